This is an optimization exercise on Yosys and OpenROAD, whose aim is a short achievable clock period and few clock cycles, not a production implementation.
Where RTL was checked, it was by simulation tests only, not by an equivalence proof against the original.
Runs are listed by start time; runs that overlapped did not see each other's results, and the first one shown may already differ from the original design.
Some runs may be left out. An edit can pass the tests and still lose a function that they never use.
Only the layout flow was run in runs 2, 3, 5, 7 and 12 to 14; the RTL was not checked for function there.
Power is estimated from default activity; no workload was simulated.

===== flow/run.sh =====
#!/bin/bash
# synth_recipe.tcl (not shown) runs the flow's synth.tcl, then flattens the netlist and writes it again
# the make line also repeats each setting of config.mk as NAME=value (left out here)
make -C /OpenROAD-flow-scripts/flow DESIGN_CONFIG=/design/flow/config.mk WORK_HOME=/design/flow/orfs CLKGATE_MAP_FILE= SYNTH_SCRIPT=/design/flow/synth_recipe.tcl finish

===== flow/config.mk =====
export PLATFORM = sky130hd
export DESIGN_NAME = open_risc_v
export DESIGN_NICKNAME = open_risc_v
export VERILOG_FILES = /design/flow/design.v
export SDC_FILE = /design/flow/constraint.sdc
export NUM_CORES = 4
export LEC_CHECK = 0
export CAP_MARGIN = 20
export CORE_MARGIN = 2
export CORE_UTILIZATION = 30
export PLACE_DENSITY = 0.45
export SLEW_MARGIN = 20

===== flow/constraint.sdc =====
create_clock -name core_clock -period 7.2 [get_ports {clk}]
set_input_delay 1.4400 -clock core_clock [delete_from_list [all_inputs] [get_ports {clk}]]
set_output_delay 1.4400 -clock core_clock [all_outputs]
set_load 0.01 [all_outputs]

===== flow/design.v =====
module ctrl(
	input wire [31:0]jump_addr_i,
	input wire    	 jump_en_i,
	input wire   	 hold_flag_ex_i,
	output reg [31:0]jump_addr_o,
	output reg    	 jump_en_o,
	output reg   	 hold_flag_o	
);
	always @(*)begin
		jump_addr_o = jump_addr_i;
		jump_en_o   = jump_en_i; 
		if( jump_en_i || hold_flag_ex_i)begin 
			hold_flag_o = 1'b1;
		end
		else begin
			hold_flag_o = 1'b0;
		end
	end
endmodule
module ifetch(
	input  wire[31:0] pc_addr_i,
	input  wire[31:0] rom_inst_i,
	output wire[31:0] if2rom_addr_o, 
	output wire[31:0] inst_addr_o, 
	output wire[31:0] inst_o
	);
	assign if2rom_addr_o = pc_addr_i;
	assign inst_addr_o  = pc_addr_i;
	assign inst_o = rom_inst_i;
endmodule
module pc_reg(
	input wire 		 clk,
	input wire 		 rst,
	input wire[31:0] jump_addr_i,
	input wire 		 jump_en,
	output reg[31:0] pc_o
);
	always @(posedge clk) begin
		if(rst == 1'b0)
			pc_o <= 32'b0;
		else if(jump_en)
			pc_o <= jump_addr_i;
		else
			pc_o <= pc_o + 3'd4;
	end
endmodule
module if_id(
	input wire clk,
	input wire rst,
	input wire hold_flag_i,
	input wire [31:0]  inst_i, 
	input wire [31:0]  inst_addr_i,
	output wire[31:0]  inst_addr_o, 
	output wire[31:0]  inst_o
);
	if_id_dff_set #(32) dff1(clk,rst,hold_flag_i,32'h00000013,inst_i,inst_o);
	if_id_dff_set #(32) dff2(clk,rst,hold_flag_i,32'b0,inst_addr_i,inst_addr_o);
endmodule
module if_id_dff_set #(
	parameter DW  = 32
)
(
	input wire clk,
	input wire rst,
	input wire hold_flag_i,
	input wire [DW-1:0]  set_data, 
	input wire [DW-1:0]  data_i, 
	output reg [DW-1:0]  data_o	
);
	always @(posedge clk)begin
		if(rst == 1'b0 || hold_flag_i == 1'b1)
			data_o <= set_data;
		else
			data_o <= data_i;
	end	
endmodule
module id(
	input wire[31:0] inst_i			,
	input wire[31:0] inst_addr_i	,
	output reg[4:0] rs1_addr_o		,
	output reg[4:0] rs2_addr_o		,
	input wire[31:0] rs1_data_i		,
	input wire[31:0] rs2_data_i		,
	output reg[31:0] inst_o			,
	output reg[31:0] inst_addr_o	,
	output reg[31:0] op1_o			,	
	output reg[31:0] op2_o			,
	output reg[4:0]  rd_addr_o		,	
	output reg 		 reg_wen		,
	output reg[31:0] base_addr_o	,
	output reg[31:0] addr_offset_o		
);
	wire[6:0] opcode; 
	wire[4:0] rd; 
	wire[2:0] func3; 
	wire[4:0] rs1;
	wire[4:0] rs2;
	wire[6:0] func7;
	wire[11:0]imm;
	wire[4:0] shamt;
	assign opcode = inst_i[6:0];
	assign rd 	  = inst_i[11:7];
	assign func3  = inst_i[14:12];
	assign rs1 	  = inst_i[19:15];
	assign rs2 	  = inst_i[24:20];
	assign func7  = inst_i[31:25];
	assign imm    = inst_i[31:20];
	assign shamt  = inst_i[24:20];
	always @(*)begin
		inst_o  	= inst_i;
		inst_addr_o = inst_addr_i;  
		case(opcode)
			7'b0010011:begin
				base_addr_o		= 32'b0;
				addr_offset_o	= 32'b0;		
				case(func3)
					3'b000,3'b010,3'b011,3'b100,3'b110,3'b111:begin
						rs1_addr_o = rs1;
						rs2_addr_o = 5'b0;
						op1_o 	   = rs1_data_i;
						op2_o      = {{20{imm[11]}},imm};
						rd_addr_o  = rd;
						reg_wen    = 1'b1;
					end
					3'b001,3'b101:begin
						rs1_addr_o = rs1;
						rs2_addr_o = 5'b0;
						op1_o 	   = rs1_data_i;
						op2_o      = {27'b0,shamt};
						rd_addr_o  = rd;
						reg_wen    = 1'b1;					
					end
					default:begin
						rs1_addr_o = 5'b0;
						rs2_addr_o = 5'b0;
						op1_o 	   = 32'b0;
						op2_o      = 32'b0;
						rd_addr_o  = 5'b0;
						reg_wen    = 1'b0;						
					end
				endcase	
			end
			7'b0110011:begin
				base_addr_o		= 32'b0;
				addr_offset_o	= 32'b0;			
				case(func3)
					3'b000,3'b010,3'b011,3'b100,3'b110,3'b111:begin
						rs1_addr_o = rs1;
						rs2_addr_o = rs2;
						op1_o 	   = rs1_data_i;
						op2_o      = rs2_data_i;
						rd_addr_o  = rd;
						reg_wen    = 1'b1;
					end
					3'b001,3'b101:begin
						rs1_addr_o = rs1;
						rs2_addr_o = rs2;
						op1_o 	   = rs1_data_i;
						op2_o      = {27'b0,rs2_data_i[4:0]};
						rd_addr_o  = rd;
						reg_wen    = 1'b1;					
					end
					default:begin
						rs1_addr_o = 5'b0;
						rs2_addr_o = 5'b0;
						op1_o 	   = 32'b0;
						op2_o      = 32'b0;
						rd_addr_o  = 5'b0;
						reg_wen    = 1'b0;						
					end
				endcase				
			end
			7'b1100011:begin
				case(func3)
					3'b001,3'b000,3'b100,3'b101,3'b110,3'b111:begin
						rs1_addr_o = rs1;
						rs2_addr_o = rs2;
						op1_o 	   = rs1_data_i;
						op2_o      = rs2_data_i;
						rd_addr_o  = 5'b0;
						reg_wen    = 1'b0;
						base_addr_o		= inst_addr_i;
						addr_offset_o	= {{19{inst_i[31]}},inst_i[31],inst_i[7],inst_i[30:25],inst_i[11:8],1'b0};						
					end	
					default:begin
						rs1_addr_o = 5'b0;
						rs2_addr_o = 5'b0;
						op1_o 	   = 32'b0;
						op2_o      = 32'b0;
						rd_addr_o  = 5'b0;
						reg_wen    = 1'b0;
						base_addr_o		= 32'b0;
						addr_offset_o	= 32'b0;						
					end
				endcase
			end
			7'b1101111:begin
				rs1_addr_o = 5'b0;
				rs2_addr_o = 5'b0;
				op1_o 	   = inst_addr_i;
				op2_o      = 32'h4;
				rd_addr_o  = rd;
				reg_wen    = 1'b1;
				base_addr_o		= inst_addr_i;
				addr_offset_o	= {{12{inst_i[31]}}, inst_i[19:12], inst_i[20], inst_i[30:21], 1'b0};				
			end
			7'b0110111:begin
				rs1_addr_o = 5'b0;
				rs2_addr_o = 5'b0;
				op1_o 	   = {inst_i[31:12],12'b0};
				op2_o      = 32'b0;
				rd_addr_o  = rd;
				reg_wen    = 1'b1;
				base_addr_o		= 32'b0;
				addr_offset_o	= 32'b0;				
			end	
			7'b1100111:begin
				rs1_addr_o = rs1;
				rs2_addr_o = 5'b0;
				op1_o 	   = inst_addr_i;
				op2_o      = 32'h4;
				rd_addr_o  = rd;
				reg_wen    = 1'b1;	
				base_addr_o		= rs1_data_i;
				addr_offset_o	= {{20{imm[11]}},imm};				
			end
			7'b0010111:begin
				rs1_addr_o = 5'b0;
				rs2_addr_o = 5'b0;
				op1_o 	   = {inst_i[31:12],12'b0};
				op2_o      = inst_addr_i;
				rd_addr_o  = rd;
				reg_wen    = 1'b1;	
				base_addr_o		= 32'b0;
				addr_offset_o	= 32'b0;				
			end
			default:begin
				rs1_addr_o = 5'b0;
				rs2_addr_o = 5'b0;
				op1_o 	   = 32'b0;
				op2_o      = 32'b0;
				rd_addr_o  = 5'b0;
				reg_wen    = 1'b0;	
				base_addr_o		= 32'b0;
				addr_offset_o	= 32'b0;				
			end
		endcase
	end
endmodule
module regs(
	input wire clk,
	input wire rst,
	input wire[4:0] reg1_raddr_i,
	input wire[4:0] reg2_raddr_i,
	output reg[31:0] reg1_rdata_o,
	output reg[31:0] reg2_rdata_o,
	input wire[4:0] reg_waddr_i,
	input wire[31:0]reg_wdata_i,
	input 			reg_wen
);
	reg[31:0] rf_mem[0:31];
	integer i;
	always @(*)begin
		if(rst == 1'b0)
			reg1_rdata_o = 32'b0;
		else if(reg1_raddr_i == 5'b0)
			reg1_rdata_o = 32'b0;
		else if(reg_wen && reg1_raddr_i == reg_waddr_i)
			reg1_rdata_o = reg_wdata_i;
		else
			reg1_rdata_o = rf_mem[reg1_raddr_i];
	end
	always @(*)begin
		if(rst == 1'b0)
			reg2_rdata_o = 32'b0;
		else if(reg2_raddr_i == 5'b0)
			reg2_rdata_o = 32'b0;
		else if(reg_wen && reg2_raddr_i == reg_waddr_i)
			reg2_rdata_o = reg_wdata_i;
		else
			reg2_rdata_o = rf_mem[reg2_raddr_i];
	end
	always @(posedge clk)begin
		if(rst == 1'b0) begin
			for(i=0;i<32;i=i+1)begin
				rf_mem[i] <= 32'b0;
			end
		end	
		else if(reg_wen && reg_waddr_i != 5'b0)begin
			rf_mem[reg_waddr_i] <= reg_wdata_i;
		end	
	end
endmodule
module id_ex(
	input wire clk					,
	input wire rst					,
	input wire hold_flag_i			,
	input wire[31:0] inst_i			,
	input wire[31:0] inst_addr_i	,
	input wire[31:0] op1_i			,	
	input wire[31:0] op2_i			,
	input wire[4:0]  rd_addr_i		,	
	input wire 		 reg_wen_i		,
	input wire[31:0] base_addr_i	,
	input wire[31:0] addr_offset_i	,	
	output wire[31:0] inst_o		,
	output wire[31:0] inst_addr_o	,
	output wire[31:0] op1_o			,	
	output wire[31:0] op2_o			,
	output wire[4:0]  rd_addr_o		,	
	output wire 	  reg_wen_o		,	
	output wire[31:0] base_addr_o	,
	output wire[31:0] addr_offset_o		
);
	id_ex_dff_set #(32) dff1(clk,rst,hold_flag_i,32'h00000013,inst_i,inst_o);
	id_ex_dff_set #(32) dff2(clk,rst,hold_flag_i,32'b0,inst_addr_i,inst_addr_o);
	id_ex_dff_set #(32) dff3(clk,rst,hold_flag_i,32'b0,op1_i,op1_o);
	id_ex_dff_set #(32) dff4(clk,rst,hold_flag_i,32'b0,op2_i,op2_o);
	id_ex_dff_set #(5) dff5(clk,rst,hold_flag_i,5'b0,rd_addr_i,rd_addr_o);
	id_ex_dff_set #(1) dff6(clk,rst,hold_flag_i,1'b0,reg_wen_i,reg_wen_o);
	id_ex_dff_set #(32) dff7(clk,rst,hold_flag_i,32'b0,base_addr_i,base_addr_o);
	id_ex_dff_set #(32) dff8(clk,rst,hold_flag_i,32'b0,addr_offset_i,addr_offset_o);
endmodule
module id_ex_dff_set #(
	parameter DW  = 32
)
(
	input wire clk,
	input wire rst,
	input wire hold_flag_i,
	input wire [DW-1:0]  set_data, 
	input wire [DW-1:0]  data_i, 
	output reg [DW-1:0]  data_o	
);
	always @(posedge clk)begin
		if(rst == 1'b0 || hold_flag_i == 1'b1)
			data_o <= set_data;
		else
			data_o <= data_i;
	end	
endmodule
module ex(
	input wire[31:0] inst_i,	
	input wire[31:0] inst_addr_i,
	input wire[31:0] op1_i,
	input wire[31:0] op2_i,
	input wire[4:0]  rd_addr_i,
	input wire 		 rd_wen_i,
	input wire[31:0] base_addr_i,
	input wire[31:0] addr_offset_i,	
	output reg[4:0] rd_addr_o,
	output reg[31:0]rd_data_o,
	output reg 	    rd_wen_o,
	output reg[31:0]jump_addr_o,
	output reg   	jump_en_o,
	output reg  	hold_flag_o
);
	wire[6:0] opcode; 
	wire[4:0] rd; 
	wire[2:0] func3; 
	wire[4:0] rs1;
	wire[4:0] rs2;
	wire[6:0] func7;
	wire[11:0]imm;
	wire[4:0] shamt;
	assign opcode = inst_i[6:0];
	assign rd 	  = inst_i[11:7];
	assign func3  = inst_i[14:12];
	assign rs1 	  = inst_i[19:15];
	assign rs2 	  = inst_i[24:20];
	assign func7  = inst_i[31:25];
	assign imm    = inst_i[31:20];
	assign shamt  = inst_i[24:20];
	wire  	   op1_i_equal_op2_i;
	wire       op1_i_less_op2_i_signed;
	wire       op1_i_less_op2_i_unsigned;
	assign	   op1_i_less_op2_i_signed = ($signed(op1_i) < $signed(op2_i))?1'b1:1'b0;
	assign	   op1_i_less_op2_i_unsigned = (op1_i < op2_i)?1'b1:1'b0;
	assign	   op1_i_equal_op2_i = (op1_i == op2_i)?1'b1:1'b0;
	wire[31:0] op1_i_add_op2_i;										
	wire[31:0] op1_i_and_op2_i;
	wire[31:0] op1_i_xor_op2_i;
	wire[31:0] op1_i_or_op2_i;
	wire[31:0] op1_i_shift_letf_op2_i;
	wire[31:0] op1_i_shift_right_op2_i;
	wire[31:0] base_addr_add_addr_offset;
	assign op1_i_add_op2_i           = op1_i + op2_i;				 
	assign op1_i_and_op2_i           = op1_i & op2_i;			     
	assign op1_i_xor_op2_i           = op1_i ^ op2_i;			     
	assign op1_i_or_op2_i 			 = op1_i | op2_i;			     
	assign op1_i_shift_letf_op2_i 	 = op1_i << op2_i;			     
	assign op1_i_shift_right_op2_i 	 = op1_i >> op2_i;			     
	assign base_addr_add_addr_offset = base_addr_i + addr_offset_i;  
	wire[31:0] SRA_mask;
	assign 	   SRA_mask = (32'hffff_ffff) >> op2_i[4:0];
	always @(*)begin
		case(opcode)		
			7'b0010011:begin
				jump_addr_o = 32'b0;
				jump_en_o	= 1'b0;
				hold_flag_o = 1'b0;			
				case(func3)				
					3'b000:begin
						rd_data_o = op1_i_add_op2_i;
						rd_addr_o = rd_addr_i;
						rd_wen_o  = 1'b1;
					end
					3'b010:begin
						rd_data_o = {31'b0,op1_i_less_op2_i_signed};
						rd_addr_o = rd_addr_i;
						rd_wen_o  = 1'b1;
					end					
					3'b011:begin
						rd_data_o = {31'b0,op1_i_less_op2_i_unsigned};
						rd_addr_o = rd_addr_i;
						rd_wen_o  = 1'b1;
					end					
					3'b100:begin
						rd_data_o = op1_i_xor_op2_i;
						rd_addr_o = rd_addr_i;
						rd_wen_o  = 1'b1;
					end					
					3'b110:begin
						rd_data_o = op1_i_or_op2_i;
						rd_addr_o = rd_addr_i;
						rd_wen_o  = 1'b1;
					end					
					3'b111:begin
						rd_data_o = op1_i_and_op2_i;
						rd_addr_o = rd_addr_i;
						rd_wen_o  = 1'b1;
					end	
					3'b001:begin
						rd_data_o = op1_i_shift_letf_op2_i;
						rd_addr_o = rd_addr_i;
						rd_wen_o  = 1'b1;					
					end
					3'b101:begin
						if(func7[5] == 1'b1) begin  
							rd_data_o = ((op1_i_shift_right_op2_i) & SRA_mask) | ({32{op1_i[31]}} & (~SRA_mask));
							rd_addr_o = rd_addr_i;
							rd_wen_o  = 1'b1;							
						end
						else begin  
							rd_data_o = op1_i_shift_right_op2_i;
							rd_addr_o = rd_addr_i;
							rd_wen_o  = 1'b1;							
						end
					end					
					default:begin
						rd_data_o = 32'b0;
						rd_addr_o = 5'b0;
						rd_wen_o  = 1'b0;
					end						
				endcase
			end	
			7'b0110011:begin
				jump_addr_o = 32'b0;
				jump_en_o	= 1'b0;
				hold_flag_o = 1'b0;			
				case(func3)				
					3'b000:begin
						if(func7[5] == 1'b0)begin 
							rd_data_o = op1_i_add_op2_i;
							rd_addr_o = rd_addr_i;
							rd_wen_o  = 1'b1;
						end
						else begin
							rd_data_o = op1_i - op2_i;
							rd_addr_o = rd_addr_i;
							rd_wen_o  = 1'b1; 								
						end
					end
					3'b001:begin
						rd_data_o = op1_i_shift_letf_op2_i;
						rd_addr_o = rd_addr_i;
						rd_wen_o  = 1'b1;	
					end
					3'b010:begin
						rd_data_o = {31'b0,op1_i_less_op2_i_signed};
						rd_addr_o = rd_addr_i;
						rd_wen_o  = 1'b1;	
					end
					3'b011:begin
						rd_data_o = {31'b0,op1_i_less_op2_i_unsigned};
						rd_addr_o = rd_addr_i;
						rd_wen_o  = 1'b1;	
					end
					3'b100:begin
						rd_data_o = op1_i_xor_op2_i;
						rd_addr_o = rd_addr_i;
						rd_wen_o  = 1'b1;	
					end	
					3'b110:begin
						rd_data_o = op1_i_or_op2_i;
						rd_addr_o = rd_addr_i;
						rd_wen_o  = 1'b1;	
					end
					3'b111:begin
						rd_data_o = op1_i_and_op2_i;
						rd_addr_o = rd_addr_i;
						rd_wen_o  = 1'b1;	
					end	
					3'b101:begin
						if(func7[5] == 1'b1) begin  
							rd_data_o = ((op1_i_shift_right_op2_i) & SRA_mask) | ({32{op1_i[31]}} & (~SRA_mask));
							rd_addr_o = rd_addr_i;
							rd_wen_o  = 1'b1;							
						end
						else begin  
							rd_data_o = op1_i_shift_right_op2_i;
							rd_addr_o = rd_addr_i;
							rd_wen_o  = 1'b1;							
						end	
					end						
					default:begin
						rd_data_o = 32'b0;
						rd_addr_o = 5'b0;
						rd_wen_o  = 1'b0;					
					end
				endcase
			end	
			7'b1100011:begin
				rd_data_o = 32'b0; 
				rd_addr_o = 5'b0;
				rd_wen_o  = 1'b0;			
				case(func3)
					3'b000:begin
						jump_addr_o = base_addr_add_addr_offset ; 
						jump_en_o	= op1_i_equal_op2_i;
						hold_flag_o = 1'b0;					
					end					
					3'b001:begin
						jump_addr_o = base_addr_add_addr_offset;
						jump_en_o	= ~op1_i_equal_op2_i;
						hold_flag_o = 1'b0;					
					end	
					3'b100:begin
						jump_addr_o = base_addr_add_addr_offset;
						jump_en_o	= op1_i_less_op2_i_signed;
						hold_flag_o = 1'b0;					
					end	
					3'b101:begin
						jump_addr_o = base_addr_add_addr_offset;
						jump_en_o	= ~op1_i_less_op2_i_signed;
						hold_flag_o = 1'b0;					
					end
					3'b110:begin
						jump_addr_o = base_addr_add_addr_offset;
						jump_en_o	= op1_i_less_op2_i_unsigned;
						hold_flag_o = 1'b0;					
					end
					3'b111:begin
						jump_addr_o = base_addr_add_addr_offset;
						jump_en_o	= ~op1_i_less_op2_i_unsigned;
						hold_flag_o = 1'b0;					
					end					
					default:begin
						jump_addr_o = 32'b0;
						jump_en_o	= 1'b0;
						hold_flag_o = 1'b0;					
					end
				endcase
			end
			7'b1101111:begin
				rd_data_o = op1_i_add_op2_i;
				rd_addr_o = rd_addr_i;
				rd_wen_o  = 1'b1;
				jump_addr_o = base_addr_add_addr_offset;
				jump_en_o	= 1'b1;
				hold_flag_o = 1'b0;				
			end
			7'b1100111:begin
				rd_data_o = op1_i_add_op2_i;
				rd_addr_o = rd_addr_i;
				rd_wen_o  = 1'b1;
				jump_addr_o = base_addr_add_addr_offset;
				jump_en_o	= 1'b1;
				hold_flag_o = 1'b0;				
			end				
			7'b0110111:begin
				rd_data_o = op1_i;
				rd_addr_o = rd_addr_i;
				rd_wen_o  = 1'b1;
				jump_addr_o = 32'b0;
				jump_en_o	= 1'b0;
				hold_flag_o = 1'b0;			
			end	
			7'b0010111:begin
				rd_data_o = op1_i_add_op2_i;
				rd_addr_o = rd_addr_i;
				rd_wen_o  = 1'b1;
				jump_addr_o = 32'b0;
				jump_en_o	= 1'b0;
				hold_flag_o = 1'b0;				
			end
			default:begin
				rd_data_o = 32'b0;
				rd_addr_o = 5'b0;
				rd_wen_o  = 1'b0;
				jump_addr_o = 32'b0;
				jump_en_o	= 1'b0;
				hold_flag_o = 1'b0;				
			end
		endcase
	end
endmodule
module open_risc_v(
	input  wire 		  clk   		,
	input  wire 		  rst		    , 
	input  wire [31:0]    inst_i		,
	output wire [31:0]    inst_addr_o	,
	output wire 		  rd_wen_o		,
	output wire [4:0]     rd_addr_o		,
	output wire [31:0]    rd_data_o
);
	wire[31:0] pc_reg_pc_o;
	wire[31:0] if_inst_addr_o;
	wire[31:0] if_inst_o;	
	wire[31:0] if_id_inst_addr_o;
	wire[31:0] if_id_inst_o;	
	wire[4:0]  ex_rd_addr_o;
	wire[31:0] ex_rd_data_o;
	wire       ex_reg_wen_o;
	wire[4:0] id_rs1_addr_o;
	wire[4:0] id_rs2_addr_o;
	wire[31:0] id_inst_o;
	wire[31:0] id_inst_addr_o;
	wire[31:0] id_op1_o;
	wire[31:0] id_op2_o;
	wire[4:0]  id_rd_addr_o;
	wire       id_reg_wen;
	wire[31:0] id_base_addr_o;	
	wire[31:0] id_addr_offset_o;	
	wire[31:0] regs_reg1_rdata_o;
	wire[31:0] regs_reg2_rdata_o;
	wire[31:0] id_ex_inst_o;
	wire[31:0] id_ex_inst_addr_o;
	wire[31:0] id_ex_op1_o;
	wire[31:0] id_ex_op2_o;
	wire[4:0]  id_ex_rd_addr_o;
	wire       id_ex_reg_wen;
	wire[31:0] id_ex_base_addr_o;	
	wire[31:0] id_ex_addr_offset_o;
	wire[31:0] ex_jump_addr_o;
	wire  	   ex_jump_en_o;
	wire 	   ex_hold_flag_o;
	wire[31:0] ctrl_jump_addr_o;
	wire  	   ctrl_jump_en_o;
	wire 	   ctrl_hold_flag_o;		
	pc_reg pc_reg_inst(
		.clk			(clk),
		.rst			(rst),
		.jump_addr_i	(ctrl_jump_addr_o),  
		.jump_en		(ctrl_jump_en_o),		
		.pc_o   		(pc_reg_pc_o)
	);
	ifetch ifetch_inst(
		.pc_addr_i		(pc_reg_pc_o),
		.rom_inst_i		(inst_i),
		.if2rom_addr_o	(inst_addr_o), 
		.inst_addr_o	(if_inst_addr_o), 
		.inst_o         (if_inst_o)
	);
	if_id if_id_inst(
		.clk			(clk		      ),
		.rst			(rst		      ),
		.hold_flag_i	(ctrl_hold_flag_o ),
		.inst_i			(if_inst_o        ),  
		.inst_addr_i	(if_inst_addr_o   ),  
		.inst_addr_o	(if_id_inst_addr_o), 
		.inst_o         (if_id_inst_o	  )
	);
	id id_inst(
		.inst_i			(if_id_inst_o		),
		.inst_addr_i	(if_id_inst_addr_o	),
		.rs1_addr_o		(id_rs1_addr_o		),
		.rs2_addr_o		(id_rs2_addr_o		),
		.rs1_data_i		(regs_reg1_rdata_o	),
		.rs2_data_i		(regs_reg2_rdata_o	),
		.inst_o			(id_inst_o			),
		.inst_addr_o	(id_inst_addr_o		),	
		.op1_o			(id_op1_o			),	
		.op2_o			(id_op2_o			),
		.rd_addr_o		(id_rd_addr_o		),	
		.reg_wen        (id_reg_wen			),
		.base_addr_o	(id_base_addr_o		),
		.addr_offset_o	(id_addr_offset_o	)	
		);
	regs regs_inst(
		.clk			(clk					),
		.rst			(rst					),
		.reg1_raddr_i	(id_rs1_addr_o			),
		.reg2_raddr_i	(id_rs2_addr_o			), 
		.reg1_rdata_o	(regs_reg1_rdata_o		),
		.reg2_rdata_o	(regs_reg2_rdata_o		),
		.reg_waddr_i	(ex_rd_addr_o			),
		.reg_wdata_i	(ex_rd_data_o			),
		.reg_wen        (ex_reg_wen_o			)
	);
	id_ex id_ex_inst(
		.clk			(clk					),
		.rst			(rst					),
		.hold_flag_i	(ctrl_hold_flag_o 		),
		.inst_i			(id_inst_o				),
		.inst_addr_i	(id_inst_addr_o			),
		.op1_i			(id_op1_o				),
		.op2_i			(id_op2_o				),
		.rd_addr_i		(id_rd_addr_o			),
		.reg_wen_i		(id_reg_wen				),
		.base_addr_i	(id_base_addr_o			),
		.addr_offset_i	(id_addr_offset_o		),		
		.inst_o			(id_ex_inst_o			),
		.inst_addr_o    (id_ex_inst_addr_o		),
		.op1_o			(id_ex_op1_o			),
		.op2_o			(id_ex_op2_o			),
		.rd_addr_o		(id_ex_rd_addr_o		),
		.reg_wen_o		(id_ex_reg_wen			),
		.base_addr_o	(id_ex_base_addr_o		),
		.addr_offset_o	(id_ex_addr_offset_o	)		
		);
	ex ex_inst(
		.inst_i			(id_ex_inst_o			),	
		.inst_addr_i	(id_ex_inst_addr_o		),
		.op1_i			(id_ex_op1_o			),
		.op2_i			(id_ex_op2_o			),
		.rd_addr_i		(id_ex_rd_addr_o		),
		.rd_wen_i		(id_ex_reg_wen			),
		.base_addr_i	(id_ex_base_addr_o		),
		.addr_offset_i	(id_ex_addr_offset_o	),		
		.rd_addr_o		(ex_rd_addr_o			),
		.rd_data_o		(ex_rd_data_o			),	
		.rd_wen_o       (ex_reg_wen_o			),
		.jump_addr_o	(ex_jump_addr_o			),		
		.jump_en_o		(ex_jump_en_o			),		
		.hold_flag_o	(ex_hold_flag_o			)		
	);
	assign rd_wen_o  = ex_reg_wen_o && (ex_rd_addr_o != 5'b0) && rst;
	assign rd_addr_o = ex_rd_addr_o;
	assign rd_data_o = ex_rd_data_o;
	ctrl ctrl_inst(
		.jump_addr_i	(ex_jump_addr_o),
		.jump_en_i		(ex_jump_en_o),
		.hold_flag_ex_i	(ex_hold_flag_o),
		.jump_addr_o	(ctrl_jump_addr_o),
		.jump_en_o		(ctrl_jump_en_o),
		.hold_flag_o	(ctrl_hold_flag_o)	
	);
endmodule

==> results of run 1 <==
## stage by stage
stage                     cell area (µm²)  worst slack, ns
after floorplan                     75100             1.67
after CTS                           86400           0.0635
after detailed placement            81200            0.620
after global placement              81200            0.381
final                               86500            0.226
after global routing                86400          0.00287
## sequential cells by signal, summed over array words and instances (netlist names)
register,flops
id_ex_inst.dff8.data_o,21
id_ex_inst.dff7.data_o,32
id_ex_inst.dff5.data_o,5
id_ex_inst.dff1.data_o,11
pc_reg_inst.pc_o,32
regs_inst.rf_mem,1024
if_id_inst.dff1.data_o,32
id_ex_inst.dff4.data_o,32
if_id_inst.dff2.data_o,32
id_ex_inst.dff3.data_o,32
## power groups by stage
| stage | registers [µW] | clock network, µW | logic (µW) |
|---|---|---|---|
| after global placement | 8340 | 0 | 2070 |
| after global routing | 8220 | 8440 | 2190 |
| final | 8200 | 8110 | 2190 |
| after CTS | 8190 | 8180 | 2070 |
| after detailed placement | 8340 | 0 | 2060 |
| after floorplan | 8260 | 0 | 978 |
## cells by family (layout without fill, tap and decap cells)
kind of cell	Yosys count	in the layout	share of synthesized area, %
AND/OR/NAND/NOR	3035	3035	17.5
adder cells (fa/ha/maj)	131	131	2.22
flip-flops	1253	1253	47.1
AO/OA/AOI/OAI	1905	1905	17.3
multiplexers	545	545	9.75
XOR/XNOR	86	86	1.00
other	1	44	0.00500
buffers and inverters	931	941	5.07
## layout by cell type (no fill, tap or decap), drive strengths merged, types with 33 or more instances in the layout
cell | synthesis | final
nor3 | 102 | 102
edfxtp | 1024 | 1024
o221ai | 41 | 41
o21ai | 291 | 291
nand3 | 278 | 278
a21oi | 506 | 506
mux4 | 138 | 138
a221o | 39 | 39
a221oi | 120 | 120
clkinv | 2 | 65
and2 | 114 | 114
mux2i | 304 | 304
o211ai | 56 | 56
o22ai | 57 | 57
a311oi | 73 | 73
nand2 | 810 | 810
a21o | 33 | 33
ha | 128 | 128
a211oi | 173 | 173
clkdlybuf4s50 | 0 | 102
a31oi | 114 | 114
and3 | 109 | 109
clkbuf | 532 | 200
nor2 | 1409 | 1409
mux2 | 103 | 103
dfxtp | 229 | 229
xnor2 | 56 | 56
a22oi | 80 | 80
inv | 152 | 158
buf | 245 | 402
## layout make-up
class | instances | area [µm²] | area share (%)
multi-input cells | 5734 | 36700 | 42.4
flip-flops and latches | 1253 | 35400 | 40.9
repair buffers | 504 | 4490 | 5.20
clock buffers | 200 | 4280 | 4.95
well taps | 3330 | 4170 | 4.82
clock inverters | 83 | 863 | 0.999
inverters | 154 | 584 | 0.676
diodes | 12 | 30.0 | 0.0347
## critical path, stage by stage, from the launching register on
cell and delay (ns):
dfxtp_1 0.49, inv_1 0.21, ha_1 0.59, o211ai_1 0.16, o21ai_1 0.30, o31a_1 0.25, a21o_1 0.36, a22oi_2 0.19
a31oi_1 0.43, mux2_2 0.39, a211o_1 0.28, a22oi_2 0.26, inv_1 0.12, clkdlybuf4s50_1 0.66
## timing repair
item | in CTS | in global routing
pin swaps | 1 | 2
setup endpoints to repair | 1 | 7
gates resized for setup | 0 | 4
buffers inserted | 1 | 1
hold endpoints to repair | 0 | 0
## worst max path at each step
| stage | to | start | depth (start not counted) |
|---|---|---|---|
| 2_1_floorplan | rd_data_o[29] | id_ex_inst.dff4.data_o[1] | 17 |
| 3_3_place_gp | rd_data_o[21] | id_ex_inst.dff3.data_o[1] | 14 |
| 3_5_place_dp | rd_data_o[24] | id_ex_inst.dff3.data_o[0] | 16 |
| 4_1_cts | rd_data_o[31] | id_ex_inst.dff3.data_o[1] | 14 |
| 5_1_grt | rd_data_o[29] | id_ex_inst.dff3.data_o[8] | 13 |
| 6_report | rd_data_o[30] | id_ex_inst.dff4.data_o[5] | 13 |
## layer usage
layer	up-vias	track usage, %	share of wire [%]
li1	28900	-	-
met4	18	18.7	6.8
met1	36100	44.3	40
met3	1219	10.1	13
met2	5625	46.6	41
met5	-	0	0.033
==> impl_metrics.csv, run 1 <==
group,metric,value,unit
logic_synthesis,ys.flop_type,"edfxtp_1",
clocking,clkSlewWorstSetupHoldPaths,0.06,ns
pwr,power_leakage,0.0294,µW
finish,nets,7969,
floorplanning,initial_core_util,30.2,%
floorplanning,ios,104,
logic_synthesis,synth_top_cell_area_share,41.0,%
finish,instances_no_fill,11300,
drt,first_iter_violations,12100,
sta,skew,0.0423,ns
pwr,power.share.sequential,44.3,%
pwr,pwr-share-clk,43.8,%
pwr,irDropWorstVdd,259,µV
placement,gp_congestion,0.983,
sta,tns,0,ns
setup_path,reg2reg_to,"id_ex_inst.dff3.data_o[5]",
logic_synthesis,ys_seq_area_share,47.1,%
pwr,p_sw_share,28.6,%
clocking,clk_latency,0.85,ns
setup_path,crit_required,5.76,ns
clocking,htreeDepth,4,
global_routing,grt_pass1_vias,66800,
logic_synthesis,post-synth-top-count-cell,"nor2_1",
placement,dpl.hpwl,285000,µm
job,cap_violations,0,
setup_path,crit_type,"reg2out",
logic_synthesis,syn_area,0.0750,mm²
clocking,cts_buffers,157,
pwr,p_per_area,214,mW/mm²
pwr,total_power,18500,µW
placement,place_inst,11000,
logic_synthesis,syn_inst,7887,
global_routing,grt_usage,33.0,%
drt,drt_first_pass_iters,10,
setup_path,r2r_slack,1.18,ns
clocking,cts_tree,"yes",
floorplanning,num_rows,183,
global_routing,grt_pass1_wl,585000,µm
sta,finalSetupViolCount,0,
sta,finalMaxSlewViolations,0,
setup_path,worstRegToRegCells,13,
logic_synthesis,netlist-cell-type-count,101,
finish,drive_above_1_share,13.4,%
sta,rsz0062_at_grt,"no",
sta,worst_pin_slew,1.24,ns
sta,finalCriticalPeriod,6.97,ns
worst_hold_path,min_from,"pc_reg_inst.pc_o[3]",
floorplanning,coreArea,0.249,mm²
global_routing,antenna_found_initial,31,
setup_path,arrival,5.53,ns
setup_path,r2r-start,"if_id_inst.dff1.data_o[5]",
global_routing,grt_max_degree,85,
sta,hold_viol_final,0,
drt,vias,71900,
drt,ant_nets,0,
worst_hold_path,min_to,"if_id_inst.dff2.data_o[3]",
clocking,cts-hold-fix-buffers,0,
pwr,internal-power,13200,µW
drt,viasPerCell,6.38,
finish,area_delta_synth_final,15.3,%
sta,hold_ws,0.524,ns
logic_synthesis,ys_warn_count,9,
floorplanning,dieArea,0.254,mm²
global_routing,overflow,0,
worst_hold_path,hold-path-cell-count,1,
logic_synthesis,synth_edf_count,1024,
drt,routed_wl,436000,µm
setup_path,critPathLaunchType,"flip-flop",
sta,finalCritPeriodShare,96.9,%
placement,port_buffers,103,
clocking,clockRootBuffer,"clkbuf_16",
finish,postLayoutCoreUtil,34.8,%
drt,wl_per_cell,38.7,µm
logic_synthesis,synth.area.top_cells,"edfxtp_1 (41%), nor2_1 (7.0%), dfxtp_1 (6.1%), mux4_2 (4.1%), mux2i_1 (4.1%)",
setup_path,cp_max_fo,11,
clocking,clock_path_buffers,3,
logic_synthesis,synth_top_area_cell,"edfxtp_1",
sta,maxSlewHeadroom,17.1,%
logic_synthesis,ys_async_sr_fraction,0,%
run_status,outcome,"no timing/DRC/antenna violations",
setup_path,endpoint_kind,"primary output",
pwr,power_frac_comb,11.8,%
drt,drc,0,
pwr,switchingPower,5290,µW
sta,max_freq,0.143,GHz
logic_synthesis,synth.avg_cell_area,9.51,µm²
floorplanning,die_h,504,µm
finish,fillCellCount,25200,
clocking,cts_sinks,1253,
worst_hold_path,hp-class,"reg2reg",
logic_synthesis,synth_seq_cells,1253,
floorplanning,fp.dieW,504,µm
logic_synthesis,synth_common_cells,"nor2_1 (1407), edfxtp_1 (1024), nand2_1 (810)",
Testbench counts, summed over its fixed seeds: cycles 83,077.
==> run 2, diff against run 1 <==
==> flow/design.v (replaced) <==
module open_risc_v(
	input  wire 		  clk   		,
	input  wire 		  rst		    ,
	input  wire [31:0]    inst_i		,
	output wire [31:0]    inst_addr_o	,
	output wire 		  rd_wen_o		,
	output wire [4:0]     rd_addr_o		,
	output wire [31:0]    rd_data_o
);
	reg [31:0] pc_q;
	reg [31:0] ras_q;
	reg        e_valid;
	reg [31:0] e_op1, e_op2;
	reg        e_fwd1, e_fwd2;
	reg [4:0]  e_rd;
	reg        e_wen;
	reg        e_add, e_sub, e_slt, e_sltu, e_xor, e_or, e_and;
	reg        e_sll, e_srl, e_sra, e_link;
	reg [31:0] e_linkv;
	reg        e_br;
	reg [2:0]  e_f3;
	reg        e_pred;
	reg [31:0] e_alt;
	reg        e_jalr;
	reg        e_jpred;
	reg [31:0] e_ptgt;
	reg        w_wen;
	reg [4:0]  w_rd;
	reg [31:0] w_data;
	reg [31:0] rf [1:31];
	wire [31:0] ins = inst_i;
	wire [4:0]  opc = ins[6:2];
	wire [2:0]  f3  = ins[14:12];
	wire [4:0]  rd  = ins[11:7];
	wire [4:0]  rs1 = ins[19:15];
	wire [4:0]  rs2 = ins[24:20];
	wire is_op    = (opc == 5'b01100);
	wire is_opimm = (opc == 5'b00100);
	wire is_lui   = (opc == 5'b01101);
	wire is_auipc = (opc == 5'b00101);
	wire is_jal   = (opc == 5'b11011);
	wire is_jalr  = (opc == 5'b11001);
	wire is_br    = (opc == 5'b11000);
	wire [31:0] imm_i = {{20{ins[31]}}, ins[31:20]};
	wire [31:0] imm_u = {ins[31:12], 12'b0};
	wire [31:0] imm_b = {{19{ins[31]}}, ins[31], ins[7], ins[30:25], ins[11:8], 1'b0};
	wire [31:0] imm_j = {{11{ins[31]}}, ins[31], ins[19:12], ins[20], ins[30:21], 1'b0};
	wire [31:0] rf1 = (rs1 == 5'd0) ? 32'b0 : rf[rs1];
	wire [31:0] rf2 = (rs2 == 5'd0) ? 32'b0 : rf[rs2];
	wire [31:0] pc4   = pc_q + 32'd4;
	wire [31:0] f_tgt = pc_q + (ins[3] ? imm_j : imm_b);
	wire f_bpred = is_br & (ins[31] | ins[12]);
	wire f_take  = is_jal | f_bpred;
	wire f_jpred = is_jalr & (ins[31:20] == 12'b0);
	wire uses1 = is_op | is_opimm | is_br | is_jalr;
	wire uses2 = is_op | is_br;
	wire e_wr  = e_valid & e_wen;
	wire [31:0] op1_d = is_auipc ? pc_q : (is_lui ? 32'b0 : rf1);
	wire [31:0] op2_d = uses2 ? rf2 : ((is_lui | is_auipc) ? imm_u : imm_i);
	wire alu_rr = is_op;
	wire alu_ri = is_opimm;
	wire alu_any = alu_rr | alu_ri;
	wire [31:0] a = e_fwd1 ? w_data : e_op1;
	wire [31:0] b = e_fwd2 ? w_data : e_op2;
	wire [31:0] sum  = a + b;
	wire [31:0] diff = a - b;
	wire        eq   = (a == b);
	wire        lt   = ($signed(a) < $signed(b));
	wire        ltu  = (a < b);
	wire [31:0] sll  = a << b[4:0];
	wire [31:0] srl  = a >> b[4:0];
	wire [31:0] sra  = $signed(a) >>> b[4:0];
	wire [31:0] result =
		({32{e_add }} & sum ) |
		({32{e_sub }} & diff) |
		({32{e_slt }} & {31'b0, lt }) |
		({32{e_sltu}} & {31'b0, ltu}) |
		({32{e_xor }} & (a ^ b)) |
		({32{e_or  }} & (a | b)) |
		({32{e_and }} & (a & b)) |
		({32{e_sll }} & sll) |
		({32{e_srl }} & srl) |
		({32{e_sra }} & sra) |
		({32{e_link}} & e_linkv);
	reg cond;
	always @(*) begin
		case (e_f3)
			3'b000:  cond = eq;
			3'b001:  cond = ~eq;
			3'b100:  cond = lt;
			3'b101:  cond = ~lt;
			3'b110: cond = ltu;
			3'b111: cond = ~ltu;
			default:    cond = 1'b0;
		endcase
	end
	wire br_mis   = e_valid & e_br & (cond != e_pred);
	wire jalr_mis = e_valid & e_jalr & ~(e_jpred & (a == e_ptgt));
	wire redirect = br_mis | jalr_mis;
	wire [31:0] redirect_tgt = e_jalr ? {sum[31:1], 1'b0} : e_alt;
	integer i;
	always @(posedge clk) begin
		if (rst == 1'b0) begin
			pc_q    <= 32'b0;
			ras_q   <= 32'b0;
			e_valid <= 1'b0;
			w_wen   <= 1'b0;
			for (i = 1; i < 32; i = i + 1)
				rf[i] <= 32'b0;
		end else begin
			if (redirect)
				pc_q <= redirect_tgt;
			else if (f_take)
				pc_q <= f_tgt;
			else if (f_jpred)
				pc_q <= ras_q;
			else
				pc_q <= pc4;
			if (~redirect & (is_jal | is_jalr) & (rd == 5'd1))
				ras_q <= pc4;
			e_valid <= ~redirect;
			w_wen <= e_wr;
			if (e_wr)
				rf[e_rd] <= result;
		end
	end
	always @(posedge clk) begin
		e_op1   <= op1_d;
		e_op2   <= op2_d;
		e_fwd1  <= uses1 & e_wr & (rs1 == e_rd);
		e_fwd2  <= uses2 & e_wr & (rs2 == e_rd);
		e_rd    <= rd;
		e_wen   <= (alu_any | is_lui | is_auipc | is_jal | is_jalr) & (rd != 5'd0);
		e_add   <= (alu_ri & f3 == 3'b000) | (alu_rr & f3 == 3'b000 & ~ins[30]) |
		           is_lui | is_auipc;
		e_sub   <= alu_rr & f3 == 3'b000 & ins[30];
		e_slt   <= alu_any & f3 == 3'b010;
		e_sltu  <= alu_any & f3 == 3'b011;
		e_xor   <= alu_any & f3 == 3'b100;
		e_or    <= alu_any & f3 == 3'b110;
		e_and   <= alu_any & f3 == 3'b111;
		e_sll   <= alu_any & f3 == 3'b001;
		e_srl   <= alu_any & f3 == 3'b101 & ~ins[30];
		e_sra   <= alu_any & f3 == 3'b101 & ins[30];
		e_link  <= is_jal | is_jalr;
		e_linkv <= pc4;
		e_br    <= is_br;
		e_f3    <= f3;
		e_pred  <= f_bpred;
		e_alt   <= f_bpred ? pc4 : f_tgt;
		e_jalr  <= is_jalr;
		e_jpred <= f_jpred;
		e_ptgt  <= ras_q;
		w_rd    <= e_rd;
		w_data  <= result;
	end
	assign inst_addr_o = pc_q;
	assign rd_wen_o    = w_wen & rst;
	assign rd_addr_o   = w_rd;
	assign rd_data_o   = w_data;
endmodule
==> impl_metrics.csv, run 2 <==
group,metric,value,unit
floorplanning,initial_core_util,30.2,%
setup_path,crit_type,"reg2reg",
finish,final_cell_mix,"nor2_1 (1178), edfxtp_1 (1024), mux4_2 (608)",
logic_synthesis,synth_common_cells,"nor2_1 (1181), edfxtp_1 (1024), mux4_2 (608)",
placement,dpl.hpwl,207000,µm
global_routing,grt_pass1_vias,52900,
setup_path,cpMostUsedCell,"mux2i_1",
sta,tns,0,ns
finish,largest_reg_flops,1024,
sta,finalSetupViolCount,0,
drt,drt_first_pass_iters,6,
pwr,irDropWorstVdd,149,µV
logic_synthesis,syn_area,0.0729,mm²
sta,skew,0.0709,ns
floorplanning,dieArea,0.247,mm²
clocking,post_cts_resized,0,
clocking,htreeDepth,4,
logic_synthesis,synth.area.top_cells,"edfxtp_1 (42%), mux4_2 (19%), dfxtp_1 (7.9%), nor2_1 (6.1%), mux2i_1 (3.2%)",
global_routing,grt_max_degree,100,
pwr,power_leakage,0.0286,µW
finish,top_register,"rf",
sta,worst_slack,0.970,ns
run_status,outcome,"no timing/DRC/antenna violations",
global_routing,grt_usage,25.3,%
placement,preCtsSetupSlack,1.14,ns
setup_path,path_cells,"buf_4 -> mux2i_1 -> ha_1 -> nor4_1 -> nand2_1 -> o21ai_0 -> o41a_1 -> a211o_1 -> o221a_2 -> and4_2 -> buf_12 -> mux2i_1",
sta,worst_pin_slew,1.16,ns
pwr,total_power,20900,µW
job,cap_violations,0,
sta,finalMaxSlewViolations,0,
sta,max_freq,0.161,GHz
setup_path,arrival,6.96,ns
pwr,internal-power,14400,µW
clocking,clock_path_buffers,3,
drt,routed_wl,320000,µm
sta,hold_viol_final,0,
logic_synthesis,ys_warn_count,1,
placement,gp_congestion,0.960,
drt,viasPerCell,5.80,
drt,first_iter_violations,6393,
global_routing,use_met1,33.6,%
setup_path,cp_max_fo,23,
logic_synthesis,synth_top_cell_area_share,42.2,%
clocking,cts_setup_buffers,0,
finish,area_delta_synth_final,13.8,%
setup_path,crit_required,7.93,ns
pwr,switchingPower,6450,µW
logic_synthesis,post-synth-top-count-cell,"nor2_1",
clocking,cts_buffers,155,
placement,port_buffers,101,
logic_synthesis,ys_seq_area_share,50.1,%
clocking,clkSlewWorstSetupHoldPaths,0.06,ns
logic_synthesis,synth_edf_count,1024,
logic_synthesis,netlist-cell-type-count,98,
global_routing,overflow,0,
global_routing,grt-busiest-layer,"met2",
setup_path,endpoint_kind,"flip-flop",
sta,finalCritPeriodShare,86.5,%
sta,finalCriticalPeriod,6.23,ns
clocking,cts-hold-fix-buffers,0,
clocking,cts_tree,"yes",
logic_synthesis,ys_async_sr_fraction,0,%
sta,hold_ws,0.365,ns
setup_path,critPathLaunchType,"flip-flop",
clocking,clk_latency,0.82,ns
floorplanning,die_h,497,µm
floorplanning,fp.dieW,497,µm
finish,nets,6039,
pwr,power.share.sequential,41.9,%
drt,drc,0,
setup_path,max_stage_delay,0.92,ns
logic_synthesis,synth_seq_cells,1312,
setup_path,crit_slowest_cell,"mux2i_1",
global_routing,grt_pass1_wl,439000,µm
clocking,cts_sinks,1312,
pwr,pwr-share-clk,38.5,%
drt,ant_nets,0,
floorplanning,ios,104,
logic_synthesis,ys.flop_type,"edfxtp_1",
drt,vias,53400,
worst_hold_path,hp-class,"reg2reg",
sta,maxSlewHeadroom,20.4,%
pwr,p_per_area,251,mW/mm²
finish,layout_commonest_cell,"nor2_1",
drt,wl_per_cell,34.8,µm
logic_synthesis,synth.avg_cell_area,12.3,µm²
sta,rsz0062_at_grt,"no",
logic_synthesis,synth_top_area_cell,"edfxtp_1",
finish,drive_above_1_share,22.0,%
pwr,p_sw_share,30.9,%
floorplanning,coreArea,0.241,mm²
setup_path,r2r_slack,0.97,ns
global_routing,grtUsageMet3,3.97,%
logic_synthesis,syn_inst,5949,
global_routing,antenna_found_initial,22,
floorplanning,num_rows,180,
clocking,clockRootBuffer,"clkbuf_16",
global_routing,use_met2,41.5,%
pwr,power_frac_comb,19.6,%
[run 2: cell types whose count changed after synthesis, moves of 72 or more]
cell,delta
mux4_2,+470
nand2_1,-397
a21oi_1,-315
nand3_1,-236
nor2_1,-226
clkbuf_1,-175
a211oi_1,-101
o21ai_0,-99
a31oi_1,-97
and2_1,-95
and3_1,-93
a221oi_1,-72
[run 2: area by class of cell]
type	instances	area, µm²
Clock inverter	76	791
Tap cell	3185	3990
Sequential cell	1312	36500
Timing Repair Buffer	303	2660
Clock buffer	212	4370
Multi-Input combinational cell	3951	34100
Antenna cell	7	17.5
Inverter	148	556
Fill cell	23800	158000
[run 2: logic make-up after synthesis]
group                      count (synthesis)  share of synthesized area [%]
and+or+nand+nor                         1895                           10.7
xor gates and xnor gates                 137                           1.65
adders and majority gates                134                           2.33
AOI/OAI and AO/OA                        864                           8.06
muxes                                    921                           23.3
DFF                                     1312                           50.1
buffers and inverters                    686                           3.87
[run 2: metrics by stage]
stage | util (%) | instances | instance area (µm²)
2_1_floorplan | - | 5949 | 72900
3_3_place_gp | 32.3 | 8898 | 77800
3_5_place_dp | 32.3 | 8899 | 77800
4_1_cts | 34.4 | 9187 | 83000
5_1_grt | 34.4 | 9188 | 83000
6_report | 34.4 | 9194 | 83000
[run 2: power by group through the flow]
stage               clock network (µW)  logic [µW]  registers (µW)
floorplan                            0        2370            8760
global placement                     0        4020            8880
detailed placement                   0        4020            8900
CTS                               8150        4030            8740
global route                      8450        4260            8760
finish                            8040        4090            8740
[run 2: worst paths after layout]
path / startpoint / end / cells past startpoint
max: e_fwd1 / ras_q[25] / 12
min reg2reg: ras_q[12] / e_ptgt[12] / 0
min: ras_q[12] / e_ptgt[12] / 0
max reg2reg: e_fwd1 / ras_q[25] / 12
[run 2: worst max-delay path, delay by kind of cell (launching register included)]
kind                     cells  cell delay (ns)
buffers and inverters        2             0.68
AO/OA/AOI/OAI                4             1.58
adder cells (fa/ha/maj)      1             0.54
flip-flops                   1             0.77
multiplexers                 2             1.15
AND/OR/NAND/NOR              3             1.36
[run 2: per-layer routing]
layer  routed length, µm  vias up
met5                 100        -
met4               13600       16
met3               22700      498
met2              152000     2439
met1              132000    28200
li1                    -    22200
==> run 3, diff against run 2 <==
==> flow/design.v (replaced) <==
module open_risc_v(
	input  wire 		  clk   		,
	input  wire 		  rst		    ,
	input  wire [31:0]    inst_i		,
	output wire [31:0]    inst_addr_o	,
	output wire 		  rd_wen_o		,
	output wire [4:0]     rd_addr_o		,
	output wire [31:0]    rd_data_o
);
	function [32:0] ks_add;
		input [31:0] x;
		input [31:0] y;
		input        cin;
		reg   [31:0] g, p, gg, pp;
		integer      i, d;
		begin
			g  = x & y;
			p  = x ^ y;
			gg = g;
			gg[0] = g[0] | (p[0] & cin);
			pp = p;
			for (d = 1; d < 32; d = d * 2)
				for (i = 31; i >= d; i = i - 1) begin
					gg[i] = gg[i] | (pp[i] & gg[i-d]);
					pp[i] = pp[i] & pp[i-d];
				end
			ks_add[0] = p[0] ^ cin;
			for (i = 1; i < 32; i = i + 1)
				ks_add[i] = p[i] ^ gg[i-1];
			ks_add[32] = gg[31];
		end
	endfunction
	localparam BB = 7;               
	reg [31:0] pc_q;                 
	reg        redir_q;              
	reg [31:0] rtgt_q;               
	reg [31:0] ras_q;                
	reg [31:0] jt_q;                 
	reg [2:0]  bt [0:(1<<BB)-1];     
	reg        e_valid;
	reg [31:0] e_op1, e_op2;
	reg [31:0] e_sha;                
	reg [4:0]  e_shb;
	reg [4:0]  e_rd;
	reg        e_wen;
	reg        e_add, e_sub, e_slt, e_sltu, e_xor, e_or, e_and;
	reg        e_sll, e_srl, e_sra, e_link;
	reg [31:0] e_pc4;
	reg [31:0] e_tgt;
	reg        e_br;
	reg        e_ceq, e_clt, e_cltu;
	reg        e_x;                  
	reg        e_pred;
	reg        e_jalr;
	reg        e_jpred;
	reg [31:0] e_ptgt;
	reg [BB-1:0] e_bidx;
	reg [2:0]  e_bctr;
	reg        u_bvalid;
	reg        u_taken;
	reg [BB-1:0] u_bidx;
	reg [2:0]  u_bctr;
	reg        u_jvalid;
	reg [31:0] u_jtgt;
	reg        w_wen;
	reg [4:0]  w_rd;
	reg [31:0] w_data;
	reg [31:0] rf [1:31];
	wire [31:0] pc  = redir_q ? rtgt_q : pc_q;
	wire [31:0] ins = inst_i;
	wire [4:0]  opc = ins[6:2];
	wire [2:0]  f3  = ins[14:12];
	wire [4:0]  rd  = ins[11:7];
	wire [4:0]  rs1 = ins[19:15];
	wire [4:0]  rs2 = ins[24:20];
	wire is_op    = (opc == 5'b01100);
	wire is_opimm = (opc == 5'b00100);
	wire is_lui   = (opc == 5'b01101);
	wire is_auipc = (opc == 5'b00101);
	wire is_jal   = (opc == 5'b11011);
	wire is_jalr  = (opc == 5'b11001);
	wire is_br    = (opc == 5'b11000);
	wire [31:0] imm_i = {{20{ins[31]}}, ins[31:20]};
	wire [31:0] imm_u = {ins[31:12], 12'b0};
	wire [31:0] imm_b = {{19{ins[31]}}, ins[31], ins[7], ins[30:25], ins[11:8], 1'b0};
	wire [31:0] imm_j = {{11{ins[31]}}, ins[31], ins[19:12], ins[20], ins[30:21], 1'b0};
	wire [31:0] rf1 = (rs1 == 5'd0) ? 32'b0 : ((w_wen & (rs1 == w_rd)) ? w_data : rf[rs1]);
	wire [31:0] rf2 = (rs2 == 5'd0) ? 32'b0 : ((w_wen & (rs2 == w_rd)) ? w_data : rf[rs2]);
	wire [32:0] pc4_c = ks_add(pc, 32'd4, 1'b0);
	wire [31:0] pc4   = pc4_c[31:0];
	wire [32:0] tgtj_c = ks_add(pc, imm_j, 1'b0);
	wire [32:0] tgtb_c = ks_add(pc, imm_b, 1'b0);
	wire [31:0] f_tgt  = ins[3] ? tgtj_c[31:0] : tgtb_c[31:0];
	wire [BB-1:0] f_bidx = pc[BB+1:2];
	wire [2:0]    f_bctr = bt[f_bidx];
	wire f_bdir  = f_bctr[2] ? f_bctr[1] : (ins[31] | ins[12]);
	wire f_bpred = is_br & f_bdir;
	wire f_take  = is_jal | f_bpred;
	wire f_jpred = is_jalr & (ins[31:20] == 12'b0);
	wire [31:0] f_jtgt = (rd == 5'd0) ? ras_q : jt_q;
	wire uses1 = is_op | is_opimm | is_br | is_jalr;
	wire uses2 = is_op | is_br;
	wire e_wr  = e_valid & e_wen;
	wire [31:0] op1_d = is_auipc ? pc : (is_lui ? 32'b0 : rf1);
	wire [31:0] op2_d = uses2 ? rf2 : ((is_lui | is_auipc) ? imm_u : imm_i);
	wire alu_rr  = is_op;
	wire alu_ri  = is_opimm;
	wire alu_any = alu_rr | alu_ri;
	wire is_shift = alu_any & ((f3 == 3'b001) | (f3 == 3'b101));
	wire fwd1    = uses1 & e_wr & (rs1 == e_rd);
	wire fwd2    = uses2 & e_wr & (rs2 == e_rd);
	wire [31:0] a = e_op1;
	wire [31:0] b = e_op2;
	wire [32:0] sum_c  = ks_add(a, b, 1'b0);
	wire [32:0] diff_c = ks_add(a, ~b, 1'b1);
	wire [31:0] sum  = sum_c[31:0];
	wire [31:0] diff = diff_c[31:0];
	wire        eq   = (a == b);
	wire        ltu  = (a < b);
	wire        lt   = ($signed(a) < $signed(b));
	wire [31:0] sll  = e_sha << e_shb;
	wire [31:0] srl  = e_sha >> e_shb;
	wire [31:0] sra  = $signed(e_sha) >>> e_shb;
	wire [31:0] result =
		({32{e_add }} & sum ) |
		({32{e_sub }} & diff) |
		({32{e_slt }} & {31'b0, lt }) |
		({32{e_sltu}} & {31'b0, ltu}) |
		({32{e_xor }} & (a ^ b)) |
		({32{e_or  }} & (a | b)) |
		({32{e_and }} & (a & b)) |
		({32{e_sll }} & sll) |
		({32{e_srl }} & srl) |
		({32{e_sra }} & sra) |
		({32{e_link}} & e_pc4);
	wire cmp      = (e_ceq & eq) | (e_clt & lt) | (e_cltu & ltu);
	wire br_mis   = e_valid & e_br & (cmp ^ e_x);
	wire jalr_mis = e_valid & e_jalr & ~(e_jpred & (a == e_ptgt));
	wire redirect = br_mis | jalr_mis;
	wire [31:0] redirect_tgt = e_jalr ? {sum[31:1], 1'b0} : (e_pred ? e_pc4 : e_tgt);
	wire taken    = cmp ^ e_x ^ e_pred;
	integer i;
	always @(posedge clk) begin
		if (rst == 1'b0) begin
			pc_q     <= 32'b0;
			redir_q  <= 1'b0;
			ras_q    <= 32'b0;
			jt_q     <= 32'b0;
			e_valid  <= 1'b0;
			u_bvalid <= 1'b0;
			u_jvalid <= 1'b0;
			w_wen    <= 1'b0;
			for (i = 0; i < (1<<BB); i = i + 1)
				bt[i] <= 3'b0;
			for (i = 1; i < 32; i = i + 1)
				rf[i] <= 32'b0;
		end else begin
			redir_q <= redirect;
			if (f_take)
				pc_q <= f_tgt;
			else if (f_jpred)
				pc_q <= f_jtgt;
			else
				pc_q <= pc4;
			if ((is_jal | is_jalr) & (rd == 5'd1))
				ras_q <= pc4;
			e_valid <= ~redirect;
			u_bvalid <= e_valid & e_br;
			u_jvalid <= e_valid & e_jalr & (e_rd != 5'd0);
			if (u_bvalid)
				bt[u_bidx] <= {1'b1, u_bctr[2] ? (u_taken ? ((u_bctr[1:0] == 2'b11) ? 2'b11 : u_bctr[1:0] + 2'b01)
				                                          : ((u_bctr[1:0] == 2'b00) ? 2'b00 : u_bctr[1:0] - 2'b01))
				                               : (u_taken ? 2'b11 : 2'b00)};
			if (u_jvalid)
				jt_q <= u_jtgt;
			w_wen <= e_wr;
			if (w_wen)
				rf[w_rd] <= w_data;
		end
	end
	always @(posedge clk) begin
		e_op1   <= fwd1 ? result : op1_d;
		e_op2   <= fwd2 ? result : op2_d;
		if (is_shift) begin
			e_sha <= fwd1 ? result : op1_d;
			e_shb <= fwd2 ? result[4:0] : op2_d[4:0];
		end
		rtgt_q  <= redirect_tgt;
		e_rd    <= rd;
		e_wen   <= (alu_any | is_lui | is_auipc | is_jal | is_jalr) & (rd != 5'd0);
		e_add   <= (alu_ri & f3 == 3'b000) | (alu_rr & f3 == 3'b000 & ~ins[30]) |
		           is_lui | is_auipc;
		e_sub   <= alu_rr & f3 == 3'b000 & ins[30];
		e_slt   <= alu_any & f3 == 3'b010;
		e_sltu  <= alu_any & f3 == 3'b011;
		e_xor   <= alu_any & f3 == 3'b100;
		e_or    <= alu_any & f3 == 3'b110;
		e_and   <= alu_any & f3 == 3'b111;
		e_sll   <= alu_any & f3 == 3'b001;
		e_srl   <= alu_any & f3 == 3'b101 & ~ins[30];
		e_sra   <= alu_any & f3 == 3'b101 & ins[30];
		e_link  <= is_jal | is_jalr;
		e_pc4   <= pc4;
		e_tgt   <= f_tgt;
		e_br    <= is_br;
		e_ceq   <= (f3[2:1] == 2'b00);
		e_clt   <= (f3[2:1] == 2'b10);
		e_cltu  <= (f3[2:1] == 2'b11);
		e_x     <= f3[0] ^ f_bpred;
		e_pred  <= f_bpred;
		e_jalr  <= is_jalr;
		e_jpred <= f_jpred;
		e_ptgt  <= f_jtgt;
		e_bidx  <= f_bidx;
		e_bctr  <= f_bctr;
		u_taken <= taken;
		u_bidx  <= e_bidx;
		u_bctr  <= e_bctr;
		u_jtgt  <= {sum[31:1], 1'b0};
		w_rd    <= e_rd;
		w_data  <= result;
	end
	assign inst_addr_o = pc;
	assign rd_wen_o    = w_wen & rst;
	assign rd_addr_o   = w_rd;
	assign rd_data_o   = w_data;
endmodule
--- a/flow/config.mk
+++ b/flow/config.mk
@@ -7,6 +7,9 @@
 export LEC_CHECK = 0
+export ABC_CLOCK_PERIOD_IN_PS = 2500
 export CAP_MARGIN = 20
 export CORE_MARGIN = 2
-export CORE_UTILIZATION = 30
-export PLACE_DENSITY = 0.45
+export CORE_UTILIZATION = 40
+export PLACE_DENSITY = 0.6
+export SETUP_SLACK_MARGIN = 4.0
 export SLEW_MARGIN = 20
+export TNS_END_PERCENT = 100
==> impl_metrics.csv, run 3 <==
group,metric,value,unit
global_routing,overflow,0,
clocking,clkSlewWorstSetupHoldPaths,0.06,ns
setup_path,cp_top_family,"buffers and inverters",
job,cap_violations,0,
finish,design_area,0.128,mm²
clocking,cts_sinks,1850,
logic_synthesis,post-synth-top-count-cell,"edfxtp_1",
sta,rsz0062_at_grt,"yes",
finish,layout_commonest_cell,"edfxtp_1",
sta,max_freq,0.252,GHz
logic_synthesis,synth_top_area_cell,"edfxtp_1",
drt,route.met2.wl,195000,µm
global_routing,antenna_found_initial,44,
placement,dpl_cell_area,0.106,mm²
sta,worst_slack,3.23,ns
setup_path,crit_slowest_cell,"dlygate4sd2_1",
sta,finalCriticalPeriod,3.97,ns
drt,wl_per_cell,33.7,µm
finish,top_regs,"rf (1024), bt (384)",
setup_path,max_stage_delay,0.79,ns
setup_path,critPathBufInv,2,
sta,skew,0.121,ns
sta,hold_viol_final,0,
drt,dr_wl_met3,52000,µm
setup_path,crit_type,"in2reg",
logic_synthesis,syn_area,0.100,mm²
setup_path,r2r_slack,3.25,ns
floorplanning,die_h,504,µm
sta,hold_ws,0.317,ns
clocking,cts_tree,"yes",
drt,drt_first_pass_iters,6,
setup_path,critPathLaunchType,"primary input",
floorplanning,fp.dieW,504,µm
placement,preCtsSetupSlack,1.63,ns
global_routing,grt_pass1_vias,79000,
logic_synthesis,synth_edf_count,1317,
pwr,p_per_area,233,mW/mm²
logic_synthesis,synth_top_cell_area_share,39.5,%
clocking,clk_latency,0.93,ns
logic_synthesis,synth_common_cells,"edfxtp_1 (1317), and2_1 (1005), nand2_1 (992)",
sta,finalMaxSlewViolations,0,
clocking,htreeDepth,4,
drt,dr.max_layer_used,"met5",
logic_synthesis,syn_inst,8984,
floorplanning,coreArea,0.249,mm²
finish,area_delta_synth_final,27.3,%
finish,largest_reg_flops,1024,
finish,top_register,"rf",
setup_path,endpoint_kind,"flip-flop",
clocking,clockRootBuffer,"clkbuf_16",
drt,ant_nets,0,
logic_synthesis,synth.area.top_cells,"edfxtp_1 (39%), dfxtp_1 (11%), mux4_2 (10%), and2_1 (6.3%), mux2i_1 (4.9%)",
finish,drive_above_1_share,29.5,%
floorplanning,ios,104,
logic_synthesis,synth_seq_cells,1850,
floorplanning,initial_core_util,40.2,%
placement,gp_congestion,0.987,
logic_synthesis,synth.avg_cell_area,11.1,µm²
logic_synthesis,ys_seq_area_share,50.1,%
setup_path,path_cells,"dlygate4sd2_1 -> ha_4 -> nor2_2 -> nor2_4 -> a21oi_2 -> o211ai_1 -> buf_4 -> a211oi_4 -> nor4b_4 -> or2_4 -> or3_4 -> a31oi_4 -> mux2_4",
clocking,cts_buffers,200,
clocking,clock_path_buffers,3,
floorplanning,num_rows,183,
global_routing,grt_usage,33.1,%
finish,nets,9661,
drt,viasPerCell,6.33,
drt,met1_length,158000,µm
floorplanning,dieArea,0.254,mm²
pwr,irDropWorstVdd,268,µV
clocking,cts-hold-fix-buffers,0,
worst_hold_path,hp-class,"reg2reg",
setup_path,cp_max_fo,4,
global_routing,grt_max_degree,91,
logic_synthesis,ys_warn_count,1,
setup_path,crit_required,7.99,ns
drt,drc,0,
drt,routed_wl,439000,µm
drt,first_iter_violations,12200,
sta,finalSetupViolCount,0,
global_routing,grt_pass1_wl,603000,µm
run_status,outcome,"no timing/DRC/antenna violations",
sta,tns,0,ns
setup_path,arrival,4.76,ns
logic_synthesis,ys_async_sr_fraction,0,%
pwr,power_leakage,0.0483,µW
logic_synthesis,netlist-cell-type-count,102,
logic_synthesis,ys.flop_type,"edfxtp_1",
drt,vias,82300,
placement,port_buffers,101,
sta,finalCritPeriodShare,55.1,%
finish,final_cell_mix,"edfxtp_1 (1317), and2_1 (1004), nand2_1 (975)",
sta,maxSlewHeadroom,17.2,%
sta,worst_pin_slew,1.24,ns
placement,dpl.hpwl,254000,µm
-- run 3: cell types whose count changed in the layout (fill, tap and decap cells not counted), moves of 214 or more --
cell / delta
and2_1: +989
buf_4: +365
edfxtp_1: +293
mux2i_1: +214
nand2_1: +624
nor2_1: -619
-- run 3: repair_timing --
item,in CTS,in global routing
pin swaps,161,182
setup buffers,440,178
cloned,85,13
resized for setup,1324,462
setup endpoints to repair,760,296
-- run 3: kinds of logic after synthesis --
kind of cell,Yosys count,share of synthesized area [%]
AOI/OAI and AO/OA,1702,11.1
xor gates and xnor gates,156,1.36
adders and majority gates,144,1.83
buffers and inverters,974,3.86
DFF,1850,50.1
muxes,1090,16.7
and+or+nand+nor,3068,15.0
-- run 3: area by class of cell --
class / count / area, µm²
Timing Repair inverter: 3 / 26.3
Timing Repair Buffer: 1053 / 12900
Tap cell: 3330 / 4170
Inverter: 206 / 940
Clock buffer: 262 / 5520
Sequential cell: 1850 / 50400
Antenna cell: 24 / 60.1
Fill cell: 21300 / 121000
Clock inverter: 110 / 1520
Multi-Input combinational cell: 6169 / 52000
-- run 3: worst paths after layout --
kind / startpoint / depth (start not counted) / end
min: e_bidx[3] / 0 / u_bidx[3]
min reg2reg: e_bidx[3] / 0 / u_bidx[3]
max: inst_i[25] / 13 / pc_q[24]
max reg2reg: redir_q / 14 / pc_q[24]
-- run 3: worst reg2reg max path: stages (launching register included) --
cell and delay, ns:
dfxtp_4 0.48, buf_6 0.16, mux2_4 0.40, buf_6 0.16
buf_12 0.14, mux4_2 0.44, a21oi_1 0.30, o21ai_0 0.17
a41oi_2 0.35, a211o_1 0.23, nor4_4 0.05, buf_6 0.15
or2_4 0.31, buf_12 0.15, mux2_4 0.29
-- run 3: layer usage --
layer / vias to the layer above / GRT usage (%)
li1: 34100 / -
met1: 41200 / 41.2
met2: 5566 / 50.9
met3: 1404 / 9.65
met4: 22 / 20.1
met5: - / 0
-- run 3: power breakdown --
part | switching, µW | leakage, µW | internal (µW)
registers | 403 | 0.0179 | 11900
clock network | 4700 | 0.00337 | 6320
logic | 3920 | 0.0270 | 2460
-- run 3: per-stage QoR --
stage | power (µW) | utilization, % | std cells
global route | 30300 | 51.2 | 13000
finish | 29700 | 51.2 | 13000
CTS | 29100 | 49.7 | 12800
global placement | 16900 | 42.5 | 11900
detailed placement | 16900 | 42.5 | 11900
floorplan | 15100 | - | 8984
==> run 4, diff against run 3 <==
--- a/flow/design.v
+++ b/flow/design.v
@@ -33,5 +33,3 @@
 	localparam BB = 7;               
-	reg [31:0] pc_q;                 
-	reg        redir_q;              
-	reg [31:0] rtgt_q;               
+	reg [31:0] pc_q;
 	reg [31:0] ras_q;                
@@ -41,4 +39,2 @@
 	reg [31:0] e_op1, e_op2;
-	reg [31:0] e_sha;                
-	reg [4:0]  e_shb;
 	reg [4:0]  e_rd;
@@ -68,3 +64,2 @@
 	reg [31:0] rf [1:31];
-	wire [31:0] pc  = redir_q ? rtgt_q : pc_q;
 	wire [31:0] ins = inst_i;
@@ -88,8 +83,7 @@
 	wire [31:0] rf2 = (rs2 == 5'd0) ? 32'b0 : ((w_wen & (rs2 == w_rd)) ? w_data : rf[rs2]);
-	wire [32:0] pc4_c = ks_add(pc, 32'd4, 1'b0);
+	wire [32:0] pc4_c = ks_add(pc_q, 32'd4, 1'b0);
 	wire [31:0] pc4   = pc4_c[31:0];
-	wire [32:0] tgtj_c = ks_add(pc, imm_j, 1'b0);
-	wire [32:0] tgtb_c = ks_add(pc, imm_b, 1'b0);
-	wire [31:0] f_tgt  = ins[3] ? tgtj_c[31:0] : tgtb_c[31:0];
-	wire [BB-1:0] f_bidx = pc[BB+1:2];
+	wire [32:0] tgt_c = ks_add(pc_q, ins[3] ? imm_j : imm_b, 1'b0);
+	wire [31:0] f_tgt = tgt_c[31:0];
+	wire [BB-1:0] f_bidx = pc_q[BB+1:2];
 	wire [2:0]    f_bctr = bt[f_bidx];
@@ -103,3 +97,3 @@
 	wire e_wr  = e_valid & e_wen;
-	wire [31:0] op1_d = is_auipc ? pc : (is_lui ? 32'b0 : rf1);
+	wire [31:0] op1_d = is_auipc ? pc_q : (is_lui ? 32'b0 : rf1);
 	wire [31:0] op2_d = uses2 ? rf2 : ((is_lui | is_auipc) ? imm_u : imm_i);
@@ -108,5 +102,2 @@
 	wire alu_any = alu_rr | alu_ri;
-	wire is_shift = alu_any & ((f3 == 3'b001) | (f3 == 3'b101));
-	wire fwd1    = uses1 & e_wr & (rs1 == e_rd);
-	wire fwd2    = uses2 & e_wr & (rs2 == e_rd);
 	wire [31:0] a = e_op1;
@@ -120,5 +111,5 @@
 	wire        lt   = ($signed(a) < $signed(b));
-	wire [31:0] sll  = e_sha << e_shb;
-	wire [31:0] srl  = e_sha >> e_shb;
-	wire [31:0] sra  = $signed(e_sha) >>> e_shb;
+	wire [31:0] sll  = a << b[4:0];
+	wire [31:0] srl  = a >> b[4:0];
+	wire [31:0] sra  = $signed(a) >>> b[4:0];
 	wire [31:0] result =
@@ -145,3 +136,2 @@
 			pc_q     <= 32'b0;
-			redir_q  <= 1'b0;
 			ras_q    <= 32'b0;
@@ -157,4 +147,5 @@
 		end else begin
-			redir_q <= redirect;
-			if (f_take)
+			if (redirect)
+				pc_q <= redirect_tgt;
+			else if (f_take)
 				pc_q <= f_tgt;
@@ -164,3 +155,3 @@
 				pc_q <= pc4;
-			if ((is_jal | is_jalr) & (rd == 5'd1))
+			if (~redirect & (is_jal | is_jalr) & (rd == 5'd1))
 				ras_q <= pc4;
@@ -181,9 +172,4 @@
 	always @(posedge clk) begin
-		e_op1   <= fwd1 ? result : op1_d;
-		e_op2   <= fwd2 ? result : op2_d;
-		if (is_shift) begin
-			e_sha <= fwd1 ? result : op1_d;
-			e_shb <= fwd2 ? result[4:0] : op2_d[4:0];
-		end
-		rtgt_q  <= redirect_tgt;
+		e_op1   <= (uses1 & e_wr & (rs1 == e_rd)) ? result : op1_d;
+		e_op2   <= (uses2 & e_wr & (rs2 == e_rd)) ? result : op2_d;
 		e_rd    <= rd;
@@ -222,3 +208,3 @@
 	end
-	assign inst_addr_o = pc;
+	assign inst_addr_o = pc_q;
 	assign rd_wen_o    = w_wen & rst;
==> impl_metrics.csv, run 4 <==
group,metric,value,unit
logic_synthesis,synth_fa_ha_area_share,1.80,%
placement,place_inst,10500,
logic_synthesis,syn_area,0.0952,mm²
global_routing,antenna_found_initial,33,
logic_synthesis,synth_edf_count,1280,
finish,largest_reg_flops,1024,
clocking,cts_tree,"yes",
pwr,p_per_area,235,mW/mm²
global_routing,grt_pass1_wl,504000,µm
global_routing,overflow,0,
finish,final_cell_mix,"edfxtp_1 (1280), and2_1 (1006), mux4_2 (781)",
sta,finalCritPeriodShare,53.0,%
logic_synthesis,ys.flop_type,"edfxtp_1",
drt,ant_nets,0,
logic_synthesis,ys_async_sr_fraction,0,%
clocking,cts_sinks,1780,
placement,dpl.hpwl,213000,µm
finish,instances_no_fill,11300,
logic_synthesis,netlist-cell-type-count,91,
pwr,pwr-share-clk,35.7,%
floorplanning,coreArea,0.237,mm²
drt,first_iter_violations,10400,
logic_synthesis,synth_top_area_cell,"edfxtp_1",
pwr,power_frac_comb,21.3,%
logic_synthesis,ys_warn_count,1,
sta,worst_slack,3.38,ns
finish,top_register,"rf",
logic_synthesis,synth-simple-area-share,14.5,%
placement,gp_congestion,0.970,
global_routing,grt_max_degree,131,
logic_synthesis,post-synth-top-count-cell,"edfxtp_1",
setup_path,critPathLaunchType,"flip-flop",
finish,drive_above_1_share,30.8,%
sta,rsz0062_at_grt,"yes",
logic_synthesis,synth_top_cell_area_share,40.4,%
sta,hold_ws,0.316,ns
sta,max_freq,0.262,GHz
pwr,irDropWorstVdd,216,µV
logic_synthesis,syn_inst,7715,
sta,tns,0,ns
pwr,internal-power,19300,µW
sta,finalMaxSlewViolations,0,
drt,viasPerCell,6.24,
sta,skew,0.0560,ns
clocking,clockRootBuffer,"clkbuf_16",
clocking,clk_latency,0.87,ns
drt,wl_per_cell,32.0,µm
floorplanning,num_rows,179,
logic_synthesis,synth.area.top_cells,"edfxtp_1 (40%), mux4_2 (18%), dfxtp_1 (11%), and2_1 (6.7%), nand2_1 (2.9%)",
logic_synthesis,muxShareOfSynthArea,21.4,%
floorplanning,dieArea,0.242,mm²
setup_path,crit_type,"reg2reg",
pwr,power_leakage,0.0435,µW
drt,drt_first_pass_iters,6,
placement,dpl_cell_area,0.101,mm²
clocking,cts-hold-fix-buffers,0,
global_routing,grt_usage,28.8,%
floorplanning,initial_core_util,40.1,%
setup_path,cp_max_fo,14,
setup_path,crit_required,7.90,ns
pwr,power.share.sequential,43.0,%
clocking,clock_path_buffers,3,
drt,vias,70600,
global_routing,grt_pass1_vias,68800,
floorplanning,fp.dieW,492,µm
job,cap_violations,0,
finish,nets,8149,
finish,fillCellCount,20200,
floorplanning,ios,104,
logic_synthesis,synth_compound_area_share,6.59,%
sta,hold_viol_final,0,
finish,multi_input_area,0.0476,mm²
setup_path,endpoint_kind,"flip-flop",
sta,finalCriticalPeriod,3.82,ns
clocking,cts_buffers,190,
logic_synthesis,synth-xor-area-share,1.33,%
logic_synthesis,synth_common_cells,"edfxtp_1 (1280), and2_1 (1014), mux4_2 (781)",
sta,worst_pin_slew,1.18,ns
setup_path,arrival,4.51,ns
logic_synthesis,synth.avg_cell_area,12.3,µm²
sta,maxSlewHeadroom,21.5,%
logic_synthesis,ys_seq_area_share,50.9,%
pwr,switchingPower,8090,µW
logic_synthesis,synth_seq_cells,1780,
logic_synthesis,synth_top_family_by_area,"multiplexers",
clocking,htreeDepth,4,
finish,seqCellArea,0.0487,mm²
finish,design_area,0.117,mm²
placement,preCtsSetupSlack,1.62,ns
worst_hold_path,hp-class,"reg2reg",
pwr,p_sw_share,29.6,%
finish,layout_commonest_cell,"edfxtp_1",
floorplanning,die_h,492,µm
drt,drc,0,
placement,port_buffers,101,
finish,area_delta_synth_final,22.6,%
drt,routed_wl,363000,µm
finish,top_regs,"rf (1024), bt (384)",
run_status,outcome,"no timing/DRC/antenna violations",
clocking,clkSlewWorstSetupHoldPaths,0.06,ns
sta,finalSetupViolCount,0,
==> run 4: changes by cell type in the layout (fill, tap and decap cells not counted), sizes merged, moves of 63 or more <==
| cell | change |
|---|---|
| nand2 | -255 |
| mux4 | +328 |
| o21ai | -213 |
| mux2 | -95 |
| a21oi | -110 |
| buf | -314 |
| a221oi | -63 |
| mux2i | -268 |
==> run 4: power groups by stage <==
stage                     combinational, µW  clock [µW]  sequential [µW]
final                                  5840        9760            11800
after global routing                   6060       10200            11800
after CTS                              5360        9820            11700
after detailed placement               4280           0            12000
after global placement                 4250           0            12000
after floorplan                        2910           0            11800
==> run 4: cell families after synthesis <==
kind of cell,count (synthesis)
AOI/OAI and AO/OA,969
and+or+nand+nor,2776
adders and majority gates,135
muxes,1056
DFF,1780
xor gates and xnor gates,145
buffers and inverters,854
==> run 4: worst paths after layout <==
check	start	endpoint	slack (ns)	cells past startpoint
max	e_op1[31]	ras_q[19]	3.38	16
min	e_bidx[3]	u_bidx[3]	0.32	0
max reg2reg	e_op1[31]	ras_q[19]	3.38	16
min reg2reg	e_bidx[3]	u_bidx[3]	0.32	0
==> run 4: worst max-delay path: stages (launching register included) <==
cell        delay, ns
dfxtp_1          0.34
buf_8            0.19
clkinvlp_4       0.14
ha_4             0.34
nor4_4           0.25
and3b_2          0.33
nand2_2          0.11
o22ai_2          0.20
nor2_2           0.08
buf_4            0.14
and4_4           0.19
o31a_1           0.41
o31a_4           0.45
buf_6            0.16
buf_16           0.15
a21oi_2          0.12
nor3_1           0.06
==> run 4: layout make-up <==
cell class,instances,share of cell area (%)
tap,3167,3.40
antenna,17,0.0365
timing repair buffer,760,8.19
multi-input combinational,5088,40.8
timing repair inverter,4,0.0268
clock inverter,86,0.717
clock buffer,261,4.49
inverter,156,0.561
sequential,1780,41.8
==> run 4: per-layer routing <==
metal	vias up	global-route usage (%)	part of all wire, %
met2	4351	45.4	46
met5	-	0	0.025
met3	751	6.54	11
li1	29200	-	-
met1	36300	39.0	38
met4	12	10.8	4.1
==> run 4: repair_timing <==
item | 4_1_cts | 5_1_grt
setup endpoints to repair | 1756 | 253
cloned | 69 | 24
resized for setup | 942 | 333
pin swaps | 161 | 148
setup buffers | 216 | 136
endpoints found under the hold margin | 0 | 0
==> run 4: stage by stage <==
step / util [%] / power [µW]
3_5_place_dp: 42.4 / 16300
4_1_cts: 47.9 / 26900
5_1_grt: 49.2 / 28100
6_report: 49.2 / 27400
2_1_floorplan: - / 14800
3_3_place_gp: 42.4 / 16300
Testbench counts for the RTL of run 4, summed over its fixed seeds: cycles 63,656.
==> run 5, diff against run 4 <==
--- a/flow/design.v
+++ b/flow/design.v
@@ -39,2 +39,4 @@
 	reg [31:0] e_op1, e_op2;
+	reg [31:0] e_sha;                
+	reg [4:0]  e_shb;
 	reg [4:0]  e_rd;
@@ -60,2 +62,4 @@
 	reg [31:0] u_jtgt;
+	reg        slow_q;
+	reg [31:0] rtgt_q;
 	reg        w_wen;
@@ -85,4 +89,5 @@
 	wire [31:0] pc4   = pc4_c[31:0];
-	wire [32:0] tgt_c = ks_add(pc_q, ins[3] ? imm_j : imm_b, 1'b0);
-	wire [31:0] f_tgt = tgt_c[31:0];
+	wire [32:0] tgtj_c = ks_add(pc_q, imm_j, 1'b0);
+	wire [32:0] tgtb_c = ks_add(pc_q, imm_b, 1'b0);
+	wire [31:0] f_tgt  = ins[3] ? tgtj_c[31:0] : tgtb_c[31:0];
 	wire [BB-1:0] f_bidx = pc_q[BB+1:2];
@@ -102,2 +107,5 @@
 	wire alu_any = alu_rr | alu_ri;
+	wire is_shift = alu_any & ((f3 == 3'b001) | (f3 == 3'b101));
+	wire fwd1    = uses1 & e_wr & (rs1 == e_rd);
+	wire fwd2    = uses2 & e_wr & (rs2 == e_rd);
 	wire [31:0] a = e_op1;
@@ -111,5 +119,5 @@
 	wire        lt   = ($signed(a) < $signed(b));
-	wire [31:0] sll  = a << b[4:0];
-	wire [31:0] srl  = a >> b[4:0];
-	wire [31:0] sra  = $signed(a) >>> b[4:0];
+	wire [31:0] sll  = e_sha << e_shb;
+	wire [31:0] srl  = e_sha >> e_shb;
+	wire [31:0] sra  = $signed(e_sha) >>> e_shb;
 	wire [31:0] result =
@@ -128,5 +136,6 @@
 	wire br_mis   = e_valid & e_br & (cmp ^ e_x);
-	wire jalr_mis = e_valid & e_jalr & ~(e_jpred & (a == e_ptgt));
+	wire jalr_mis = e_valid & e_jalr & e_jpred & (a != e_ptgt);
+	wire jalr_slow = e_valid & e_jalr & ~e_jpred;
 	wire redirect = br_mis | jalr_mis;
-	wire [31:0] redirect_tgt = e_jalr ? {sum[31:1], 1'b0} : (e_pred ? e_pc4 : e_tgt);
+	wire [31:0] redirect_tgt = e_jalr ? {a[31:1], 1'b0} : (e_pred ? e_pc4 : e_tgt);
 	wire taken    = cmp ^ e_x ^ e_pred;
@@ -136,2 +145,3 @@
 			pc_q     <= 32'b0;
+			slow_q   <= 1'b0;
 			ras_q    <= 32'b0;
@@ -147,3 +157,6 @@
 		end else begin
-			if (redirect)
+			slow_q <= jalr_slow;
+			if (slow_q)
+				pc_q <= rtgt_q;
+			else if (redirect)
 				pc_q <= redirect_tgt;
@@ -155,5 +168,5 @@
 				pc_q <= pc4;
-			if (~redirect & (is_jal | is_jalr) & (rd == 5'd1))
+			if ((is_jal | is_jalr) & (rd == 5'd1))
 				ras_q <= pc4;
-			e_valid <= ~redirect;
+			e_valid <= ~(redirect | jalr_slow | slow_q);
 			u_bvalid <= e_valid & e_br;
@@ -172,4 +185,8 @@
 	always @(posedge clk) begin
-		e_op1   <= (uses1 & e_wr & (rs1 == e_rd)) ? result : op1_d;
-		e_op2   <= (uses2 & e_wr & (rs2 == e_rd)) ? result : op2_d;
+		e_op1   <= fwd1 ? result : op1_d;
+		e_op2   <= fwd2 ? result : op2_d;
+		if (is_shift) begin
+			e_sha <= fwd1 ? result : op1_d;
+			e_shb <= fwd2 ? result[4:0] : op2_d[4:0];
+		end
 		e_rd    <= rd;
@@ -205,2 +222,3 @@
 		u_jtgt  <= {sum[31:1], 1'b0};
+		rtgt_q  <= {sum[31:1], 1'b0};
 		w_rd    <= e_rd;
==> impl_metrics.csv, run 5 <==
group,metric,value,unit
setup_path,max_stage_delay,0.53,ns
logic_synthesis,synth_top_area_cell,"edfxtp_1",
sta,maxSlewHeadroom,18.3,%
pwr,irDropWorstVdd,229,µV
setup_path,crit_slowest_cell,"mux4_2",
setup_path,path_cells,"buf_8 -> buf_12 -> mux4_2 -> mux2i_2 -> mux4_2 -> o211ai_1 -> a221o_1 -> buf_6 -> buf_6 -> a21boi_4 -> a21oi_4 -> buf_12 -> buf_12 -> mux2_4 -> a22oi_2 -> nand2_1",
pwr,pwr-share-clk,37.2,%
logic_synthesis,synth_edf_count,1317,
drt,vias,73200,
logic_synthesis,ys_warn_count,1,
setup_path,arrival,4.62,ns
drt,wl_per_cell,33.5,µm
finish,design_area,0.121,mm²
global_routing,overflow,0,
global_routing,antenna_found_initial,24,
logic_synthesis,post-synth-top-count-cell,"edfxtp_1",
sta,worst_pin_slew,1.22,ns
global_routing,grt_pass1_wl,534000,µm
placement,port_buffers,101,
clocking,cts-hold-fix-buffers,0,
finish,layout_commonest_cell,"edfxtp_1",
clocking,clock_path_buffers,3,
floorplanning,fp.dieW,497,µm
finish,largest_reg_flops,1024,
run_status,outcome,"no timing/DRC/antenna violations",
setup_path,cpMostUsedCell,"buf_12",
pwr,p_sw_share,29.5,%
drt,drt_first_pass_iters,7,
sta,tns,0,ns
job,cap_violations,0,
placement,dpl_cell_area,0.103,mm²
floorplanning,dieArea,0.247,mm²
clocking,cts_buffers,198,
floorplanning,initial_core_util,40.3,%
floorplanning,die_h,497,µm
placement,dpl.hpwl,229000,µm
logic_synthesis,netlist-cell-type-count,86,
sta,finalCritPeriodShare,53.6,%
global_routing,grt_pass1_vias,70900,
setup_path,critPathBufInv,6,
pwr,internal-power,19900,µW
floorplanning,num_rows,180,
finish,final_cell_mix,"edfxtp_1 (1317), and2_1 (1007), nand2_1 (816)",
setup_path,critPathLaunchType,"flip-flop",
pwr,switchingPower,8320,µW
sta,hold_viol_final,0,
finish,top_regs,"rf (1024), bt (384)",
setup_path,crit_required,7.96,ns
floorplanning,coreArea,0.241,mm²
drt,routed_wl,390000,µm
logic_synthesis,ys.flop_type,"edfxtp_1",
setup_path,crit_type,"reg2reg",
clocking,htreeDepth,4,
sta,finalCriticalPeriod,3.86,ns
logic_synthesis,ys_async_sr_fraction,0,%
finish,fillCellCount,20600,
drt,ant_nets,0,
global_routing,grt_usage,30.5,%
finish,drive_above_1_share,30.8,%
clocking,clockRootBuffer,"clkbuf_16",
drt,drc,0,
floorplanning,ios,104,
logic_synthesis,syn_area,0.0971,mm²
pwr,power.share.sequential,42.8,%
logic_synthesis,syn_inst,7930,
drt,first_iter_violations,10000,
logic_synthesis,synth_seq_cells,1818,
sta,skew,0.0811,ns
placement,gp_congestion,0.963,
setup_path,cp_top_family,"multiplexers",
finish,area_delta_synth_final,24.4,%
setup_path,cp_max_fo,6,
sta,rsz0062_at_grt,"yes",
logic_synthesis,synth.area.top_cells,"edfxtp_1 (41%), mux4_2 (17%), dfxtp_1 (10%), and2_1 (6.5%), nand2_1 (3.2%)",
clocking,clkSlewWorstSetupHoldPaths,0.06,ns
sta,finalMaxSlewViolations,0,
global_routing,grt_max_degree,99,
pwr,p_per_area,233,mW/mm²
setup_path,endpoint_kind,"flip-flop",
worst_hold_path,hp-class,"reg2reg",
logic_synthesis,ys_seq_area_share,51.1,%
finish,top_register,"rf",
clocking,cts_sinks,1818,
drt,viasPerCell,6.29,
pwr,power_frac_comb,20.0,%
clocking,cts_tree,"yes",
finish,nets,8456,
logic_synthesis,synth_common_cells,"edfxtp_1 (1317), and2_1 (1008), nand2_1 (832)",
sta,finalSetupViolCount,0,
logic_synthesis,synth_top_cell_area_share,40.7,%
clocking,clk_latency,0.90,ns
sta,hold_ws,0.325,ns
sta,max_freq,0.259,GHz
pwr,power_leakage,0.0452,µW
logic_synthesis,synth.avg_cell_area,12.2,µm²
-- run 5: changes by cell type in the layout (fill, tap and decap cells not counted), moves of 53 or more --
cell	previous run	this run
mux4_2	781	720
nand2_1	727	816
nor2_1	593	519
mux2i_1	171	257
nor3_1	100	47
a21oi_1	235	162
-- run 5: power groups by stage --
stage,Combinational [µW],Clock [µW],Sequential [µW]
6_report,5630,10500,12100
4_1_cts,5060,10500,12000
2_1_floorplan,2560,0,12100
5_1_grt,5790,11000,12100
3_5_place_dp,3970,0,12300
3_3_place_gp,3940,0,12300
-- run 5: logic make-up after synthesis --
family / share of synthesized area, %
and+or+nand+nor: 14.3
AOI/OAI and AO/OA: 7.27
buffers and inverters: 3.40
xor gates and xnor gates: 1.40
muxes: 20.6
DFF: 51.1
adders and majority gates: 1.89
-- run 5: worst paths after layout --
kind	from	end	slack (ns)	cells past startpoint
min	e_bidx[0]	u_bidx[0]	0.33	0
max reg2reg	pc_q[2]	pc_q[22]	3.34	16
max	pc_q[2]	pc_q[22]	3.34	16
min reg2reg	e_bidx[0]	u_bidx[0]	0.33	0
-- run 5: through the flow --
stage / util (%) / power, µW / instances / setup slack, ns
3_3_place_gp: 42.6 / 16200 / 10800 / 1.69
4_1_cts: 48.8 / 27600 / 11500 / 3.36
2_1_floorplan: - / 14700 / 7930 / 3.39
3_5_place_dp: 42.6 / 16300 / 10800 / 1.64
6_report: 50.1 / 28200 / 11600 / 3.34
5_1_grt: 50.1 / 28800 / 11600 / 3.31
-- run 5: what timing repair did --
item,CTS,global route
resized for setup,1205,318
gates cloned,52,21
setup buffers,268,159
endpoints found under the setup margin,952,417
pin swaps,155,158
-- run 5: area by class of cell --
| cell class | instances | area, µm² | area share (%) |
|---|---|---|---|
| flip-flops and latches | 1818 | 49900 | 41.3 |
| multi-input cells | 5272 | 49600 | 41.1 |
| repair buffers | 817 | 9970 | 8.26 |
| clock buffers | 275 | 5460 | 4.52 |
| well taps | 3185 | 3990 | 3.30 |
| clock inverters | 96 | 1130 | 0.934 |
| inverters | 171 | 726 | 0.601 |
| diodes | 4 | 10.0 | 0.00829 |
-- run 5: layer usage --
| metal | vias to the layer above | GRT usage (%) | routed length [µm] |
|---|---|---|---|
| met5 | - | 0 | 142 |
| met4 | 20 | 16.0 | 23400 |
| met3 | 1012 | 7.58 | 43100 |
| met2 | 4544 | 47.6 | 178000 |
| met1 | 37400 | 39.3 | 145000 |
| li1 | 30200 | - | - |
-- run 5: worst reg2reg max path: cells and delay by family (launching register included) --
| kind | cells | cell delay, ns |
|---|---|---|
| AOI/OAI and AO/OA | 5 | 1.08 |
| buffers and inverters | 6 | 0.85 |
| DFF | 1 | 0.42 |
| muxes | 4 | 1.34 |
| and+or+nand+nor | 1 | 0.06 |
==> run 6, diff against run 5 <==
--- a/flow/design.v
+++ b/flow/design.v
@@ -62,4 +62,2 @@
 	reg [31:0] u_jtgt;
-	reg        slow_q;
-	reg [31:0] rtgt_q;
 	reg        w_wen;
@@ -136,6 +134,5 @@
 	wire br_mis   = e_valid & e_br & (cmp ^ e_x);
-	wire jalr_mis = e_valid & e_jalr & e_jpred & (a != e_ptgt);
-	wire jalr_slow = e_valid & e_jalr & ~e_jpred;
+	wire jalr_mis = e_valid & e_jalr & ~(e_jpred & (a == e_ptgt));
 	wire redirect = br_mis | jalr_mis;
-	wire [31:0] redirect_tgt = e_jalr ? {a[31:1], 1'b0} : (e_pred ? e_pc4 : e_tgt);
+	wire [31:0] redirect_tgt = e_jalr ? {sum[31:1], 1'b0} : (e_pred ? e_pc4 : e_tgt);
 	wire taken    = cmp ^ e_x ^ e_pred;
@@ -145,3 +142,2 @@
 			pc_q     <= 32'b0;
-			slow_q   <= 1'b0;
 			ras_q    <= 32'b0;
@@ -157,6 +153,3 @@
 		end else begin
-			slow_q <= jalr_slow;
-			if (slow_q)
-				pc_q <= rtgt_q;
-			else if (redirect)
+			if (redirect)
 				pc_q <= redirect_tgt;
@@ -170,3 +163,3 @@
 				ras_q <= pc4;
-			e_valid <= ~(redirect | jalr_slow | slow_q);
+			e_valid <= ~redirect;
 			u_bvalid <= e_valid & e_br;
@@ -222,3 +215,2 @@
 		u_jtgt  <= {sum[31:1], 1'b0};
-		rtgt_q  <= {sum[31:1], 1'b0};
 		w_rd    <= e_rd;
==> impl_metrics.csv, run 6 <==
group,metric,value,unit
clocking,clkSlewWorstSetupHoldPaths,0.07,ns
setup_path,critPathLaunchType,"flip-flop",
setup_path,worstRegToRegCells,16,
placement,preCtsSetupSlack,1.70,ns
pwr,p_per_area,227,mW/mm²
placement,dpl.hpwl,228000,µm
logic_synthesis,synth_seq_cells,1817,
finish,top_regs,"rf (1024), bt (384)",
drt,wl_per_cell,32.9,µm
clocking,cts_sinks,1817,
logic_synthesis,ys_warn_count,1,
global_routing,grt_pass1_wl,526000,µm
global_routing,grt_pass1_vias,70800,
logic_synthesis,ys_seq_area_share,51.1,%
logic_synthesis,post-synth-top-count-cell,"edfxtp_1",
sta,maxSlewHeadroom,5.19,%
floorplanning,dieArea,0.247,mm²
finish,top_register,"rf",
worst_hold_path,min_from,"e_bidx[0]",
finish,layout_commonest_cell,"edfxtp_1",
job,cap_violations,0,
finish,drive_above_1_share,30.7,%
finish,fillCellCount,20700,
setup_path,crit_required,7.94,ns
setup_path,reg2reg_to,"e_op2[30]",
sta,finalMaxSlewViolations,0,
clocking,cts_buffers,192,
sta,rsz0062_at_grt,"yes",
floorplanning,initial_core_util,40.3,%
sta,finalCriticalPeriod,3.76,ns
logic_synthesis,ys.flop_type,"edfxtp_1",
finish,multi_input_area,0.0489,mm²
floorplanning,ios,104,
logic_synthesis,syn_inst,7964,
clocking,clk_latency,0.89,ns
drt,drc,0,
clocking,cts_tree,"yes",
logic_synthesis,ys_async_sr_fraction,0,%
clocking,cts-hold-fix-buffers,0,
finish,nets,8447,
sta,hold_viol_final,0,
clocking,clockRootBuffer,"clkbuf_16",
setup_path,crit_type,"reg2reg",
sta,finalSetupViolCount,0,
logic_synthesis,netlist-cell-type-count,93,
finish,area_delta_synth_final,23.0,%
finish,seqCellArea,0.0498,mm²
drt,viasPerCell,6.29,
setup_path,r2r-start,"e_op1[0]",
clocking,clock_path_buffers,3,
floorplanning,num_rows,180,
logic_synthesis,syn_area,0.0971,mm²
floorplanning,coreArea,0.241,mm²
floorplanning,fp.dieW,497,µm
setup_path,cp_max_fo,3,
placement,port_buffers,101,
pwr,irDropWorstVdd,202,µV
drt,first_iter_violations,10100,
global_routing,grt_usage,30.0,%
placement,gp_congestion,1.03,
sta,skew,0.0672,ns
logic_synthesis,synth_top_area_cell,"edfxtp_1",
sta,worst_slack,3.44,ns
logic_synthesis,synth_edf_count,1317,
finish,final_cell_mix,"edfxtp_1 (1317), and2_1 (1003), nand2_1 (771)",
sta,worst_pin_slew,1.42,ns
setup_path,arrival,4.49,ns
sta,tns,0,ns
setup_path,setup.worst_path.start,"e_op1[0]",
pwr,power_leakage,0.0447,µW
floorplanning,die_h,497,µm
sta,finalCritPeriodShare,52.2,%
setup_path,r2r_slack,3.44,ns
global_routing,antenna_found_initial,27,
sta,max_freq,0.266,GHz
drt,ant_nets,0,
setup_path,endpoint_kind,"flip-flop",
logic_synthesis,synth_top_cell_area_share,40.7,%
finish,postLayoutCoreUtil,49.5,%
logic_synthesis,synth_common_cells,"edfxtp_1 (1317), and2_1 (1007), nand2_1 (783)",
setup_path,endpoint,"e_op2[30]",
drt,drt_first_pass_iters,10,
clocking,htreeDepth,4,
run_status,outcome,"no timing/DRC/antenna violations",
logic_synthesis,synth.area.top_cells,"edfxtp_1 (41%), mux4_2 (16%), dfxtp_1 (10%), and2_1 (6.5%), nand2_1 (3.0%)",
global_routing,grt_max_degree,94,
worst_hold_path,hp-class,"reg2reg",
logic_synthesis,synth.avg_cell_area,12.2,µm²
drt,vias,73200,
drt,routed_wl,382000,µm
finish,largest_reg_flops,1024,
global_routing,overflow,0,
==> run 6: changes by cell type after synthesis, moves of 27 or more <==
cell      before  now
nand2_1      832  783
nor2_1       579  628
a21oi_1      261  304
nor2b_1       65   30
a211oi_1      31   58
==> run 6: cells by family after synthesis <==
logic type	count (synthesis)	synth area share, %
AND/OR/NAND/NOR	2773	14.1
adder cells (fa/ha/maj)	144	1.89
multiplexers	1087	20.5
buffers and inverters	873	3.58
flip-flops	1817	51.1
AO/OA/AOI/OAI	1112	7.46
XOR/XNOR	158	1.43
==> run 6: metrics by stage <==
| stage | cell area [µm²] | std cells | power, µW | hold WS, ns |
|---|---|---|---|---|
| finish | 119000 | 11600 | 27100 | 0.326 |
| global route | 119000 | 11600 | 27800 | 0.332 |
| CTS | 116000 | 11400 | 26600 | 0.326 |
| detailed placement | 102000 | 10800 | 16000 | 0.312 |
| global placement | 102000 | 10800 | 15900 | 0.312 |
| floorplan | 99000 | 7964 | 14500 | 0.310 |
==> run 6: final cells by class <==
| class | count | share of cell area (%) |
|---|---|---|
| clock inverter | 98 | 0.827 |
| inverter | 190 | 0.634 |
| tap | 3185 | 3.34 |
| clock buffer | 258 | 4.38 |
| sequential | 1817 | 41.8 |
| timing repair buffer | 788 | 8.08 |
| antenna | 16 | 0.0335 |
| multi-input combinational | 5280 | 41.0 |
==> run 6: what timing repair did <==
item	in CTS	in global routing
gates resized for setup	1069	399
cloned	55	20
setup endpoints to repair	1313	289
setup buffers	230	155
pin swaps	139	141
==> run 6: power by group <==
part           switching (µW)  internal (µW)
Combinational            3110           2090
Clock                    4440           5500
Sequential                323          11700
Total                    7880          19200
==> run 6: routing by layer <==
metal,track usage (%),vias up,wire length (µm)
met5,0,-,31
met4,15.6,6,23500
met3,5.98,1017,40500
met2,47.3,4614,176000
met1,39.1,37300,142000
li1,-,30200,-
==> run 6: worst max-delay path: stages (launching register included) <==
cell       delay, ns
dfxtp_4         0.35
inv_4           0.06
ha_4            0.14
inv_2           0.03
fa_2            0.33
nor2b_4         0.14
o311a_4         0.34
buf_4           0.15
o31ai_4         0.28
a31oi_2         0.16
o31a_1          0.35
a211oi_4        0.34
or4b_4          0.20
a31oi_4         0.10
a2111oi_4       0.35
buf_4           0.24
a21oi_2         0.06
==> run 6: how the worst min path moves through the flow <==
stage | end | slack [ns] | depth (start not counted)
2_1_floorplan | u_bctr[0] | 0.31 | 0
3_3_place_gp | u_bctr[1] | 0.31 | 0
3_5_place_dp | u_bidx[4] | 0.31 | 0
4_1_cts | u_bidx[4] | 0.33 | 0
5_1_grt | u_bidx[6] | 0.33 | 0
6_report | u_bidx[0] | 0.33 | 0
Testbench counts for the RTL of run 6, summed over its fixed seeds: cycles 63,656.
==> run 7, diff against run 6 <==
--- a/flow/design.v
+++ b/flow/design.v
@@ -32,3 +32,3 @@
 	endfunction
-	localparam BB = 7;               
+	localparam BB = 6;               
 	reg [31:0] pc_q;
@@ -41,2 +41,3 @@
 	reg [4:0]  e_shb;
+	reg [31:0] e_ca, e_cb;           
 	reg [4:0]  e_rd;
@@ -62,2 +63,4 @@
 	reg [31:0] u_jtgt;
+	reg        slow_q;
+	reg [31:0] rtgt_q;
 	reg        w_wen;
@@ -97,2 +100,5 @@
 	wire [31:0] f_jtgt = (rd == 5'd0) ? ras_q : jt_q;
+	wire [31:0] fpc_nb = f_jpred ? f_jtgt : pc4;
+	wire [31:0] fpc_t  = slow_q ? rtgt_q : ((is_jal | is_br) ? f_tgt : fpc_nb);
+	wire [31:0] fpc_n  = slow_q ? rtgt_q : (is_jal ? f_tgt : fpc_nb);
 	wire uses1 = is_op | is_opimm | is_br | is_jalr;
@@ -106,2 +112,3 @@
 	wire is_shift = alu_any & ((f3 == 3'b001) | (f3 == 3'b101));
+	wire is_cmp   = is_br | is_jalr | (alu_any & ((f3 == 3'b010) | (f3 == 3'b011)));
 	wire fwd1    = uses1 & e_wr & (rs1 == e_rd);
@@ -114,5 +121,5 @@
 	wire [31:0] diff = diff_c[31:0];
-	wire        eq   = (a == b);
-	wire        ltu  = (a < b);
-	wire        lt   = ($signed(a) < $signed(b));
+	wire        eq   = (e_ca == e_cb);
+	wire        ltu  = (e_ca < e_cb);
+	wire        lt   = ($signed(e_ca) < $signed(e_cb));
 	wire [31:0] sll  = e_sha << e_shb;
@@ -120,5 +127,3 @@
 	wire [31:0] sra  = $signed(e_sha) >>> e_shb;
-	wire [31:0] result =
-		({32{e_add }} & sum ) |
-		({32{e_sub }} & diff) |
+	wire [31:0] res_other =
 		({32{e_slt }} & {31'b0, lt }) |
@@ -132,7 +137,9 @@
 		({32{e_link}} & e_pc4);
+	wire [31:0] result = ({32{e_add}} & sum) | ({32{e_sub}} & diff) | res_other;
 	wire cmp      = (e_ceq & eq) | (e_clt & lt) | (e_cltu & ltu);
 	wire br_mis   = e_valid & e_br & (cmp ^ e_x);
-	wire jalr_mis = e_valid & e_jalr & ~(e_jpred & (a == e_ptgt));
+	wire jalr_mis = e_valid & e_jalr & e_jpred & (e_ca != e_ptgt);
+	wire jalr_slow = e_valid & e_jalr & ~e_jpred;
 	wire redirect = br_mis | jalr_mis;
-	wire [31:0] redirect_tgt = e_jalr ? {sum[31:1], 1'b0} : (e_pred ? e_pc4 : e_tgt);
+	wire [31:0] redirect_tgt = e_jalr ? {e_ca[31:1], 1'b0} : (e_pred ? e_pc4 : e_tgt);
 	wire taken    = cmp ^ e_x ^ e_pred;
@@ -142,2 +149,3 @@
 			pc_q     <= 32'b0;
+			slow_q   <= 1'b0;
 			ras_q    <= 32'b0;
@@ -153,13 +161,12 @@
 		end else begin
+			slow_q <= jalr_slow;
 			if (redirect)
 				pc_q <= redirect_tgt;
-			else if (f_take)
-				pc_q <= f_tgt;
-			else if (f_jpred)
-				pc_q <= f_jtgt;
+			else if (f_bdir)
+				pc_q <= fpc_t;
 			else
-				pc_q <= pc4;
+				pc_q <= fpc_n;
 			if ((is_jal | is_jalr) & (rd == 5'd1))
 				ras_q <= pc4;
-			e_valid <= ~redirect;
+			e_valid <= ~(redirect | jalr_slow | slow_q);
 			u_bvalid <= e_valid & e_br;
@@ -178,4 +185,10 @@
 	always @(posedge clk) begin
-		e_op1   <= fwd1 ? result : op1_d;
-		e_op2   <= fwd2 ? result : op2_d;
+		e_op1   <= ({32{fwd1 & e_add}} & sum) | ({32{fwd1 & e_sub}} & diff) |
+		           ({32{fwd1}} & res_other) | ({32{~fwd1}} & op1_d);
+		e_op2   <= ({32{fwd2 & e_add}} & sum) | ({32{fwd2 & e_sub}} & diff) |
+		           ({32{fwd2}} & res_other) | ({32{~fwd2}} & op2_d);
+		if (is_cmp) begin
+			e_ca <= fwd1 ? result : op1_d;
+			e_cb <= fwd2 ? result : op2_d;
+		end
 		if (is_shift) begin
@@ -215,2 +228,3 @@
 		u_jtgt  <= {sum[31:1], 1'b0};
+		rtgt_q  <= {sum[31:1], 1'b0};
 		w_rd    <= e_rd;
==> impl_metrics.csv, run 7 <==
group,metric,value,unit
run_status,outcome,"no timing/DRC/antenna violations",
clocking,clk_latency,0.87,ns
sta,rsz0062_at_grt,"yes",
pwr,p_per_area,221,mW/mm²
logic_synthesis,synth_compound_area_share,7.98,%
drt,vias,69500,
pwr,power.share.sequential,44.0,%
drt,drc,0,
floorplanning,num_rows,175,
sta,hold_viol_final,0,
setup_path,crit_slowest_cell,"a311o_2",
pwr,power_frac_comb,18.7,%
placement,gp_congestion,1.02,
pwr,power_leakage,0.0431,µW
finish,largest_reg_flops,1024,
global_routing,grt_max_degree,89,
logic_synthesis,synth_top_family_by_area,"multiplexers",
sta,finalMaxSlewViolations,0,
setup_path,endpoint,"pc_q[29]",
logic_synthesis,synth_top_area_cell,"edfxtp_1",
job,cap_violations,0,
sta,finalSetupViolCount,0,
finish,drive_above_1_share,33.4,%
sta,finalCriticalPeriod,3.64,ns
setup_path,cp_top_family,"compound AO/OA/AOI/OAI gates",
drt,first_iter_violations,9453,
logic_synthesis,syn_inst,7395,
setup_path,setup.worst_path.start,"inst_i[9]",
setup_path,critPathBufInv,4,
pwr,switchingPower,7160,µW
logic_synthesis,synth_top_cell_area_share,41.0,%
global_routing,antenna_found_initial,27,
setup_path,crit_required,7.94,ns
logic_synthesis,post-synth-top-count-cell,"edfxtp_1",
floorplanning,ios,104,
logic_synthesis,synth_seq_cells,1688,
clocking,clkSlewWorstSetupHoldPaths,0.06,ns
drt,viasPerCell,6.31,
setup_path,crit_type,"in2reg",
logic_synthesis,syn_area,0.0918,mm²
sta,worst_pin_slew,1.17,ns
finish,top_register,"rf",
logic_synthesis,muxShareOfSynthArea,20.7,%
global_routing,overflow,0,
pwr,irDropWorstVdd,311,µV
clocking,clock_path_buffers,3,
drt,routed_wl,367000,µm
setup_path,critPathLaunchType,"primary input",
global_routing,grt_usage,30.7,%
logic_synthesis,synth.area.top_cells,"edfxtp_1 (41%), mux4_2 (17%), dfxtp_1 (9.5%), and2_1 (6.8%), mux2i_1 (3.0%)",
logic_synthesis,synth-simple-area-share,13.4,%
logic_synthesis,synth-xor-area-share,1.55,%
logic_synthesis,ys_warn_count,1,
floorplanning,dieArea,0.233,mm²
drt,ant_nets,0,
sta,skew,0.0393,ns
logic_synthesis,ys.flop_type,"edfxtp_1",
floorplanning,coreArea,0.228,mm²
finish,nets,8063,
sta,tns,0,ns
global_routing,grt_pass1_wl,508000,µm
placement,port_buffers,101,
logic_synthesis,ys_seq_area_share,50.5,%
clocking,cts_tree,"yes",
logic_synthesis,synth_edf_count,1253,
finish,top_regs,"rf (1024), bt (192)",
floorplanning,die_h,483,µm
finish,area_delta_synth_final,25.6,%
logic_synthesis,synth_fa_ha_area_share,2.42,%
drt,wl_per_cell,33.3,µm
sta,maxSlewHeadroom,21.6,%
worst_hold_path,hp-class,"reg2reg",
clocking,htreeDepth,4,
logic_synthesis,ys_async_sr_fraction,0,%
clocking,cts_buffers,185,
pwr,p_sw_share,28.2,%
logic_synthesis,synth.avg_cell_area,12.4,µm²
floorplanning,initial_core_util,40.3,%
setup_path,reg2reg_to,"pc_q[29]",
finish,layout_commonest_cell,"edfxtp_1",
pwr,total_power,25400,µW
setup_path,path_cells,"buf_6 -> buf_8 -> inv_4 -> fa_2 -> nand2b_4 -> a211oi_4 -> buf_6 -> o2111ai_4 -> a21boi_2 -> a31oi_1 -> a311o_2 -> o31ai_4 -> xor2_2 -> a211oi_2 -> o32ai_1",
finish,final_cell_mix,"edfxtp_1 (1253), and2_1 (999), mux4_2 (673)",
sta,max_freq,0.275,GHz
global_routing,grt_pass1_vias,67800,
setup_path,crit_cells,15,
finish,fillCellCount,19200,
logic_synthesis,synth_common_cells,"edfxtp_1 (1253), and2_1 (1001), mux4_2 (673)",
drt,drt_first_pass_iters,6,
logic_synthesis,netlist-cell-type-count,91,
setup_path,cpMostUsedCell,"buf_6",
pwr,pwr-share-clk,37.3,%
setup_path,cp_max_fo,4,
floorplanning,fp.dieW,483,µm
clocking,clockRootBuffer,"clkbuf_16",
clocking,cts_sinks,1688,
setup_path,r2r_slack,3.60,ns
pwr,internal-power,18300,µW
setup_path,worstRegToRegCells,14,
sta,finalCritPeriodShare,50.6,%
placement,dpl.hpwl,218000,µm
setup_path,arrival,4.38,ns
setup_path,max_stage_delay,0.40,ns
setup_path,endpoint_kind,"flip-flop",
setup_path,r2r-start,"pc_q[2]",
## run 7: changes by cell type after synthesis, moves of 27 or more
cell	before	now
o21ai_0	269	240
clkbuf_1	526	477
edfxtp_1	1317	1253
dfxtp_1	500	435
a21boi_0	6	33
nor2b_1	30	58
nor3_1	83	46
nand2_1	783	594
nor2_1	628	476
ha_1	140	171
mux4_2	703	673
## run 7: timing repair
item,in CTS,in global routing
hold buffers,0,0
setup buffers,351,165
endpoints found under the setup margin,1323,385
gates resized for setup,1041,360
gates cloned,61,13
pin swaps,204,203
## run 7: how the worst min path moves through the flow
stage	from	end	cells past startpoint
floorplan	e_bctr[0]	u_bctr[0]	0
global placement	e_bctr[1]	u_bctr[1]	0
detailed placement	e_bctr[2]	u_bctr[2]	0
CTS	e_bidx[0]	u_bidx[0]	0
global route	e_bidx[4]	u_bidx[4]	0
finish	e_bidx[0]	u_bidx[0]	0
## run 7: final cells by class
type / count / area (µm²) / share of cell area (%)
flip-flops and latches: 1688 / 46500 / 40.3
diodes: 8 / 20.0 / 0.0174
well taps: 3009 / 3760 / 3.27
repair buffers: 899 / 11000 / 9.52
inverters: 181 / 704 / 0.611
clock inverters: 99 / 931 / 0.808
clock buffers: 238 / 5000 / 4.34
multi-input cells: 4899 / 47400 / 41.1
## run 7: power groups by stage
stage                     clock (µW)  sequential, µW  combinational (µW)
after global routing            9930           11200                4920
final                           9500           11200                4750
after detailed placement           0           11400                3340
after floorplan                    0           11300                2270
after global placement             0           11400                3310
after CTS                       9560           11200                4290
## run 7: logic make-up (layout without fill, tap and decap cells)
logic type | Yosys count | count (layout)
flip-flops | 1688 | 1688
buffers and inverters | 817 | 1417
XOR/XNOR | 162 | 162
AND/OR/NAND/NOR | 2399 | 2407
adder cells (fa/ha/maj) | 175 | 175
AO/OA/AOI/OAI | 1111 | 1112
multiplexers | 1043 | 1043
other | 0 | 8
## run 7: per-stage QoR
stage / instance area (µm²) / util [%] / std cells / setup slack [ns] / hold slack [ns]
2_1_floorplan: 94000 / - / 7395 / 3.09 / 0.310
6_report: 115000 / 50.6 / 11000 / 3.56 / 0.323
3_5_place_dp: 97400 / 42.8 / 10100 / 1.26 / 0.312
3_3_place_gp: 97300 / 42.7 / 10100 / 1.27 / 0.310
5_1_grt: 115000 / 50.6 / 11000 / 3.49 / 0.328
4_1_cts: 112000 / 49.2 / 10800 / 3.46 / 0.322
## run 7: metal layers
metal  track usage, %  part of all wire [%]
met1             38.8                    36
met2             49.4                    47
met3             7.50                    11
met4             14.7                   5.5
met5                0                 0.025
==> run 8, diff against run 7 <==
--- a/flow/design.v
+++ b/flow/design.v
@@ -32,3 +32,3 @@
 	endfunction
-	localparam BB = 6;               
+	localparam BB = 7;               
 	reg [31:0] pc_q;
@@ -100,5 +100,2 @@
 	wire [31:0] f_jtgt = (rd == 5'd0) ? ras_q : jt_q;
-	wire [31:0] fpc_nb = f_jpred ? f_jtgt : pc4;
-	wire [31:0] fpc_t  = slow_q ? rtgt_q : ((is_jal | is_br) ? f_tgt : fpc_nb);
-	wire [31:0] fpc_n  = slow_q ? rtgt_q : (is_jal ? f_tgt : fpc_nb);
 	wire uses1 = is_op | is_opimm | is_br | is_jalr;
@@ -162,8 +159,12 @@
 			slow_q <= jalr_slow;
-			if (redirect)
+			if (slow_q)
+				pc_q <= rtgt_q;
+			else if (redirect)
 				pc_q <= redirect_tgt;
-			else if (f_bdir)
-				pc_q <= fpc_t;
+			else if (f_take)
+				pc_q <= f_tgt;
+			else if (f_jpred)
+				pc_q <= f_jtgt;
 			else
-				pc_q <= fpc_n;
+				pc_q <= pc4;
 			if ((is_jal | is_jalr) & (rd == 5'd1))
==> impl_metrics.csv, run 8 <==
group,metric,value,unit
floorplanning,dieArea,0.254,mm²
pwr,irDropWorstVdd,324,µV
sta,finalSetupViolCount,0,
logic_synthesis,netlist-cell-type-count,89,
floorplanning,die_h,504,µm
finish,largest_reg_flops,1024,
logic_synthesis,synth.avg_cell_area,12.3,µm²
finish,top_register,"rf",
setup_path,cp_max_fo,18,
drt,wl_per_cell,33.4,µm
job,cap_violations,0,
clocking,cts_sinks,1882,
drt,drc,0,
global_routing,grt_pass1_vias,73000,
logic_synthesis,ys_warn_count,1,
sta,rsz0062_at_grt,"yes",
logic_synthesis,synth_top_area_cell,"edfxtp_1",
finish,design_area,0.125,mm²
drt,routed_wl,401000,µm
global_routing,grt_usage,30.2,%
clocking,clock_path_buffers,3,
finish,drive_above_1_share,31.6,%
logic_synthesis,ys_seq_area_share,51.4,%
placement,dpl.hpwl,237000,µm
sta,hold_viol_final,0,
sta,worst_pin_slew,1.29,ns
finish,postLayoutCoreUtil,50.1,%
floorplanning,fp.dieW,504,µm
pwr,power_leakage,0.0467,µW
logic_synthesis,synth_edf_count,1381,
clocking,cts_tree,"yes",
global_routing,grt_pass1_wl,551000,µm
logic_synthesis,syn_area,0.100,mm²
sta,tns,0,ns
finish,final_cell_mix,"edfxtp_1 (1381), and2_1 (1000), nand2_1 (736)",
drt,vias,75600,
pwr,total_power,27800,µW
floorplanning,ios,104,
sta,max_freq,0.273,GHz
global_routing,antenna_found_initial,46,
logic_synthesis,synth_top_cell_area_share,41.4,%
clocking,clkSlewWorstSetupHoldPaths,0.07,ns
setup_path,crit_type,"in2reg",
sta,hold_ws,0.326,ns
global_routing,grt_max_degree,224,
drt,drt_first_pass_iters,7,
clocking,cts_buffers,198,
worst_hold_path,hp-class,"reg2reg",
logic_synthesis,synth_common_cells,"edfxtp_1 (1381), and2_1 (1004), nand2_1 (760)",
global_routing,overflow,0,
setup_path,crit_required,7.97,ns
logic_synthesis,ys.flop_type,"edfxtp_1",
placement,dpl_cell_area,0.106,mm²
setup_path,endpoint_kind,"flip-flop",
placement,port_buffers,101,
logic_synthesis,synth_seq_cells,1882,
floorplanning,initial_core_util,40.2,%
drt,ant_nets,0,
pwr,p_per_area,223,mW/mm²
sta,finalCriticalPeriod,3.67,ns
drt,viasPerCell,6.28,
clocking,htreeDepth,4,
clocking,clk_latency,0.89,ns
logic_synthesis,syn_inst,8119,
floorplanning,num_rows,183,
placement,gp_congestion,0.980,
clocking,clockRootBuffer,"clkbuf_16",
logic_synthesis,ys_async_sr_fraction,0,%
finish,area_delta_synth_final,24.5,%
sta,maxSlewHeadroom,13.1,%
sta,finalCritPeriodShare,50.9,%
run_status,outcome,"no timing/DRC/antenna violations",
finish,top_regs,"rf (1024), bt (384)",
drt,first_iter_violations,11500,
floorplanning,coreArea,0.249,mm²
finish,nets,8719,
logic_synthesis,post-synth-top-count-cell,"edfxtp_1",
finish,layout_commonest_cell,"edfxtp_1",
sta,finalMaxSlewViolations,0,
setup_path,critPathLaunchType,"primary input",
logic_synthesis,synth.area.top_cells,"edfxtp_1 (41%), mux4_2 (16%), dfxtp_1 (10%), and2_1 (6.3%), mux2i_1 (3.0%)",
sta,skew,0.0840,ns
setup_path,arrival,4.43,ns
-- run 8: changes by cell type after synthesis, moves of 33 or more --
| cell | delta |
|---|---|
| a21oi_1 | -65 |
| a22oi_1 | +38 |
| clkbuf_1 | +80 |
| dfxtp_1 | +66 |
| edfxtp_1 | +128 |
| nand2_1 | +166 |
| nor2_1 | +33 |
| nor3_1 | +48 |
| o21ai_0 | +114 |
| xnor2_1 | +42 |
-- run 8: cell type report --
cell class / instances / area (µm²)
multi-input cells: 5343 / 50600
clock inverters: 129 / 1340
inverters: 201 / 787
fillers: 21300 / 124000
repair buffers: 884 / 10900
diodes: 14 / 35.0
flip-flops and latches: 1882 / 51700
well taps: 3330 / 4170
clock buffers: 241 / 5190
-- run 8: report_power, final --
| part | switching [µW] | internal [µW] | total (µW) | leakage, µW |
|---|---|---|---|---|
| logic | 2870 | 2030 | 4890 | 0.0253 |
| clock network | 4700 | 5790 | 10500 | 0.00318 |
| registers | 330 | 12100 | 12400 | 0.0183 |
| total | 7900 | 19900 | 27800 | 0.0467 |
-- run 8: repair_timing --
item	in CTS	in global routing
cloned	60	18
resized for setup	1147	441
pin swaps	182	204
endpoints found under the setup margin	1709	419
setup buffers	322	160
hold buffers	0	0
-- run 8: stage by stage --
step	std cells	setup slack [ns]
after floorplan	8119	3.29
after global placement	11100	1.75
after detailed placement	11100	1.75
after CTS	11800	3.54
after global routing	12000	3.48
final	12000	3.53
-- run 8: logic make-up after synthesis --
| logic type | count (synthesis) | share of synthesized area, % |
|---|---|---|
| compound gates | 1222 | 8.08 |
| fa+ha+maj | 175 | 2.22 |
| buf+inv | 905 | 3.54 |
| mux | 1091 | 19.8 |
| flops | 1882 | 51.4 |
| simple gates | 2671 | 13.4 |
| xor+xnor | 173 | 1.51 |
-- run 8: per-layer routing --
metal / GRT usage (%) / share of wire [%]
met1: 39.1 / 37
met3: 7.99 / 12
met5: 0 / 0.038
met4: 14.2 / 5.5
met2: 47.4 / 46
-- run 8: path summary, 6_finish.rpt --
kind	start	to	slack, ns	cells after the start
min reg2reg	e_bidx[4]	u_bidx[4]	0.33	0
min	e_bidx[4]	u_bidx[4]	0.33	0
max reg2reg	pc_q[2]	pc_q[30]	3.56	11
max	inst_i[6]	pc_q[17]	3.53	11
-- run 8: worst max-delay path: stages --
cell and delay (ns):
clkdlybuf4s50_1 0.59, nand2_1 0.20, nor3_4 0.48, and2_2 0.39
and4_4 0.27, buf_12 0.18, buf_4 0.28, nor2_1 0.06
a21oi_1 0.22, nor2_4 0.06, a211o_1 0.22
Testbench counts for the RTL of run 8, summed over its fixed seeds: cycles 63,656.
==> run 9, diff against run 8 <==
--- a/flow/config.mk
+++ b/flow/config.mk
@@ -11,3 +11,3 @@
 export CORE_UTILIZATION = 40
-export PLACE_DENSITY = 0.6
+export PLACE_DENSITY = 0.7
 export SETUP_SLACK_MARGIN = 4.0
==> impl_metrics.csv, run 9 <==
group,metric,value,unit
placement,dpl_cell_area,0.106,mm²
setup_path,cpMostUsedCell,"buf_6",
floorplanning,coreArea,0.249,mm²
drt,vias,76600,
pwr,pwr-share-clk,38.0,%
logic_synthesis,synth_seq_cells,1882,
logic_synthesis,netlist-cell-type-count,89,
setup_path,cp_top_family,"simple AND/OR/NAND/NOR gates",
drt,ant_nets,0,
setup_path,arrival,4.39,ns
sta,finalMaxSlewViolations,0,
clocking,cts-hold-fix-buffers,0,
sta,maxSlewHeadroom,17.4,%
logic_synthesis,synth_edf_count,1381,
floorplanning,ios,104,
logic_synthesis,syn_area,0.100,mm²
drt,viasPerCell,6.37,
logic_synthesis,synth.area.top_cells,"edfxtp_1 (41%), mux4_2 (16%), dfxtp_1 (10%), and2_1 (6.3%), mux2i_1 (3.0%)",
finish,final_cell_mix,"edfxtp_1 (1381), and2_1 (1000), nand2_1 (745)",
finish,instances_no_fill,12000,
finish,top_register,"rf",
finish,layout_commonest_cell,"edfxtp_1",
clocking,clkSlewWorstSetupHoldPaths,0.06,ns
clocking,cts_sinks,1882,
setup_path,cp_max_fo,6,
worst_hold_path,hold-path-cell-count,0,
setup_path,crit_required,7.93,ns
drt,wl_per_cell,32.6,µm
finish,largest_reg_flops,1024,
run_status,outcome,"no timing/DRC/antenna violations",
logic_synthesis,ys_async_sr_fraction,0,%
clocking,clock_path_buffers,3,
placement,dpl.hpwl,223000,µm
logic_synthesis,ys_warn_count,1,
logic_synthesis,synth_common_cells,"edfxtp_1 (1381), and2_1 (1004), nand2_1 (760)",
sta,worst_pin_slew,1.24,ns
logic_synthesis,ys.flop_type,"edfxtp_1",
sta,hold_ws,0.302,ns
sta,rsz0062_at_grt,"yes",
drt,routed_wl,391000,µm
clocking,clk_latency,0.90,ns
drt,first_iter_violations,11200,
floorplanning,num_rows,183,
setup_path,r2r-start,"e_ca[7]",
sta,tns,0,ns
sta,finalSetupViolCount,0,
logic_synthesis,post-synth-top-count-cell,"edfxtp_1",
setup_path,path_cells,"xnor2_2 -> nand4_1 -> nor4_4 -> a21oi_1 -> a31oi_1 -> a21o_2 -> buf_6 -> buf_6 -> nand2_8 -> buf_6 -> buf_12 -> o21ai_1",
drt,drt_first_pass_iters,7,
worst_hold_path,min_from,"e_bctr[0]",
drt,drc,0,
floorplanning,die_h,504,µm
logic_synthesis,synth_top_cell_area_share,41.4,%
worst_hold_path,min_to,"u_bctr[0]",
floorplanning,fp.dieW,504,µm
finish,area_delta_synth_final,24.1,%
pwr,irDropWorstVdd,217,µV
pwr,p_sw_share,28.0,%
finish,nets,8719,
finish,drive_above_1_share,31.1,%
pwr,power_frac_comb,17.4,%
pwr,p_per_area,224,mW/mm²
clocking,htreeDepth,4,
pwr,power_leakage,0.0466,µW
global_routing,overflow,0,
sta,finalCriticalPeriod,3.66,ns
logic_synthesis,synth_top_area_cell,"edfxtp_1",
global_routing,grt_pass1_vias,74500,
sta,skew,0.109,ns
setup_path,crit_type,"reg2reg",
setup_path,endpoint_kind,"flip-flop",
placement,place_inst,11100,
floorplanning,dieArea,0.254,mm²
setup_path,worstRegToRegCells,12,
setup_path,r2r_slack,3.54,ns
placement,gp_congestion,1.00,
logic_synthesis,syn_inst,8119,
logic_synthesis,synth.avg_cell_area,12.3,µm²
sta,finalCritPeriodShare,50.8,%
setup_path,reg2reg_to,"pc_q[6]",
placement,port_buffers,101,
logic_synthesis,ys_seq_area_share,51.4,%
worst_hold_path,hp-class,"reg2reg",
sta,hold_viol_final,0,
sta,max_freq,0.273,GHz
floorplanning,initial_core_util,40.2,%
global_routing,grt_usage,29.2,%
pwr,power.share.sequential,44.6,%
setup_path,critPathLaunchType,"flip-flop",
pwr,switchingPower,7810,µW
clocking,cts_buffers,194,
pwr,internal-power,20100,µW
clocking,cts_tree,"yes",
global_routing,antenna_found_initial,12,
global_routing,grt_max_degree,132,
clocking,clockRootBuffer,"clkbuf_16",
setup_path,crit_slowest_cell,"nor4_4",
finish,design_area,0.124,mm²
global_routing,grt_pass1_wl,539000,µm
setup_path,max_stage_delay,0.55,ns
finish,top_regs,"rf (1024), bt (384)",
job,cap_violations,0,
setup_path,critPathBufInv,4,
-- run 9: cell counts after synthesis --
No cell type changed its count.
-- run 9: logic make-up (layout without fill, tap and decap cells) --
group                      after synthesis  count (layout)  share of synthesized area (%)
muxes                                 1091            1091                           19.8
xor gates and xnor gates               173             173                           1.51
DFF                                   1882            1882                           51.4
buffers and inverters                  905            1459                           3.54
other                                    0               5                              0
adders and majority gates              175             175                           2.22
and+or+nand+nor                       2671            2675                           13.4
AOI/OAI and AO/OA                     1222            1222                           8.08
-- run 9: worst register-to-register path: cells and delay by family, from the launching register on --
| family | cells | cell delay (ns) |
|---|---|---|
| simple gates | 3 | 1.11 |
| xor+xnor | 1 | 0.48 |
| flops | 1 | 0.54 |
| buf+inv | 4 | 0.51 |
| compound gates | 4 | 0.90 |
-- run 9: area by class of cell --
class	instances	area, µm²
inverter	201	788
tap	3330	4170
sequential	1882	51700
fill	20700	125000
multi-input combinational	5336	50100
antenna	5	12.5
clock inverter	105	1240
clock buffer	258	5390
timing repair buffer	895	10900
-- run 9: repair_timing --
item	4_1_cts	5_1_grt
buffers inserted	261	223
cloned	69	21
setup endpoints to repair	781	355
resized for setup	1067	434
pin swaps	171	219
-- run 9: power groups by stage --
stage	Sequential, µW	Clock, µW	Combinational (µW)
6_report	12400	10600	4860
5_1_grt	12400	11000	4990
4_1_cts	12400	10600	4300
3_5_place_dp	12700	0	3470
3_3_place_gp	12600	0	3440
2_1_floorplan	12500	0	2380
-- run 9: metrics by stage --
step / total power (µW) / worst slack (ns) / utilization [%]
6_report: 27900 / 3.54 / 49.9
5_1_grt: 28500 / 3.51 / 49.9
4_1_cts: 27300 / 3.61 / 48.1
3_5_place_dp: 16100 / 1.79 / 42.4
3_3_place_gp: 16000 / 1.74 / 42.4
2_1_floorplan: 14900 / 3.29 / -
-- run 9: layer usage --
layer	global-route usage [%]	routed length (µm)	up-vias
met3	7.53	50200	1322
met2	46.1	179000	5871
li1	-	-	31000
met1	35.6	133000	38300
met4	18.7	28400	8
met5	0	110	-
-- run 9: how the worst max path moves through the flow --
| stage | startpoint | end | slack [ns] | cells after the start |
|---|---|---|---|---|
| final | e_ca[7] | pc_q[6] | 3.54 | 12 |
| after global routing | pc_q[2] | pc_q[29] | 3.51 | 15 |
| after global placement | inst_i[31] | pc_q[31] | 1.74 | 12 |
| after floorplan | inst_i[22] | pc_q[31] | 3.29 | 15 |
| after detailed placement | inst_i[31] | pc_q[31] | 1.79 | 11 |
| after CTS | e_op1[0] | e_ca[26] | 3.61 | 13 |
==> run 10, diff against run 9 <==
--- a/flow/config.mk
+++ b/flow/config.mk
@@ -11,3 +11,3 @@
 export CORE_UTILIZATION = 40
-export PLACE_DENSITY = 0.7
+export PLACE_DENSITY = 0.75
 export SETUP_SLACK_MARGIN = 4.0
==> impl_metrics.csv, run 10 <==
group,metric,value,unit
run_status,outcome,"no timing/DRC/antenna violations",
worst_hold_path,min_from,"e_bidx[2]",
sta,finalCritPeriodShare,50.6,%
sta,skew,0.107,ns
setup_path,path_cells,"buf_16 -> buf_16 -> buf_12 -> buf_16 -> buf_4 -> mux4_2 -> o211ai_1 -> a211oi_2 -> a21oi_2 -> nor2_1 -> a21oi_2 -> a21oi_2",
logic_synthesis,post-synth-top-count-cell,"edfxtp_1",
logic_synthesis,netlist-cell-type-count,89,
sta,max_freq,0.275,GHz
setup_path,endpoint_kind,"flip-flop",
finish,area_delta_synth_final,24.2,%
drt,routed_wl,389000,µm
drt,ant_nets,0,
sta,rsz0062_at_grt,"yes",
finish,seqCellArea,0.0517,mm²
logic_synthesis,synth_top_area_cell,"edfxtp_1",
drt,drc,0,
logic_synthesis,synth.avg_cell_area,12.3,µm²
sta,worst_pin_slew,1.16,ns
finish,top_regs,"rf (1024), bt (384)",
drt,first_iter_violations,13200,
pwr,total_power,27900,µW
logic_synthesis,syn_area,0.100,mm²
setup_path,r2r_slack,3.57,ns
finish,postLayoutCoreUtil,50.0,%
sta,maxSlewHeadroom,22.5,%
finish,design_area,0.124,mm²
worst_hold_path,min_to,"u_bidx[2]",
setup_path,setup.worst_path.start,"inst_i[15]",
worst_hold_path,hold-path-cell-count,0,
placement,gp_congestion,0.961,
clocking,cts_tree,"yes",
pwr,power_leakage,0.0466,µW
finish,drive_above_1_share,31.3,%
finish,fillCellCount,20300,
floorplanning,fp.dieW,504,µm
floorplanning,coreArea,0.249,mm²
drt,vias,77500,
clocking,htreeDepth,4,
worst_hold_path,hp-class,"reg2reg",
logic_synthesis,ys_warn_count,1,
finish,instances_no_fill,12000,
sta,hold_viol_final,0,
logic_synthesis,synth_top_cell_area_share,41.4,%
clocking,clockRootBuffer,"clkbuf_16",
logic_synthesis,synth.area.top_cells,"edfxtp_1 (41%), mux4_2 (16%), dfxtp_1 (10%), and2_1 (6.3%), mux2i_1 (3.0%)",
setup_path,crit_required,7.78,ns
floorplanning,initial_core_util,40.2,%
logic_synthesis,ys.flop_type,"edfxtp_1",
logic_synthesis,synth_common_cells,"edfxtp_1 (1381), and2_1 (1004), nand2_1 (760)",
setup_path,r2r-start,"pc_q[2]",
finish,multi_input_area,0.0503,mm²
floorplanning,die_h,504,µm
finish,largest_reg_flops,1024,
setup_path,arrival,4.22,ns
placement,dpl_cell_area,0.105,mm²
logic_synthesis,synth_edf_count,1381,
drt,drt_first_pass_iters,6,
logic_synthesis,ys_seq_area_share,51.4,%
global_routing,grt_pass1_vias,75600,
global_routing,grt_usage,28.9,%
sta,finalSetupViolCount,0,
global_routing,antenna_found_initial,27,
setup_path,critPathLaunchType,"primary input",
global_routing,grt_max_degree,94,
clocking,cts_buffers,191,
finish,nets,8689,
global_routing,overflow,0,
drt,viasPerCell,6.47,
logic_synthesis,syn_inst,8119,
finish,top_register,"rf",
floorplanning,ios,104,
placement,dpl.hpwl,221000,µm
clocking,clk_latency,0.88,ns
setup_path,worstRegToRegCells,15,
placement,port_buffers,101,
finish,final_cell_mix,"edfxtp_1 (1381), and2_1 (1001), nand2_1 (743)",
floorplanning,num_rows,183,
sta,tns,0,ns
setup_path,max_stage_delay,0.66,ns
setup_path,crit_type,"in2reg",
logic_synthesis,ys_async_sr_fraction,0,%
floorplanning,dieArea,0.254,mm²
logic_synthesis,synth_seq_cells,1882,
setup_path,reg2reg_to,"pc_q[2]",
clocking,clkSlewWorstSetupHoldPaths,0.06,ns
clocking,cts-hold-fix-buffers,0,
sta,finalCriticalPeriod,3.64,ns
finish,layout_commonest_cell,"edfxtp_1",
setup_path,cp_max_fo,7,
pwr,irDropWorstVdd,230,µV
global_routing,grt_pass1_wl,536000,µm
clocking,cts_sinks,1882,
sta,finalMaxSlewViolations,0,
job,cap_violations,0,
drt,wl_per_cell,32.5,µm
clocking,clock_path_buffers,3,
pwr,p_per_area,224,mW/mm²
placement,place_inst,11100,
setup_path,crit_slowest_cell,"o211ai_1",
==> run 10: worst max path at each step <==
stage | end | slack, ns | depth (start not counted)
floorplan | pc_q[31] | 3.29 | 15
global placement | pc_q[25] | 1.58 | 13
detailed placement | pc_q[25] | 1.60 | 13
CTS | pc_q[30] | 3.63 | 12
global route | pc_q[9] | 3.52 | 13
finish | e_sha[10] | 3.56 | 12
==> run 10: area by class of cell <==
| class | instances | area share [%] |
|---|---|---|
| antenna | 11 | 0.0221 |
| clock buffer | 236 | 4.12 |
| clock inverter | 119 | 1.19 |
| inverter | 201 | 0.634 |
| multi-input combinational | 5335 | 40.4 |
| sequential | 1882 | 41.6 |
| tap | 3330 | 3.35 |
| timing repair buffer | 869 | 8.69 |
==> run 10: timing repair <==
action | in CTS | in global routing
endpoints found under the setup margin | 516 | 333
gates cloned | 67 | 20
resized for setup | 1111 | 449
pin swaps | 192 | 219
setup buffers | 269 | 189
==> run 10: worst max-delay path: cells and delay by family <==
| family | cells | cell delay, ns |
|---|---|---|
| compound gates | 5 | 1.44 |
| mux | 1 | 0.49 |
| buf+inv | 5 | 0.70 |
| simple gates | 1 | 0.10 |
==> run 10: power by group <==
part	switching, µW	internal (µW)
sequential	334	12100
clock	4630	5960
combinational	2840	2050
total	7810	20100
==> run 10: routing by layer <==
layer  GRT usage (%)  wire length [µm]  vias up
li1                -                 -    31000
met1            34.5            129000    38400
met2            45.4            175000     6537
met3            8.20             53100     1624
met4            19.4             32000       14
met5               0               104        -
==> run 10: logic make-up after synthesis <==
group	after synthesis	synth area share, %
adders and majority gates	175	2.22
and+or+nand+nor	2671	13.4
AOI/OAI and AO/OA	1222	8.08
muxes	1091	19.8
buffers and inverters	905	3.54
xor gates and xnor gates	173	1.51
DFF	1882	51.4
==> run 10: per-stage QoR <==
stage / worst slack, ns / hold WS, ns
final: 3.56 / 0.328
after detailed placement: 1.60 / 0.312
after CTS: 3.63 / 0.327
after global placement: 1.58 / 0.310
after floorplan: 3.29 / 0.310
after global routing: 3.52 / 0.331
==> run 11, diff against run 10 <==
--- a/flow/design.v
+++ b/flow/design.v
@@ -100,2 +100,5 @@
 	wire [31:0] f_jtgt = (rd == 5'd0) ? ras_q : jt_q;
+	wire [31:0] fpc_nb = f_jpred ? f_jtgt : pc4;
+	wire [31:0] fpc_t  = slow_q ? rtgt_q : ((is_jal | is_br) ? f_tgt : fpc_nb);
+	wire [31:0] fpc_n  = slow_q ? rtgt_q : (is_jal ? f_tgt : fpc_nb);
 	wire uses1 = is_op | is_opimm | is_br | is_jalr;
@@ -159,12 +162,8 @@
 			slow_q <= jalr_slow;
-			if (slow_q)
-				pc_q <= rtgt_q;
-			else if (redirect)
+			if (redirect)
 				pc_q <= redirect_tgt;
-			else if (f_take)
-				pc_q <= f_tgt;
-			else if (f_jpred)
-				pc_q <= f_jtgt;
+			else if (f_bdir)
+				pc_q <= fpc_t;
 			else
-				pc_q <= pc4;
+				pc_q <= fpc_n;
 			if ((is_jal | is_jalr) & (rd == 5'd1))
--- a/flow/config.mk
+++ b/flow/config.mk
@@ -11,3 +11,3 @@
 export CORE_UTILIZATION = 40
-export PLACE_DENSITY = 0.75
+export PLACE_DENSITY = 0.7
 export SETUP_SLACK_MARGIN = 4.0
==> impl_metrics.csv, run 11 <==
group,metric,value,unit
setup_path,endpoint_kind,"flip-flop",
global_routing,antenna_found_initial,23,
finish,top_regs,"rf (1024), bt (384)",
pwr,p_per_area,222,mW/mm²
floorplanning,initial_core_util,40.1,%
clocking,htreeDepth,4,
global_routing,grt_pass1_vias,75600,
pwr,power_leakage,0.0478,µW
floorplanning,dieArea,0.255,mm²
floorplanning,die_h,505,µm
sta,skew,0.0891,ns
clocking,cts_tree,"yes",
drt,drt_first_pass_iters,6,
worst_hold_path,min_from,"e_bidx[6]",
sta,finalMaxSlewViolations,0,
logic_synthesis,synth.area.top_cells,"edfxtp_1 (41%), mux4_2 (16%), dfxtp_1 (10%), and2_1 (6.3%), nand2_1 (3.0%)",
setup_path,worstRegToRegCells,13,
logic_synthesis,ys_warn_count,1,
setup_path,reg2reg_to,"pc_q[8]",
sta,finalSetupViolCount,0,
sta,maxSlewHeadroom,15.4,%
logic_synthesis,synth_top_cell_area_share,41.3,%
floorplanning,ios,104,
logic_synthesis,ys_seq_area_share,51.2,%
worst_hold_path,min_to,"u_bidx[6]",
placement,dpl.hpwl,226000,µm
finish,layout_commonest_cell,"edfxtp_1",
sta,finalCritPeriodShare,48.9,%
run_status,outcome,"no timing/DRC/antenna violations",
setup_path,r2r_slack,3.68,ns
logic_synthesis,syn_inst,8190,
clocking,clkSlewWorstSetupHoldPaths,0.06,ns
finish,largest_reg_flops,1024,
sta,max_freq,0.284,GHz
clocking,clk_latency,0.91,ns
sta,finalCriticalPeriod,3.52,ns
finish,final_cell_mix,"edfxtp_1 (1381), and2_1 (1001), nand2_1 (785)",
clocking,cts-hold-fix-buffers,0,
setup_path,crit_required,7.92,ns
sta,hold_viol_final,0,
worst_hold_path,hp-class,"reg2reg",
logic_synthesis,synth_top_area_cell,"edfxtp_1",
setup_path,crit_type,"reg2reg",
finish,instances_no_fill,12200,
logic_synthesis,ys_async_sr_fraction,0,%
setup_path,cp_max_fo,8,
drt,routed_wl,396000,µm
sta,rsz0062_at_grt,"yes",
clocking,cts_sinks,1882,
placement,place_inst,11200,
drt,drc,0,
global_routing,overflow,0,
clocking,clockRootBuffer,"clkbuf_16",
setup_path,r2r-start,"pc_q[2]",
setup_path,arrival,4.24,ns
clocking,clock_path_buffers,3,
logic_synthesis,post-synth-top-count-cell,"edfxtp_1",
placement,port_buffers,101,
placement,gp_congestion,0.966,
drt,viasPerCell,6.39,
floorplanning,coreArea,0.251,mm²
logic_synthesis,synth_edf_count,1381,
logic_synthesis,ys.flop_type,"edfxtp_1",
logic_synthesis,synth_seq_cells,1882,
finish,top_register,"rf",
finish,drive_above_1_share,33.1,%
logic_synthesis,syn_area,0.101,mm²
logic_synthesis,synth.avg_cell_area,12.3,µm²
logic_synthesis,synth_common_cells,"edfxtp_1 (1381), and2_1 (1007), nand2_1 (801)",
global_routing,grt_usage,29.7,%
finish,nets,8870,
logic_synthesis,netlist-cell-type-count,94,
job,cap_violations,0,
global_routing,grt_max_degree,257,
sta,tns,0,ns
pwr,irDropWorstVdd,282,µV
drt,vias,77900,
worst_hold_path,hold-path-cell-count,0,
floorplanning,num_rows,184,
global_routing,grt_pass1_wl,548000,µm
sta,worst_pin_slew,1.27,ns
finish,area_delta_synth_final,26.5,%
floorplanning,fp.dieW,505,µm
drt,ant_nets,0,
setup_path,critPathLaunchType,"flip-flop",
drt,first_iter_violations,12300,
clocking,cts_buffers,197,
drt,wl_per_cell,32.5,µm
run 11: layout make-up:
class	instances	area (µm²)
Sequential cell	1882	51700
Inverter	202	807
Multi-Input combinational cell	5426	52000
Clock buffer	245	5250
Antenna cell	7	17.5
Fill cell	20400	124000
Tap cell	3348	4190
Timing Repair Buffer	952	11800
Clock inverter	120	1370
run 11: cell families after synthesis:
| group | synth area share, % |
|---|---|
| compound gates | 7.56 |
| xor+xnor | 1.47 |
| mux | 19.9 |
| simple gates | 14.1 |
| fa+ha+maj | 2.21 |
| flops | 51.2 |
| buf+inv | 3.49 |
run 11: worst max-delay path by stage:
stage	from	to	slack, ns
after floorplan	rst	rf[21][0]	3.22
after global placement	inst_i[5]	e_cb[28]	1.66
after detailed placement	inst_i[17]	e_sha[1]	1.63
after CTS	rst	rd_wen_o	3.60
after global routing	pc_q[2]	pc_q[8]	3.61
final	pc_q[2]	pc_q[8]	3.68
run 11: per-stage QoR:
step / hold WS, ns / power [µW] / utilization [%] / cell area (µm²) / setup slack (ns)
floorplan: 0.310 / 14900 / - / 103000 / 3.22
global placement: 0.310 / 16200 / 42.4 / 106000 / 1.66
detailed placement: 0.312 / 16300 / 42.4 / 106000 / 1.63
CTS: 0.303 / 27600 / 49.2 / 123000 / 3.60
global route: 0.319 / 28800 / 50.7 / 127000 / 3.61
finish: 0.306 / 28200 / 50.7 / 127000 / 3.68
run 11: critical path: stages (launching register included):
cell and delay, ns:
dfxtp_4 0.37, buf_12 0.18, buf_16 0.16, buf_12 0.13, mux4_2 0.53, a22o_1 0.24, nor3_4 0.29, a22oi_2 0.20
o311a_4 0.48, buf_12 0.16, nand2_8 0.11, mux2_4 0.30, mux2i_1 0.13, o22ai_1 0.09
run 11: timing repair:
action | in CTS | in global routing
endpoints found under the hold margin | 0 | 0
resized for setup | 1303 | 368
endpoints found under the setup margin | 1551 | 366
pin swaps | 251 | 229
cloned | 83 | 18
buffers inserted | 390 | 156
run 11: report_power, final:
group          internal [µW]  total, µW  switching, µW
Sequential             12100      12400            349
Combinational           2190       5220           3020
Clock                   5880      10500           4660
run 11: routing by layer:
metal | vias to the layer above | wire length, µm | track usage (%)
met5 | - | 129 | 0
met4 | 10 | 29900 | 19.1
met1 | 38800 | 135000 | 36.8
li1 | 31400 | - | -
met3 | 1417 | 58100 | 9.72
met2 | 6267 | 173000 | 44.7
Testbench counts for the RTL of run 11, summed over its fixed seeds: cycles 63,656.
==> run 12, diff against run 11 <==
--- a/flow/design.v
+++ b/flow/design.v
@@ -92,3 +92,2 @@
 	wire [32:0] tgtb_c = ks_add(pc_q, imm_b, 1'b0);
-	wire [31:0] f_tgt  = ins[3] ? tgtj_c[31:0] : tgtb_c[31:0];
 	wire [BB-1:0] f_bidx = pc_q[BB+1:2];
@@ -101,4 +100,4 @@
 	wire [31:0] fpc_nb = f_jpred ? f_jtgt : pc4;
-	wire [31:0] fpc_t  = slow_q ? rtgt_q : ((is_jal | is_br) ? f_tgt : fpc_nb);
-	wire [31:0] fpc_n  = slow_q ? rtgt_q : (is_jal ? f_tgt : fpc_nb);
+	wire [31:0] fpc_t  = is_jal ? tgtj_c[31:0] : (is_br ? tgtb_c[31:0] : fpc_nb);
+	wire [31:0] fpc_n  = is_jal ? tgtj_c[31:0] : fpc_nb;
 	wire uses1 = is_op | is_opimm | is_br | is_jalr;
@@ -144,2 +143,4 @@
 	wire [31:0] redirect_tgt = e_jalr ? {e_ca[31:1], 1'b0} : (e_pred ? e_pc4 : e_tgt);
+	wire        redirect2     = redirect | slow_q;
+	wire [31:0] redirect2_tgt = slow_q ? rtgt_q : redirect_tgt;
 	wire taken    = cmp ^ e_x ^ e_pred;
@@ -162,4 +163,4 @@
 			slow_q <= jalr_slow;
-			if (redirect)
-				pc_q <= redirect_tgt;
+			if (redirect2)
+				pc_q <= redirect2_tgt;
 			else if (f_bdir)
@@ -212,3 +213,3 @@
 		e_pc4   <= pc4;
-		e_tgt   <= f_tgt;
+		e_tgt   <= tgtb_c[31:0];       
 		e_br    <= is_br;
==> impl_metrics.csv, run 12 <==
group,metric,value,unit
run_status,outcome,"no timing/DRC/antenna violations",
setup_path,crit_required,7.77,ns
setup_path,cp_top_family,"compound AO/OA/AOI/OAI gates",
global_routing,use_met1,36.9,%
global_routing,overflow,0,
worst_hold_path,hold-path-cell-count,0,
drt,first_iter_violations,12000,
floorplanning,num_rows,184,
logic_synthesis,ys_warn_count,1,
logic_synthesis,synth.avg_cell_area,12.2,µm²
sta,worst_pin_slew,1.24,ns
drt,vias,78000,
sta,finalCriticalPeriod,3.79,ns
floorplanning,initial_core_util,40.1,%
clocking,clock_path_buffers,3,
pwr,pwr-share-clk,38.0,%
worst_hold_path,hp-class,"reg2reg",
setup_path,worstRegToRegCells,14,
worst_hold_path,min_to,"u_bidx[6]",
clocking,htreeDepth,4,
pwr,p_sw_share,28.3,%
clocking,cts_buffers,199,
setup_path,endpoint_kind,"flip-flop",
global_routing,antenna_found_initial,34,
clocking,clkSlewWorstSetupHoldPaths,0.07,ns
drt,ant_nets,0,
setup_path,crit_type,"in2reg",
drt,wl_per_cell,32.5,µm
setup_path,arrival,4.36,ns
global_routing,grt_pass1_vias,75700,
clocking,cts-hold-fix-buffers,0,
setup_path,r2r-start,"e_op1[0]",
finish,nets,8890,
job,cap_violations,0,
sta,hold_ws,0.314,ns
worst_hold_path,min_from,"e_bidx[6]",
placement,gp_congestion,0.990,
global_routing,grt-busiest-layer,"met2",
setup_path,max_stage_delay,0.55,ns
sta,skew,0.0785,ns
finish,final_cell_mix,"edfxtp_1 (1381), and2_1 (1009), nand2_1 (810)",
pwr,power_frac_comb,18.3,%
global_routing,grt_max_degree,76,
setup_path,critPathLaunchType,"primary input",
placement,port_buffers,101,
global_routing,grtUsageMet3,9.31,%
sta,maxSlewHeadroom,17.3,%
logic_synthesis,netlist-cell-type-count,102,
logic_synthesis,ys_seq_area_share,51.2,%
finish,drive_above_1_share,31.7,%
logic_synthesis,ys_async_sr_fraction,0,%
pwr,switchingPower,8060,µW
pwr,irDropWorstVdd,272,µV
logic_synthesis,syn_inst,8261,
clocking,clockRootBuffer,"clkbuf_16",
pwr,power.share.sequential,43.7,%
sta,finalSetupViolCount,0,
setup_path,r2r_slack,3.41,ns
finish,top_register,"rf",
logic_synthesis,post-synth-top-count-cell,"edfxtp_1",
global_routing,grt_pass1_wl,547000,µm
logic_synthesis,syn_area,0.101,mm²
sta,finalCritPeriodShare,52.6,%
global_routing,use_met2,44.6,%
setup_path,critPathBufInv,3,
sta,hold_viol_final,0,
setup_path,reg2reg_to,"e_cb[26]",
floorplanning,ios,104,
finish,largest_reg_flops,1024,
logic_synthesis,synth_seq_cells,1882,
floorplanning,coreArea,0.251,mm²
sta,rsz0062_at_grt,"yes",
global_routing,grt_usage,29.7,%
drt,drt_first_pass_iters,8,
drt,routed_wl,396000,µm
setup_path,cp_max_fo,6,
setup_path,crit_slowest_cell,"mux4_2",
logic_synthesis,synth_common_cells,"edfxtp_1 (1381), and2_1 (1015), nand2_1 (825)",
setup_path,path_cells,"buf_16 -> buf_16 -> buf_6 -> mux4_2 -> mux2_4 -> a221oi_2 -> nor2_1 -> a21oi_1 -> o21ai_1 -> a221oi_2 -> a21oi_2",
placement,dpl.hpwl,228000,µm
clocking,cts_sinks,1882,
finish,layout_commonest_cell,"edfxtp_1",
clocking,clk_latency,0.91,ns
pwr,total_power,28500,µW
pwr,power_leakage,0.0472,µW
clocking,cts_tree,"yes",
floorplanning,fp.dieW,505,µm
sta,finalMaxSlewViolations,0,
sta,max_freq,0.264,GHz
setup_path,crit_cells,11,
floorplanning,die_h,505,µm
floorplanning,dieArea,0.255,mm²
pwr,internal-power,20400,µW
logic_synthesis,synth_top_area_cell,"edfxtp_1",
drt,viasPerCell,6.39,
logic_synthesis,synth.area.top_cells,"edfxtp_1 (41%), mux4_2 (16%), dfxtp_1 (10%), and2_1 (6.3%), nand2_1 (3.1%)",
drt,drc,0,
pwr,p_per_area,226,mW/mm²
finish,area_delta_synth_final,25.3,%
sta,tns,0,ns
logic_synthesis,ys.flop_type,"edfxtp_1",
logic_synthesis,synth_edf_count,1381,
finish,top_regs,"rf (1024), bt (384)",
logic_synthesis,synth_top_cell_area_share,41.2,%
==> run 12: cell families after synthesis <==
kind of cell	synth area share (%)
simple gates	14.0
flops	51.2
compound gates	7.55
mux	19.7
buf+inv	3.69
xor+xnor	1.63
fa+ha+maj	2.21
==> run 12: power groups by stage <==
stage / combinational [µW] / clock (µW) / sequential [µW]
4_1_cts: 4730 / 10800 / 12400
2_1_floorplan: 2470 / 0 / 12500
3_3_place_gp: 3600 / 0 / 12600
6_report: 5200 / 10800 / 12400
5_1_grt: 5330 / 11300 / 12500
3_5_place_dp: 3630 / 0 / 12700
==> run 12: worst max path at each step <==
stage / start / end / slack [ns]
3_3_place_gp: inst_i[5] / e_cb[18] / 1.12
3_5_place_dp: inst_i[5] / e_cb[17] / 1.12
5_1_grt: e_op1[0] / e_cb[26] / 3.39
4_1_cts: e_op1[0] / e_cb[26] / 3.48
6_report: inst_i[15] / e_sha[28] / 3.41
2_1_floorplan: inst_i[29] / pc_q[30] / 3.45
==> run 12: layout make-up <==
cell class / instances / area, µm²
diodes: 10 / 25.0
clock buffers: 244 / 5250
clock inverters: 126 / 1580
fillers: 20800 / 125000
inverters: 197 / 787
multi-input cells: 5480 / 51000
flip-flops and latches: 1882 / 51700
well taps: 3348 / 4190
repair buffers: 921 / 11500
==> run 12: what timing repair did <==
item | in CTS | in global routing
setup buffers | 364 | 162
pin swaps | 214 | 185
gates cloned | 78 | 16
resized for setup | 1192 | 390
endpoints found under the setup margin | 992 | 260
==> run 12: layer usage <==
layer	vias to the layer above	wire length [µm]
li1	31500	-
met1	39000	135000
met2	6130	175000
met3	1361	55700
met4	22	29800
met5	-	185
==> run 12: through the flow <==
stage	util, %	std cells	setup slack [ns]	area, µm²
final	50.3	12200	3.41	126000
after global routing	50.3	12200	3.39	126000
after CTS	48.9	12000	3.48	122000
after detailed placement	42.3	11200	1.12	106000
after global placement	42.2	11200	1.12	106000
after floorplan	-	8261	3.45	103000
==> run 13, diff against run 12 <==
--- a/flow/design.v
+++ b/flow/design.v
@@ -191,8 +191,12 @@
 		if (is_cmp) begin
-			e_ca <= fwd1 ? result : op1_d;
-			e_cb <= fwd2 ? result : op2_d;
+			e_ca <= ({32{fwd1 & e_add}} & sum) | ({32{fwd1 & e_sub}} & diff) |
+			        ({32{fwd1}} & res_other) | ({32{~fwd1}} & op1_d);
+			e_cb <= ({32{fwd2 & e_add}} & sum) | ({32{fwd2 & e_sub}} & diff) |
+			        ({32{fwd2}} & res_other) | ({32{~fwd2}} & op2_d);
 		end
 		if (is_shift) begin
-			e_sha <= fwd1 ? result : op1_d;
-			e_shb <= fwd2 ? result[4:0] : op2_d[4:0];
+			e_sha <= ({32{fwd1 & e_add}} & sum) | ({32{fwd1 & e_sub}} & diff) |
+			         ({32{fwd1}} & res_other) | ({32{~fwd1}} & op1_d);
+			e_shb <= ({5{fwd2 & e_add}} & sum[4:0]) | ({5{fwd2 & e_sub}} & diff[4:0]) |
+			         ({5{fwd2}} & res_other[4:0]) | ({5{~fwd2}} & op2_d[4:0]);
 		end
==> impl_metrics.csv, run 13 <==
group,metric,value,unit
logic_synthesis,ys.flop_type,"edfxtp_1",
setup_path,cpMostUsedCell,"buf_6",
sta,tns,0,ns
logic_synthesis,syn_inst,8235,
global_routing,grt_usage,30.2,%
setup_path,crit_type,"reg2reg",
sta,finalCriticalPeriod,3.75,ns
sta,finalCritPeriodShare,52.0,%
floorplanning,initial_core_util,40.3,%
placement,dpl.hpwl,231000,µm
drt,viasPerCell,6.51,
logic_synthesis,synth_seq_cells,1882,
finish,largest_reg_flops,1024,
drt,drt_first_pass_iters,9,
finish,postLayoutCoreUtil,50.2,%
finish,top_regs,"rf (1024), bt (384)",
placement,preCtsSetupSlack,1.81,ns
finish,final_cell_mix,"edfxtp_1 (1381), and2_1 (1003), nand2_1 (728)",
floorplanning,ios,104,
drt,first_iter_violations,13900,
pwr,power_leakage,0.0466,µW
finish,fillCellCount,20600,
logic_synthesis,synth_common_cells,"edfxtp_1 (1381), and2_1 (1006), nand2_1 (749)",
floorplanning,coreArea,0.249,mm²
setup_path,endpoint_kind,"flip-flop",
setup_path,max_stage_delay,0.52,ns
clocking,cts_sinks,1882,
sta,finalSetupViolCount,0,
finish,area_delta_synth_final,24.7,%
clocking,clkSlewWorstSetupHoldPaths,0.06,ns
setup_path,arrival,4.47,ns
logic_synthesis,post-synth-top-count-cell,"edfxtp_1",
placement,gp_congestion,1.01,
setup_path,critPathBufInv,5,
floorplanning,dieArea,0.255,mm²
global_routing,grt_pass1_wl,555000,µm
clocking,clockRootBuffer,"clkbuf_16",
logic_synthesis,synth_edf_count,1381,
clocking,cts-hold-fix-buffers,0,
floorplanning,num_rows,183,
global_routing,overflow,0,
logic_synthesis,synth.area.top_cells,"edfxtp_1 (41%), mux4_2 (16%), dfxtp_1 (10%), and2_1 (6.3%), mux2i_1 (2.9%)",
clocking,cts_buffers,193,
drt,vias,79000,
logic_synthesis,syn_area,0.100,mm²
logic_synthesis,synth.avg_cell_area,12.2,µm²
sta,max_freq,0.267,GHz
finish,drive_above_1_share,31.3,%
pwr,p_per_area,223,mW/mm²
sta,worst_pin_slew,1.26,ns
clocking,clk_latency,0.88,ns
finish,top_register,"rf",
drt,wl_per_cell,33.5,µm
setup_path,crit_required,7.92,ns
floorplanning,fp.dieW,505,µm
sta,rsz0062_at_grt,"yes",
setup_path,cp_top_family,"compound AO/OA/AOI/OAI gates",
setup_path,critPathLaunchType,"flip-flop",
placement,port_buffers,101,
logic_synthesis,ys_seq_area_share,51.3,%
clocking,cts_tree,"yes",
global_routing,antenna_found_initial,38,
placement,place_inst,11200,
sta,finalMaxSlewViolations,0,
logic_synthesis,synth_top_cell_area_share,41.3,%
sta,worst_slack,3.45,ns
logic_synthesis,ys_warn_count,1,
drt,ant_nets,0,
setup_path,path_cells,"buf_6 -> mux4_2 -> mux2_4 -> a221o_1 -> a41o_1 -> o32a_1 -> o21ai_4 -> or2_4 -> buf_16 -> buf_12 -> inv_16 -> buf_6 -> a211oi_4 -> o32ai_2",
setup_path,crit_slowest_cell,"mux4_2",
clocking,htreeDepth,4,
job,cap_violations,0,
drt,drc,0,
drt,routed_wl,407000,µm
sta,hold_viol_final,0,
global_routing,grt_max_degree,102,
finish,seqCellArea,0.0517,mm²
pwr,irDropWorstVdd,216,µV
finish,multi_input_area,0.0508,mm²
finish,instances_no_fill,12100,
sta,maxSlewHeadroom,15.6,%
worst_hold_path,hp-class,"reg2reg",
finish,nets,8840,
sta,skew,0.0732,ns
floorplanning,die_h,505,µm
global_routing,grt_pass1_vias,75900,
setup_path,cp_max_fo,8,
clocking,clock_path_buffers,3,
logic_synthesis,netlist-cell-type-count,85,
finish,layout_commonest_cell,"edfxtp_1",
run_status,outcome,"no timing/DRC/antenna violations",
pwr,total_power,27900,µW
logic_synthesis,ys_async_sr_fraction,0,%
logic_synthesis,synth_top_area_cell,"edfxtp_1",
## run 13: cell count changes after synthesis, sizes merged, moves of 22 or more
cell	change
a221oi	-55
nand2	-77
nor3	+31
clkbuf	+22
o21ai	+95
a21oi	-47
## run 13: what timing repair did
| action | CTS | global route |
|---|---|---|
| pin swaps | 215 | 220 |
| cloned | 84 | 19 |
| endpoints found under the setup margin | 1266 | 370 |
| buffers inserted | 320 | 166 |
| hold endpoints to repair | 0 | 0 |
| gates resized for setup | 1258 | 426 |
## run 13: kinds of logic (layout without fill, tap and decap cells)
logic type / count (synthesis) / count (layout) / share of synthesized area, %
DFF: 1882 / 1882 / 51.3
other: 0 / 20 / 0
muxes: 1091 / 1091 / 20.0
xor gates and xnor gates: 177 / 177 / 1.54
adders and majority gates: 175 / 175 / 2.21
buffers and inverters: 912 / 1455 / 3.54
and+or+nand+nor: 2792 / 2802 / 13.7
AOI/OAI and AO/OA: 1206 / 1207 / 7.71
## run 13: worst paths after layout
| path | start | to | slack (ns) | cells past startpoint |
|---|---|---|---|---|
| min reg2reg | e_bidx[6] | u_bidx[6] | 0.33 | 0 |
| min | e_bidx[6] | u_bidx[6] | 0.33 | 0 |
| max | pc_q[2] | pc_q[31] | 3.45 | 14 |
| max reg2reg | pc_q[2] | pc_q[31] | 3.45 | 14 |
## run 13: worst register-to-register path: stages (launching register included)
cell and delay (ns):
dfxtp_4 0.51, buf_6 0.18, mux4_2 0.52, mux2_4 0.34, a221o_1 0.32, a41o_1 0.23
o32a_1 0.24, o21ai_4 0.20, or2_4 0.18, buf_16 0.19, buf_12 0.19, inv_16 0.05
buf_6 0.12, a211oi_4 0.24, o32ai_2 0.10
## run 13: per-layer routing
layer	GRT usage (%)	share of wire [%]	vias up
li1	-	-	31400
met1	37.8	34	39200
met2	45.2	44	6740
met3	10.8	15	1682
met4	17.2	7.4	28
met5	0	0.085	-
## run 13: power by group
| group | internal (µW) | switching [µW] | leakage, µW |
|---|---|---|---|
| Combinational | 2220 | 3180 | 0.0253 |
| Sequential | 12100 | 341 | 0.0183 |
| Clock | 5500 | 4560 | 0.00301 |
| Total | 19800 | 8080 | 0.0466 |
## run 13: layout make-up
type / instances / area share (%)
clock buffer: 256 / 4.21
clock inverter: 97 / 0.711
antenna: 20 / 0.0400
timing repair inverter: 7 / 0.0930
tap: 3330 / 3.33
inverter: 203 / 0.648
timing repair buffer: 892 / 9.07
sequential: 1882 / 41.3
multi-input combinational: 5452 / 40.6
## run 13: metrics by stage
stage / cell area (µm²) / hold WS [ns]
global route: 125000 / 0.329
detailed placement: 106000 / 0.313
global placement: 105000 / 0.310
CTS: 121000 / 0.327
finish: 125000 / 0.326
floorplan: 102000 / 0.310
==> run 14, diff against run 13 <==
--- a/flow/design.v
+++ b/flow/design.v
@@ -92,2 +92,3 @@
 	wire [32:0] tgtb_c = ks_add(pc_q, imm_b, 1'b0);
+	wire [31:0] f_tgt  = ins[3] ? tgtj_c[31:0] : tgtb_c[31:0];
 	wire [BB-1:0] f_bidx = pc_q[BB+1:2];
@@ -100,4 +101,4 @@
 	wire [31:0] fpc_nb = f_jpred ? f_jtgt : pc4;
-	wire [31:0] fpc_t  = is_jal ? tgtj_c[31:0] : (is_br ? tgtb_c[31:0] : fpc_nb);
-	wire [31:0] fpc_n  = is_jal ? tgtj_c[31:0] : fpc_nb;
+	wire [31:0] fpc_t  = slow_q ? rtgt_q : ((is_jal | is_br) ? f_tgt : fpc_nb);
+	wire [31:0] fpc_n  = slow_q ? rtgt_q : (is_jal ? f_tgt : fpc_nb);
 	wire uses1 = is_op | is_opimm | is_br | is_jalr;
@@ -143,4 +144,2 @@
 	wire [31:0] redirect_tgt = e_jalr ? {e_ca[31:1], 1'b0} : (e_pred ? e_pc4 : e_tgt);
-	wire        redirect2     = redirect | slow_q;
-	wire [31:0] redirect2_tgt = slow_q ? rtgt_q : redirect_tgt;
 	wire taken    = cmp ^ e_x ^ e_pred;
@@ -163,4 +162,4 @@
 			slow_q <= jalr_slow;
-			if (redirect2)
-				pc_q <= redirect2_tgt;
+			if (redirect)
+				pc_q <= redirect_tgt;
 			else if (f_bdir)
@@ -217,3 +216,3 @@
 		e_pc4   <= pc4;
-		e_tgt   <= tgtb_c[31:0];       
+		e_tgt   <= f_tgt;
 		e_br    <= is_br;
==> impl_metrics.csv, run 14 <==
group,metric,value,unit
pwr,power_leakage,0.0473,µW
clocking,cts_sinks,1882,
setup_path,crit_required,7.95,ns
global_routing,grt_max_degree,91,
drt,ant_nets,0,
job,cap_violations,0,
placement,gp_congestion,0.978,
floorplanning,coreArea,0.249,mm²
drt,drt_first_pass_iters,6,
worst_hold_path,hp-class,"reg2reg",
finish,top_register,"rf",
finish,drive_above_1_share,32.2,%
sta,finalMaxSlewViolations,0,
setup_path,path_cells,"buf_12 -> buf_12 -> clkinvlp_4 -> fa_2 -> nand2b_4 -> a2111oi_4 -> o31ai_4 -> a21oi_2 -> a31oi_4 -> o41ai_2 -> buf_4 -> a221oi_4 -> xor2_2 -> mux2i_1 -> a221o_1",
setup_path,cpMostUsedCell,"buf_12",
setup_path,r2r_slack,3.39,ns
logic_synthesis,ys_warn_count,1,
finish,area_delta_synth_final,25.1,%
clocking,cts_buffers,195,
finish,fillCellCount,20600,
setup_path,crit_slowest_cell,"fa_2",
sta,rsz0062_at_grt,"yes",
logic_synthesis,synth_edf_count,1381,
sta,max_freq,0.263,GHz
finish,layout_commonest_cell,"edfxtp_1",
finish,postLayoutCoreUtil,50.4,%
floorplanning,initial_core_util,40.3,%
logic_synthesis,synth_seq_cells,1882,
sta,tns,0,ns
global_routing,grt_pass1_vias,74900,
logic_synthesis,post-synth-top-count-cell,"edfxtp_1",
drt,viasPerCell,6.50,
sta,hold_viol_final,0,
logic_synthesis,netlist-cell-type-count,90,
setup_path,worstRegToRegCells,15,
setup_path,cp_top_family,"compound AO/OA/AOI/OAI gates",
logic_synthesis,synth.area.top_cells,"edfxtp_1 (41%), mux4_2 (16%), dfxtp_1 (10%), and2_1 (6.2%), nand2_1 (2.9%)",
logic_synthesis,synth_fa_ha_area_share,2.22,%
logic_synthesis,syn_inst,8143,
logic_synthesis,synth-simple-area-share,14.0,%
setup_path,arrival,4.55,ns
setup_path,cp_max_fo,4,
clocking,clock_path_buffers,3,
logic_synthesis,synth-xor-area-share,1.42,%
pwr,irDropWorstVdd,217,µV
global_routing,grt_usage,29.9,%
setup_path,setup.worst_path.start,"pc_q[2]",
logic_synthesis,syn_area,0.100,mm²
sta,maxSlewHeadroom,12.8,%
worst_hold_path,min_from,"e_bidx[0]",
global_routing,antenna_found_initial,39,
drt,wl_per_cell,33.4,µm
pwr,p_per_area,226,mW/mm²
setup_path,crit_type,"reg2reg",
global_routing,overflow,0,
floorplanning,num_rows,183,
setup_path,critPathLaunchType,"flip-flop",
logic_synthesis,synth_compound_area_share,7.49,%
placement,dpl.hpwl,232000,µm
finish,largest_reg_flops,1024,
logic_synthesis,ys.flop_type,"edfxtp_1",
logic_synthesis,muxShareOfSynthArea,20.0,%
setup_path,r2r-start,"pc_q[2]",
clocking,cts_tree,"yes",
floorplanning,ios,104,
sta,worst_pin_slew,1.31,ns
global_routing,grt_pass1_wl,548000,µm
logic_synthesis,synth_top_area_cell,"edfxtp_1",
floorplanning,fp.dieW,505,µm
clocking,htreeDepth,4,
clocking,clockRootBuffer,"clkbuf_16",
clocking,clkSlewWorstSetupHoldPaths,0.06,ns
logic_synthesis,ys_async_sr_fraction,0,%
setup_path,reg2reg_to,"pc_q[29]",
floorplanning,dieArea,0.255,mm²
logic_synthesis,synth_top_family_by_area,"multiplexers",
finish,top_regs,"rf (1024), bt (384)",
pwr,total_power,28300,µW
floorplanning,die_h,505,µm
logic_synthesis,synth_common_cells,"edfxtp_1 (1381), and2_1 (1001), nand2_1 (778)",
run_status,outcome,"no timing/DRC/antenna violations",
logic_synthesis,synth.avg_cell_area,12.3,µm²
logic_synthesis,ys_seq_area_share,51.4,%
sta,finalCritPeriodShare,52.9,%
sta,hold_ws,0.327,ns
clocking,clk_latency,0.89,ns
setup_path,critPathBufInv,4,
drt,first_iter_violations,13000,
drt,vias,78800,
finish,final_cell_mix,"edfxtp_1 (1381), and2_1 (997), nand2_1 (766)",
drt,routed_wl,405000,µm
setup_path,endpoint_kind,"flip-flop",
sta,finalSetupViolCount,0,
sta,worst_slack,3.39,ns
worst_hold_path,hold-path-cell-count,0,
finish,nets,8806,
worst_hold_path,min_to,"u_bidx[0]",
sta,skew,0.0548,ns
logic_synthesis,synth_top_cell_area_share,41.4,%
placement,port_buffers,101,
sta,finalCriticalPeriod,3.81,ns
placement,preCtsSetupSlack,1.64,ns
drt,drc,0,
setup_path,max_stage_delay,0.43,ns
## run 14: metal layers
metal	global-route usage (%)	share of wire [%]
met1	36.6	33
met2	45.5	44
met3	8.83	14
met4	20.2	8.5
met5	0	0.023
## run 14: area by class of cell
class	instances	area [µm²]	area share, %
clock buffers	255	5320	4.24
multi-input cells	5386	51000	40.7
inverters	199	790	0.630
repair inverters	1	5.00	0.00399
flip-flops and latches	1882	51700	41.2
well taps	3330	4170	3.32
clock inverters	108	1010	0.806
repair buffers	932	11300	9.03
diodes	22	55.1	0.0439
## run 14: timing repair
action	4_1_cts	5_1_grt
hold buffers	0	0
pin swaps	139	212
setup buffers	281	233
endpoints found under the setup margin	957	373
gates cloned	68	33
gates resized for setup	1175	505
## run 14: cell families after synthesis
| kind of cell | after synthesis |
|---|---|
| muxes | 1091 |
| DFF | 1882 |
| and+or+nand+nor | 2811 |
| buffers and inverters | 887 |
| xor gates and xnor gates | 162 |
| AOI/OAI and AO/OA | 1135 |
| adders and majority gates | 175 |
## run 14: stage by stage
step                std cells  cell area, µm²
floorplan                8143          102000
global placement        11100          106000
detailed placement      11100          106000
CTS                     11800          120000
global route            12100          125000
finish                  12100          125000
## run 14: worst max path at each step
stage / to / slack, ns / cells after the start
floorplan: pc_q[29] / 3.04 / 15
global placement: pc_q[29] / 1.61 / 12
detailed placement: pc_q[29] / 1.64 / 12
CTS: pc_q[8] / 3.59 / 12
global route: pc_q[29] / 3.37 / 15
finish: pc_q[29] / 3.39 / 15
## run 14: power breakdown
group / leakage [µW] / internal (µW) / switching, µW
combinational: 0.0260 / 2310 / 3220
clock: 0.00310 / 5670 / 4600
sequential: 0.0182 / 12100 / 423

## what the ideal ports hide
Ports are ideal in the flow. The routed layouts listed here were re-timed in OpenROAD.
Step 1 assumes that a clkbuf_16 drives the clock port and a buf_2 every other input.
Step 2, shift: input delay + t, output delay - t, t = (earliest + latest rising clock arrival at the registers) / 2. This alone moves slack from input paths to output paths.
a / b / c = no drivers / after step 1 / after step 2; a / b = the first two.
run | shift t [ns] | setup WS [ns] | clock arrival spread, ns
run 1 | 0.920 | 0.226 / 0.134 / 1.055 | 0.045 / 0.045
run 2 | 0.877 | 0.970 / 0.970 / 0.970 | 0.075 / 0.075
run 3 | 0.970 | 3.230 / 3.253 / 2.339 | 0.134 / 0.133
run 4 | 0.937 | 3.384 / 3.335 / 2.398 | 0.056 / 0.056
run 5 | 0.965 | 3.339 / 3.269 / 2.305 | 0.083 / 0.083
run 6 | 0.946 | 3.444 / 3.153 / 2.207 | 0.067 / 0.068
run 7 | 0.952 | 3.559 / 3.391 / 2.439 | 0.043 / 0.042
run 8 | 0.950 | 3.535 / 3.521 / 2.571 | 0.084 / 0.084
run 9 | 0.931 | 3.541 / 3.240 / 2.309 | 0.119 / 0.120
run 10 | 0.918 | 3.559 / 3.296 / 2.378 | 0.121 / 0.121
run 11 | 0.949 | 3.681 / 3.236 / 2.287 | 0.090 / 0.090
run 12 | 0.970 | 3.410 / 2.968 / 1.998 | 0.087 / 0.087
run 13 | 0.927 | 3.453 / 3.219 / 2.292 | 0.081 / 0.082
run 14 | 0.946 | 3.394 / 3.266 / 2.320 | 0.063 / 0.062
After both steps setup and hold are still met in every run listed. The setup slack of run 12, which loses most, moves by -0.442 ns with the drivers and by -1.412 ns with both steps.
